Background: an optimization exercise with open tools, aiming at small area, a short achievable clock period and few clock cycles. Do not read the settings as production practice.
At most, simulation tests tie the RTL to the original design; equivalence was not proved.
Order is by start time. A run may have started before the one above it ended, and the first run may already hold edits.
Not every run is shown, and edits may drop behaviour that the tests do not exercise.
No functional check of the RTL was part of runs 4, 5, 8, 11, 16 and 17.
No activity file was given, so power comes from the tool's default toggle rates.

$ cat flow/flow/run.sh
#!/bin/bash
# The standard layout, with two changes: synthesis maps the logic with ABC's
# area-oriented &nf mapper (flow/abc.script) instead of ORFS's script, and the
# port buffers are plain buf_1 cells. Everything else, the registers included,
# is the standard synthesis and flow.
set -euo pipefail
work=$PWD
cat > $work/flow_synth.tcl <<EOT
proc abc {args} {
  set i [lsearch -exact \$args -script]
  if {\$i >= 0} { set args [lreplace \$args \$i [expr {\$i + 1}] -script $work/flow/abc.script] }
  yosys abc {*}\$args
}
source $work/synth_recipe.tcl
EOT
bash standard.sh SYNTH_SCRIPT=$work/flow_synth.tcl \
  "BUFFER_PORTS_ARGS=-buffer_cell sky130_fd_sc_hd__buf_1" finish > $work/flow.log 2>&1
$ cat flow/flow/abc.script
&get -n
&dch
&nf -R 1000
&put
$ cat flow/standard.sh
#!/bin/bash
# synth_recipe.tcl (not shown) runs the flow's synth.tcl, then flattens the netlist and writes it again
# the make line also repeats each setting of config.mk as NAME=value (left out here)
make -C /OpenROAD-flow-scripts/flow DESIGN_CONFIG=/design/flow/config.mk WORK_HOME=/design/flow/orfs CLKGATE_MAP_FILE= SYNTH_SCRIPT=/design/flow/synth_recipe.tcl "${@:-finish}"
$ cat flow/config.mk
export PLATFORM = sky130hd
export DESIGN_NAME = lab2
export DESIGN_NICKNAME = lab2
export VERILOG_FILES = /design/flow/design.v
export SDC_FILE = /design/flow/constraint.sdc
export NUM_CORES = 4
export LEC_CHECK = 0
export CAP_MARGIN = 20
export CORE_AREA = 2 2 60 60
export DIE_AREA = 0 0 62 62
export SLEW_MARGIN = 20
$ cat flow/constraint.sdc
create_clock -name core_clock -period 5.0 [get_ports {clk_i}]
set_input_delay 1.0000 -clock core_clock [delete_from_list [all_inputs] [get_ports {clk_i}]]
set_output_delay 1.0000 -clock core_clock [all_outputs]
set_load 0.01 [all_outputs]
$ cat flow/design.v
`timescale 1ns / 1ps
module mul;
endmodule
`timescale 1ns / 1ps
module cuberoot(input [7:0] a_i, input [7:0] b_i, output [2:0] y);
wire n1;
wire n2;
wire n3;
wire n4;
wire n5;
wire n6;
wire n7;
wire n8;
wire n9;
wire n10;
wire n11;
wire n12;
wire n13;
wire n14;
wire n15;
wire n16;
wire n17;
wire n18;
wire n19;
wire n20;
wire n21;
wire n22;
wire n23;
wire n24;
wire n25;
wire n26;
wire n27;
wire n28;
wire n29;
wire n30;
wire n31;
wire n32;
wire n33;
wire n34;
wire n35;
wire n36;
wire n37;
wire n38;
wire n39;
wire n40;
wire n41;
wire n42;
wire n43;
wire n44;
wire n45;
wire n46;
wire n47;
wire n48;
wire n49;
wire n50;
wire n51;
wire n52;
wire n53;
wire n54;
wire n55;
wire n56;
wire n57;
wire n58;
wire n59;
wire n60;
wire n61;
wire n62;
wire n63;
wire n64;
wire n65;
wire n66;
wire n67;
wire n68;
wire n69;
wire n70;
wire n71;
wire n72;
wire n73;
wire n74;
wire n75;
wire n76;
wire n77;
wire n78;
wire n79;
wire n80;
wire n81;
wire n82;
wire n83;
wire n84;
wire n85;
assign n1 = ~b_i[6] & ~b_i[7];
assign n2 = ~a_i[3] & n1;
assign n3 = a_i[4] & ~n2;
assign n4 = a_i[3] & ~n1;
assign n5 = ~b_i[4] & ~b_i[5];
assign n6 = ~b_i[6] & n5;
assign n7 = b_i[6] & ~b_i[7];
assign n8 = ~n6 & ~n7;
assign n9 = a_i[2] & n8;
assign n10 = ~a_i[2] & ~n8;
assign n11 = ~n9 & ~n10;
assign n12 = ~b_i[2] & ~b_i[3];
assign n13 = ~b_i[4] & n12;
assign n14 = ~b_i[5] & b_i[6];
assign n15 = b_i[7] & ~n14;
assign n16 = n13 & ~n15;
assign n17 = ~b_i[5] & ~b_i[7];
assign n18 = ~b_i[6] & b_i[7];
assign n19 = ~n17 & ~n18;
assign n20 = ~n6 & ~n19;
assign n21 = ~n16 & ~n20;
assign n22 = ~a_i[1] & ~n21;
assign n23 = n11 & ~n22;
assign n24 = a_i[1] & n21;
assign n25 = n13 & ~n17;
assign n26 = ~b_i[4] & ~n6;
assign n27 = ~b_i[0] & ~b_i[1];
assign n28 = ~b_i[2] & n27;
assign n29 = ~b_i[3] & n28;
assign n30 = ~n26 & ~n29;
assign n31 = ~n25 & ~n30;
assign n32 = b_i[3] & ~n28;
assign n33 = b_i[5] & ~b_i[6];
assign n34 = ~n14 & ~n33;
assign n35 = ~n13 & n34;
assign n36 = ~n32 & n35;
assign n37 = ~n31 & ~n36;
assign n38 = ~n15 & ~n37;
assign n39 = b_i[6] & ~n29;
assign n40 = ~b_i[4] & ~n32;
assign n41 = ~n39 & n40;
assign n42 = b_i[5] & ~n41;
assign n43 = b_i[7] & ~n5;
assign n44 = ~n42 & n43;
assign n45 = ~n38 & ~n44;
assign n46 = a_i[0] & n45;
assign n47 = ~n24 & ~n46;
assign n48 = n23 & ~n47;
assign n49 = ~n9 & ~n48;
assign n50 = ~n4 & n49;
assign n51 = n3 & ~n50;
assign n52 = ~n11 & ~n24;
assign n53 = ~n48 & ~n52;
assign n54 = ~a_i[0] & ~n45;
assign n55 = ~n23 & n54;
assign n56 = n53 & ~n55;
assign n57 = ~n51 & ~n56;
assign n58 = ~a_i[4] & ~n4;
assign n59 = ~n3 & n49;
assign n60 = ~n58 & ~n59;
assign n61 = a_i[5] & a_i[6];
assign n62 = n60 & n61;
assign n63 = ~n57 & n62;
assign n64 = ~a_i[7] & ~n63;
assign n65 = ~a_i[5] & ~n60;
assign n66 = a_i[6] & a_i[7];
assign n67 = ~n65 & n66;
assign n68 = ~n64 & ~n67;
assign n69 = a_i[5] & n51;
assign n70 = ~a_i[6] & ~a_i[7];
assign y[2] = ~(~n69 & n70);
assign n71 = ~n11 & ~n22;
assign n72 = ~n54 & n71;
assign n73 = ~n53 & ~n72;
assign n74 = n60 & ~n73;
assign n75 = ~a_i[4] & ~a_i[5];
assign n76 = n2 & n75;
assign n77 = n49 & n76;
assign n78 = ~n74 & ~n77;
assign n79 = ~n11 & n22;
assign n80 = n54 & n79;
assign n81 = ~n78 & ~n80;
assign n82 = ~a_i[5] & ~n51;
assign n83 = ~n81 & n82;
assign n84 = ~y[2] & ~n83;
assign y[0] = ~(~n68 & ~n84);
assign n85 = ~y[2] & ~n77;
assign y[1] = ~(~n67 & ~n85);
endmodule
`timescale 1ns / 1ps
module root;
endmodule
`timescale 1ns / 1ps
module lab2(
    input clk_i,
    input rst_i,
    input [7:0] a_i,
    input [7:0] b_i,
    input start_i,
    output wire busy_o,
    output wire [3:0] y_bo
);
wire [2:0] y_next;
reg  [2:0] y;
cuberoot cuberoot_inst (.a_i(a_i), .b_i(b_i), .y(y_next));
assign busy_o = 1'b0;
assign y_bo = {1'b0, y};
always @(posedge clk_i)
    if (start_i && !rst_i)
        y <= y_next;
endmodule
==> impl_summary.txt, run 1 <==
----------------------------------------------------
[Die]
  Site row count ... 21
  Initial core utilization ... 0.123
  Core box area ... 3280 um^2
  Die area ... 3840 um^2
  Die boundary height ... 62 um
  Io pins ... 24
  Die boundary width ... 62 um

[Pwr]
  Worst VDD drop ... 0.0000348 V
  Clock network fraction of design power ... 0.383
  Sw frac ... 0.332
  Total net switching power ... 0.0375 mW
  Reported leakage power ... 0.178 nW
  Sequential share of power ... 0.272
  Design internal power ... 0.0757 mW
  PwrDens ... 204 nW/um^2
  Part of the power in combinational logic ... 0.345

[Critical path]
  Combined buffer and inverter count along the critical path ... 1
  Critical path endpoint category ... flop
  Maximum single-stage delay on the critical path ... 0.54 ns
  Highest net fanout along the worst path ... 3
  Data arrival time of the worst path ... 3.33 ns
  Number of gates on the worst path with buffers counted ... 14
  Max stage delay cell, worst path ... or4_1
  Worst setup path class ... input port to flop
  Setup crit start kind ... input port
  Most frequent cell on the critical path ... a21oi_1
  Cell type group with the largest total delay on the critical path ... simple AND/OR/NAND/NOR gates
  Cell-by-cell listing of the critical path ... buf_1, or4_1, o21ai_0, o21ai_0, a21oi_1, nor2_1, a21oi_1, nor2_1, nor2_1, nor4b_1, a21oi_1, a21oi_1, nor3_1, o21ai_0
  Worst EP required ... 5.08 ns

[Route]
  Detailed Routing Iterations Pass 1 ... 4
  Vias per std cell ... 4.02
  Antenna-violating nets left ... 0
  Routed wire length ... 1120 um
  First DRT Iteration DRCs ... 37
  Detailed-route via count ... 515
  DRC errors left ... 0
  Final routed wire length divided by cell count ... 8.72 um

[Run]
  Max-cap viol count ... 0

[STA]
  Final count of pins violating max slew ... 0
  RSZ-0062 raised after global routing ... false
  F_max ... 307 MHz
  Number of hold violations in the final report ... 0
  Finish-stage setup viols ... 0
  Min Tclk post-route ... 3.26 ns
  Setup TNS ... 0 ns
  Final worst path period share ... 0.652

[Global route]
  Global-route wire length before repair ... 1700 um
  Leftover overflow at the end of global routing ... 0
  Number of antenna violations at the first check in global routing ... 0
  Maximum number of pins on one net before global-route repair ... 8
  Via count of the first global-routing pass ... 442
  GRT busiest layer ... met1
  Total global routing track utilization ... 0.0593
  Met3 track utilization from global routing ... 0.00621
  Met2 routing resource usage after global routing ... 0.0833
  Met1 global-route usage ... 0.0855

[Placement]
  Final weighted congestion in routability-driven placement ... 0.801
  Instance area after placement ... 528 um^2
  Detail Placement HPWL ... 921 um
  Count of buffers inserted at the top-level ports ... 21

[Final layout]
  Largest register by flop count ... y
  Biggest registers after layout ... y x3
  Number of nets in the final layout ... 104
  Layout area overhead ... 37.6%
  Max reg flops ... 3
  Design area ... 554 um^2
  Number of diodes added for antenna fixing ... 0
  Layout cells sized above 1 ... 0.0366

[Synthesis]
  Proportion of synthesized chip area in sequential cells ... 0.224
  Post-Syn Area ... 403 um^2
  Number of distinct library cell variants in the gate-level netlist after synthesis ... 25
  Commonest cells in the netlist ... nor2_1 (9), o21ai_0 (9), a21oi_1 (8)
  Synthesized instance count ... 58
  Cell type with the highest aggregate area in the netlist ... edfxtp_1
  Number of synthesized register bits ... 3
  Synthesized area per cell ... 6.95 um^2
  Synth warn ... 1
  Cell types with the largest area share after synthesis ... edfxtp_1 (22%), o21ai_0 (11%), a21oi_1 (9.9%), nor2_1 (8.4%), ha_1 (6.2%)
  Number of flops mapped to enable cells by yosys ... 3
  Async S/R FF share, synth ... 0
  Top flip-flop cell by instance count after synthesis ... edfxtp_1
  Yosys top cell area share ... 0.224

[Hold path]
  Path class of the lowest-slack min-delay path ... input port to flop
  Worst hold stages ... 2

[Clock network]
  Clock root buffer master ... clkbuf_4
  Cts bufs inserted ... 3
  Setup repair bufs after CTS ... 0
  Count of hold-fix buffers inserted at cts ... 0
  Clock slew seen by the registers of the worst setup and hold paths ... 0.04 ns
  CTS-repair resized insts ... 0
  TritonCTS clock tree ... yes
  Sink Count ... 3
  CTS HTree Levels ... 1
  Number of buffers on the longest clock path ... 2

[Status]
  Result of the run ... complete, no violations

----------------------------------------------------
## layout by cell type, fill, tap and decap left out, types with 2 or more instances in the layout
cell / synthesis / layout
buf_1: 0 / 21
nor2_1: 9 / 9
o21ai_0: 9 / 9
a21oi_1: 8 / 8
clkinv_1: 3 / 3
nand2_1: 3 / 3
clkbuf_4: 0 / 3
edfxtp_1: 3 / 3
nor3_1: 2 / 2
or3_1: 2 / 2
ha_1: 2 / 2
conb_1: 1 / 2
## routing by layer
metal | wire [um] | share of wire
met1 | 545 | 0.49
met2 | 453 | 0.41
met3 | 91 | 0.082
met4 | 25 | 0.022
met5 | 0 | 0
## cells by family after synthesis
kind of cell	after synthesis	share of synthesized area
buffers and inverters	5	0.0652
DFF	3	0.224
other	1	0.00931
and+or+nand+nor	23	0.286
AOI/OAI and AO/OA	24	0.354
adders and majority gates	2	0.0621
## through the flow
step	cells	hold WS, ns	power, mW	worst slack, ns	util
2_1_floorplan	59	1.20	0.0572	1.95	-
5_1_grt	128	1.15	0.124	1.46	0.169
6_report	128	1.09	0.113	1.74	0.169
3_5_place_dp	124	1.34	0.0700	1.56	0.161
4_1_cts	128	1.10	0.115	1.75	0.169
3_3_place_gp	124	1.32	0.0697	1.62	0.161
## power groups by stage
stage               clock network, mW  logic, mW  registers (mW)
finish                         0.0433     0.0391          0.0308
global route                   0.0469     0.0457          0.0310
CTS                            0.0448     0.0392          0.0308
detailed placement                  0     0.0389          0.0312
global placement                    0     0.0387          0.0310
floorplan                           0     0.0250          0.0322
## final cells by class
cell class / count / area [um^2]
flip-flops and latches: 3 / 90.1
well taps: 46 / 57.6
fillers: 389 / 2730
multi-input cells: 51 / 290
inverters: 3 / 11.3
clock buffers: 4 / 26.3
repair buffers: 21 / 78.8
## worst paths after layout
kind | from | endpoint | slack [ns]
max | b_i[2] | y[0]$_DFFE_PP_ | 1.74
min | rst_i | y[1]$_DFFE_PP_ | 1.09
Testbench counts, summed over its fixed seeds: cycles 3,200.
==> run 2, diff against run 1 <==
--- a/flow/config.mk
+++ b/flow/config.mk
@@ -9,3 +9,4 @@
 export CORE_AREA = 2 2 60 60
 export DIE_AREA = 0 0 62 62
+export SETUP_SLACK_MARGIN = 1.5
 export SLEW_MARGIN = 20
==> run 2 against run 1 <==
Power is 0.40% higher. Largest power group unchanged. Count of clock-buffer cells in the layout unchanged. Largest cell class unchanged. Area after synthesis unchanged. Non-clock buffer count stayed put. Setup slack improved by 0.14 ns. Still clean.
==> impl_summary.txt, run 2 <==
----------------------------------------------------
[Final layout]
  Number of nets in the final layout ... 104 (unchanged)
  Highest-count cells in the layout ignoring fill and taps ... buf_1 (21), nor2_1 (9), o21ai_0 (9)
  Max reg flops ... 3 (unchanged)
  Layout area overhead ... 39.1%
  Layout cells sized above 1 ... 0.0488 (+0.0122)
  Leading cell type in the layout, fill and taps excluded ... buf_1
  Largest register by flop count ... y
  Biggest registers after layout ... y x3
  Number of diodes added for antenna fixing ... 0 (unchanged)

[Pwr]
  Reported leakage power ... 0.179 nW (+0.71%)
  PwrDens ... 203 nW/um^2 (-0.72%)
  Worst VDD drop ... 0.0000348 V (about the same)
  Total net switching power ... 0.0378 mW (+0.79%)
  Design internal power ... 0.0758 mW (+0.21%)
  Part of the power in combinational logic ... 0.348 (+0.003)
  Sw frac ... 0.333 (+0.00129)
  Sequential share of power ... 0.271 (about the same)
  Clock network fraction of design power ... 0.381 (-0.002)

[Critical path]
  Most frequent cell on the critical path ... o21ai_0
  Worst EP required ... 4.98 ns (-0.10 ns)
  Cell-by-cell listing of the critical path ... buf_1, or4_1, o21ai_0, o21ai_0, a21oi_1, nor2_1, a21oi_1, nor2_1, nor2_1, a21oi_1, o2111a_1, o21ai_0, o21ai_0
  Setup crit start kind ... input port
  Worst setup path class ... input port to flop
  Max stage delay cell, worst path ... or4_1
  End point of the critical path ... y[0]$_DFFE_PP_
  Critical path endpoint category ... flop
  Maximum single-stage delay on the critical path ... 0.54 ns (about the same)
  Highest net fanout along the worst path ... 3 (unchanged)
  Worst setup path startpoint ... b_i[2]
  Data arrival time of the worst path ... 3.10 ns (-0.23 ns)

[Route]
  Detailed Routing Iterations Pass 1 ... 4 (unchanged)
  Antenna-violating nets left ... 0 (unchanged)
  First DRT Iteration DRCs ... 35 (-5.4%)
  DRC errors left ... 0 (unchanged)
  Routed wire length ... 1120 um (about the same)
  Detailed-route via count ... 516 (+0.19%)
  Final routed wire length divided by cell count ... 8.73 um (about the same)
  Vias per std cell ... 4.03 (+0.19%)

[Die]
  Io pins ... 24 (unchanged)
  Site row count ... 21 (unchanged)
  Die boundary height ... 62 um (unchanged)
  Die boundary width ... 62 um (unchanged)
  Die area ... 3840 um^2 (unchanged)
  Core box area ... 3280 um^2 (unchanged)
  Initial core utilization ... 0.123 (unchanged)

[Clock network]
  Sink Count ... 3 (unchanged)
  Count of hold-fix buffers inserted at cts ... 0 (unchanged)
  Clock root buffer master ... clkbuf_4
  Number of buffers on the longest clock path ... 2 (unchanged)
  CTS HTree Levels ... 1 (unchanged)
  TritonCTS clock tree ... yes
  Clock slew seen by the registers of the worst setup and hold paths ... 0.04 ns (about the same)
  Cts bufs inserted ... 3 (unchanged)

[STA]
  Min Tclk post-route ... 3.12 ns (-0.138 ns)
  RSZ-0062 raised after global routing ... false
  F_max ... 320 MHz (+4.4%)
  Setup TNS ... 0 ns (unchanged)
  Finish-stage setup viols ... 0 (unchanged)
  Final count of pins violating max slew ... 0 (unchanged)
  Final worst path period share ... 0.624 (-0.0276)
  Number of hold violations in the final report ... 0 (unchanged)
  Hold slack final ... 1.09 ns (-0.000630 ns)

[Synthesis]
  Proportion of synthesized chip area in sequential cells ... 0.224 (unchanged)
  Synthesized area per cell ... 6.95 um^2 (unchanged)
  Synthesized instance count ... 58 (unchanged)
  Post-Syn Area ... 403 um^2 (unchanged)
  Number of synthesized register bits ... 3 (unchanged)
  Number of flops mapped to enable cells by yosys ... 3 (unchanged)
  Commonest cells in the netlist ... nor2_1 (9), o21ai_0 (9), a21oi_1 (8)
  Async S/R FF share, synth ... 0 (unchanged)
  Yosys top cell area share ... 0.224 (unchanged)
  Cell types with the largest area share after synthesis ... edfxtp_1 (22%), o21ai_0 (11%), a21oi_1 (9.9%), nor2_1 (8.4%), ha_1 (6.2%)
  Synth warn ... 1 (unchanged)
  Number of distinct library cell variants in the gate-level netlist after synthesis ... 25 (unchanged)
  Top flip-flop cell by instance count after synthesis ... edfxtp_1
  Cell type with the highest aggregate area in the netlist ... edfxtp_1

[Hold path]
  Path class of the lowest-slack min-delay path ... input port to flop

[Run]
  Max-cap viol count ... 0 (unchanged)

[Global route]
  Global-route wire length before repair ... 1700 um (unchanged)
  Number of antenna violations at the first check in global routing ... 0 (unchanged)
  Via count of the first global-routing pass ... 442 (unchanged)
  Total global routing track utilization ... 0.0593 (unchanged)
  Maximum number of pins on one net before global-route repair ... 8 (unchanged)
  Leftover overflow at the end of global routing ... 0 (unchanged)

[Placement]
  Final weighted congestion in routability-driven placement ... 0.801 (unchanged)
  Count of buffers inserted at the top-level ports ... 21 (unchanged)
  Detail Placement HPWL ... 921 um (unchanged)

[Status]
  Result of the run ... complete, no violations

----------------------------------------------------
==> run 2: cell types whose count changed in the layout (fill, tap and decap cells not counted) <==
cell / delta
nor4b_1: -1
nor4b_2: +1
==> run 2: critical path: cells and delay by family <==
kind,cells,cell delay [ns]
AND/OR/NAND/NOR,4,0.84
AO/OA/AOI/OAI,8,1.17
buffers and inverters,1,0.09
==> run 2: per-stage QoR <==
stage | area (um^2) | utilization | power, mW | setup slack [ns] | instances
floorplan | 407 | - | 0.0572 | 1.95 | 59
global placement | 528 | 0.161 | 0.0697 | 1.62 | 124
detailed placement | 528 | 0.161 | 0.0700 | 1.56 | 124
CTS | 554 | 0.169 | 0.115 | 1.75 | 128
global route | 561 | 0.171 | 0.124 | 1.61 | 128
finish | 561 | 0.171 | 0.114 | 1.88 | 128
==> run 2: cells by family (layout without fill, tap and decap cells) <==
family / count (synthesis) / in the layout / synth area share
buffers and inverters: 5 / 28 / 0.0652
and+or+nand+nor: 23 / 23 / 0.286
DFF: 3 / 3 / 0.224
AOI/OAI and AO/OA: 24 / 24 / 0.354
adders and majority gates: 2 / 2 / 0.0621
other: 1 / 2 / 0.00931
==> run 2: power groups by stage <==
stage	combinational (mW)	sequential, mW	clock (mW)
6_report	0.0395	0.0308	0.0433
5_1_grt	0.0460	0.0310	0.0469
4_1_cts	0.0392	0.0308	0.0448
3_5_place_dp	0.0389	0.0312	0
3_3_place_gp	0.0387	0.0310	0
2_1_floorplan	0.0250	0.0322	0
==> run 2: area by class of cell <==
class                   count  area, um^2
inverters                   3        11.3
well taps                  46        57.6
multi-input cells          51         297
clock buffers               4        26.3
fillers                   387        2720
repair buffers             21        78.8
flip-flops and latches      3        90.1
==> run 2: how the worst min path moves through the flow <==
stage / slack (ns) / depth (start not counted) / endpoint / startpoint
detailed placement: 1.34 / 2 / y[2]$_DFFE_PP_ / rst_i
CTS: 1.10 / 2 / y[1]$_DFFE_PP_ / rst_i
floorplan: 1.20 / 1 / y[2]$_DFFE_PP_ / a_i[7]
finish: 1.09 / 2 / y[1]$_DFFE_PP_ / rst_i
global route: 1.15 / 2 / y[1]$_DFFE_PP_ / rst_i
global placement: 1.32 / 2 / y[0]$_DFFE_PP_ / rst_i
==> run 2: what timing repair did <==
| item | in CTS | in global routing |
|---|---|---|
| resized for setup | 0 | 1 |
| endpoints found under the setup margin | 0 | 1 |
| setup buffers | 0 | 0 |
==> run 2: layer usage <==
metal / part of all wire / track usage / up-vias
met5: 0 / 0 / -
met3: 0.072 / 0.00621 / 3
li1: - / - / 265
met4: 0.022 / 0.0365 / 0
met1: 0.50 / 0.0855 / 224
met2: 0.41 / 0.0833 / 24
==> run 3, diff against run 2 <==
--- a/flow/config.mk
+++ b/flow/config.mk
@@ -9,4 +9,4 @@
 export CORE_AREA = 2 2 60 60
 export DIE_AREA = 0 0 62 62
-export SETUP_SLACK_MARGIN = 1.5
+export SETUP_SLACK_MARGIN = 3.0
 export SLEW_MARGIN = 20
==> run 3 against run 2 <==
Sequential power hardly changed. Critical path type unchanged. Power is 6.7% higher. Routed wire length is 0.90% higher. Largest cell class unchanged. Flip-flop and latch count stayed put. Maximum frequency is 6.6% higher. Sequential share of layout area is 1.3 points lower. Core utilization is 1.5 points higher. Largest power group is now combinational logic.
==> impl_summary.txt, run 3 <==
----------------------------------------------------
[Global route]
  Maximum number of pins on one net before global-route repair ... 8 (unchanged)
  Via count of the first global-routing pass ... 411 (-7.0%)
  Leftover overflow at the end of global routing ... 0 (unchanged)
  Total global routing track utilization ... 0.0618 (+0.00252)
  Global-route wire length before repair ... 1700 um (unchanged)
  Number of antenna violations at the first check in global routing ... 0 (unchanged)

[Die]
  Die boundary height ... 62 um (unchanged)
  Die area ... 3840 um^2 (unchanged)
  Die boundary width ... 62 um (unchanged)
  Core box area ... 3280 um^2 (unchanged)
  Initial core utilization ... 0.123 (unchanged)
  Io pins ... 24 (unchanged)
  Site row count ... 21 (unchanged)

[Final layout]
  Leading cell type in the layout, fill and taps excluded ... buf_1
  Layout area overhead ... 51.2%
  Largest register by flop count ... y
  Total area of multi-input combinational cells ... 322 um^2 (+8.4%)
  Max reg flops ... 3 (unchanged)
  Highest-count cells in the layout ignoring fill and taps ... buf_1 (19), nor2_1 (8), a21oi_1 (5), o21ai_1 (5), o21ai_0 (4)
  Filler Cells Inserted ... 376 (-2.8%)
  Design area ... 609 um^2 (+8.7%)
  Layout cells sized above 1 ... 0.179 (+0.130)
  FF+latch area ... 90.1 um^2 (unchanged)
  Biggest registers after layout ... y x3
  Number of diodes added for antenna fixing ... 0 (unchanged)
  Number of nets in the final layout ... 106 (+1.9%)

[Pwr]
  Reported leakage power ... 0.200 nW (+12%)
  Sequential share of power ... 0.253 (-0.018)
  Sw frac ... 0.335 (+0.00224)
  PnR Total Power ... 0.121 mW (+6.7%)
  Design internal power ... 0.0806 mW (+6.3%)
  Part of the power in combinational logic ... 0.391 (+0.043)
  Total net switching power ... 0.0406 mW (+7.4%)
  PwrDens ... 199 nW/um^2 (-1.9%)
  Worst VDD drop ... 0.0000369 V (+5.9%)
  Clock network fraction of design power ... 0.357 (-0.024)

[STA]
  Final worst path period share ... 0.586 (-0.0384)
  Setup TNS ... 0 ns (unchanged)
  Final count of pins violating max slew ... 0 (unchanged)
  RSZ-0062 raised after global routing ... true
  Hold slack final ... 1.10 ns (+0.00261 ns)
  Number of hold violations in the final report ... 0 (unchanged)
  Min Tclk post-route ... 2.93 ns (-0.192 ns)
  F_max ... 341 MHz (+6.6%)
  Finish-stage setup viols ... 0 (unchanged)

[Synthesis]
  Cell types with the largest area share after synthesis ... edfxtp_1 (22%), o21ai_0 (11%), a21oi_1 (9.9%), nor2_1 (8.4%), ha_1 (6.2%)
  Adder and majority cell fraction of the synthesized area ... 0.0621 (unchanged)
  Fraction of the mapped netlist area in compound gates ... 0.354 (unchanged)
  Number of synthesized register bits ... 3 (unchanged)
  Main combinational cell family by area after synthesis ... compound AO/OA/AOI/OAI gates
  Commonest cells in the netlist ... nor2_1 (9), o21ai_0 (9), a21oi_1 (8)
  Synth warn ... 1 (unchanged)
  Post-Syn Area ... 403 um^2 (unchanged)
  Synthesized area per cell ... 6.95 um^2 (unchanged)
  Number of flops mapped to enable cells by yosys ... 3 (unchanged)
  Number of distinct library cell variants in the gate-level netlist after synthesis ... 25 (unchanged)
  Top flip-flop cell by instance count after synthesis ... edfxtp_1
  Simple-gate share of the synthesized area ... 0.286 (unchanged)
  Cell type with the highest aggregate area in the netlist ... edfxtp_1
  Synthesized instance count ... 58 (unchanged)
  Async S/R FF share, synth ... 0 (unchanged)
  Mux share of post-synthesis cell area ... 0 (unchanged)
  Proportion of synthesized chip area in sequential cells ... 0.224 (unchanged)
  Yosys top cell area share ... 0.224 (unchanged)
  Fraction of synthesized cell area in xor and xnor cells ... 0 (unchanged)

[Route]
  Detailed-route via count ... 527 (+2.1%)
  DRC errors left ... 0 (unchanged)
  Final routed wire length divided by cell count ... 8.67 um (-0.66%)
  Routed wire length ... 1130 um (+0.90%)
  First DRT Iteration DRCs ... 16 (-54%)
  Antenna-violating nets left ... 0 (unchanged)
  Detailed Routing Iterations Pass 1 ... 4 (unchanged)
  Vias per std cell ... 4.05 (+0.56%)

[Critical path]
  Critical path endpoint category ... flop
  Setup crit start kind ... input port
  Worst EP required ... 4.98 ns (about the same)
  Data arrival time of the worst path ... 2.91 ns (-0.19 ns)
  Worst setup path class ... input port to flop
  Highest net fanout along the worst path ... 3 (unchanged)

[Hold path]
  Path class of the lowest-slack min-delay path ... input port to flop

[Clock network]
  Count of hold-fix buffers inserted at cts ... 0 (unchanged)
  Cts bufs inserted ... 3 (unchanged)
  Clock root buffer master ... clkbuf_4
  Clock slew seen by the registers of the worst setup and hold paths ... 0.04 ns (about the same)
  TritonCTS clock tree ... yes
  Sink Count ... 3 (unchanged)
  Number of buffers on the longest clock path ... 2 (unchanged)
  CTS HTree Levels ... 1 (unchanged)

[Placement]
  Instance area after placement ... 549 um^2 (+4.0%)
  Final weighted congestion in routability-driven placement ... 0.794 (-0.86%)
  Detail Placement HPWL ... 923 um (+0.12%)
  Count of buffers inserted at the top-level ports ... 21 (unchanged)

[Status]
  Result of the run ... complete, no violations

[Run]
  Max-cap viol count ... 0 (unchanged)

----------------------------------------------------
run 3: what timing repair did:
| item | CTS | global route |
|---|---|---|
| resized for setup | 3 | 4 |
| setup buffers | 2 | 0 |
| pin swaps | 4 | 4 |
| endpoints found under the setup margin | 3 | 3 |
run 3: critical path, stage by stage:
cell and delay (ns):
buf_6 0.09, or4_4 0.53, o21ai_1 0.09, o21ai_1 0.08
a21oi_1 0.12, nor2_1 0.07, buf_4 0.13, buf_4 0.12
nor2_1 0.14, a21oi_1 0.10, o2111a_1 0.25, o21ai_1 0.10
o21ai_1 0.07
run 3: kinds of logic after synthesis:
family	Yosys count
AOI/OAI and AO/OA	24
DFF	3
adders and majority gates	2
buffers and inverters	5
other	1
and+or+nand+nor	23
run 3: layer usage:
metal | vias up | global-route usage | wire length, um
li1 | 270 | - | -
met1 | 239 | 0.0767 | 479
met2 | 18 | 0.0908 | 540
met3 | 0 | 0.0166 | 107
met4 | 0 | 0.0456 | 0
met5 | - | 0 | 0
run 3: worst paths after layout:
check / from / endpoint / cells after the start
setup / recovery: b_i[2] / y[0]$_DFFE_PP_ / 13
hold / removal: rst_i / y[2]$_DFFE_PP_ / 2
run 3: area by class of cell:
class / count / share of cell area
Timing Repair Buffer: 23 / 0.168
Multi-Input combinational cell: 51 / 0.528
Tap cell: 46 / 0.0945
Clock buffer: 4 / 0.0431
Inverter: 3 / 0.0185
Sequential cell: 3 / 0.148
run 3: power by group through the flow:
stage,combinational (mW),sequential (mW),clock [mW]
after CTS,0.0457,0.0307,0.0454
after global placement,0.0420,0.0310,0
after global routing,0.0533,0.0310,0.0477
after floorplan,0.0277,0.0322,0
after detailed placement,0.0420,0.0310,0
final,0.0474,0.0306,0.0432
run 3: metrics by stage:
step,setup WS [ns],utilization,cells
finish,2.07,0.186,130
floorplan,2.06,-,59
global placement,1.78,0.167,124
CTS,2.07,0.182,130
global route,1.90,0.186,130
detailed placement,1.80,0.167,124
==> run 4, diff against run 3 <==
==> flow/design.v (replaced) <==
`timescale 1ns / 1ps
module mul;
endmodule
`timescale 1ns / 1ps
module cuberoot(input [7:0] a_i, input [7:0] b_i, output [2:0] y);
wire n1;
wire n2;
wire n3;
wire n4;
wire n5;
wire n6;
wire n7;
wire n8;
wire n9;
wire n10;
wire n11;
wire n12;
wire n13;
wire n14;
wire n15;
wire n16;
wire n17;
wire n18;
wire n19;
wire n20;
wire n21;
wire n22;
wire n23;
wire n24;
wire n25;
wire n26;
wire n27;
wire n28;
wire n29;
wire n30;
wire n31;
wire n32;
wire n33;
wire n34;
wire n35;
wire n36;
wire n37;
wire n38;
wire n39;
wire n40;
wire n41;
wire n42;
wire n43;
wire n44;
wire n45;
wire n46;
wire n47;
wire n48;
wire n49;
wire n50;
wire n51;
wire n52;
wire n53;
wire n54;
wire n55;
wire n56;
wire n57;
wire n58;
wire n59;
wire n60;
wire n61;
wire n62;
wire n63;
wire n64;
wire n65;
wire n66;
wire n67;
wire n68;
wire n69;
wire n70;
wire n71;
wire n72;
wire n73;
wire n74;
wire n75;
wire n76;
wire n77;
wire n78;
wire n79;
wire n80;
wire n81;
wire n82;
wire n83;
wire n84;
wire n85;
assign n1 = ~b_i[6] & ~b_i[7];
assign n2 = ~a_i[3] & n1;
assign n3 = a_i[4] & ~n2;
assign n4 = ~b_i[4] & ~b_i[5];
assign n5 = ~b_i[6] & n4;
assign n6 = ~b_i[6] & b_i[7];
assign n7 = ~b_i[5] & ~b_i[7];
assign n8 = ~n6 & ~n7;
assign n9 = ~n5 & ~n8;
assign n10 = ~b_i[4] & ~n6;
assign n11 = ~b_i[2] & ~b_i[3];
assign n12 = n10 & ~n11;
assign n13 = b_i[4] & b_i[5];
assign n14 = b_i[5] & b_i[7];
assign n15 = ~b_i[4] & ~n14;
assign n16 = ~n13 & ~n15;
assign n17 = ~n12 & ~n16;
assign n18 = n10 & n17;
assign n19 = ~n9 & ~n18;
assign n20 = ~a_i[1] & ~n19;
assign n21 = ~n7 & ~n14;
assign n22 = ~b_i[0] & ~b_i[1];
assign n23 = ~b_i[2] & n22;
assign n24 = b_i[3] & ~n23;
assign n25 = n11 & n22;
assign n26 = b_i[6] & ~n25;
assign n27 = ~n24 & ~n26;
assign n28 = ~n21 & ~n27;
assign n29 = ~n17 & ~n28;
assign n30 = n13 & ~n24;
assign n31 = ~n4 & ~n30;
assign n32 = ~b_i[6] & ~n25;
assign n33 = ~b_i[7] & ~n32;
assign n34 = ~n31 & n33;
assign n35 = ~n29 & ~n34;
assign n36 = a_i[0] & n35;
assign n37 = ~n20 & n36;
assign n38 = a_i[1] & n19;
assign n39 = b_i[6] & ~b_i[7];
assign n40 = ~n5 & ~n39;
assign n41 = a_i[2] & n40;
assign n42 = ~n38 & ~n41;
assign n43 = ~n37 & n42;
assign n44 = ~a_i[2] & ~n40;
assign n45 = ~n43 & ~n44;
assign n46 = a_i[3] & ~n1;
assign n47 = ~n45 & ~n46;
assign n48 = n3 & ~n47;
assign n49 = a_i[5] & n48;
assign n50 = ~a_i[6] & ~n49;
assign y[2] = ~(~a_i[7] & n50);
assign n51 = a_i[6] & a_i[7];
assign n52 = y[2] & ~n51;
assign n53 = ~a_i[4] & ~n46;
assign n54 = a_i[7] & n53;
assign n55 = n45 & ~n54;
assign n56 = ~a_i[4] & n2;
assign n57 = ~a_i[7] & ~n56;
assign n58 = ~a_i[5] & ~n3;
assign n59 = ~n57 & n58;
assign n60 = ~n55 & n59;
assign y[1] = ~n52 & ~n60;
assign n61 = ~a_i[0] & ~n35;
assign n62 = ~n20 & ~n61;
assign n63 = ~n41 & ~n44;
assign n64 = ~n38 & ~n63;
assign n65 = ~a_i[5] & n64;
assign n66 = ~n62 & n65;
assign n67 = ~n48 & n66;
assign n68 = ~n3 & ~n41;
assign n69 = ~n53 & ~n68;
assign n70 = ~a_i[5] & ~n69;
assign n71 = ~a_i[7] & ~n70;
assign n72 = ~n67 & n71;
assign n73 = y[1] & ~n72;
assign n74 = a_i[5] & a_i[6];
assign n75 = n69 & n74;
assign n76 = ~n50 & ~n75;
assign n77 = a_i[6] & n64;
assign n78 = ~a_i[6] & ~n65;
assign n79 = ~n20 & ~n38;
assign n80 = n61 & ~n79;
assign n81 = ~n78 & n80;
assign n82 = ~n77 & ~n81;
assign n83 = ~n48 & ~n82;
assign n84 = ~n76 & ~n83;
assign n85 = ~a_i[7] & ~n84;
assign y[0] = ~n73 & ~n85;
endmodule
`timescale 1ns / 1ps
module root;
endmodule
`timescale 1ns / 1ps
module lab2(
    input clk_i,
    input rst_i,
    input [7:0] a_i,
    input [7:0] b_i,
    input start_i,
    output wire busy_o,
    output wire [3:0] y_bo
);
wire [2:0] y_next;
reg  [2:0] y;
cuberoot cuberoot_inst (.a_i(a_i), .b_i(b_i), .y(y_next));
assign busy_o = 1'b0;
assign y_bo = {1'b0, y};
always @(posedge clk_i)
    if (start_i && !rst_i)
        y <= y_next;
endmodule
--- a/flow/config.mk
+++ b/flow/config.mk
@@ -9,4 +9,4 @@
 export CORE_AREA = 2 2 60 60
 export DIE_AREA = 0 0 62 62
-export SETUP_SLACK_MARGIN = 3.0
+export SETUP_SLACK_MARGIN = 1.5
 export SLEW_MARGIN = 20
==> run 4 against run 3 <==
Highest routed layer is now met4. Global-route usage barely moved. Routed wire length rose by 5.9%. Flip-flop and latch count did not move. Hold slack got worse by 0.014 ns. Still clean on timing, DRC and antenna. Critical path depth fell by 1. Setup slack got worse by 0.30 ns. Sequential power barely moved. Clock power fell by 4%.
==> impl_summary.txt, run 4 <==
----------------------------------------------------
[Final layout]
  Leading cell type in the layout, fill and taps excluded ... buf_1
  Filler Cells Inserted ... 379 (+0.80%)
  Layout cells sized above 1 ... 0.0778 (-0.101)
  Biggest registers after layout ... y x3
  Max reg flops ... 3 (unchanged)
  Number of nets in the final layout ... 115 (+8.5%)
  Number of diodes added for antenna fixing ... 0 (unchanged)
  Share of the core filled with cells in the final layout ... 0.195 (+0.00990)
  Highest-count cells in the layout ignoring fill and taps ... buf_1 (20), nor2_1 (11), a21oi_1 (8)
  Largest register by flop count ... y
  Layout area overhead ... 36.8%
  Final standard cell count with taps included and fillers excluded ... 136 (+4.6%)

[Placement]
  Final weighted congestion in routability-driven placement ... 0.718 (-9.7%)
  Number of placed instances with taps included ... 132 (+6.5%)
  Detail Placement HPWL ... 963 um (+4.4%)
  Worst setup slack after placement ... 1.36 ns (-0.433 ns)
  Count of buffers inserted at the top-level ports ... 21 (unchanged)

[Global route]
  Global-route wire length before repair ... 1770 um (+4.1%)
  Number of antenna violations at the first check in global routing ... 0 (unchanged)
  Via count of the first global-routing pass ... 483 (+18%)
  Maximum number of pins on one net before global-route repair ... 10 (+2)
  Leftover overflow at the end of global routing ... 0 (unchanged)
  Total global routing track utilization ... 0.0614 (-0.000423)

[Synthesis]
  Number of distinct library cell variants in the gate-level netlist after synthesis ... 25 (unchanged)
  Proportion of synthesized chip area in sequential cells ... 0.192 (-0.0316)
  Number of synthesized register bits ... 3 (unchanged)
  Yosys top cell area share ... 0.192 (-0.0316)
  Synthesized instance count ... 66 (+14%)
  Cell type with the highest aggregate area in the netlist ... edfxtp_1
  Post-Syn Area ... 469 um^2 (+16%)
  Commonest cells in the netlist ... nor2_1 (11), a21oi_1 (8), clkinv_1 (5), ha_1 (5), nand2_1 (4)
  Number of flops mapped to enable cells by yosys ... 3 (unchanged)
  Synth warn ... 1 (unchanged)
  Cell types with the largest area share after synthesis ... edfxtp_1 (19%), ha_1 (13%), nor2_1 (8.8%), a21oi_1 (8.5%), nor3b_1 (4.8%)
  Most frequently used cell type in the post-synthesis netlist ... nor2_1
  Async S/R FF share, synth ... 0 (unchanged)
  Synthesized area per cell ... 7.11 um^2 (+2.3%)
  Top flip-flop cell by instance count after synthesis ... edfxtp_1

[Clock network]
  Setup repair bufs after CTS ... 0 (-2)
  Cts bufs inserted ... 3 (unchanged)
  TritonCTS clock tree ... yes
  Count of hold-fix buffers inserted at cts ... 0 (unchanged)
  Number of buffers on the longest clock path ... 2 (unchanged)
  Clock slew seen by the registers of the worst setup and hold paths ... 0.04 ns (about the same)
  Clock root buffer master ... clkbuf_4
  Sink Count ... 3 (unchanged)
  CTS HTree Levels ... 1 (unchanged)

[Route]
  Detailed-route via count ... 557 (+5.7%)
  Routed wire length ... 1190 um (+5.9%)
  First DRT Iteration DRCs ... 12 (-4)
  Detailed Routing Iterations Pass 1 ... 4 (unchanged)
  Final routed wire length divided by cell count ... 8.77 um (+1.2%)
  Vias per std cell ... 4.10 (+1.0%)
  Antenna-violating nets left ... 0 (unchanged)
  DRC errors left ... 0 (unchanged)

[Critical path]
  Highest net fanout along the worst path ... 8 (+5)
  Data arrival time of the worst path ... 3.20 ns (+0.29 ns)
  Worst setup path class ... input port to flop
  Max stage delay cell, worst path ... o41ai_2
  Critical path endpoint category ... flop
  Cell type group with the largest total delay on the critical path ... compound AO/OA/AOI/OAI gates
  Maximum single-stage delay on the critical path ... 0.38 ns (-0.15 ns)
  Cell-by-cell listing of the critical path ... buf_1, ha_1, o41ai_2, clkinv_1, ha_1, nor3_1, nor2_1, o21ai_1, o21bai_1, or2_0, a21oi_1, a21oi_1
  Setup crit start kind ... input port
  Worst EP required ... 4.97 ns (about the same)
  Combined buffer and inverter count along the critical path ... 2 (-1)

[STA]
  Slew Limit Headroom ... 0.663
  RSZ-0062 raised after global routing ... false
  Final worst path period share ... 0.646 (+0.0600)
  Finish-stage setup viols ... 0 (unchanged)
  Final count of pins violating max slew ... 0 (unchanged)
  Setup TNS ... 0 ns (unchanged)
  F_max ... 310 MHz (-9.3%)
  Min Tclk post-route ... 3.23 ns (+0.300 ns)
  Worst slew pin tran ... 0.492 ns
  Number of hold violations in the final report ... 0 (unchanged)
  Final Worst Setup Slack ... 1.77 ns (-0.300 ns)

[Die]
  Die boundary height ... 62 um (unchanged)
  Io pins ... 24 (unchanged)
  Die boundary width ... 62 um (unchanged)
  Core box area ... 3280 um^2 (unchanged)
  Die area ... 3840 um^2 (unchanged)
  Site row count ... 21 (unchanged)
  Initial core utilization ... 0.143 (+0.0202)

[Status]
  Result of the run ... complete, no violations

[Run]
  Max-cap viol count ... 0 (unchanged)

[Pwr]
  Reported leakage power ... 0.215 nW (+7.9%)
  Worst VDD drop ... 0.0000345 V (-6.5%)
  PwrDens ... 180 nW/um^2 (-9.3%)
  PnR Total Power ... 0.116 mW (-4.5%)

[Hold path]
  Path class of the lowest-slack min-delay path ... input port to flop

----------------------------------------------------
## run 4: changes by cell type in the layout (fill, tap and decap cells not counted), sizes merged, moves of 2 or more
cell and change:
nor2 +2, buf -2, or3 -2, nor2b +2, o21ai -6, clkinv +2
ha +3, nor3b +3
## run 4: repair_timing
action,CTS,global route
hold endpoints to repair,0,0
gates resized for setup,0,5
setup endpoints to repair,0,2
## run 4: final timing paths
kind / from / slack [ns] / to / cells past startpoint
setup / recovery: b_i[7] / 1.77 / y[0]$_DFFE_PP_ / 12
hold / removal: rst_i / 1.08 / y[0]$_DFFE_PP_ / 2
## run 4: cell type report
class	instances	area [um^2]	share of cell area
Tap cell	46	57.6	0.0897
Inverter	5	18.8	0.0292
Clock buffer	4	26.3	0.0409
Timing Repair Buffer	21	80.1	0.125
Sequential cell	3	90.1	0.140
Multi-Input combinational cell	57	369	0.575
## run 4: per-layer routing
metal  share of wire  track usage  routed length (um)  vias to the layer above
met5               0            0                   0                        -
met1            0.42       0.0681                 499                      252
li1                -            -                   -                      286
met2            0.50        0.106                 592                       17
met4           0.018       0.0426                  21                        0
met3           0.066       0.0104                  79                        2
## run 4: logic make-up after synthesis
| group | share of synthesized area |
|---|---|
| AND/OR/NAND/NOR | 0.307 |
| AO/OA/AOI/OAI | 0.288 |
| buffers and inverters | 0.0720 |
| adder cells (fa/ha/maj) | 0.133 |
| flip-flops | 0.192 |
| other | 0.00799 |
## run 4: report_power, final
part	switching, mW	total [mW]	internal (mW)
combinational	0.0254	0.0433	0.0179
sequential	0.000436	0.0309	0.0304
clock	0.0117	0.0416	0.0299
## run 4: per-stage QoR
stage | hold WS, ns | area, um^2
after floorplan | 1.22 | 473
after global placement | 1.32 | 594
after detailed placement | 1.32 | 594
after CTS | 1.08 | 621
after global routing | 1.12 | 642
final | 1.08 | 642
==> run 5, diff against run 4 <==
==> flow/design.v (replaced) <==
`timescale 1ns / 1ps
module mul;
endmodule
`timescale 1ns / 1ps
module cuberoot(input [7:0] a_i, input [7:0] b_i, output [2:0] y);
wire n1;
wire n2;
wire n3;
wire n4;
wire n5;
wire n6;
wire n7;
wire n8;
wire n9;
wire n10;
wire n11;
wire n12;
wire n13;
wire n14;
wire n15;
wire n16;
wire n17;
wire n18;
wire n19;
wire n20;
wire n21;
wire n22;
wire n23;
wire n24;
wire n25;
wire n26;
wire n27;
wire n28;
wire n29;
wire n30;
wire n31;
wire n32;
wire n33;
wire n34;
wire n35;
wire n36;
wire n37;
wire n38;
wire n39;
wire n40;
wire n41;
wire n42;
wire n43;
wire n44;
wire n45;
wire n46;
wire n47;
wire n48;
wire n49;
wire n50;
wire n51;
wire n52;
wire n53;
wire n54;
wire n55;
wire n56;
wire n57;
wire n58;
wire n59;
wire n60;
wire n61;
wire n62;
wire n63;
wire n64;
wire n65;
wire n66;
wire n67;
wire n68;
wire n69;
wire n70;
wire n71;
wire n72;
wire n73;
wire n74;
wire n75;
wire n76;
wire n77;
wire n78;
wire n79;
wire n80;
wire n81;
wire n82;
wire n83;
wire n84;
wire n85;
wire n86;
wire n87;
wire n88;
wire n89;
wire n90;
wire n91;
wire n92;
wire n93;
wire n94;
wire n95;
wire n96;
wire n97;
wire n98;
wire n99;
wire n100;
wire n101;
wire n102;
assign n1 = ~b_i[4] & ~b_i[6];
assign n2 = ~b_i[5] & n1;
assign n3 = b_i[5] & b_i[7];
assign n4 = b_i[4] & ~b_i[7];
assign n5 = ~n3 & ~n4;
assign n6 = ~n2 & n5;
assign n7 = ~b_i[2] & ~b_i[3];
assign n8 = ~b_i[0] & ~b_i[1];
assign n9 = n7 & n8;
assign n10 = ~n6 & ~n9;
assign n11 = ~b_i[2] & n8;
assign n12 = b_i[3] & ~n11;
assign n13 = b_i[6] & ~b_i[7];
assign n14 = ~b_i[6] & b_i[7];
assign n15 = ~n13 & ~n14;
assign n16 = b_i[5] & n15;
assign n17 = ~n12 & ~n16;
assign n18 = ~b_i[6] & ~b_i[7];
assign n19 = ~b_i[5] & ~n18;
assign n20 = n17 & ~n19;
assign n21 = n10 & ~n20;
assign n22 = ~b_i[4] & ~n3;
assign n23 = n7 & n22;
assign n24 = ~b_i[5] & ~b_i[7];
assign n25 = ~n1 & n24;
assign n26 = a_i[1] & ~n14;
assign n27 = ~n25 & n26;
assign n28 = ~n23 & n27;
assign n29 = a_i[1] & n14;
assign n30 = n2 & n29;
assign n31 = ~n28 & ~n30;
assign n32 = n7 & ~n8;
assign n33 = n22 & n32;
assign n34 = ~n6 & n33;
assign n35 = b_i[4] & n3;
assign n36 = n7 & ~n24;
assign n37 = n22 & n36;
assign n38 = ~n35 & ~n37;
assign n39 = ~n34 & n38;
assign n40 = n31 & n39;
assign n41 = ~n21 & n40;
assign n42 = ~n14 & ~n25;
assign n43 = ~n23 & n42;
assign n44 = n2 & n14;
assign n45 = ~a_i[1] & ~n44;
assign n46 = ~n43 & n45;
assign n47 = ~n2 & ~n13;
assign n48 = a_i[2] & n47;
assign n49 = ~a_i[2] & ~n47;
assign n50 = ~n48 & ~n49;
assign n51 = ~n46 & n50;
assign n52 = ~a_i[0] & n31;
assign n53 = n51 & ~n52;
assign n54 = ~n41 & n53;
assign n55 = ~a_i[3] & n18;
assign n56 = a_i[4] & ~n55;
assign n57 = ~n48 & ~n56;
assign n58 = ~n54 & n57;
assign n59 = a_i[3] & ~n18;
assign n60 = ~a_i[4] & ~n59;
assign n61 = ~n58 & ~n60;
assign n62 = ~a_i[5] & ~n61;
assign n63 = a_i[6] & a_i[7];
assign n64 = ~n62 & n63;
assign n65 = ~n48 & ~n59;
assign n66 = ~n54 & n65;
assign n67 = n56 & ~n66;
assign n68 = a_i[5] & n67;
assign n69 = ~n57 & ~n60;
assign n70 = ~n54 & n69;
assign n71 = ~a_i[0] & n39;
assign n72 = ~n21 & n71;
assign n73 = ~n51 & n72;
assign n74 = n31 & ~n50;
assign n75 = a_i[5] & ~n74;
assign n76 = ~n73 & n75;
assign n77 = n70 & n76;
assign n78 = a_i[6] & ~a_i[7];
assign n79 = ~n77 & n78;
assign n80 = ~n68 & n79;
assign n81 = ~n64 & ~n80;
assign n82 = ~n46 & ~n72;
assign n83 = n74 & ~n82;
assign n84 = n70 & ~n83;
assign n85 = ~n67 & ~n84;
assign n86 = ~n48 & ~n54;
assign n87 = n46 & ~n50;
assign n88 = n72 & n87;
assign n89 = ~a_i[4] & n55;
assign n90 = ~n88 & n89;
assign n91 = n86 & n90;
assign n92 = ~a_i[6] & ~a_i[7];
assign n93 = ~a_i[5] & n92;
assign n94 = ~n91 & n93;
assign n95 = n85 & n94;
assign n96 = a_i[5] & n92;
assign n97 = n67 & n96;
assign n98 = ~n95 & ~n97;
assign y[0] = n81 & n98;
assign y[2] = ~(~n68 & n92);
assign n99 = ~a_i[4] & ~a_i[5];
assign n100 = n55 & n99;
assign n101 = n86 & n100;
assign n102 = ~y[2] & ~n101;
assign y[1] = ~(~n64 & ~n102);
endmodule
`timescale 1ns / 1ps
module root;
endmodule
`timescale 1ns / 1ps
module lab2(
    input clk_i,
    input rst_i,
    input [7:0] a_i,
    input [7:0] b_i,
    input start_i,
    output wire busy_o,
    output wire [3:0] y_bo
);
wire [2:0] y_next;
reg  [2:0] y;
cuberoot cuberoot_inst (.a_i(a_i), .b_i(b_i), .y(y_next));
assign busy_o = 1'b0;
assign y_bo = {1'b0, y};
always @(posedge clk_i)
    if (start_i && !rst_i)
        y <= y_next;
endmodule
==> flow/flow/abc.script (replaced) <==
&get -n
&nf -p
&put
==> run 5 against run 4 <==
Largest cell class unchanged. Flip-flop and latch count unchanged. Area after synthesis up 16%. Critical path type unchanged. Sequential share of layout area is 1.3 points lower. Routed wire length rose by 17%. Cell area increased by 10%. Global-route usage increased by 1.6 points. Highest routed layer unchanged.
==> impl_summary.txt, run 5 <==
----------------------------------------------------
[Status]
  Result of the run ... complete, no violations

[Die]
  Core box area ... 3280 um^2 (unchanged)
  Die boundary height ... 62 um (unchanged)
  Site row count ... 21 (unchanged)
  Die boundary width ... 62 um (unchanged)
  Io pins ... 24 (unchanged)
  Die area ... 3840 um^2 (unchanged)
  Initial core utilization ... 0.166 (+0.0229)

[Pwr]
  Reported leakage power ... 0.245 nW (+14%)
  PwrDens ... 171 nW/um^2 (-5.3%)
  Worst VDD drop ... 0.0000282 V (-18%)

[Hold path]
  Path class of the lowest-slack min-delay path ... input port to flop
  Hold Path End ... y[2]$_DFFE_PP_
  Hold path start ... rst_i
  Worst hold stages ... 2 (unchanged)

[Synthesis]
  Commonest cells in the netlist ... clkinv_1 (8), nor2_1 (8), a21oi_1 (5), ha_1 (5), nor3_1 (4)
  Synth warn ... 1 (unchanged)
  Number of flops mapped to enable cells by yosys ... 3 (unchanged)
  Async S/R FF share, synth ... 0 (unchanged)
  Synthesized area per cell ... 7.46 um^2 (+4.9%)
  Yosys top cell area share ... 0.166 (-0.0265)
  Top flip-flop cell by instance count after synthesis ... edfxtp_1
  Cell types with the largest area share after synthesis ... edfxtp_1 (17%), ha_1 (11%), clkinv_1 (5.5%), nor2_1 (5.5%), a21oi_1 (4.6%)
  Number of distinct library cell variants in the gate-level netlist after synthesis ... 33 (+32%)
  Synthesized instance count ... 73 (+11%)
  Number of synthesized register bits ... 3 (unchanged)
  Proportion of synthesized chip area in sequential cells ... 0.166 (-0.0265)
  Post-Syn Area ... 544 um^2 (+16%)
  Cell type with the highest aggregate area in the netlist ... edfxtp_1

[Route]
  First DRT Iteration DRCs ... 18 (+6)
  Detailed-route via count ... 638 (+15%)
  Antenna-violating nets left ... 0 (unchanged)
  Total length of routed met2 wires ... 615 um (+3.9%)
  Vias per std cell ... 4.46 (+8.9%)
  DRC errors left ... 0 (unchanged)
  Final routed wire length divided by cell count ... 9.73 um (+11%)
  DR top layer ... met4
  Routed wire length ... 1390 um (+17%)
  Routed met3 length ... 110 um (+39%)
  Met1 routed wirelength after detailed routing ... 641 um (+28%)
  Detailed Routing Iterations Pass 1 ... 5 (+1)

[STA]
  F_max ... 304 MHz (-1.8%)
  Hold slack final ... 1.10 ns (+0.0143 ns)
  Setup TNS ... 0 ns (unchanged)
  Final count of pins violating max slew ... 0 (unchanged)
  Number of hold violations in the final report ... 0 (unchanged)
  RSZ-0062 raised after global routing ... false
  Min Tclk post-route ... 3.29 ns (+0.0596 ns)
  Finish-stage setup viols ... 0 (unchanged)
  Final worst path period share ... 0.658 (+0.0119)
  Final Worst Setup Slack ... 1.71 ns (-0.0596 ns)

[Final layout]
  Final standard cell count with taps included and fillers excluded ... 143 (+5.1%)
  Leading cell type in the layout, fill and taps excluded ... buf_1
  Filler Cells Inserted ... 373 (-1.6%)
  Number of nets in the final layout ... 122 (+6.1%)
  Layout area overhead ... 30.1%
  Biggest registers after layout ... y x3
  Highest-count cells in the layout ignoring fill and taps ... buf_1 (20), clkinv_1 (8), nor2_1 (8)
  Number of diodes added for antenna fixing ... 0 (unchanged)
  Largest register by flop count ... y
  Max reg flops ... 3 (unchanged)
  Layout cells sized above 1 ... 0.0619 (-0.0159)

[Global route]
  Global-route wire length before repair ... 2230 um (+26%)
  Number of antenna violations at the first check in global routing ... 0 (unchanged)
  Total global routing track utilization ... 0.0771 (+0.0157)
  Leftover overflow at the end of global routing ... 0 (unchanged)
  Via count of the first global-routing pass ... 556 (+15%)
  Maximum number of pins on one net before global-route repair ... 9 (-1)

[Clock network]
  Sink Count ... 3 (unchanged)
  Clock root buffer master ... clkbuf_4
  Cts bufs inserted ... 3 (unchanged)
  Setup repair bufs after CTS ... 0 (unchanged)
  CTS HTree Levels ... 1 (unchanged)
  Number of buffers on the longest clock path ... 2 (unchanged)
  Clock slew seen by the registers of the worst setup and hold paths ... 0.04 ns (about the same)
  TritonCTS clock tree ... yes

[Placement]
  Final weighted congestion in routability-driven placement ... 0.789 (+10%)
  Worst setup slack after placement ... 1.42 ns (+0.0570 ns)
  Count of buffers inserted at the top-level ports ... 21 (unchanged)
  Detail Placement HPWL ... 1140 um (+19%)
  Number of placed instances with taps included ... 139 (+5.3%)

[Critical path]
  Worst EP required ... 4.97 ns (about the same)
  Number of gates on the worst path with buffers counted ... 10 (-2)
  Maximum single-stage delay on the critical path ... 0.40 ns (+0.02 ns)
  Cell-by-cell listing of the critical path ... buf_1, clkinv_1, ha_1, clkinv_1, a221oi_2, nor2_1, o311a_1, o311a_1, a221oi_1, nor4_1
  Combined buffer and inverter count along the critical path ... 3 (+1)
  Max stage delay cell, worst path ... o311a_1
  Setup crit start kind ... input port
  Cell type group with the largest total delay on the critical path ... compound AO/OA/AOI/OAI gates
  Worst setup path class ... input port to flop
  Critical path endpoint category ... flop
  Data arrival time of the worst path ... 3.25 ns (+0.05 ns)
  Highest net fanout along the worst path ... 5 (-3)

[Run]
  Max-cap viol count ... 0 (unchanged)

----------------------------------------------------
==> run 5: kinds of logic (layout without fill, tap and decap cells) <==
group | count (synthesis) | count (layout) | synth area share
buffers and inverters | 10 | 33 | 0.0828
AOI/OAI and AO/OA | 23 | 23 | 0.329
adders and majority gates | 5 | 5 | 0.115
DFF | 3 | 3 | 0.166
other | 1 | 2 | 0.00689
and+or+nand+nor | 30 | 30 | 0.280
muxes | 1 | 1 | 0.0207
==> run 5: how the worst max path moves through the flow <==
stage / startpoint / endpoint / slack (ns)
finish: b_i[6] / y[0]$_DFFE_PP_ / 1.71
global route: b_i[6] / y[0]$_DFFE_PP_ / 1.49
CTS: b_i[7] / y[0]$_DFFE_PP_ / 1.65
detailed placement: b_i[7] / y[0]$_DFFE_PP_ / 1.42
global placement: b_i[7] / y[1]$_DFFE_PP_ / 1.49
floorplan: b_i[6] / y[0]$_DFFE_PP_ / 1.90
==> run 5: timing repair <==
item,4_1_cts,5_1_grt
hold buffers,0,0
resized for setup,0,3
endpoints found under the setup margin,0,3
==> run 5: metal layers <==
layer | vias up | track usage
li1 | 325 | -
met1 | 285 | 0.105
met2 | 24 | 0.103
met3 | 4 | 0.0145
met4 | 0 | 0.0638
met5 | - | 0
==> run 5: area by class of cell <==
type,count,area (um^2),area share
well taps,46,57.6,0.0813
multi-input cells,61,424,0.599
clock buffers,4,26.3,0.0371
repair buffers,21,80.1,0.113
inverters,8,30.0,0.0424
flip-flops and latches,3,90.1,0.127
==> run 5: power breakdown <==
| part | switching (mW) | internal, mW |
|---|---|---|
| clock network | 0.0125 | 0.0299 |
| registers | 0.000401 | 0.0304 |
| logic | 0.0290 | 0.0188 |
| total | 0.0419 | 0.0791 |
==> run 5: per-stage QoR <==
stage          area [um^2]   util  total power, mW
5_1_grt                708  0.216            0.133
2_1_floorplan          548      -           0.0623
4_1_cts                696  0.212            0.122
3_5_place_dp           669  0.204           0.0770
6_report               708  0.216            0.121
3_3_place_gp           669  0.204           0.0775
==> run 6, diff against run 5 <==
==> flow/design.v: back to that of run 1 <==
==> flow/flow/abc.script (replaced) <==
&get -n
&dch
&nf -R 1000
&put
topo
upsize
dnsize
==> run 6 against run 5 <==
Global-route usage decreased by 1.9 points. Cell area decreased by 19%. Via count shrank 23%. Hold slack lost 0.0022 ns. Critical path type unchanged. Flip-flop and latch count did not move. Core utilization down 4.2 points. Count of clock-buffer cells in the layout is the same. Clock power is essentially flat.
==> impl_summary.txt, run 6 <==
----------------------------------------------------
[Route]
  Antenna-violating nets left ... 0 (unchanged)
  Routed wire length ... 1050 um (-25%)
  DRC errors left ... 0 (unchanged)
  Detailed-route via count ... 494 (-23%)
  First DRT Iteration DRCs ... 24 (+6)
  Detailed Routing Iterations Pass 1 ... 4 (-1)
  Vias per std cell ... 3.86 (-13%)
  Final routed wire length divided by cell count ... 8.19 um (-16%)

[STA]
  Final Worst Setup Slack ... 2.07 ns (+0.358 ns)
  Final worst path period share ... 0.586 (-0.0716)
  Setup TNS ... 0 ns (unchanged)
  Min Tclk post-route ... 2.93 ns (-0.358 ns)
  RSZ-0062 raised after global routing ... false
  Number of hold violations in the final report ... 0 (unchanged)
  Finish-stage setup viols ... 0 (unchanged)
  Final count of pins violating max slew ... 0 (unchanged)
  F_max ... 341 MHz (+12%)

[Pwr]
  Worst VDD drop ... 0.0000420 V (+49%)
  Clock network fraction of design power ... 0.368 (+0.017)
  Sw frac ... 0.327 (-0.0192)
  Sequential share of power ... 0.268 (+0.014)
  PwrDens ... 201 nW/um^2 (+17%)
  Reported leakage power ... 0.189 nW (-23%)
  Total net switching power ... 0.0375 mW (-10%)
  Part of the power in combinational logic ... 0.364 (-0.031)
  Design internal power ... 0.0772 mW (-2.4%)

[Final layout]
  Layout cells sized above 1 ... 0.0976 (+0.0357)
  Number of nets in the final layout ... 104 (-15%)
  Design area ... 572 um^2 (-19%)
  Filler Cells Inserted ... 383 (+2.7%)
  Share of the core filled with cells in the final layout ... 0.174 (-0.0415)
  Max reg flops ... 3 (unchanged)
  Layout area overhead ... 36.0%
  Highest-count cells in the layout ignoring fill and taps ... buf_1 (21), nor2_1 (8), a21oi_1 (7)
  Leading cell type in the layout, fill and taps excluded ... buf_1
  FF+latch area ... 90.1 um^2 (unchanged)
  Largest register by flop count ... y
  Biggest registers after layout ... y x3
  Total area of multi-input combinational cells ... 308 um^2 (-27%)
  Number of diodes added for antenna fixing ... 0 (unchanged)

[Clock network]
  Clock root buffer master ... clkbuf_4
  Clock slew seen by the registers of the worst setup and hold paths ... 0.04 ns (about the same)
  Sink Count ... 3 (unchanged)
  Setup repair bufs after CTS ... 0 (unchanged)
  Count of hold-fix buffers inserted at cts ... 0 (unchanged)
  CTS HTree Levels ... 1 (unchanged)
  CTS-repair resized insts ... 0 (unchanged)
  TritonCTS clock tree ... yes
  Number of buffers on the longest clock path ... 2 (unchanged)
  Cts bufs inserted ... 3 (unchanged)

[Run]
  Max-cap viol count ... 0 (unchanged)

[Synthesis]
  Cell types with the largest area share after synthesis ... edfxtp_1 (21%), a21oi_1 (8.3%), nor2_1 (7.1%), ha_1 (6.0%), o21ai_0 (6.0%)
  Commonest cells in the netlist ... nor2_1 (8), a21oi_1 (7), o21ai_0 (5)
  Cell type with the highest aggregate area in the netlist ... edfxtp_1
  Post-Syn Area ... 420 um^2 (-23%)
  Number of flops mapped to enable cells by yosys ... 3 (unchanged)
  Synthesized area per cell ... 7.25 um^2 (-2.8%)
  Top flip-flop cell by instance count after synthesis ... edfxtp_1
  Synthesized instance count ... 58 (-21%)
  Synth warn ... 1 (unchanged)
  Proportion of synthesized chip area in sequential cells ... 0.214 (+0.0488)
  Yosys top cell area share ... 0.214 (+0.0488)
  Async S/R FF share, synth ... 0 (unchanged)
  Number of distinct library cell variants in the gate-level netlist after synthesis ... 30 (-9.1%)
  Number of synthesized register bits ... 3 (unchanged)
  Most frequently used cell type in the post-synthesis netlist ... nor2_1

[Placement]
  Final weighted congestion in routability-driven placement ... 0.720 (-8.8%)
  Detail Placement HPWL ... 917 um (-20%)
  Instance area after placement ... 546 um^2 (-19%)
  Count of buffers inserted at the top-level ports ... 21 (unchanged)
  Worst setup slack after placement ... 1.81 ns (+0.390 ns)

[Critical path]
  Setup crit start kind ... input port
  Highest net fanout along the worst path ... 3 (-2)
  Data arrival time of the worst path ... 2.91 ns (-0.34 ns)
  Critical path endpoint category ... flop
  Worst EP required ... 4.98 ns (about the same)
  Worst setup path class ... input port to flop

[Hold path]
  Path class of the lowest-slack min-delay path ... input port to flop
  Worst hold stages ... 2 (unchanged)
  Hold path start ... rst_i
  Hold Path End ... y[1]$_DFFE_PP_

[Global route]
  Number of antenna violations at the first check in global routing ... 0 (unchanged)
  Maximum number of pins on one net before global-route repair ... 8 (-1)
  Global-route wire length before repair ... 1680 um (-25%)
  Met1 global-route usage ... 0.0705 (-0.0347)
  Leftover overflow at the end of global routing ... 0 (unchanged)
  Met3 track utilization from global routing ... 0.0166 (+0.00207)
  Total global routing track utilization ... 0.0580 (-0.0191)
  Met2 routing resource usage after global routing ... 0.0938 (-0.00893)
  GRT busiest layer ... met2
  Via count of the first global-routing pass ... 426 (-23%)

[Die]
  Core box area ... 3280 um^2 (unchanged)
  Site row count ... 21 (unchanged)
  Io pins ... 24 (unchanged)
  Die area ... 3840 um^2 (unchanged)
  Initial core utilization ... 0.128 (-0.0377)
  Die boundary width ... 62 um (unchanged)
  Die boundary height ... 62 um (unchanged)

[Status]
  Result of the run ... complete, no violations

----------------------------------------------------
## run 6: changes by cell type after synthesis, moves of 3 or more
cell / delta
clkinv_1: -7
ha_1: -3
o21ai_0: +4
o21ai_1: +4
## run 6: worst max-delay path by stage
stage                 from        endpoint  slack, ns  depth (start not counted)
finish              b_i[2]  y[0]$_DFFE_PP_       2.07                         13
global route        b_i[5]  y[0]$_DFFE_PP_       1.79                         14
CTS                 b_i[2]  y[0]$_DFFE_PP_       2.05                         13
detailed placement  b_i[2]  y[0]$_DFFE_PP_       1.81                         13
global placement    b_i[2]  y[0]$_DFFE_PP_       1.81                         13
floorplan           b_i[2]  y[0]$_DFFE_PP_       2.06                         12
## run 6: stage by stage
stage / cells / power (mW) / hold WS (ns)
5_1_grt: 128 / 0.126 / 1.12
3_5_place_dp: 124 / 0.0730 / 1.33
4_1_cts: 128 / 0.117 / 1.09
2_1_floorplan: 59 / 0.0602 / 1.21
3_3_place_gp: 124 / 0.0730 / 1.32
6_report: 128 / 0.115 / 1.09
## run 6: worst max-delay path: stages
cell,delay (ns)
buf_1,0.09
or4_1,0.54
o21ai_0,0.09
o21ai_1,0.09
a21oi_1,0.15
nor2_1,0.09
a21oi_2,0.15
nor2_1,0.08
nor2_4,0.09
a21oi_1,0.10
o2111a_1,0.27
o21ai_1,0.10
o21ai_1,0.07
## run 6: power groups by stage
stage	Combinational, mW	Clock [mW]	Sequential (mW)
after CTS	0.0422	0.0442	0.0307
after global placement	0.0419	0	0.0310
final	0.0418	0.0423	0.0307
after detailed placement	0.0419	0	0.0311
after global routing	0.0484	0.0470	0.0311
after floorplan	0.0280	0	0.0322
## run 6: routing by layer
layer / vias up / share of wire / routed length [um]
met5: - / 0 / 0
met4: 0 / 0.0048 / 5
met3: 2 / 0.084 / 88
met2: 22 / 0.46 / 480
met1: 207 / 0.45 / 474
li1: 263 / - / -
## run 6: kinds of logic after synthesis
| group | after synthesis | synth area share |
|---|---|---|
| and+or+nand+nor | 23 | 0.307 |
| AOI/OAI and AO/OA | 24 | 0.348 |
| adders and majority gates | 2 | 0.0595 |
| other | 1 | 0.00892 |
| buffers and inverters | 5 | 0.0625 |
| DFF | 3 | 0.214 |
## run 6: area by class of cell
class,count,area share
Multi-Input combinational cell,51,0.538
Sequential cell,3,0.158
Timing Repair Buffer,21,0.138
Tap cell,46,0.101
Clock buffer,4,0.0460
Inverter,3,0.0197
Testbench counts for the RTL of run 6, summed over its fixed seeds: cycles 3,200.
==> run 7, diff against run 6 <==
==> flow/flow/abc.script (replaced) <==
dch
map
topo
upsize
dnsize
==> run 7 against run 6 <==
The flow now stops in 1_2_yosys.
==> impl_summary.txt, run 7 <==
----------------------------------------------------
[Status]
  Err ... ERROR: ABC script did not complete successfully
  Stopping stage ... 1_2_yosys
  Result of the run ... did not finish

[Synthesis]
  Synth warn ... 1 (unchanged)

----------------------------------------------------
==> run 8, diff against run 7 <==
==> flow/design.v (replaced) <==
`timescale 1ns / 1ps
module mul;
endmodule
`timescale 1ns / 1ps
module cuberoot(input [7:0] a_i, input [7:0] b_i, output [2:0] y);
wire n1;
wire n2;
wire n3;
wire n4;
wire n5;
wire n6;
wire n7;
wire n8;
wire n9;
wire n10;
wire n11;
wire n12;
wire n13;
wire n14;
wire n15;
wire n16;
wire n17;
wire n18;
wire n19;
wire n20;
wire n21;
wire n22;
wire n23;
wire n24;
wire n25;
wire n26;
wire n27;
wire n28;
wire n29;
wire n30;
wire n31;
wire n32;
wire n33;
wire n34;
wire n35;
wire n36;
wire n37;
wire n38;
wire n39;
wire n40;
wire n41;
wire n42;
wire n43;
wire n44;
wire n45;
wire n46;
wire n47;
wire n48;
wire n49;
wire n50;
wire n51;
wire n52;
wire n53;
wire n54;
wire n55;
wire n56;
wire n57;
wire n58;
wire n59;
wire n60;
wire n61;
wire n62;
wire n63;
wire n64;
wire n65;
wire n66;
wire n67;
wire n68;
wire n69;
wire n70;
wire n71;
wire n72;
wire n73;
wire n74;
wire n75;
wire n76;
wire n77;
wire n78;
wire n79;
wire n80;
wire n81;
wire n82;
wire n83;
wire n84;
assign n1 = ~a_i[6] & ~a_i[7];
assign n2 = ~b_i[6] & ~b_i[7];
assign n3 = ~a_i[3] & n2;
assign n4 = a_i[4] & ~n3;
assign n5 = b_i[6] & ~b_i[7];
assign n6 = ~b_i[4] & ~b_i[5];
assign n7 = ~b_i[6] & n6;
assign n8 = ~n5 & ~n7;
assign n9 = a_i[2] & n8;
assign n10 = ~a_i[2] & ~n8;
assign n11 = ~n9 & ~n10;
assign n12 = ~b_i[6] & b_i[7];
assign n13 = ~b_i[5] & ~b_i[7];
assign n14 = ~n12 & ~n13;
assign n15 = ~n7 & ~n14;
assign n16 = ~b_i[4] & ~n12;
assign n17 = b_i[5] & b_i[7];
assign n18 = ~b_i[2] & ~b_i[3];
assign n19 = ~n17 & n18;
assign n20 = n16 & n19;
assign n21 = ~n15 & ~n20;
assign n22 = ~a_i[1] & ~n21;
assign n23 = n11 & ~n22;
assign n24 = a_i[1] & n21;
assign n25 = ~b_i[0] & ~b_i[1];
assign n26 = ~b_i[2] & n25;
assign n27 = ~b_i[5] & n2;
assign n28 = b_i[4] & ~n5;
assign n29 = b_i[5] & ~n16;
assign n30 = ~n28 & n29;
assign n31 = ~n27 & ~n30;
assign n32 = n26 & ~n31;
assign n33 = ~n26 & n31;
assign n34 = ~b_i[3] & ~n33;
assign n35 = b_i[4] & ~b_i[7];
assign n36 = ~n17 & ~n35;
assign n37 = ~n27 & n36;
assign n38 = ~n34 & ~n37;
assign n39 = b_i[4] & n17;
assign n40 = ~n12 & ~n20;
assign n41 = ~n15 & ~n40;
assign n42 = ~n39 & ~n41;
assign n43 = ~n38 & n42;
assign n44 = ~n32 & ~n43;
assign n45 = a_i[0] & n44;
assign n46 = ~n24 & ~n45;
assign n47 = n23 & ~n46;
assign n48 = ~n9 & ~n47;
assign n49 = a_i[3] & ~n2;
assign n50 = n48 & ~n49;
assign n51 = n4 & ~n50;
assign n52 = a_i[5] & n51;
assign n53 = ~a_i[4] & ~n49;
assign n54 = ~n4 & n48;
assign n55 = ~n53 & ~n54;
assign n56 = ~n47 & n55;
assign n57 = ~n11 & ~n24;
assign n58 = ~a_i[0] & ~n44;
assign n59 = ~n22 & ~n58;
assign n60 = n57 & ~n59;
assign n61 = n56 & ~n60;
assign n62 = ~a_i[4] & n3;
assign n63 = n48 & n62;
assign n64 = ~n11 & n22;
assign n65 = n58 & n64;
assign n66 = n63 & ~n65;
assign n67 = ~a_i[5] & ~n51;
assign n68 = ~n66 & n67;
assign n69 = ~n61 & n68;
assign n70 = ~n52 & ~n69;
assign n71 = n1 & ~n70;
assign n72 = ~n23 & n58;
assign n73 = a_i[5] & ~n57;
assign n74 = ~n72 & n73;
assign n75 = n56 & n74;
assign n76 = a_i[6] & ~a_i[7];
assign n77 = ~n52 & n76;
assign n78 = ~n75 & n77;
assign n79 = ~a_i[5] & ~n55;
assign n80 = a_i[6] & a_i[7];
assign n81 = ~n79 & n80;
assign n82 = ~n78 & ~n81;
assign y[0] = ~n71 & n82;
assign y[2] = ~(n1 & ~n52);
assign n83 = n63 & n79;
assign n84 = ~y[2] & ~n83;
assign y[1] = ~(~n81 & ~n84);
endmodule
`timescale 1ns / 1ps
module root;
endmodule
`timescale 1ns / 1ps
module lab2(
    input clk_i,
    input rst_i,
    input [7:0] a_i,
    input [7:0] b_i,
    input start_i,
    output wire busy_o,
    output wire [3:0] y_bo
);
wire [2:0] y_next;
reg  [2:0] y;
cuberoot cuberoot_inst (.a_i(a_i), .b_i(b_i), .y(y_next));
assign busy_o = 1'b0;
assign y_bo = {1'b0, y};
always @(posedge clk_i)
    if (start_i && !rst_i)
        y <= y_next;
endmodule
==> flow/flow/abc.script (replaced) <==
&get -n
&dch
&nf -R 1000
&put
==> run 8 against run 7 <==
The run now finishes clean.
==> impl_summary.txt, run 8 <==
----------------------------------------------------
[Status]
  Result of the run ... complete, no violations

[Critical path]
  Setup crit start kind ... input port
  Cell-by-cell listing of the critical path ... clkbuf_2, nor2b_1, or2_0, or4_4, clkinv_1, o21ai_0, a32oi_1, nand2_1, a21oi_2, nor2_1, a22oi_2, nand2b_1, o2111ai_1, nand2_1, a21oi_1
  Highest net fanout along the worst path ... 9
  Maximum single-stage delay on the critical path ... 0.50 ns
  Worst EP required ... 5.09 ns
  Max stage delay cell, worst path ... or4_4
  Data arrival time of the worst path ... 3.45 ns
  Number of gates on the worst path with buffers counted ... 15
  Critical path endpoint category ... flop
  Most frequent cell on the critical path ... nand2_1
  Cell type group with the largest total delay on the critical path ... simple AND/OR/NAND/NOR gates
  Worst setup path class ... input port to flop
  Combined buffer and inverter count along the critical path ... 2

[Route]
  Final routed wire length divided by cell count ... 8.10 um
  Total length of routed met2 wires ... 411 um
  Routed wire length ... 1100 um
  Vias per std cell ... 3.82
  Detailed-route via count ... 520
  Routed met3 length ... 106 um
  Met1 routed wirelength after detailed routing ... 564 um
  Antenna-violating nets left ... 0
  Detailed Routing Iterations Pass 1 ... 4
  DRC errors left ... 0
  First DRT Iteration DRCs ... 11
  DR top layer ... met4

[Synthesis]
  Number of distinct library cell variants in the gate-level netlist after synthesis ... 26
  Commonest cells in the netlist ... nand2_1 (12), nor2_1 (8), o21ai_0 (6)
  Synthesized area per cell ... 6.45 um^2
  Most frequently used cell type in the post-synthesis netlist ... nand2_1
  Proportion of synthesized chip area in sequential cells ... 0.212
  Async S/R FF share, synth ... 0
  Number of synthesized register bits ... 3
  Top flip-flop cell by instance count after synthesis ... edfxtp_1
  Post-Syn Area ... 425 um^2
  Synth warn ... 1 (unchanged)
  Yosys top cell area share ... 0.212
  Number of flops mapped to enable cells by yosys ... 3
  Synthesized instance count ... 66
  Cell types with the largest area share after synthesis ... edfxtp_1 (21%), nand2_1 (11%), o21ai_0 (7.1%), nor2_1 (7.1%), a21oi_1 (4.7%)
  Cell type with the highest aggregate area in the netlist ... edfxtp_1

[Global route]
  Number of antenna violations at the first check in global routing ... 0
  Total global routing track utilization ... 0.0567
  Via count of the first global-routing pass ... 403
  Global-route wire length before repair ... 1590 um
  Leftover overflow at the end of global routing ... 0
  Maximum number of pins on one net before global-route repair ... 10

[Hold path]
  Hold Path End ... y[1]$_DFFE_PP_
  Hold path start ... rst_i
  Path class of the lowest-slack min-delay path ... input port to flop
  Worst hold stages ... 2

[Clock network]
  Clock root buffer master ... clkbuf_4
  Setup repair bufs after CTS ... 0
  CTS HTree Levels ... 1
  Number of buffers on the longest clock path ... 2
  Cts bufs inserted ... 3
  Count of hold-fix buffers inserted at cts ... 0
  Sink Count ... 3
  TritonCTS clock tree ... yes
  Clock slew seen by the registers of the worst setup and hold paths ... 0.04 ns

[Final layout]
  Highest-count cells in the layout ignoring fill and taps ... buf_1 (19), nand2_1 (12), nor2_1 (8)
  Largest register by flop count ... y
  Final standard cell count with taps included and fillers excluded ... 136
  Number of diodes added for antenna fixing ... 0
  Biggest registers after layout ... y x3
  Number of nets in the final layout ... 111
  Filler Cells Inserted ... 375
  Layout cells sized above 1 ... 0.0889
  Leading cell type in the layout, fill and taps excluded ... buf_1
  Design area ... 592 um^2
  Max reg flops ... 3
  Layout area overhead ... 39.1%

[Die]
  Core box area ... 3280 um^2
  Initial core utilization ... 0.130
  Die boundary height ... 62 um
  Die area ... 3840 um^2
  Site row count ... 21
  Io pins ... 24
  Die boundary width ... 62 um

[Pwr]
  Part of the power in combinational logic ... 0.366
  PnR Total Power ... 0.116 mW
  PwrDens ... 197 nW/um^2
  Design internal power ... 0.0773 mW
  Sw frac ... 0.336
  Sequential share of power ... 0.264
  Total net switching power ... 0.0391 mW
  Reported leakage power ... 0.202 nW
  Worst VDD drop ... 0.0000384 V
  Clock network fraction of design power ... 0.370

[Placement]
  Instance area after placement ... 551 um^2
  Final weighted congestion in routability-driven placement ... 0.829
  Number of placed instances with taps included ... 132
  Count of buffers inserted at the top-level ports ... 21
  Detail Placement HPWL ... 922 um

[Run]
  Max-cap viol count ... 0

[STA]
  Setup TNS ... 0 ns
  Finish-stage setup viols ... 0
  Final count of pins violating max slew ... 0
  Final worst path period share ... 0.672
  Number of hold violations in the final report ... 0
  RSZ-0062 raised after global routing ... false
  F_max ... 298 MHz
  Min Tclk post-route ... 3.36 ns

----------------------------------------------------
run 8: per-stage QoR:
step,hold WS [ns],setup WS [ns],util
floorplan,1.20,1.75,-
global placement,1.32,1.26,0.168
detailed placement,1.32,1.22,0.168
CTS,1.07,1.51,0.178
global route,1.12,1.50,0.180
finish,1.08,1.64,0.180
run 8: routing by layer:
| layer | vias to the layer above | global-route usage |
|---|---|---|
| met5 | - | 0 |
| met4 | 0 | 0.0365 |
| met3 | 2 | 0.00828 |
| met2 | 22 | 0.0789 |
| met1 | 212 | 0.0804 |
| li1 | 284 | - |
run 8: worst max path at each step:
stage	startpoint	endpoint	slack [ns]
after global routing	b_i[7]	y[0]$_DFFE_PP_	1.50
after floorplan	b_i[7]	y[0]$_DFFE_PP_	1.75
after detailed placement	b_i[6]	y[0]$_DFFE_PP_	1.22
after CTS	b_i[7]	y[0]$_DFFE_PP_	1.51
after global placement	b_i[7]	y[0]$_DFFE_PP_	1.26
final	b_i[7]	y[0]$_DFFE_PP_	1.64
run 8: cell type report:
class,instances,area [um^2],area share
tap,46,57.6,0.0973
multi-input combinational,58,322,0.543
timing repair buffer,21,81.3,0.137
clock buffer,4,26.3,0.0444
inverter,4,15.0,0.0254
sequential,3,90.1,0.152
run 8: logic make-up (layout without fill, tap and decap cells):
logic type / after synthesis / count (layout) / share of synthesized area
DFF: 3 / 3 / 0.212
and+or+nand+nor: 37 / 37 / 0.415
buffers and inverters: 6 / 29 / 0.0706
adders and majority gates: 1 / 1 / 0.0294
other: 1 / 2 / 0.00882
AOI/OAI and AO/OA: 18 / 18 / 0.265
run 8: power by group through the flow:
stage	Clock (mW)	Combinational [mW]	Sequential (mW)
after floorplan	0	0.0263	0.0323
final	0.0431	0.0426	0.0307
after detailed placement	0	0.0402	0.0311
after global placement	0	0.0404	0.0311
after global routing	0.0460	0.0483	0.0310
after CTS	0.0455	0.0413	0.0307
run 8: what timing repair did:
item                       CTS  global route
pin swaps                    0             2
setup endpoints to repair    1             2
gates cloned                 0             0
resized for setup            2             3
==> run 9, diff against run 8 <==
==> flow/design.v: back to that of run 1 <==
==> flow/flow/abc.script (replaced) <==
&get -n
&dch
&nf -R 40
&put
==> run 9 against run 8 <==
Global-route usage is 0.59 points higher. Via count down 6.2%. Highest routed layer is now met3. Critical path type unchanged. Hold slack gained 0.0017 ns.
==> impl_summary.txt, run 9 <==
----------------------------------------------------
[Clock network]
  TritonCTS clock tree ... yes
  Number of buffers on the longest clock path ... 2 (unchanged)
  CTS-repair resized insts ... 0 (-2)
  Setup repair bufs after CTS ... 0 (unchanged)
  Count of hold-fix buffers inserted at cts ... 0 (unchanged)
  Clock root buffer master ... clkbuf_4
  CTS HTree Levels ... 1 (unchanged)
  Clock slew seen by the registers of the worst setup and hold paths ... 0.04 ns (about the same)
  Cts bufs inserted ... 3 (unchanged)
  Sink Count ... 3 (unchanged)

[Synthesis]
  Proportion of synthesized chip area in sequential cells ... 0.216 (+0.00445)
  Top flip-flop cell by instance count after synthesis ... edfxtp_1
  Synth warn ... 1 (unchanged)
  Number of distinct library cell variants in the gate-level netlist after synthesis ... 25 (-3.8%)
  Async S/R FF share, synth ... 0 (unchanged)
  Synthesized area per cell ... 7.58 um^2 (+18%)
  Synthesized instance count ... 55 (-17%)
  Yosys top cell area share ... 0.216 (+0.00445)
  Cell type with the highest aggregate area in the netlist ... edfxtp_1
  Cell types with the largest area share after synthesis ... edfxtp_1 (22%), a21oi_1 (7.2%), o21ai_0 (7.2%), ha_1 (6.0%), a22oi_1 (5.4%)
  Number of flops mapped to enable cells by yosys ... 3 (unchanged)
  Post-Syn Area ... 417 um^2 (-2.1%)
  Commonest cells in the netlist ... a21oi_1 (6), nor2_1 (6), o21ai_0 (6)
  Number of synthesized register bits ... 3 (unchanged)

[Route]
  DRC errors left ... 0 (unchanged)
  First DRT Iteration DRCs ... 32 (+21)
  Detailed Routing Iterations Pass 1 ... 4 (unchanged)
  Routed wire length ... 1110 um (+0.82%)
  Vias per std cell ... 3.90 (+2.1%)
  Final routed wire length divided by cell count ... 8.88 um (+9.7%)
  Antenna-violating nets left ... 0 (unchanged)
  Detailed-route via count ... 488 (-6.2%)

[Hold path]
  Path class of the lowest-slack min-delay path ... input port to flop

[Critical path]
  Setup crit start kind ... input port
  Highest net fanout along the worst path ... 6 (-3)
  Critical path endpoint category ... flop
  Data arrival time of the worst path ... 3.09 ns (-0.36 ns)
  Worst setup path class ... input port to flop
  Worst EP required ... 4.98 ns (-0.11 ns)

[Die]
  Die boundary width ... 62 um (unchanged)
  Core box area ... 3280 um^2 (unchanged)
  Io pins ... 24 (unchanged)
  Die area ... 3840 um^2 (unchanged)
  Site row count ... 21 (unchanged)
  Die boundary height ... 62 um (unchanged)
  Initial core utilization ... 0.127 (-0.00267)

[Pwr]
  PwrDens ... 203 nW/um^2 (+3.4%)
  PnR Total Power ... 0.115 mW (-0.77%)
  Reported leakage power ... 0.174 nW (-14%)
  Worst VDD drop ... 0.0000398 V (+3.6%)

[STA]
  Final Worst Setup Slack ... 1.89 ns (+0.249 ns)
  F_max ... 321 MHz (+8.0%)
  Finish-stage setup viols ... 0 (unchanged)
  RSZ-0062 raised after global routing ... false
  Final worst path period share ... 0.622 (-0.0497)
  Number of hold violations in the final report ... 0 (unchanged)
  Min Tclk post-route ... 3.11 ns (-0.249 ns)
  Final count of pins violating max slew ... 0 (unchanged)
  Setup TNS ... 0 ns (unchanged)

[Final layout]
  Highest-count cells in the layout ignoring fill and taps ... buf_1 (21), nor2_1 (6), a21oi_1 (6), o21ai_0 (6), nor3_1 (4)
  Leading cell type in the layout, fill and taps excluded ... buf_1
  Share of the core filled with cells in the final layout ... 0.173 (-0.00724)
  Final standard cell count with taps included and fillers excluded ... 125 (-8.1%)
  Biggest registers after layout ... y x3
  Number of nets in the final layout ... 101 (-9.0%)
  Max reg flops ... 3 (unchanged)
  Number of diodes added for antenna fixing ... 0 (unchanged)
  Layout area overhead ... 36.3%
  Largest register by flop count ... y
  Layout cells sized above 1 ... 0.0380 (-0.0509)

[Placement]
  Detail Placement HPWL ... 902 um (-2.2%)
  Final weighted congestion in routability-driven placement ... 0.784 (-5.4%)
  Count of buffers inserted at the top-level ports ... 21 (unchanged)
  Worst setup slack after placement ... 1.68 ns (+0.454 ns)
  Number of placed instances with taps included ... 121 (-8.3%)

[Run]
  Max-cap viol count ... 0 (unchanged)

[Global route]
  Via count of the first global-routing pass ... 467 (+16%)
  Total global routing track utilization ... 0.0627 (+0.00593)
  Leftover overflow at the end of global routing ... 0 (unchanged)
  Number of antenna violations at the first check in global routing ... 0 (unchanged)
  Maximum number of pins on one net before global-route repair ... 8 (-2)
  Global-route wire length before repair ... 1790 um (+13%)

[Status]
  Result of the run ... complete, no violations

----------------------------------------------------
-- run 9: changes by cell type after synthesis, sizes merged, moves of 2 or more --
cell	change
a22oi	+2
nand2b	-2
nor4	-2
nand2	-11
or2	-2
o31ai	+2
a21oi	+2
nand3	-2
nor2	-2
-- run 9: worst paths after layout --
path                   start        endpoint  slack (ns)  cells past startpoint
worst min-delay path   rst_i  y[2]$_DFFE_PP_        1.08                      2
worst max-delay path  b_i[5]  y[0]$_DFFE_PP_        1.89                     13
-- run 9: stage by stage --
stage | hold slack [ns] | instance area [um^2]
finish | 1.08 | 568
global placement | 1.32 | 542
global route | 1.09 | 568
CTS | 1.07 | 568
detailed placement | 1.32 | 542
floorplan | 1.20 | 420
-- run 9: routing by layer --
metal	track usage	up-vias	routed length, um
met3	0.0166	0	113
met1	0.0804	198	549
met2	0.0893	23	446
met5	0	-	0
li1	-	267	-
met4	0.0456	0	0
-- run 9: logic make-up after synthesis --
kind of cell,share of synthesized area
AO/OA/AOI/OAI,0.426
adder cells (fa/ha/maj),0.0601
buffers and inverters,0.0631
flip-flops,0.216
other,0.00900
AND/OR/NAND/NOR,0.225
-- run 9: report_power, final --
part	leakage [nW]	total [mW]	internal, mW	switching [mW]
clock network	0.0150	0.0431	0.0300	0.0132
logic	0.131	0.0417	0.0168	0.0248
registers	0.0287	0.0307	0.0303	0.000410
-- run 9: layout make-up --
class | count | area, um^2
fillers | 381 | 2720
multi-input cells | 48 | 304
flip-flops and latches | 3 | 90.1
repair buffers | 21 | 78.8
well taps | 46 | 57.6
clock buffers | 4 | 26.3
inverters | 3 | 11.3
-- run 9: worst max-delay path, cell delays in order --
cell and delay, ns:
buf_1 0.21, clkinv_1 0.11, ha_1 0.30, o31ai_1 0.07, o221ai_1 0.14, a22oi_1 0.28, a22oi_1 0.11, nor2_1 0.16
or2_0 0.17, a21oi_1 0.06, o2111a_1 0.23, o21ai_0 0.15, o21ai_0 0.10
Testbench counts for the RTL of run 9, summed over its fixed seeds: cycles 3,200.
==> run 10, diff against run 9 <==
==> flow/flow/abc.script (replaced) <==
&get -n
&dch
&nf -R 1000
&put
--- a/flow/config.mk
+++ b/flow/config.mk
@@ -9,4 +9,4 @@
 export CORE_AREA = 2 2 60 60
 export DIE_AREA = 0 0 62 62
-export SETUP_SLACK_MARGIN = 1.5
+export SETUP_SLACK_MARGIN = 1.0
 export SLEW_MARGIN = 20
==> run 10 against run 9 <==
Critical endpoint unchanged. Routed wire length increased by 0.54%. Cell count increased by 2.4%. Sequential power about the same.
==> impl_summary.txt, run 10 <==
----------------------------------------------------
[Global route]
  Number of antenna violations at the first check in global routing ... 0 (unchanged)
  Via count of the first global-routing pass ... 442 (-5.4%)
  Leftover overflow at the end of global routing ... 0 (unchanged)
  Global-route wire length before repair ... 1700 um (-5.4%)
  Total global routing track utilization ... 0.0593 (-0.00336)
  Maximum number of pins on one net before global-route repair ... 8 (unchanged)

[Final layout]
  Number of diodes added for antenna fixing ... 0 (unchanged)
  Largest register by flop count ... y
  Layout cells sized above 1 ... 0.0366 (-0.00139)
  Biggest registers after layout ... y x3
  Number of nets in the final layout ... 104 (+3.0%)
  Highest-count cells in the layout ignoring fill and taps ... buf_1 (21), nor2_1 (9), o21ai_0 (9)
  Design area ... 554 um^2 (-2.4%)
  Leading cell type in the layout, fill and taps excluded ... buf_1
  Layout area overhead ... 37.6%
  Max reg flops ... 3 (unchanged)

[Route]
  Vias per std cell ... 4.02 (+3.1%)
  Final routed wire length divided by cell count ... 8.72 um (-1.8%)
  DRC errors left ... 0 (unchanged)
  First DRT Iteration DRCs ... 37 (+16%)
  Detailed-route via count ... 515 (+5.5%)
  Detailed Routing Iterations Pass 1 ... 4 (unchanged)
  Routed wire length ... 1120 um (+0.54%)
  Antenna-violating nets left ... 0 (unchanged)

[Clock network]
  Clock slew seen by the registers of the worst setup and hold paths ... 0.04 ns (about the same)
  Sink Count ... 3 (unchanged)
  Cts bufs inserted ... 3 (unchanged)
  Setup repair bufs after CTS ... 0 (unchanged)
  Number of buffers on the longest clock path ... 2 (unchanged)
  Count of hold-fix buffers inserted at cts ... 0 (unchanged)
  Clock root buffer master ... clkbuf_4
  CTS-repair resized insts ... 0 (unchanged)
  TritonCTS clock tree ... yes
  CTS HTree Levels ... 1 (unchanged)

[Synthesis]
  Number of synthesized register bits ... 3 (unchanged)
  Synth warn ... 1 (unchanged)
  Number of distinct library cell variants in the gate-level netlist after synthesis ... 25 (unchanged)
  Top flip-flop cell by instance count after synthesis ... edfxtp_1
  Async S/R FF share, synth ... 0 (unchanged)
  Synthesized instance count ... 58 (+5.5%)
  Synthesized area per cell ... 6.95 um^2 (-8.3%)
  Post-Syn Area ... 403 um^2 (-3.3%)
  Yosys top cell area share ... 0.224 (+0.00739)
  Cell type with the highest aggregate area in the netlist ... edfxtp_1
  Commonest cells in the netlist ... nor2_1 (9), o21ai_0 (9), a21oi_1 (8)
  Proportion of synthesized chip area in sequential cells ... 0.224 (+0.00739)
  Cell types with the largest area share after synthesis ... edfxtp_1 (22%), o21ai_0 (11%), a21oi_1 (9.9%), nor2_1 (8.4%), ha_1 (6.2%)
  Number of flops mapped to enable cells by yosys ... 3 (unchanged)

[Critical path]
  Setup crit start kind ... input port
  Worst EP required ... 5.08 ns (+0.10 ns)
  Critical path endpoint category ... flop
  Data arrival time of the worst path ... 3.33 ns (+0.24 ns)
  Worst setup path class ... input port to flop
  Highest net fanout along the worst path ... 3 (-3)
  Worst setup path startpoint ... b_i[2]

[Die]
  Initial core utilization ... 0.123 (-0.00419)
  Die area ... 3840 um^2 (unchanged)
  Core box area ... 3280 um^2 (unchanged)
  Die boundary width ... 62 um (unchanged)
  Io pins ... 24 (unchanged)
  Die boundary height ... 62 um (unchanged)
  Site row count ... 21 (unchanged)

[Placement]
  Detail Placement HPWL ... 921 um (+2.1%)
  Instance area after placement ... 528 um^2 (-2.5%)
  Count of buffers inserted at the top-level ports ... 21 (unchanged)
  Final weighted congestion in routability-driven placement ... 0.801 (+2.1%)

[STA]
  Finish-stage setup viols ... 0 (unchanged)
  Final worst path period share ... 0.652 (+0.0292)
  Setup TNS ... 0 ns (unchanged)
  F_max ... 307 MHz (-4.5%)
  Min Tclk post-route ... 3.26 ns (+0.146 ns)
  Final count of pins violating max slew ... 0 (unchanged)
  RSZ-0062 raised after global routing ... false
  Number of hold violations in the final report ... 0 (unchanged)

[Status]
  Result of the run ... complete, no violations

[Hold path]
  Path class of the lowest-slack min-delay path ... input port to flop
  Hold path start ... rst_i

[Pwr]
  PnR Total Power ... 0.113 mW (-2.0%)
  Reported leakage power ... 0.178 nW (+1.9%)
  Worst VDD drop ... 0.0000348 V (-13%)
  PwrDens ... 204 nW/um^2 (+0.43%)

[Run]
  Max-cap viol count ... 0 (unchanged)

----------------------------------------------------
## run 10: cell count changes after synthesis, moves of 2 or more
| cell | delta |
|---|---|
| nor2_1 | +3 |
| a21oi_1 | +2 |
| o21ai_0 | +3 |
| nand2_1 | +2 |
| a22oi_1 | -2 |
| o31ai_1 | -2 |
| nor3_1 | -2 |
## run 10: area by class of cell
type                       instances  area, um^2
clock buffer                       4        26.3
timing repair buffer              21        78.8
sequential                         3        90.1
fill                             389        2730
multi-input combinational         51         290
tap                               46        57.6
inverter                           3        11.3
## run 10: cell families (layout without fill, tap and decap cells)
group / after synthesis / count (layout) / synth area share
compound gates: 24 / 24 / 0.354
fa+ha+maj: 2 / 2 / 0.0621
buf+inv: 5 / 28 / 0.0652
flops: 3 / 3 / 0.224
other cells: 1 / 2 / 0.00931
simple gates: 23 / 23 / 0.286
## run 10: power by group
part / total, mW / internal [mW] / switching, mW
registers: 0.0308 / 0.0303 / 0.000460
logic: 0.0391 / 0.0154 / 0.0237
clock network: 0.0433 / 0.0300 / 0.0134
total: 0.113 / 0.0757 / 0.0375
## run 10: per-stage QoR
step           hold slack [ns]   util  cells  setup slack (ns)
2_1_floorplan             1.20      -     59              1.95
3_3_place_gp              1.32  0.161    124              1.62
3_5_place_dp              1.34  0.161    124              1.56
4_1_cts                   1.10  0.169    128              1.75
5_1_grt                   1.15  0.169    128              1.46
6_report                  1.09  0.169    128              1.74
## run 10: layer usage
layer | GRT usage | vias to the layer above | part of all wire
met4 | 0.0365 | 0 | 0.022
li1 | - | 263 | -
met2 | 0.0833 | 27 | 0.41
met1 | 0.0855 | 222 | 0.49
met3 | 0.00621 | 3 | 0.082
met5 | 0 | - | 0
## run 10: worst max-delay path, cell delays in order
cell,delay (ns)
buf_1,0.09
or4_1,0.54
o21ai_0,0.09
o21ai_0,0.12
a21oi_1,0.16
nor2_1,0.08
a21oi_1,0.19
nor2_1,0.07
nor2_1,0.14
nor4b_1,0.42
a21oi_1,0.09
a21oi_1,0.14
nor3_1,0.06
o21ai_0,0.16
## run 10: final timing paths
kind | endpoint | slack [ns] | cells past startpoint
max | y[0]$_DFFE_PP_ | 1.74 | 14
min | y[1]$_DFFE_PP_ | 1.09 | 2
==> run 11, diff against run 10 <==
==> flow/design.v (replaced) <==
`timescale 1ns / 1ps
module mul;
endmodule
`timescale 1ns / 1ps
module cuberoot(input [7:0] a_i, input [7:0] b_i, output [2:0] y);
wire n1;
wire n2;
wire n3;
wire n4;
wire n5;
wire n6;
wire n7;
wire n8;
wire n9;
wire n10;
wire n11;
wire n12;
wire n13;
wire n14;
wire n15;
wire n16;
wire n17;
wire n18;
wire n19;
wire n20;
wire n21;
wire n22;
wire n23;
wire n24;
wire n25;
wire n26;
wire n27;
wire n28;
wire n29;
wire n30;
wire n31;
wire n32;
wire n33;
wire n34;
wire n35;
wire n36;
wire n37;
wire n38;
wire n39;
wire n40;
wire n41;
wire n42;
wire n43;
wire n44;
wire n45;
wire n46;
wire n47;
wire n48;
wire n49;
wire n50;
wire n51;
wire n52;
wire n53;
wire n54;
wire n55;
wire n56;
wire n57;
wire n58;
wire n59;
wire n60;
wire n61;
wire n62;
wire n63;
wire n64;
wire n65;
wire n66;
wire n67;
wire n68;
wire n69;
wire n70;
wire n71;
wire n72;
wire n73;
wire n74;
wire n75;
wire n76;
wire n77;
wire n78;
wire n79;
wire n80;
wire n81;
wire n82;
wire n83;
wire n84;
wire n85;
assign n1 = ~b_i[5] & ~b_i[6];
assign n2 = ~b_i[4] & n1;
assign n3 = ~b_i[5] & ~b_i[7];
assign n4 = ~b_i[6] & b_i[7];
assign n5 = ~n3 & ~n4;
assign n6 = ~n2 & ~n5;
assign n7 = ~b_i[2] & ~b_i[3];
assign n8 = b_i[5] & b_i[7];
assign n9 = ~b_i[4] & ~n8;
assign n10 = n7 & n9;
assign n11 = ~n4 & n10;
assign n12 = ~n6 & ~n11;
assign n13 = b_i[6] & ~b_i[7];
assign n14 = ~n2 & ~n13;
assign n15 = n12 & n14;
assign n16 = ~b_i[0] & ~b_i[1];
assign n17 = ~b_i[2] & n16;
assign n18 = b_i[3] & ~n17;
assign n19 = ~n12 & ~n14;
assign n20 = ~n18 & ~n19;
assign n21 = ~n15 & n20;
assign n22 = n7 & n16;
assign n23 = ~b_i[4] & ~n1;
assign n24 = ~b_i[7] & ~n23;
assign n25 = ~n8 & ~n24;
assign n26 = ~n22 & ~n25;
assign n27 = ~n21 & n26;
assign n28 = b_i[4] & n8;
assign n29 = ~n2 & ~n10;
assign n30 = ~n3 & ~n29;
assign n31 = ~n28 & ~n30;
assign n32 = ~n27 & n31;
assign n33 = ~a_i[0] & n32;
assign n34 = ~a_i[2] & ~n14;
assign n35 = a_i[2] & n14;
assign n36 = ~n34 & ~n35;
assign n37 = a_i[1] & n12;
assign n38 = ~n36 & ~n37;
assign n39 = ~a_i[1] & ~n12;
assign n40 = ~a_i[6] & ~n39;
assign n41 = n38 & ~n40;
assign n42 = n33 & n41;
assign n43 = ~a_i[6] & ~n42;
assign n44 = ~a_i[7] & ~n43;
assign n45 = ~b_i[6] & ~b_i[7];
assign n46 = a_i[3] & ~n45;
assign n47 = ~a_i[4] & ~n46;
assign n48 = a_i[7] & n47;
assign n49 = ~a_i[3] & n45;
assign n50 = a_i[4] & ~n49;
assign n51 = ~n35 & ~n50;
assign n52 = a_i[0] & ~n39;
assign n53 = ~n32 & n52;
assign n54 = ~n37 & ~n53;
assign n55 = n36 & ~n54;
assign n56 = n51 & ~n55;
assign n57 = ~n48 & ~n56;
assign n58 = ~a_i[4] & n49;
assign n59 = ~a_i[7] & ~n58;
assign n60 = ~a_i[5] & ~n59;
assign n61 = ~n57 & n60;
assign n62 = ~n44 & n61;
assign n63 = ~n35 & ~n46;
assign n64 = ~n55 & n63;
assign n65 = n50 & ~n64;
assign n66 = a_i[5] & n65;
assign n67 = ~a_i[6] & ~a_i[7];
assign n68 = n66 & n67;
assign n69 = ~n37 & ~n39;
assign n70 = a_i[6] & ~n69;
assign n71 = ~n38 & ~n70;
assign n72 = n33 & ~n71;
assign n73 = ~n47 & ~n51;
assign n74 = ~n41 & n73;
assign n75 = ~n72 & n74;
assign n76 = a_i[5] & ~a_i[6];
assign n77 = ~a_i[7] & ~n76;
assign n78 = ~n75 & n77;
assign n79 = ~n65 & n78;
assign n80 = a_i[5] & ~a_i[7];
assign n81 = a_i[6] & ~n80;
assign n82 = ~n79 & ~n81;
assign n83 = ~n68 & n82;
assign y[0] = ~(~n62 & ~n83);
assign y[2] = ~(~n66 & n67);
assign n84 = a_i[6] & a_i[7];
assign n85 = y[2] & ~n84;
assign y[1] = ~n61 & ~n85;
endmodule
`timescale 1ns / 1ps
module root;
endmodule
`timescale 1ns / 1ps
module lab2(
    input clk_i,
    input rst_i,
    input [7:0] a_i,
    input [7:0] b_i,
    input start_i,
    output wire busy_o,
    output wire [3:0] y_bo
);
wire [2:0] y_next;
reg  [2:0] y;
cuberoot cuberoot_inst (.a_i(a_i), .b_i(b_i), .y(y_next));
assign busy_o = 1'b0;
assign y_bo = {1'b0, y};
always @(posedge clk_i)
    if (start_i && !rst_i)
        y <= y_next;
endmodule
--- a/flow/config.mk
+++ b/flow/config.mk
@@ -9,4 +9,4 @@
 export CORE_AREA = 2 2 60 60
 export DIE_AREA = 0 0 62 62
-export SETUP_SLACK_MARGIN = 1.0
+export SETUP_SLACK_MARGIN = 1.5
 export SLEW_MARGIN = 20
==> run 11 against run 10 <==
Die area unchanged. Critical endpoint unchanged. First-iteration DRC count decreased by 89%. Still clean on timing, DRC and antenna. Clock power decreased by 0.9%. Largest cell class unchanged.
==> impl_summary.txt, run 11 <==
----------------------------------------------------
[Final layout]
  Max reg flops ... 3 (unchanged)
  Number of diodes added for antenna fixing ... 0 (unchanged)
  Leading cell type in the layout, fill and taps excluded ... buf_1
  Share of the core filled with cells in the final layout ... 0.187 (+0.0179)
  Filler Cells Inserted ... 389 (unchanged)
  Number of nets in the final layout ... 110 (+5.8%)
  Total area of multi-input combinational cells ... 340 um^2 (+17%)
  Layout cells sized above 1 ... 0.0920 (+0.0554)
  Biggest registers after layout ... y x3
  Design area ... 613 um^2 (+11%)
  Layout area overhead ... 44.1%
  FF+latch area ... 90.1 um^2 (unchanged)
  Highest-count cells in the layout ignoring fill and taps ... buf_1 (20), nor2_1 (11), a21oi_1 (8)
  Largest register by flop count ... y

[Critical path]
  Worst EP required ... 4.97 ns (-0.11 ns)
  Highest net fanout along the worst path ... 6 (+3)
  Worst setup path class ... input port to flop
  Critical path endpoint category ... flop
  Data arrival time of the worst path ... 3.17 ns (-0.16 ns)
  Setup crit start kind ... input port

[Route]
  Vias per std cell ... 4.05 (+0.73%)
  Detailed Routing Iterations Pass 1 ... 4 (unchanged)
  Detailed-route via count ... 539 (+4.7%)
  DRC errors left ... 0 (unchanged)
  Routed wire length ... 1140 um (+1.9%)
  Final routed wire length divided by cell count ... 8.55 um (-1.9%)
  Antenna-violating nets left ... 0 (unchanged)
  First DRT Iteration DRCs ... 4 (-89%)

[STA]
  Setup TNS ... 0 ns (unchanged)
  Final count of pins violating max slew ... 0 (unchanged)
  F_max ... 313 MHz (+2.1%)
  Finish-stage setup viols ... 0 (unchanged)
  Final worst path period share ... 0.638 (-0.0134)
  Number of hold violations in the final report ... 0 (unchanged)
  RSZ-0062 raised after global routing ... false
  Min Tclk post-route ... 3.19 ns (-0.0668 ns)

[Global route]
  Leftover overflow at the end of global routing ... 0 (unchanged)
  Met1 global-route usage ... 0.0680 (-0.0175)
  Global-route wire length before repair ... 1680 um (-0.82%)
  Total global routing track utilization ... 0.0601 (+0.000796)
  Maximum number of pins on one net before global-route repair ... 10 (+2)
  Met2 routing resource usage after global routing ... 0.101 (+0.0179)
  GRT busiest layer ... met2
  Via count of the first global-routing pass ... 451 (+2.0%)
  Met3 track utilization from global routing ... 0.00828 (+0.00207)
  Number of antenna violations at the first check in global routing ... 0 (unchanged)

[Die]
  Site row count ... 21 (unchanged)
  Io pins ... 24 (unchanged)
  Die boundary height ... 62 um (unchanged)
  Die boundary width ... 62 um (unchanged)
  Core box area ... 3280 um^2 (unchanged)
  Initial core utilization ... 0.130 (+0.00686)
  Die area ... 3840 um^2 (unchanged)

[Clock network]
  Count of hold-fix buffers inserted at cts ... 0 (unchanged)
  Setup repair bufs after CTS ... 0 (unchanged)
  Clock slew seen by the registers of the worst setup and hold paths ... 0.04 ns (about the same)
  Cts bufs inserted ... 3 (unchanged)
  Sink Count ... 3 (unchanged)
  TritonCTS clock tree ... yes
  Clock root buffer master ... clkbuf_4
  CTS HTree Levels ... 1 (unchanged)
  Number of buffers on the longest clock path ... 2 (unchanged)

[Synthesis]
  Proportion of synthesized chip area in sequential cells ... 0.212 (-0.0118)
  Number of distinct library cell variants in the gate-level netlist after synthesis ... 24 (-4.0%)
  Number of flops mapped to enable cells by yosys ... 3 (unchanged)
  Yosys top cell area share ... 0.212 (-0.0118)
  Async S/R FF share, synth ... 0 (unchanged)
  Number of synthesized register bits ... 3 (unchanged)
  Cell type with the highest aggregate area in the netlist ... edfxtp_1
  Most frequently used cell type in the post-synthesis netlist ... nor2_1
  Cell types with the largest area share after synthesis ... edfxtp_1 (21%), a21oi_1 (11%), nor2_1 (9.7%), ha_1 (8.8%), o21ai_0 (8.2%)
  Top flip-flop cell by instance count after synthesis ... edfxtp_1
  Synthesized area per cell ... 6.75 um^2 (-2.8%)
  Synth warn ... 1 (unchanged)
  Post-Syn Area ... 425 um^2 (+5.6%)
  Commonest cells in the netlist ... nor2_1 (11), a21oi_1 (9), o21ai_0 (7)
  Synthesized instance count ... 63 (+8.6%)

[Placement]
  Detail Placement HPWL ... 946 um (+2.6%)
  Instance area after placement ... 551 um^2 (+4.3%)
  Final weighted congestion in routability-driven placement ... 0.717 (-11%)
  Count of buffers inserted at the top-level ports ... 21 (unchanged)

[Status]
  Result of the run ... complete, no violations

[Pwr]
  PnR Total Power ... 0.115 mW (+1.6%)
  Worst VDD drop ... 0.0000367 V (+5.3%)
  PwrDens ... 187 nW/um^2 (-8.2%)
  Reported leakage power ... 0.195 nW (+9.7%)

[Run]
  Max-cap viol count ... 0 (unchanged)

[Hold path]
  Path class of the lowest-slack min-delay path ... input port to flop

----------------------------------------------------
==> run 11: cell families (layout without fill, tap and decap cells) <==
logic type,count (synthesis),after routing,share of synthesized area
other,1,2,0.00882
and+or+nand+nor,25,25,0.274
AOI/OAI and AO/OA,24,24,0.338
adders and majority gates,3,3,0.0882
buffers and inverters,7,30,0.0794
DFF,3,3,0.212
==> run 11: worst paths after layout <==
check	slack (ns)	from	depth (start not counted)	to
worst max-delay path	1.81	b_i[5]	12	y[0]$_DFFE_PP_
worst min-delay path	1.08	rst_i	2	y[0]$_DFFE_PP_
==> run 11: final cells by class <==
type                            count  area share
Tap cell                           46      0.0939
Clock buffer                        4      0.0429
Sequential cell                     3       0.147
Inverter                            5      0.0306
Timing Repair Buffer               21       0.131
Multi-Input combinational cell     54       0.555
==> run 11: per-stage QoR <==
| stage | hold slack, ns | setup WS [ns] | cells |
|---|---|---|---|
| 6_report | 1.08 | 1.81 | 133 |
| 2_1_floorplan | 1.18 | 1.81 | 64 |
| 3_3_place_gp | 1.32 | 1.21 | 129 |
| 4_1_cts | 1.08 | 1.52 | 133 |
| 5_1_grt | 1.11 | 1.54 | 133 |
| 3_5_place_dp | 1.32 | 1.22 | 129 |
==> run 11: power by group <==
part	internal, mW	switching (mW)	total (mW)
Combinational	0.0164	0.0248	0.0412
Clock	0.0299	0.0130	0.0429
Sequential	0.0304	0.000423	0.0308
Total	0.0767	0.0382	0.115
==> run 11: metal layers <==
metal,share of wire,routed length (um)
met1,0.46,521
met5,0,0
met4,0.0053,6
met2,0.46,527
met3,0.073,83
==> run 11: worst max-delay path: stages <==
cell and delay [ns]:
buf_1 0.27, or2_0 0.18, a21oi_1 0.08, a21oi_2 0.20
o21ai_0 0.10, a21oi_1 0.17, o311ai_2 0.14, and3b_1 0.20
o21ai_0 0.23, a21oi_1 0.13, o41ai_1 0.35, o21ai_0 0.11
==> run 11: timing repair <==
action / 4_1_cts / 5_1_grt
pin swaps: 0 / 0
endpoints found under the setup margin: 1 / 3
gates resized for setup: 1 / 7
==> run 12, diff against run 11 <==
==> flow/design.v: back to that of run 1 <==
==> flow/flow/abc.script (replaced) <==
strash
dch
map
topo
upsize
dnsize
==> run 12 against run 11 <==
Non-clock buffer count is the same. Flip-flop and latch count is the same. Via count grew 16%. Global-route usage grew 0.73 points. Largest power group is now combinational logic. Core utilization grew 3.0 points. First-iteration DRC count is the same. Setup slack gained 0.52 ns. Power grew 13%. Maximum frequency grew 20%.
==> impl_summary.txt, run 12 <==
----------------------------------------------------
[Critical path]
  Highest net fanout along the worst path ... 5 (-1)
  Data arrival time of the worst path ... 2.65 ns (-0.52 ns)
  Worst EP required ... 4.98 ns (about the same)
  Worst setup path class ... input port to flop
  Setup crit start kind ... input port
  Critical path endpoint category ... flop

[Synthesis]
  Synthesized instance count ... 84 (+33%)
  Number of flops mapped to enable cells by yosys ... 3 (unchanged)
  Fraction of synthesized cell area in xor and xnor cells ... 0 (unchanged)
  Adder and majority cell fraction of the synthesized area ... 0.0445 (-0.0437)
  Cell types with the largest area share after synthesis ... edfxtp_1 (16%), clkinv_1 (8.7%), nand2_1 (8.7%), a21oi_1 (6.2%), nand3_1 (5.3%)
  Simple-gate share of the synthesized area ... 0.307 (+0.0338)
  Post-Syn Area ... 562 um^2 (+32%)
  Synthesized area per cell ... 6.69 um^2 (-0.96%)
  Fraction of the mapped netlist area in compound gates ... 0.345 (+0.00698)
  Mux share of post-synthesis cell area ... 0 (unchanged)
  Yosys top cell area share ... 0.160 (-0.0514)
  Commonest cells in the netlist ... clkinv_1 (13), nand2_1 (13), nor2_1 (8)
  Async S/R FF share, synth ... 0 (unchanged)
  Cell type with the highest aggregate area in the netlist ... edfxtp_1
  Number of distinct library cell variants in the gate-level netlist after synthesis ... 32 (+33%)
  Synth warn ... 1 (unchanged)
  Number of synthesized register bits ... 3 (unchanged)
  Main combinational cell family by area after synthesis ... compound AO/OA/AOI/OAI gates
  Proportion of synthesized chip area in sequential cells ... 0.160 (-0.0514)
  Top flip-flop cell by instance count after synthesis ... edfxtp_1

[Global route]
  Met1 global-route usage ... 0.0870 (+0.0190)
  Total global routing track utilization ... 0.0674 (+0.00731)
  Met3 track utilization from global routing ... 0.0104 (+0.00207)
  Maximum number of pins on one net before global-route repair ... 7 (-3)
  GRT busiest layer ... met2
  Leftover overflow at the end of global routing ... 0 (unchanged)
  Met2 routing resource usage after global routing ... 0.116 (+0.0149)
  Number of antenna violations at the first check in global routing ... 0 (unchanged)
  Via count of the first global-routing pass ... 501 (+11%)
  Global-route wire length before repair ... 1950 um (+16%)

[Route]
  Final routed wire length divided by cell count ... 8.14 um (-4.8%)
  Detailed-route via count ... 627 (+16%)
  DRC errors left ... 0 (unchanged)
  Antenna-violating nets left ... 0 (unchanged)
  First DRT Iteration DRCs ... 4 (unchanged)
  Detailed Routing Iterations Pass 1 ... 4 (unchanged)
  Routed wire length ... 1250 um (+10%)
  Vias per std cell ... 4.07 (+0.46%)

[STA]
  Hold slack final ... 1.08 ns (-0.00302 ns)
  Min Tclk post-route ... 2.67 ns (-0.522 ns)
  Final Worst Setup Slack ... 2.33 ns (+0.522 ns)
  F_max ... 375 MHz (+20%)
  RSZ-0062 raised after global routing ... false
  Finish-stage setup viols ... 0 (unchanged)
  Final count of pins violating max slew ... 0 (unchanged)
  Number of hold violations in the final report ... 0 (unchanged)
  Setup TNS ... 0 ns (unchanged)
  Final worst path period share ... 0.534 (-0.104)

[Final layout]
  Number of diodes added for antenna fixing ... 0 (unchanged)
  Largest register by flop count ... y
  Leading cell type in the layout, fill and taps excluded ... buf_1
  Highest-count cells in the layout ignoring fill and taps ... buf_1 (21), clkinv_1 (13), nand2_1 (13)
  Number of nets in the final layout ... 130 (+18%)
  Layout area overhead ... 26.9%
  Biggest registers after layout ... y x3
  Max reg flops ... 3 (unchanged)
  Layout cells sized above 1 ... 0.148 (+0.0562)

[Clock network]
  Setup repair bufs after CTS ... 0 (unchanged)
  CTS HTree Levels ... 1 (unchanged)
  Sink Count ... 3 (unchanged)
  Number of buffers on the longest clock path ... 2 (unchanged)
  Count of hold-fix buffers inserted at cts ... 0 (unchanged)
  TritonCTS clock tree ... yes
  Clock slew seen by the registers of the worst setup and hold paths ... 0.03 ns (about the same)
  Clock root buffer master ... clkbuf_4
  CTS-repair resized insts ... 0 (-1)
  Cts bufs inserted ... 3 (unchanged)

[Hold path]
  Path class of the lowest-slack min-delay path ... input port to flop
  Hold Path End ... y[1]$_DFFE_PP_
  Worst hold stages ... 2 (unchanged)
  Hold path start ... rst_i

[Placement]
  Final weighted congestion in routability-driven placement ... 0.775 (+8.0%)
  Count of buffers inserted at the top-level ports ... 21 (unchanged)
  Detail Placement HPWL ... 1140 um (+21%)
  Worst setup slack after placement ... 2.11 ns (+0.888 ns)

[Die]
  Initial core utilization ... 0.171 (+0.0415)
  Die boundary height ... 62 um (unchanged)
  Die area ... 3840 um^2 (unchanged)
  Io pins ... 24 (unchanged)
  Die boundary width ... 62 um (unchanged)
  Site row count ... 21 (unchanged)
  Core box area ... 3280 um^2 (unchanged)

[Pwr]
  PwrDens ... 182 nW/um^2 (-3.0%)
  Reported leakage power ... 0.257 nW (+32%)
  Worst VDD drop ... 0.0000375 V (+2.4%)

[Run]
  Max-cap viol count ... 0 (unchanged)

[Status]
  Result of the run ... complete, no violations

----------------------------------------------------
==> run 12: cell count changes after synthesis, moves of 3 or more <==
| cell | before | now |
|---|---|---|
| o21ai_0 | 7 | 0 |
| clkinv_1 | 5 | 13 |
| nand2_1 | 4 | 13 |
| nor2_1 | 11 | 8 |
| nand3_1 | 1 | 6 |
==> run 12: power by group <==
group          total [mW]  internal [mW]  leakage (nW)  switching [mW]
clock              0.0412         0.0298        0.0150          0.0113
combinational      0.0579         0.0227         0.214          0.0352
sequential         0.0307         0.0303        0.0287        0.000346
==> run 12: layout make-up <==
type                       instances  area [um^2]
timing repair buffer              21         78.8
tap                               46         57.6
fill                             385         2570
multi-input combinational         64          399
inverter                          16         61.3
sequential                         3         90.1
clock buffer                       4         26.3
==> run 12: worst max path at each step <==
stage | end | depth (start not counted) | from
final | y[1]$_DFFE_PP_ | 10 | b_i[5]
after global routing | y[0]$_DFFE_PP_ | 13 | b_i[5]
after CTS | y[1]$_DFFE_PP_ | 10 | b_i[5]
after detailed placement | y[1]$_DFFE_PP_ | 10 | b_i[5]
after global placement | y[1]$_DFFE_PP_ | 10 | b_i[5]
after floorplan | y[1]$_DFFE_PP_ | 8 | b_i[6]
==> run 12: critical path, cell delays in order <==
cell and delay [ns]:
buf_1 0.11, clkinv_2 0.10, ha_1 0.21, o21ai_1 0.21
nand3_1 0.14, nand2_1 0.10, nand2_1 0.13, o211ai_2 0.24
a31oi_2 0.14, a31o_2 0.25
==> run 12: layer usage <==
| metal | vias up | share of wire |
|---|---|---|
| li1 | 342 | - |
| met1 | 276 | 0.44 |
| met2 | 9 | 0.53 |
| met3 | 0 | 0.027 |
| met4 | 0 | 0 |
| met5 | - | 0 |
==> run 12: cells by family after synthesis <==
logic type	Yosys count
flip-flops	3
AO/OA/AOI/OAI	24
other	1
AND/OR/NAND/NOR	36
buffers and inverters	18
adder cells (fa/ha/maj)	2
==> run 12: through the flow <==
step	utilization	instances	power, mW	cell area, um^2
CTS	0.217	154	0.132	713
global route	0.217	154	0.142	713
global placement	0.209	150	0.0891	687
detailed placement	0.209	150	0.0893	687
finish	0.217	154	0.130	713
floorplan	-	85	0.0744	566
Testbench counts for the RTL of run 12, summed over its fixed seeds: cycles 3,200.
==> run 13, diff against run 12 <==
==> flow/flow/abc.script (replaced) <==
&get -n
&dch
&nf -R 1000
&put
topo
upsize
dnsize
upsize
dnsize
==> run 13 against run 12 <==
Still clean. Cell area is 20% lower. Count of clock-buffer cells in the layout unchanged. Sequential share of layout area is 3.1 points higher. Non-clock buffer count stayed put. Critical path depth up 3. Flip-flop and latch count unchanged. First-iteration DRC count grew to 6.0 times the previous value. Area after synthesis decreased by 25%. Routed wire length fell by 16%.
==> impl_summary.txt, run 13 <==
----------------------------------------------------
[Synthesis]
  Yosys top cell area share ... 0.214 (+0.0539)
  Cell type with the highest aggregate area in the netlist ... edfxtp_1
  Most frequently used cell type in the post-synthesis netlist ... nor2_1
  Top flip-flop cell by instance count after synthesis ... edfxtp_1
  Synth warn ... 1 (unchanged)
  Number of distinct library cell variants in the gate-level netlist after synthesis ... 30 (-6.3%)
  Proportion of synthesized chip area in sequential cells ... 0.214 (+0.0539)
  Number of synthesized register bits ... 3 (unchanged)
  Post-Syn Area ... 420 um^2 (-25%)
  Cell types with the largest area share after synthesis ... edfxtp_1 (21%), a21oi_1 (8.3%), nor2_1 (7.1%), ha_1 (6.0%), o21ai_0 (6.0%)
  Synthesized instance count ... 58 (-31%)
  Commonest cells in the netlist ... nor2_1 (8), a21oi_1 (7), o21ai_0 (5)
  Synthesized area per cell ... 7.25 um^2 (+8.4%)
  Async S/R FF share, synth ... 0 (unchanged)
  Number of flops mapped to enable cells by yosys ... 3 (unchanged)

[Die]
  Die boundary height ... 62 um (unchanged)
  Die area ... 3840 um^2 (unchanged)
  Initial core utilization ... 0.128 (-0.0430)
  Die boundary width ... 62 um (unchanged)
  Core box area ... 3280 um^2 (unchanged)
  Io pins ... 24 (unchanged)
  Site row count ... 21 (unchanged)

[STA]
  Finish-stage setup viols ... 0 (unchanged)
  F_max ... 341 MHz (-8.9%)
  Min Tclk post-route ... 2.93 ns (+0.261 ns)
  Final worst path period share ... 0.586 (+0.0521)
  Number of hold violations in the final report ... 0 (unchanged)
  Hold slack final ... 1.09 ns (+0.0122 ns)
  Final count of pins violating max slew ... 0 (unchanged)
  RSZ-0062 raised after global routing ... false
  Setup TNS ... 0 ns (unchanged)

[Critical path]
  Highest net fanout along the worst path ... 3 (-2)
  Critical path endpoint category ... flop
  End point of the critical path ... y[0]$_DFFE_PP_
  Worst EP required ... 4.98 ns (about the same)
  Setup crit start kind ... input port
  Worst setup path class ... input port to flop
  Worst setup path startpoint ... b_i[2]
  Data arrival time of the worst path ... 2.91 ns (+0.26 ns)

[Route]
  First DRT Iteration DRCs ... 24 (+20)
  Detailed-route via count ... 494 (-21%)
  Antenna-violating nets left ... 0 (unchanged)
  Detailed Routing Iterations Pass 1 ... 4 (unchanged)
  Vias per std cell ... 3.86 (-5.2%)
  DRC errors left ... 0 (unchanged)
  Routed wire length ... 1050 um (-16%)
  Final routed wire length divided by cell count ... 8.19 um (+0.63%)

[Final layout]
  Share of the core filled with cells in the final layout ... 0.174 (-0.0430)
  Layout area overhead ... 36.0%
  Number of nets in the final layout ... 104 (-20%)
  Leading cell type in the layout, fill and taps excluded ... buf_1
  Biggest registers after layout ... y x3
  Layout cells sized above 1 ... 0.0976 (-0.0506)
  Filler Cells Inserted ... 383 (-0.52%)
  Number of diodes added for antenna fixing ... 0 (unchanged)
  Highest-count cells in the layout ignoring fill and taps ... buf_1 (21), nor2_1 (8), a21oi_1 (7)
  Max reg flops ... 3 (unchanged)
  FF+latch area ... 90.1 um^2 (unchanged)
  Total area of multi-input combinational cells ... 308 um^2 (-23%)
  Largest register by flop count ... y
  Final standard cell count with taps included and fillers excluded ... 128 (-17%)

[Clock network]
  Sink Count ... 3 (unchanged)
  Clock root buffer master ... clkbuf_4
  TritonCTS clock tree ... yes
  Number of buffers on the longest clock path ... 2 (unchanged)
  Count of hold-fix buffers inserted at cts ... 0 (unchanged)
  CTS HTree Levels ... 1 (unchanged)
  Cts bufs inserted ... 3 (unchanged)
  Clock slew seen by the registers of the worst setup and hold paths ... 0.04 ns (about the same)
  Setup repair bufs after CTS ... 0 (unchanged)
  CTS-repair resized insts ... 0 (unchanged)

[Global route]
  Via count of the first global-routing pass ... 426 (-15%)
  Number of antenna violations at the first check in global routing ... 0 (unchanged)
  Maximum number of pins on one net before global-route repair ... 8 (+1)
  Leftover overflow at the end of global routing ... 0 (unchanged)
  Global-route wire length before repair ... 1680 um (-14%)
  Total global routing track utilization ... 0.0580 (-0.00940)

[Placement]
  Final weighted congestion in routability-driven placement ... 0.720 (-7.1%)
  Number of placed instances with taps included ... 124 (-17%)
  Detail Placement HPWL ... 917 um (-20%)
  Count of buffers inserted at the top-level ports ... 21 (unchanged)

[Hold path]
  Path class of the lowest-slack min-delay path ... input port to flop

[Run]
  Max-cap viol count ... 0 (unchanged)

[Pwr]
  PwrDens ... 201 nW/um^2 (+10%)
  Worst VDD drop ... 0.0000420 V (+12%)
  Reported leakage power ... 0.189 nW (-26%)
  PnR Total Power ... 0.115 mW (-12%)

[Status]
  Result of the run ... complete, no violations

----------------------------------------------------
run 13: logic make-up after synthesis:
| family | after synthesis | synth area share |
|---|---|---|
| adder cells (fa/ha/maj) | 2 | 0.0595 |
| flip-flops | 3 | 0.214 |
| buffers and inverters | 5 | 0.0625 |
| AND/OR/NAND/NOR | 23 | 0.307 |
| AO/OA/AOI/OAI | 24 | 0.348 |
| other | 1 | 0.00892 |
run 13: worst min path at each step:
stage / from / end / slack, ns / cells after the start
floorplan: a_i[7] / y[0]$_DFFE_PP_ / 1.21 / 2
global route: rst_i / y[2]$_DFFE_PP_ / 1.12 / 2
CTS: rst_i / y[1]$_DFFE_PP_ / 1.09 / 2
global placement: rst_i / y[1]$_DFFE_PP_ / 1.32 / 2
finish: rst_i / y[1]$_DFFE_PP_ / 1.09 / 2
detailed placement: rst_i / y[1]$_DFFE_PP_ / 1.33 / 2
run 13: per-stage QoR:
stage | setup WS (ns) | area, um^2
6_report | 2.07 | 572
5_1_grt | 1.79 | 572
4_1_cts | 2.05 | 572
3_5_place_dp | 1.81 | 546
3_3_place_gp | 1.81 | 546
2_1_floorplan | 2.06 | 424
run 13: metal layers:
layer	GRT usage	up-vias	wire length, um
met4	0.0274	0	5
met2	0.0938	22	480
met3	0.0166	2	88
met1	0.0705	207	474
li1	-	263	-
met5	0	-	0
run 13: where the power goes:
group | total (mW) | internal, mW | switching (mW)
clock | 0.0423 | 0.0299 | 0.0124
sequential | 0.0307 | 0.0303 | 0.000405
combinational | 0.0418 | 0.0170 | 0.0248
total | 0.115 | 0.0772 | 0.0375
run 13: area by class of cell:
class,count,share of cell area
multi-input combinational,51,0.538
sequential,3,0.158
timing repair buffer,21,0.138
tap,46,0.101
clock buffer,4,0.0460
inverter,3,0.0197
run 13: critical path: stages:
cell and delay, ns:
buf_1 0.09, or4_1 0.54, o21ai_0 0.09, o21ai_1 0.09, a21oi_1 0.15, nor2_1 0.09, a21oi_2 0.15, nor2_1 0.08
nor2_4 0.09, a21oi_1 0.10, o2111a_1 0.27, o21ai_1 0.10, o21ai_1 0.07
==> run 14, diff against run 13 <==
==> flow/flow/abc.script (replaced) <==
&get -n
&dch
&nf -R 1000
&put
topo
buffer -c
upsize
dnsize
==> run 14 against run 13 <==
Still clean on timing, DRC and antenna. Sequential share of layout area is 0.14 points higher. Setup slack worse by 0.062 ns. Core utilization is 0.15 points lower. Global-route usage hardly changed. Combinational power is 3% lower. Critical path depth stayed put. Area after synthesis is 1.2% lower. Critical path type unchanged.
==> impl_summary.txt, run 14 <==
----------------------------------------------------
[Route]
  DRC errors left ... 0 (unchanged)
  Detailed Routing Iterations Pass 1 ... 4 (unchanged)
  Detailed-route via count ... 497 (+0.61%)
  Routed wire length ... 1060 um (+1.0%)
  Final routed wire length divided by cell count ... 8.27 um (+1.0%)
  Vias per std cell ... 3.88 (+0.61%)
  First DRT Iteration DRCs ... 9 (-63%)
  Antenna-violating nets left ... 0 (unchanged)

[Synthesis]
  Fraction of the mapped netlist area in compound gates ... 0.352 (+0.00420)
  Post-Syn Area ... 415 um^2 (-1.2%)
  Async S/R FF share, synth ... 0 (unchanged)
  Synth warn ... 1 (unchanged)
  Synthesized area per cell ... 7.16 um^2 (-1.2%)
  Number of synthesized register bits ... 3 (unchanged)
  Synthesized instance count ... 58 (unchanged)
  Proportion of synthesized chip area in sequential cells ... 0.217 (+0.00258)
  Fraction of synthesized cell area in xor and xnor cells ... 0 (unchanged)
  Yosys top cell area share ... 0.217 (+0.00258)
  Commonest cells in the netlist ... nor2_1 (8), a21oi_1 (7), o21ai_0 (6)
  Most frequently used cell type in the post-synthesis netlist ... nor2_1
  Main combinational cell family by area after synthesis ... compound AO/OA/AOI/OAI gates
  Cell types with the largest area share after synthesis ... edfxtp_1 (22%), a21oi_1 (8.4%), o21ai_0 (7.2%), nor2_1 (7.2%), ha_1 (6.0%)
  Adder and majority cell fraction of the synthesized area ... 0.0602 (+0.000717)
  Cell type with the highest aggregate area in the netlist ... edfxtp_1
  Number of flops mapped to enable cells by yosys ... 3 (unchanged)
  Number of distinct library cell variants in the gate-level netlist after synthesis ... 28 (-6.7%)
  Top flip-flop cell by instance count after synthesis ... edfxtp_1
  Simple-gate share of the synthesized area ... 0.298 (-0.00835)
  Mux share of post-synthesis cell area ... 0 (unchanged)

[Critical path]
  Setup crit start kind ... input port
  Worst EP required ... 4.98 ns (about the same)
  Critical path endpoint category ... flop
  Worst setup path class ... input port to flop
  Highest net fanout along the worst path ... 3 (unchanged)
  Data arrival time of the worst path ... 2.97 ns (+0.06 ns)

[Hold path]
  Hold Path End ... y[1]$_DFFE_PP_
  Hold path start ... rst_i
  Path class of the lowest-slack min-delay path ... input port to flop
  Worst hold stages ... 2 (unchanged)

[Die]
  Initial core utilization ... 0.126 (-0.00152)
  Die boundary width ... 62 um (unchanged)
  Io pins ... 24 (unchanged)
  Die area ... 3840 um^2 (unchanged)
  Core box area ... 3280 um^2 (unchanged)
  Die boundary height ... 62 um (unchanged)
  Site row count ... 21 (unchanged)

[Clock network]
  TritonCTS clock tree ... yes
  Sink Count ... 3 (unchanged)
  Number of buffers on the longest clock path ... 2 (unchanged)
  CTS HTree Levels ... 1 (unchanged)
  CTS-repair resized insts ... 0 (unchanged)
  Cts bufs inserted ... 3 (unchanged)
  Clock slew seen by the registers of the worst setup and hold paths ... 0.04 ns (about the same)
  Clock root buffer master ... clkbuf_4
  Setup repair bufs after CTS ... 0 (unchanged)
  Count of hold-fix buffers inserted at cts ... 0 (unchanged)

[STA]
  Min Tclk post-route ... 2.99 ns (+0.0616 ns)
  Setup TNS ... 0 ns (unchanged)
  Finish-stage setup viols ... 0 (unchanged)
  Number of hold violations in the final report ... 0 (unchanged)
  Final count of pins violating max slew ... 0 (unchanged)
  F_max ... 334 MHz (-2.1%)
  Final worst path period share ... 0.598 (+0.0123)
  RSZ-0062 raised after global routing ... false

[Final layout]
  Layout cells sized above 1 ... 0.0854 (-0.0122)
  Highest-count cells in the layout ignoring fill and taps ... buf_1 (21), nor2_1 (8), a21oi_1 (7)
  Largest register by flop count ... y
  Number of nets in the final layout ... 104 (unchanged)
  Biggest registers after layout ... y x3
  Max reg flops ... 3 (unchanged)
  Layout area overhead ... 36.4%
  Number of diodes added for antenna fixing ... 0 (unchanged)
  Leading cell type in the layout, fill and taps excluded ... buf_1
  Share of the core filled with cells in the final layout ... 0.173 (-0.00152)

[Pwr]
  PwrDens ... 202 nW/um^2 (+0.77%)
  Reported leakage power ... 0.193 nW (+1.8%)
  Worst VDD drop ... 0.0000446 V (+6.2%)

[Placement]
  Final weighted congestion in routability-driven placement ... 0.791 (+9.9%)
  Detail Placement HPWL ... 905 um (-1.3%)
  Count of buffers inserted at the top-level ports ... 21 (unchanged)

[Global route]
  Number of antenna violations at the first check in global routing ... 0 (unchanged)
  Total global routing track utilization ... 0.0584 (+0.000399)
  Maximum number of pins on one net before global-route repair ... 8 (unchanged)
  Leftover overflow at the end of global routing ... 0 (unchanged)
  Via count of the first global-routing pass ... 430 (+0.94%)
  Global-route wire length before repair ... 1690 um (+0.84%)

[Run]
  Max-cap viol count ... 0 (unchanged)

[Status]
  Result of the run ... complete, no violations

----------------------------------------------------
[run 14: cell types whose count changed after synthesis]
| cell | delta |
|---|---|
| clkinv_1 | -1 |
| o21ai_1 | -1 |
| nor2_2 | +1 |
| o21ai_0 | +1 |
| nor2_4 | -1 |
| inv_1 | +2 |
| inv_2 | -1 |
[run 14: how the worst max path moves through the flow]
| stage | end | depth (start not counted) | slack (ns) | startpoint |
|---|---|---|---|---|
| 6_report | y[0]$_DFFE_PP_ | 13 | 2.01 | b_i[2] |
| 5_1_grt | y[0]$_DFFE_PP_ | 14 | 1.84 | b_i[2] |
| 4_1_cts | y[0]$_DFFE_PP_ | 13 | 2.02 | b_i[2] |
| 3_5_place_dp | y[0]$_DFFE_PP_ | 13 | 1.78 | b_i[2] |
| 3_3_place_gp | y[0]$_DFFE_PP_ | 13 | 1.79 | b_i[2] |
| 2_1_floorplan | y[0]$_DFFE_PP_ | 12 | 2.03 | b_i[2] |
[run 14: layout make-up]
type / count / area, um^2
clock buffers: 4 / 26.3
fillers: 388 / 2720
inverters: 3 / 11.3
multi-input cells: 51 / 303
flip-flops and latches: 3 / 90.1
well taps: 46 / 57.6
repair buffers: 21 / 78.8
[run 14: routing by layer]
metal  routed length (um)  part of all wire  track usage  vias up
met2                  468              0.44       0.0908       19
met1                  470              0.44       0.0742      210
met5                    0                 0            0        -
met3                   94             0.089       0.0104        3
met4                   25             0.024       0.0365        0
li1                     -                 -            -      265
[run 14: worst max-delay path, cell delays in order]
cell and delay [ns]:
buf_1 0.09, or4_1 0.54, o21ai_0 0.09, o21ai_1 0.08, a21oi_1 0.16, nor2_1 0.10, a21oi_2 0.15, nor2_1 0.07
nor2_2 0.11, a21oi_1 0.11, o2111a_1 0.26, o21ai_0 0.14, o21ai_1 0.08
[run 14: cell families (layout without fill, tap and decap cells)]
logic type | Yosys count | in the layout
AOI/OAI and AO/OA | 24 | 24
adders and majority gates | 2 | 2
and+or+nand+nor | 23 | 23
buffers and inverters | 5 | 28
DFF | 3 | 3
other | 1 | 2
[run 14: through the flow]
step / std cells / hold WS (ns) / instance area, um^2 / setup slack [ns] / total power [mW]
after floorplan: 59 / 1.21 / 419 / 2.03 / 0.0590
after global placement: 124 / 1.32 / 541 / 1.79 / 0.0713
after detailed placement: 124 / 1.33 / 541 / 1.78 / 0.0715
after CTS: 128 / 1.08 / 567 / 2.02 / 0.117
after global routing: 128 / 1.11 / 567 / 1.84 / 0.125
final: 128 / 1.08 / 567 / 2.01 / 0.115
[run 14: power by group]
group | switching [mW] | internal (mW)
Combinational | 0.0241 | 0.0164
Clock | 0.0135 | 0.0300
Sequential | 0.000362 | 0.0303
==> run 15, diff against run 14 <==
==> flow/flow/abc.script (replaced) <==
strash
dch
map -D 1300
topo
upsize -D 1300
dnsize -D 1300
==> run 15 against run 14 <==
Global-route usage rose by 0.35 points. Count of clock-buffer cells in the layout did not move. Core utilization rose by 2.4 points. Still clean on timing, DRC and antenna. Via count rose by 10%. Sequential power barely moved. Cell area rose by 14%. Largest cell class unchanged. Critical path depth fell by 1.
==> impl_summary.txt, run 15 <==
----------------------------------------------------
[Final layout]
  Final standard cell count with taps included and fillers excluded ... 144 (+13%)
  Leading cell type in the layout, fill and taps excluded ... buf_1
  Highest-count cells in the layout ignoring fill and taps ... buf_1 (21), clkinv_1 (15), nor2_1 (10)
  Largest register by flop count ... y
  Filler Cells Inserted ... 380 (-2.1%)
  Biggest registers after layout ... y x3
  Layout cells sized above 1 ... 0.143 (+0.0575)
  Max reg flops ... 3 (unchanged)
  Layout area overhead ... 30.6%
  Number of diodes added for antenna fixing ... 0 (unchanged)
  Number of nets in the final layout ... 120 (+15%)

[Die]
  Initial core utilization ... 0.150 (+0.0240)
  Die area ... 3840 um^2 (unchanged)
  Die boundary width ... 62 um (unchanged)
  Site row count ... 21 (unchanged)
  Core box area ... 3280 um^2 (unchanged)
  Die boundary height ... 62 um (unchanged)
  Io pins ... 24 (unchanged)

[Clock network]
  CTS-repair resized insts ... 0 (unchanged)
  Setup repair bufs after CTS ... 0 (unchanged)
  Clock root buffer master ... clkbuf_4
  TritonCTS clock tree ... yes
  Number of buffers on the longest clock path ... 2 (unchanged)
  Sink Count ... 3 (unchanged)
  Count of hold-fix buffers inserted at cts ... 0 (unchanged)
  CTS HTree Levels ... 1 (unchanged)
  Clock slew seen by the registers of the worst setup and hold paths ... 0.04 ns (about the same)
  Cts bufs inserted ... 3 (unchanged)

[STA]
  RSZ-0062 raised after global routing ... false
  Final Worst Setup Slack ... 2.17 ns (+0.159 ns)
  Finish-stage setup viols ... 0 (unchanged)
  Final count of pins violating max slew ... 0 (unchanged)
  Number of hold violations in the final report ... 0 (unchanged)
  Min Tclk post-route ... 2.83 ns (-0.159 ns)
  Setup TNS ... 0 ns (unchanged)
  Final worst path period share ... 0.567 (-0.0317)
  F_max ... 353 MHz (+5.6%)

[Critical path]
  Number of gates on the worst path with buffers counted ... 12 (-1)
  End point of the critical path ... y[1]$_DFFE_PP_
  Cell type group with the largest total delay on the critical path ... compound AO/OA/AOI/OAI gates
  Worst setup path startpoint ... b_i[5]
  Setup crit start kind ... input port
  Combined buffer and inverter count along the critical path ... 4 (+3)
  Cell-by-cell listing of the critical path ... buf_1, clkinv_1, ha_1, clkinv_1, nor3_1, o21ai_2, a31oi_2, o21ai_2, a21oi_2, inv_1, o211ai_2, o21ai_1
  Max stage delay cell, worst path ... ha_1
  Worst setup path class ... input port to flop
  Worst EP required ... 4.97 ns (about the same)
  Critical path endpoint category ... flop
  Data arrival time of the worst path ... 2.81 ns (-0.16 ns)
  Maximum single-stage delay on the critical path ... 0.29 ns (-0.25 ns)
  Highest net fanout along the worst path ... 5 (+2)

[Run]
  Max-cap viol count ... 0 (unchanged)

[Placement]
  Worst setup slack after placement ... 1.93 ns (+0.148 ns)
  Count of buffers inserted at the top-level ports ... 21 (unchanged)
  Final weighted congestion in routability-driven placement ... 0.737 (-6.9%)
  Detail Placement HPWL ... 974 um (+7.6%)
  Number of placed instances with taps included ... 140 (+13%)

[Synthesis]
  Number of synthesized register bits ... 3 (unchanged)
  Commonest cells in the netlist ... clkinv_1 (15), nor2_1 (10), nand2_1 (7)
  Post-Syn Area ... 494 um^2 (+19%)
  Synthesized area per cell ... 6.68 um^2 (-6.7%)
  Proportion of synthesized chip area in sequential cells ... 0.182 (-0.0346)
  Cell types with the largest area share after synthesis ... edfxtp_1 (18%), clkinv_1 (11%), nor2_1 (7.6%), nor3_2 (6.1%), nand2_1 (5.3%)
  Synth warn ... 1 (unchanged)
  Most frequently used cell type in the post-synthesis netlist ... clkinv_1
  Async S/R FF share, synth ... 0 (unchanged)
  Number of flops mapped to enable cells by yosys ... 3 (unchanged)
  Number of distinct library cell variants in the gate-level netlist after synthesis ... 28 (unchanged)
  Top flip-flop cell by instance count after synthesis ... edfxtp_1
  Synthesized instance count ... 74 (+28%)
  Cell type with the highest aggregate area in the netlist ... edfxtp_1
  Yosys top cell area share ... 0.182 (-0.0346)

[Route]
  Antenna-violating nets left ... 0 (unchanged)
  Vias per std cell ... 3.81 (-2.0%)
  Detailed-route via count ... 548 (+10%)
  First DRT Iteration DRCs ... 8 (-1)
  Detailed Routing Iterations Pass 1 ... 6 (+2)
  DRC errors left ... 0 (unchanged)
  Final routed wire length divided by cell count ... 7.66 um (-7.4%)
  Routed wire length ... 1100 um (+4.2%)

[Pwr]
  PwrDens ... 188 nW/um^2 (-6.9%)
  Reported leakage power ... 0.210 nW (+8.9%)
  Worst VDD drop ... 0.0000369 V (-17%)

[Hold path]
  Hold path start ... rst_i
  Path class of the lowest-slack min-delay path ... input port to flop

[Global route]
  Via count of the first global-routing pass ... 469 (+9.1%)
  Total global routing track utilization ... 0.0619 (+0.00346)
  Number of antenna violations at the first check in global routing ... 0 (unchanged)
  Leftover overflow at the end of global routing ... 0 (unchanged)
  Maximum number of pins on one net before global-route repair ... 7 (-1)
  Global-route wire length before repair ... 1700 um (+0.41%)

[Status]
  Result of the run ... complete, no violations

----------------------------------------------------
==> run 15: cells by family after synthesis <==
kind of cell    synth area share
other cells              0.00759
compound gates             0.342
buf+inv                    0.159
flops                      0.182
fa+ha+maj                 0.0506
simple gates               0.258
==> run 15: metal layers <==
| metal | part of all wire | up-vias | routed length [um] | track usage |
|---|---|---|---|---|
| met1 | 0.42 | 238 | 459 | 0.0620 |
| met3 | 0.026 | 0 | 29 | 0.0124 |
| li1 | - | 299 | - | - |
| met2 | 0.56 | 11 | 614 | 0.116 |
| met4 | 0 | 0 | 0 | 0.0365 |
| met5 | 0 | - | 0 | 0 |
==> run 15: how the worst min path moves through the flow <==
stage / cells past startpoint / endpoint
4_1_cts: 2 / y[2]$_DFFE_PP_
3_3_place_gp: 2 / y[0]$_DFFE_PP_
3_5_place_dp: 2 / y[0]$_DFFE_PP_
6_report: 2 / y[2]$_DFFE_PP_
2_1_floorplan: 1 / y[0]$_DFFE_PP_
5_1_grt: 2 / y[2]$_DFFE_PP_
==> run 15: stage by stage <==
| stage | util | instance area (um^2) | hold WS (ns) | power [mW] |
|---|---|---|---|---|
| after CTS | 0.197 | 646 | 1.08 | 0.124 |
| after global placement | 0.189 | 619 | 1.32 | 0.0800 |
| after floorplan | - | 498 | 1.22 | 0.0666 |
| final | 0.197 | 646 | 1.08 | 0.121 |
| after global routing | 0.197 | 646 | 1.09 | 0.132 |
| after detailed placement | 0.189 | 619 | 1.32 | 0.0806 |
==> run 15: area by class of cell <==
| cell class | instances | area [um^2] | share of cell area |
|---|---|---|---|
| clock buffer | 4 | 26.3 | 0.0407 |
| multi-input combinational | 53 | 329 | 0.510 |
| timing repair buffer | 21 | 78.8 | 0.122 |
| sequential | 3 | 90.1 | 0.140 |
| inverter | 17 | 63.8 | 0.0988 |
| tap | 46 | 57.6 | 0.0891 |
==> run 15: where the power goes <==
| part | switching [mW] | leakage, nW | internal [mW] |
|---|---|---|---|
| clock network | 0.0116 | 0.0150 | 0.0298 |
| logic | 0.0303 | 0.166 | 0.0190 |
| registers | 0.000344 | 0.0288 | 0.0303 |
==> run 16, diff against run 15 <==
==> flow/design.v: back to that of run 11 <==
==> flow/flow/abc.script (replaced) <==
&get -n
&dch
&nf -R 1000
&put
topo
upsize
dnsize
==> run 16 against run 15 <==
Count of clock-buffer cells in the layout stayed put. Setup slack worse by 0.25 ns. Cell area is 5.0% lower. Still clean. Combinational power is 12% lower. Global-route usage is 0.21 points higher. Die area stayed put. Routed wire length is 1.9% lower. Area after synthesis is 6.6% lower. Highest routed layer unchanged.
==> impl_summary.txt, run 16 <==
----------------------------------------------------
[Synthesis]
  Synthesized area per cell ... 7.33 um^2 (+9.7%)
  Number of distinct library cell variants in the gate-level netlist after synthesis ... 28 (unchanged)
  Top flip-flop cell by instance count after synthesis ... edfxtp_1
  Main combinational cell family by area after synthesis ... compound AO/OA/AOI/OAI gates
  Fraction of the mapped netlist area in compound gates ... 0.390 (+0.0485)
  Proportion of synthesized chip area in sequential cells ... 0.195 (+0.0128)
  Yosys top cell area share ... 0.195 (+0.0128)
  Simple-gate share of the synthesized area ... 0.252 (-0.00620)
  Commonest cells in the netlist ... nor2_1 (11), a21oi_1 (7), clkinv_1 (5)
  Async S/R FF share, synth ... 0 (unchanged)
  Mux share of post-synthesis cell area ... 0 (unchanged)
  Most frequently used cell type in the post-synthesis netlist ... nor2_1
  Adder and majority cell fraction of the synthesized area ... 0.0813 (+0.0307)
  Cell types with the largest area share after synthesis ... edfxtp_1 (20%), nor2_1 (8.9%), ha_1 (8.1%), a21oi_1 (7.6%), a2111oi_4 (6.0%)
  Fraction of synthesized cell area in xor and xnor cells ... 0 (unchanged)
  Number of flops mapped to enable cells by yosys ... 3 (unchanged)
  Post-Syn Area ... 462 um^2 (-6.6%)
  Synthesized instance count ... 63 (-15%)
  Cell type with the highest aggregate area in the netlist ... edfxtp_1
  Number of synthesized register bits ... 3 (unchanged)
  Synth warn ... 1 (unchanged)

[Critical path]
  Worst EP required ... 4.97 ns (about the same)
  Setup crit start kind ... input port
  Max stage delay cell, worst path ... a2111oi_4
  Cell-by-cell listing of the critical path ... buf_1, a2111oi_4, a21oi_2, o21ai_1, a21oi_1, o311ai_1, and3b_1, o21ai_2, a21oi_2, nand2_1, nor3_1, o21ai_1
  Maximum single-stage delay on the critical path ... 0.42 ns (+0.13 ns)
  Critical path endpoint category ... flop
  Highest net fanout along the worst path ... 9 (+4)
  Data arrival time of the worst path ... 3.05 ns (+0.24 ns)
  Worst setup path class ... input port to flop

[Clock network]
  Number of buffers on the longest clock path ... 2 (unchanged)
  CTS HTree Levels ... 1 (unchanged)
  Setup repair bufs after CTS ... 0 (unchanged)
  Sink Count ... 3 (unchanged)
  Cts bufs inserted ... 3 (unchanged)
  Clock slew seen by the registers of the worst setup and hold paths ... 0.03 ns (about the same)
  CTS-repair resized insts ... 0 (unchanged)
  Clock root buffer master ... clkbuf_4
  TritonCTS clock tree ... yes
  Count of hold-fix buffers inserted at cts ... 0 (unchanged)

[Route]
  Detailed Routing Iterations Pass 1 ... 3 (-3)
  Detailed-route via count ... 519 (-5.3%)
  Final routed wire length divided by cell count ... 8.14 um (+6.2%)
  Antenna-violating nets left ... 0 (unchanged)
  First DRT Iteration DRCs ... 11 (+3)
  DRC errors left ... 0 (unchanged)
  Routed wire length ... 1080 um (-1.9%)
  Vias per std cell ... 3.90 (+2.5%)

[Die]
  Die area ... 3840 um^2 (unchanged)
  Initial core utilization ... 0.141 (-0.00990)
  Die boundary width ... 62 um (unchanged)
  Site row count ... 21 (unchanged)
  Io pins ... 24 (unchanged)
  Die boundary height ... 62 um (unchanged)
  Core box area ... 3280 um^2 (unchanged)

[STA]
  Final Worst Setup Slack ... 1.92 ns (-0.247 ns)
  Setup TNS ... 0 ns (unchanged)
  Final count of pins violating max slew ... 0 (unchanged)
  Final worst path period share ... 0.616 (+0.0493)
  F_max ... 325 MHz (-8.0%)
  RSZ-0062 raised after global routing ... false
  Finish-stage setup viols ... 0 (unchanged)
  Number of hold violations in the final report ... 0 (unchanged)
  Min Tclk post-route ... 3.08 ns (+0.247 ns)

[Final layout]
  Leading cell type in the layout, fill and taps excluded ... buf_1
  Number of nets in the final layout ... 110 (-8.3%)
  Largest register by flop count ... y
  Layout cells sized above 1 ... 0.0920 (-0.0509)
  Design area ... 613 um^2 (-5.0%)
  Final standard cell count with taps included and fillers excluded ... 133 (-7.6%)
  Highest-count cells in the layout ignoring fill and taps ... buf_1 (21), nor2_1 (11), a21oi_1 (7)
  Max reg flops ... 3 (unchanged)
  Biggest registers after layout ... y x3
  Number of diodes added for antenna fixing ... 0 (unchanged)
  Layout area overhead ... 32.8%

[Placement]
  Number of placed instances with taps included ... 129 (-7.9%)
  Final weighted congestion in routability-driven placement ... 0.818 (+11%)
  Instance area after placement ... 587 um^2 (-5.3%)
  Detail Placement HPWL ... 946 um (-2.8%)
  Count of buffers inserted at the top-level ports ... 21 (unchanged)
  Worst setup slack after placement ... 1.67 ns (-0.256 ns)

[Pwr]
  Reported leakage power ... 0.191 nW (-8.9%)
  Worst VDD drop ... 0.0000325 V (-12%)
  PwrDens ... 188 nW/um^2 (about the same)

[Global route]
  Number of antenna violations at the first check in global routing ... 0 (unchanged)
  Global-route wire length before repair ... 1840 um (+8.1%)
  Via count of the first global-routing pass ... 463 (-1.3%)
  Maximum number of pins on one net before global-route repair ... 10 (+3)
  Total global routing track utilization ... 0.0639 (+0.00206)
  Leftover overflow at the end of global routing ... 0 (unchanged)

[Hold path]
  Hold Path End ... y[1]$_DFFE_PP_
  Worst hold stages ... 2 (unchanged)
  Path class of the lowest-slack min-delay path ... input port to flop
  Hold path start ... rst_i

[Status]
  Result of the run ... complete, no violations

[Run]
  Max-cap viol count ... 0 (unchanged)

----------------------------------------------------
==> run 16: how the worst max path moves through the flow <==
stage	slack, ns	to	start
floorplan	2.14	y[0]$_DFFE_PP_	b_i[7]
global placement	1.77	y[0]$_DFFE_PP_	b_i[7]
detailed placement	1.67	y[0]$_DFFE_PP_	b_i[7]
CTS	1.91	y[0]$_DFFE_PP_	b_i[7]
global route	1.65	y[0]$_DFFE_PP_	b_i[7]
finish	1.92	y[0]$_DFFE_PP_	b_i[7]
==> run 16: through the flow <==
| step | power (mW) | util | hold slack, ns |
|---|---|---|---|
| detailed placement | 0.0748 | 0.179 | 1.33 |
| global placement | 0.0746 | 0.179 | 1.32 |
| finish | 0.115 | 0.187 | 1.09 |
| global route | 0.128 | 0.187 | 1.12 |
| floorplan | 0.0601 | - | 1.18 |
| CTS | 0.118 | 0.187 | 1.09 |
==> run 16: logic make-up after synthesis <==
kind of cell | Yosys count
simple gates | 25
compound gates | 24
buf+inv | 7
fa+ha+maj | 3
flops | 3
other cells | 1
==> run 16: power breakdown <==
part	internal, mW	total, mW	switching (mW)
Sequential	0.0304	0.0308	0.000433
Combinational	0.0173	0.0436	0.0263
Clock	0.0298	0.0409	0.0111
Total	0.0775	0.115	0.0379
==> run 16: cell type report <==
cell class                      count  area, um^2
Timing Repair Buffer               21        78.8
Multi-Input combinational cell     54         342
Inverter                            5        18.8
Fill cell                         381        2670
Tap cell                           46        57.6
Clock buffer                        4        26.3
Sequential cell                     3        90.1
==> run 16: per-layer routing <==
metal,share of wire,track usage
met1,0.50,0.0842
met3,0.082,0.0104
met4,0,0.0365
met2,0.41,0.0982
met5,0,0
==> run 16: worst max-delay path: cells and delay by family <==
family          cells  cell delay (ns)
compound gates      8             1.43
buf+inv             1             0.19
simple gates        3             0.43
==> run 17, diff against run 16 <==
==> flow/design.v (replaced) <==
`timescale 1ns / 1ps
module mul;
endmodule
`timescale 1ns / 1ps
module cuberoot(input [7:0] a_i, input [7:0] b_i, output [2:0] y);
wire n1;
wire n2;
wire n3;
wire n4;
wire n5;
wire n6;
wire n7;
wire n8;
wire n9;
wire n10;
wire n11;
wire n12;
wire n13;
wire n14;
wire n15;
wire n16;
wire n17;
wire n18;
wire n19;
wire n20;
wire n21;
wire n22;
wire n23;
wire n24;
wire n25;
wire n26;
wire n27;
wire n28;
wire n29;
wire n30;
wire n31;
wire n32;
wire n33;
wire n34;
wire n35;
wire n36;
wire n37;
wire n38;
wire n39;
wire n40;
wire n41;
wire n42;
wire n43;
wire n44;
wire n45;
wire n46;
wire n47;
wire n48;
wire n49;
wire n50;
wire n51;
wire n52;
wire n53;
wire n54;
wire n55;
wire n56;
wire n57;
wire n58;
wire n59;
wire n60;
wire n61;
wire n62;
wire n63;
wire n64;
wire n65;
wire n66;
wire n67;
wire n68;
wire n69;
wire n70;
wire n71;
wire n72;
wire n73;
wire n74;
wire n75;
wire n76;
wire n77;
wire n78;
wire n79;
wire n80;
wire n81;
wire n82;
wire n83;
assign n1 = ~a_i[6] & ~a_i[7];
assign n2 = b_i[5] & b_i[7];
assign n3 = ~b_i[2] & ~b_i[3];
assign n4 = ~b_i[4] & n3;
assign n5 = ~n2 & n4;
assign n6 = ~b_i[6] & b_i[7];
assign n7 = n5 & ~n6;
assign n8 = ~b_i[4] & ~b_i[6];
assign n9 = ~b_i[5] & n8;
assign n10 = ~b_i[5] & ~b_i[7];
assign n11 = ~n6 & ~n10;
assign n12 = ~n9 & ~n11;
assign n13 = ~n7 & ~n12;
assign n14 = a_i[1] & n13;
assign n15 = ~b_i[0] & ~b_i[1];
assign n16 = ~b_i[2] & n15;
assign n17 = ~b_i[3] & n16;
assign n18 = b_i[4] & ~b_i[7];
assign n19 = ~n2 & ~n18;
assign n20 = ~n9 & n19;
assign n21 = ~n17 & ~n20;
assign n22 = b_i[4] & n2;
assign n23 = ~n21 & ~n22;
assign n24 = b_i[3] & ~n16;
assign n25 = ~b_i[6] & ~b_i[7];
assign n26 = ~b_i[5] & ~n25;
assign n27 = b_i[6] & ~b_i[7];
assign n28 = b_i[5] & ~n8;
assign n29 = ~n27 & n28;
assign n30 = ~n26 & ~n29;
assign n31 = ~n24 & n30;
assign n32 = ~n23 & ~n31;
assign n33 = n10 & ~n21;
assign n34 = n5 & ~n33;
assign n35 = ~n32 & ~n34;
assign n36 = a_i[0] & ~n35;
assign n37 = ~n14 & ~n36;
assign n38 = ~a_i[1] & ~n13;
assign n39 = ~n9 & ~n27;
assign n40 = a_i[2] & n39;
assign n41 = ~a_i[2] & ~n39;
assign n42 = ~n40 & ~n41;
assign n43 = ~n38 & n42;
assign n44 = ~n37 & n43;
assign n45 = ~a_i[3] & n25;
assign n46 = a_i[4] & ~n45;
assign n47 = a_i[3] & ~n25;
assign n48 = ~a_i[4] & ~n47;
assign n49 = ~n40 & ~n44;
assign n50 = ~n48 & ~n49;
assign n51 = ~n46 & ~n50;
assign n52 = ~n44 & ~n51;
assign n53 = ~n14 & ~n42;
assign n54 = ~a_i[0] & n35;
assign n55 = ~n38 & ~n54;
assign n56 = n53 & ~n55;
assign n57 = n52 & ~n56;
assign n58 = ~a_i[4] & n45;
assign n59 = n49 & n58;
assign n60 = n38 & ~n42;
assign n61 = n54 & n60;
assign n62 = n59 & ~n61;
assign n63 = ~n47 & n49;
assign n64 = n46 & ~n63;
assign n65 = ~a_i[5] & ~n64;
assign n66 = ~n62 & n65;
assign n67 = ~n57 & n66;
assign n68 = a_i[5] & n64;
assign n69 = ~n67 & ~n68;
assign n70 = n1 & ~n69;
assign n71 = ~a_i[5] & n51;
assign n72 = a_i[6] & a_i[7];
assign n73 = ~n71 & n72;
assign n74 = ~n53 & ~n54;
assign n75 = ~n43 & ~n74;
assign n76 = a_i[5] & ~n75;
assign n77 = n52 & n76;
assign n78 = a_i[6] & ~a_i[7];
assign n79 = ~n68 & n78;
assign n80 = ~n77 & n79;
assign n81 = ~n73 & ~n80;
assign y[0] = ~n70 & n81;
assign n82 = n59 & n71;
assign y[2] = ~(n1 & ~n68);
assign n83 = ~n73 & y[2];
assign y[1] = ~n82 & ~n83;
endmodule
`timescale 1ns / 1ps
module root;
endmodule
`timescale 1ns / 1ps
module lab2(
    input clk_i,
    input rst_i,
    input [7:0] a_i,
    input [7:0] b_i,
    input start_i,
    output wire busy_o,
    output wire [3:0] y_bo
);
wire [2:0] y_next;
reg  [2:0] y;
cuberoot cuberoot_inst (.a_i(a_i), .b_i(b_i), .y(y_next));
assign busy_o = 1'b0;
assign y_bo = {1'b0, y};
always @(posedge clk_i)
    if (start_i && !rst_i)
        y <= y_next;
endmodule
==> flow/flow/abc.script (replaced) <==
strash
dch
map -D 1700
topo
upsize -D 1700
dnsize -D 1700
==> run 17 against run 16 <==
Still clean on timing, DRC and antenna. Clock power grew 5.4%. Via count grew 3.7%. Routed wire length is essentially flat. Synthesized cell count grew 16%. Power shrank 1.2%. Global-route usage shrank 0.29 points. Flip-flop and latch count is the same. Critical path type unchanged. Highest routed layer is now met4.
==> impl_summary.txt, run 17 <==
----------------------------------------------------
[Status]
  Result of the run ... complete, no violations

[Placement]
  Instance area after placement ... 551 um^2 (-6.2%)
  Count of buffers inserted at the top-level ports ... 21 (unchanged)
  Detail Placement HPWL ... 970 um (+2.6%)
  Final weighted congestion in routability-driven placement ... 0.745 (-8.9%)

[Critical path]
  Maximum single-stage delay on the critical path ... 0.29 ns (-0.13 ns)
  Critical path endpoint category ... flop
  Highest net fanout along the worst path ... 4 (-5)
  Worst EP required ... 4.98 ns (about the same)
  Cell-by-cell listing of the critical path ... buf_1, nor3_1, nor2_1, o32ai_1, o21ai_1, a21oi_1, nor2_1, or2_1, o22ai_1, nor2_1, nand3_1, nand4_1, nand2_1, a31oi_1
  Combined buffer and inverter count along the critical path ... 1 (unchanged)
  Cell type group with the largest total delay on the critical path ... simple AND/OR/NAND/NOR gates
  Max stage delay cell, worst path ... nor3_1
  Setup crit start kind ... input port
  Most frequent cell on the critical path ... nor2_1
  Data arrival time of the worst path ... 2.87 ns (-0.18 ns)
  Worst setup path class ... input port to flop

[Route]
  Antenna-violating nets left ... 0 (unchanged)
  Total length of routed met2 wires ... 602 um (+34%)
  Routed wire length ... 1080 um (about the same)
  First DRT Iteration DRCs ... 11 (unchanged)
  Routed met3 length ... 45 um (-49%)
  Met1 routed wirelength after detailed routing ... 406 um (-26%)
  Vias per std cell ... 3.76 (-3.6%)
  Final routed wire length divided by cell count ... 7.57 um (-6.9%)
  DR top layer ... met4
  DRC errors left ... 0 (unchanged)
  Detailed Routing Iterations Pass 1 ... 2 (-1)
  Detailed-route via count ... 538 (+3.7%)

[Synthesis]
  Synth warn ... 1 (unchanged)
  Top flip-flop cell by instance count after synthesis ... edfxtp_1
  Most frequently used cell type in the post-synthesis netlist ... nor2_1
  Number of flops mapped to enable cells by yosys ... 3 (unchanged)
  Commonest cells in the netlist ... nor2_1 (16), clkinv_1 (12), nand2_1 (10)
  Proportion of synthesized chip area in sequential cells ... 0.212 (+0.0166)
  Cell type with the highest aggregate area in the netlist ... edfxtp_1
  Synthesized instance count ... 73 (+16%)
  Synthesized area per cell ... 5.83 um^2 (-20%)
  Post-Syn Area ... 425 um^2 (-7.9%)
  Cell types with the largest area share after synthesis ... edfxtp_1 (21%), nor2_1 (14%), clkinv_1 (11%), nand2_1 (8.8%), nand3_1 (5.9%)
  Number of synthesized register bits ... 3 (unchanged)
  Async S/R FF share, synth ... 0 (unchanged)
  Yosys top cell area share ... 0.212 (+0.0166)
  Number of distinct library cell variants in the gate-level netlist after synthesis ... 21 (-25%)

[Final layout]
  Highest-count cells in the layout ignoring fill and taps ... buf_1 (21), nor2_1 (16), clkinv_1 (12)
  Number of diodes added for antenna fixing ... 0 (unchanged)
  Filler Cells Inserted ... 388 (+1.8%)
  Leading cell type in the layout, fill and taps excluded ... buf_1
  Largest register by flop count ... y
  Number of nets in the final layout ... 118 (+7.3%)
  Layout area overhead ... 35.6%
  Biggest registers after layout ... y x3
  Layout cells sized above 1 ... 0.0309 (-0.0610)
  Max reg flops ... 3 (unchanged)
  Design area ... 577 um^2 (-5.9%)

[STA]
  Min Tclk post-route ... 2.90 ns (-0.184 ns)
  RSZ-0062 raised after global routing ... false
  Final count of pins violating max slew ... 0 (unchanged)
  F_max ... 345 MHz (+6.4%)
  Number of hold violations in the final report ... 0 (unchanged)
  Final worst path period share ... 0.579 (-0.0368)
  Finish-stage setup viols ... 0 (unchanged)
  Setup TNS ... 0 ns (unchanged)

[Clock network]
  CTS HTree Levels ... 1 (unchanged)
  Clock slew seen by the registers of the worst setup and hold paths ... 0.04 ns (about the same)
  CTS-repair resized insts ... 0 (unchanged)
  Count of hold-fix buffers inserted at cts ... 0 (unchanged)
  Cts bufs inserted ... 3 (unchanged)
  Sink Count ... 3 (unchanged)
  Number of buffers on the longest clock path ... 2 (unchanged)
  TritonCTS clock tree ... yes
  Setup repair bufs after CTS ... 0 (unchanged)
  Clock root buffer master ... clkbuf_4

[Global route]
  Maximum number of pins on one net before global-route repair ... 7 (-3)
  Global-route wire length before repair ... 1720 um (-6.4%)
  Number of antenna violations at the first check in global routing ... 0 (unchanged)
  Total global routing track utilization ... 0.0610 (-0.00294)
  Leftover overflow at the end of global routing ... 0 (unchanged)
  Via count of the first global-routing pass ... 509 (+9.9%)

[Die]
  Core box area ... 3280 um^2 (unchanged)
  Die boundary width ... 62 um (unchanged)
  Initial core utilization ... 0.130 (-0.0110)
  Io pins ... 24 (unchanged)
  Die boundary height ... 62 um (unchanged)
  Site row count ... 21 (unchanged)
  Die area ... 3840 um^2 (unchanged)

[Run]
  Max-cap viol count ... 0 (unchanged)

[Pwr]
  PwrDens ... 198 nW/um^2 (+5.0%)
  Worst VDD drop ... 0.0000441 V (+35%)
  Sw frac ... 0.337 (+0.00895)
  Total net switching power ... 0.0384 mW (+1.5%)
  Sequential share of power ... 0.269 (+0.002)
  Part of the power in combinational logic ... 0.352 (-0.026)
  Clock network fraction of design power ... 0.378 (+0.023)
  Reported leakage power ... 0.202 nW (+5.5%)
  Design internal power ... 0.0755 mW (-2.5%)

[Hold path]
  Path class of the lowest-slack min-delay path ... input port to flop

----------------------------------------------------
==> run 17: cell count changes after synthesis, sizes merged, moves of 2 or more <==
cell | previous run | this run
nand3 | 1 | 5
nor2 | 11 | 16
clkinv | 5 | 12
a2111oi | 2 | 0
nand2 | 4 | 10
a32oi | 0 | 2
ha | 3 | 1
a21oi | 9 | 2
==> run 17: layout make-up <==
| type | count | area, um^2 | area share |
|---|---|---|---|
| flip-flops and latches | 3 | 90.1 | 0.156 |
| clock buffers | 4 | 26.3 | 0.0456 |
| multi-input cells | 56 | 275 | 0.477 |
| repair buffers | 21 | 78.8 | 0.137 |
| inverters | 13 | 48.8 | 0.0846 |
| well taps | 46 | 57.6 | 0.0998 |
==> run 17: power groups by stage <==
| stage | sequential, mW | combinational (mW) | clock (mW) |
|---|---|---|---|
| floorplan | 0.0323 | 0.0272 | 0 |
| global placement | 0.0311 | 0.0397 | 0 |
| detailed placement | 0.0311 | 0.0404 | 0 |
| CTS | 0.0307 | 0.0406 | 0.0448 |
| global route | 0.0310 | 0.0464 | 0.0457 |
| finish | 0.0307 | 0.0401 | 0.0431 |
==> run 17: layer usage <==
layer  vias up  global-route usage
met5         -                   0
met3         4             0.00621
met1       233              0.0520
li1        291                   -
met2        10               0.125
met4         0              0.0456
==> run 17: logic make-up (layout without fill, tap and decap cells) <==
logic type | Yosys count | count (layout) | share of synthesized area
simple gates | 38 | 38 | 0.379
fa+ha+maj | 1 | 1 | 0.0294
other cells | 1 | 2 | 0.00882
flops | 3 | 3 | 0.212
compound gates | 15 | 15 | 0.221
buf+inv | 15 | 38 | 0.150
==> run 17: final timing paths <==
path / from / endpoint / slack, ns / depth (start not counted)
setup / recovery: b_i[1] / y[0]$_DFFE_PP_ / 2.10 / 14
hold / removal: rst_i / y[0]$_DFFE_PP_ / 1.07 / 2
==> run 17: stage by stage <==
stage	utilization	power [mW]	std cells	worst slack [ns]	hold WS (ns)
floorplan	-	0.0595	74	2.22	1.22
global placement	0.168	0.0708	139	1.90	1.33
detailed placement	0.168	0.0715	139	1.87	1.32
CTS	0.176	0.116	143	2.12	1.08
global route	0.176	0.123	143	1.95	1.11
finish	0.176	0.114	143	2.10	1.07
==> run 18, diff against run 17 <==
==> flow/design.v: back to that of run 1 <==
==> flow/flow/abc.script (replaced) <==
&get -n
&dch
&nf -R 1000
&put
topo
upsize
dnsize
--- a/flow/config.mk
+++ b/flow/config.mk
@@ -9,4 +9,4 @@
 export CORE_AREA = 2 2 60 60
 export DIE_AREA = 0 0 62 62
-export SETUP_SLACK_MARGIN = 1.5
+export SETUP_SLACK_MARGIN = 0.5
 export SLEW_MARGIN = 20
==> run 18 against run 17 <==
Still clean on timing, DRC and antenna. Routed wire length down 3.2%. Count of clock-buffer cells in the layout is the same. Sequential power about the same. Setup slack lost 0.035 ns. Critical path depth is 1 lower. Sequential share of layout area up 0.14 points. Cell count decreased by 10%. Die area did not move. Critical path type unchanged. Largest power group unchanged.
==> impl_summary.txt, run 18 <==
----------------------------------------------------
[Status]
  Result of the run ... complete, no violations

[Critical path]
  Max stage delay cell, worst path ... or4_1
  Highest net fanout along the worst path ... 3 (-1)
  Maximum single-stage delay on the critical path ... 0.54 ns (+0.25 ns)
  Most frequent cell on the critical path ... o21ai_1
  Data arrival time of the worst path ... 2.91 ns (+0.04 ns)
  Critical path endpoint category ... flop
  Worst EP required ... 4.98 ns (about the same)
  Cell-by-cell listing of the critical path ... buf_1, or4_1, o21ai_0, o21ai_1, a21oi_1, nor2_1, a21oi_2, nor2_1, nor2_4, a21oi_1, o2111a_1, o21ai_1, o21ai_1
  Worst setup path class ... input port to flop
  Setup crit start kind ... input port

[Synthesis]
  Cell types with the largest area share after synthesis ... edfxtp_1 (21%), a21oi_1 (8.3%), nor2_1 (7.1%), ha_1 (6.0%), o21ai_0 (6.0%)
  Proportion of synthesized chip area in sequential cells ... 0.214 (+0.00252)
  Synthesized instance count ... 58 (-21%)
  Number of flops mapped to enable cells by yosys ... 3 (unchanged)
  Commonest cells in the netlist ... nor2_1 (8), a21oi_1 (7), o21ai_0 (5)
  Number of distinct library cell variants in the gate-level netlist after synthesis ... 30 (+43%)
  Most frequently used cell type in the post-synthesis netlist ... nor2_1
  Yosys top cell area share ... 0.214 (+0.00252)
  Synth warn ... 1 (unchanged)
  Async S/R FF share, synth ... 0 (unchanged)
  Synthesized area per cell ... 7.25 um^2 (+24%)
  Post-Syn Area ... 420 um^2 (-1.2%)
  Top flip-flop cell by instance count after synthesis ... edfxtp_1
  Cell type with the highest aggregate area in the netlist ... edfxtp_1
  Number of synthesized register bits ... 3 (unchanged)

[Pwr]
  Worst VDD drop ... 0.0000420 V (-4.7%)
  PwrDens ... 201 nW/um^2 (+1.5%)
  PnR Total Power ... 0.115 mW (+0.64%)
  Reported leakage power ... 0.189 nW (-6.1%)

[Clock network]
  Number of buffers on the longest clock path ... 2 (unchanged)
  Cts bufs inserted ... 3 (unchanged)
  CTS HTree Levels ... 1 (unchanged)
  Clock root buffer master ... clkbuf_4
  Clock slew seen by the registers of the worst setup and hold paths ... 0.04 ns (about the same)
  Sink Count ... 3 (unchanged)
  TritonCTS clock tree ... yes
  Count of hold-fix buffers inserted at cts ... 0 (unchanged)
  Setup repair bufs after CTS ... 0 (unchanged)
  CTS-repair resized insts ... 0 (unchanged)

[Die]
  Die boundary height ... 62 um (unchanged)
  Die boundary width ... 62 um (unchanged)
  Site row count ... 21 (unchanged)
  Io pins ... 24 (unchanged)
  Initial core utilization ... 0.128 (-0.00152)
  Core box area ... 3280 um^2 (unchanged)
  Die area ... 3840 um^2 (unchanged)

[Final layout]
  Highest-count cells in the layout ignoring fill and taps ... buf_1 (21), nor2_1 (8), a21oi_1 (7)
  Total area of multi-input combinational cells ... 308 um^2 (+12%)
  FF+latch area ... 90.1 um^2 (unchanged)
  Layout cells sized above 1 ... 0.0976 (+0.0666)
  Number of nets in the final layout ... 104 (-12%)
  Max reg flops ... 3 (unchanged)
  Largest register by flop count ... y
  Number of diodes added for antenna fixing ... 0 (unchanged)
  Final standard cell count with taps included and fillers excluded ... 128 (-10%)
  Leading cell type in the layout, fill and taps excluded ... buf_1
  Layout area overhead ... 36.0%
  Biggest registers after layout ... y x3
  Filler Cells Inserted ... 383 (-1.3%)
  Share of the core filled with cells in the final layout ... 0.174 (-0.00152)

[Global route]
  Total global routing track utilization ... 0.0580 (-0.00299)
  Via count of the first global-routing pass ... 426 (-16%)
  Leftover overflow at the end of global routing ... 0 (unchanged)
  Maximum number of pins on one net before global-route repair ... 8 (+1)
  Global-route wire length before repair ... 1680 um (-2.4%)
  Number of antenna violations at the first check in global routing ... 0 (unchanged)

[Route]
  First DRT Iteration DRCs ... 24 (+13)
  Final routed wire length divided by cell count ... 8.19 um (+8.1%)
  Detailed Routing Iterations Pass 1 ... 4 (+2)
  Routed wire length ... 1050 um (-3.2%)
  Detailed-route via count ... 494 (-8.2%)
  DRC errors left ... 0 (unchanged)
  Vias per std cell ... 3.86 (+2.6%)
  Antenna-violating nets left ... 0 (unchanged)

[Placement]
  Number of placed instances with taps included ... 124 (-11%)
  Count of buffers inserted at the top-level ports ... 21 (unchanged)
  Final weighted congestion in routability-driven placement ... 0.720 (-3.4%)
  Detail Placement HPWL ... 917 um (-5.5%)

[Hold path]
  Path class of the lowest-slack min-delay path ... input port to flop

[STA]
  F_max ... 341 MHz (-1.2%)
  Number of hold violations in the final report ... 0 (unchanged)
  Final worst path period share ... 0.586 (+0.00692)
  Hold slack final ... 1.09 ns (+0.0200 ns)
  Finish-stage setup viols ... 0 (unchanged)
  RSZ-0062 raised after global routing ... false
  Setup TNS ... 0 ns (unchanged)
  Final count of pins violating max slew ... 0 (unchanged)
  Min Tclk post-route ... 2.93 ns (+0.0346 ns)

[Run]
  Max-cap viol count ... 0 (unchanged)

----------------------------------------------------
-- run 18: area by class of cell --
type,count,share of cell area
Multi-Input combinational cell,51,0.538
Sequential cell,3,0.158
Timing Repair Buffer,21,0.138
Tap cell,46,0.101
Clock buffer,4,0.0460
Inverter,3,0.0197
-- run 18: kinds of logic after synthesis --
logic type,after synthesis,synth area share
AO/OA/AOI/OAI,24,0.348
adder cells (fa/ha/maj),2,0.0595
buffers and inverters,5,0.0625
flip-flops,3,0.214
other,1,0.00892
AND/OR/NAND/NOR,23,0.307
-- run 18: stage by stage --
step	instance area, um^2	setup WS [ns]
after floorplan	424	2.06
after global placement	546	1.81
after detailed placement	546	1.81
after CTS	572	2.05
after global routing	572	1.79
final	572	2.07
-- run 18: critical path: cells and delay by family --
family,cells,cell delay (ns)
compound gates,8,1.02
buf+inv,1,0.09
simple gates,4,0.80
-- run 18: power breakdown --
part | switching (mW) | internal [mW]
clock network | 0.0124 | 0.0299
registers | 0.000405 | 0.0303
logic | 0.0248 | 0.0170
total | 0.0375 | 0.0772
-- run 18: routing by layer --
metal,part of all wire,up-vias,track usage
met4,0.0048,0,0.0274
met5,0,-,0
met2,0.46,22,0.0938
met3,0.084,2,0.0166
li1,-,263,-
met1,0.45,207,0.0705
-- run 18: worst paths after layout --
| kind | from | end | cells past startpoint |
|---|---|---|---|
| setup / recovery | b_i[2] | y[0]$_DFFE_PP_ | 13 |
| hold / removal | rst_i | y[1]$_DFFE_PP_ | 2 |
Testbench counts for the RTL of run 18, summed over its fixed seeds: cycles 3,200.
==> run 19, diff against run 18 <==
--- a/flow/config.mk
+++ b/flow/config.mk
@@ -8,5 +8,7 @@
 export CAP_MARGIN = 20
 export CORE_AREA = 2 2 60 60
+export CTS_CLUSTER_DIAMETER = 200
+export CTS_CLUSTER_SIZE = 30
 export DIE_AREA = 0 0 62 62
-export SETUP_SLACK_MARGIN = 0.5
+export SETUP_SLACK_MARGIN = 1.5
 export SLEW_MARGIN = 20
==> run 19 against run 18 <==
Core utilization is the same. Cell area is the same. Die area is the same. Critical path depth is the same. Routed wire length is the same. Sequential share of layout area is the same. Setup slack is the same. Synthesized cell count is the same. Critical path type unchanged. Largest power group unchanged.
==> impl_summary.txt, run 19 <==
----------------------------------------------------
[Status]
  Result of the run ... complete, no violations

[Route]
  Final routed wire length divided by cell count ... 8.19 um (unchanged)
  Antenna-violating nets left ... 0 (unchanged)
  DRC errors left ... 0 (unchanged)
  First DRT Iteration DRCs ... 24 (unchanged)
  Detailed Routing Iterations Pass 1 ... 4 (unchanged)
  Vias per std cell ... 3.86 (unchanged)
  Detailed-route via count ... 494 (unchanged)
  Routed wire length ... 1050 um (unchanged)

[Clock network]
  Setup repair bufs after CTS ... 0 (unchanged)
  CTS HTree Levels ... 1 (unchanged)
  Clock slew seen by the registers of the worst setup and hold paths ... 0.04 ns (about the same)
  Sink Count ... 3 (unchanged)
  CTS-repair resized insts ... 0 (unchanged)
  Cts bufs inserted ... 3 (unchanged)
  Number of buffers on the longest clock path ... 2 (unchanged)
  Count of hold-fix buffers inserted at cts ... 0 (unchanged)
  Clock root buffer master ... clkbuf_4
  TritonCTS clock tree ... yes

[Critical path]
  Cell-by-cell listing of the critical path ... buf_1, or4_1, o21ai_0, o21ai_1, a21oi_1, nor2_1, a21oi_2, nor2_1, nor2_4, a21oi_1, o2111a_1, o21ai_1, o21ai_1
  Most frequent cell on the critical path ... o21ai_1
  Highest net fanout along the worst path ... 3 (unchanged)
  Combined buffer and inverter count along the critical path ... 1 (unchanged)
  Data arrival time of the worst path ... 2.91 ns (about the same)
  Max stage delay cell, worst path ... or4_1
  Cell type group with the largest total delay on the critical path ... compound AO/OA/AOI/OAI gates
  Worst EP required ... 4.98 ns (about the same)
  Worst setup path class ... input port to flop
  Setup crit start kind ... input port
  Critical path endpoint category ... flop
  Maximum single-stage delay on the critical path ... 0.54 ns (about the same)

[Die]
  Site row count ... 21 (unchanged)
  Io pins ... 24 (unchanged)
  Initial core utilization ... 0.128 (unchanged)
  Die area ... 3840 um^2 (unchanged)
  Die boundary height ... 62 um (unchanged)
  Die boundary width ... 62 um (unchanged)
  Core box area ... 3280 um^2 (unchanged)

[Final layout]
  Number of diodes added for antenna fixing ... 0 (unchanged)
  Total area of multi-input combinational cells ... 308 um^2 (unchanged)
  Leading cell type in the layout, fill and taps excluded ... buf_1
  Biggest registers after layout ... y x3
  Highest-count cells in the layout ignoring fill and taps ... buf_1 (21), nor2_1 (8), a21oi_1 (7)
  Layout area overhead ... 36.0% (unchanged)
  Filler Cells Inserted ... 383 (unchanged)
  Design area ... 572 um^2 (unchanged)
  FF+latch area ... 90.1 um^2 (unchanged)
  Max reg flops ... 3 (unchanged)
  Largest register by flop count ... y
  Number of nets in the final layout ... 104 (unchanged)
  Layout cells sized above 1 ... 0.0976 (unchanged)

[Global route]
  Total global routing track utilization ... 0.0580 (unchanged)
  Leftover overflow at the end of global routing ... 0 (unchanged)
  Number of antenna violations at the first check in global routing ... 0 (unchanged)
  Via count of the first global-routing pass ... 426 (unchanged)
  Maximum number of pins on one net before global-route repair ... 8 (unchanged)
  Global-route wire length before repair ... 1680 um (unchanged)

[STA]
  Final worst path period share ... 0.586 (unchanged)
  Final count of pins violating max slew ... 0 (unchanged)
  RSZ-0062 raised after global routing ... false
  Number of hold violations in the final report ... 0 (unchanged)
  Setup TNS ... 0 ns (unchanged)
  F_max ... 341 MHz (unchanged)
  Finish-stage setup viols ... 0 (unchanged)
  Min Tclk post-route ... 2.93 ns (unchanged)

[Synthesis]
  Fraction of synthesized cell area in xor and xnor cells ... 0 (unchanged)
  Number of distinct library cell variants in the gate-level netlist after synthesis ... 30 (unchanged)
  Cell type with the highest aggregate area in the netlist ... edfxtp_1
  Mux share of post-synthesis cell area ... 0 (unchanged)
  Fraction of the mapped netlist area in compound gates ... 0.348 (unchanged)
  Proportion of synthesized chip area in sequential cells ... 0.214 (unchanged)
  Simple-gate share of the synthesized area ... 0.307 (unchanged)
  Post-Syn Area ... 420 um^2 (unchanged)
  Adder and majority cell fraction of the synthesized area ... 0.0595 (unchanged)
  Commonest cells in the netlist ... nor2_1 (8), a21oi_1 (7), o21ai_0 (5)
  Main combinational cell family by area after synthesis ... compound AO/OA/AOI/OAI gates
  Cell types with the largest area share after synthesis ... edfxtp_1 (21%), a21oi_1 (8.3%), nor2_1 (7.1%), ha_1 (6.0%), o21ai_0 (6.0%)
  Async S/R FF share, synth ... 0 (unchanged)
  Yosys top cell area share ... 0.214 (unchanged)
  Synthesized area per cell ... 7.25 um^2 (unchanged)
  Synthesized instance count ... 58 (unchanged)
  Synth warn ... 1 (unchanged)
  Top flip-flop cell by instance count after synthesis ... edfxtp_1
  Number of synthesized register bits ... 3 (unchanged)
  Number of flops mapped to enable cells by yosys ... 3 (unchanged)
  Most frequently used cell type in the post-synthesis netlist ... nor2_1

[Pwr]
  Reported leakage power ... 0.189 nW (unchanged)
  Worst VDD drop ... 0.0000420 V (unchanged)
  PwrDens ... 201 nW/um^2 (unchanged)

[Placement]
  Detail Placement HPWL ... 917 um (unchanged)
  Final weighted congestion in routability-driven placement ... 0.720 (unchanged)
  Instance area after placement ... 546 um^2 (unchanged)
  Count of buffers inserted at the top-level ports ... 21 (unchanged)

[Hold path]
  Path class of the lowest-slack min-delay path ... input port to flop

[Run]
  Max-cap viol count ... 0 (unchanged)

----------------------------------------------------
==> run 19: cell counts in the layout (fill, tap and decap cells not counted) <==
No cell type changed its count.
==> run 19: cells by family after synthesis <==
| group | count (synthesis) |
|---|---|
| flops | 3 |
| fa+ha+maj | 2 |
| other cells | 1 |
| simple gates | 23 |
| buf+inv | 5 |
| compound gates | 24 |
==> run 19: power breakdown <==
group          internal, mW  switching, mW
registers            0.0303       0.000405
clock network        0.0299         0.0124
logic                0.0170         0.0248
total                0.0772         0.0375
==> run 19: layout make-up <==
cell class / instances / area share
flip-flops and latches: 3 / 0.158
clock buffers: 4 / 0.0460
inverters: 3 / 0.0197
well taps: 46 / 0.101
repair buffers: 21 / 0.138
multi-input cells: 51 / 0.538
==> run 19: final timing paths <==
| kind | startpoint | endpoint | depth (start not counted) |
|---|---|---|---|
| setup / recovery | b_i[2] | y[0]$_DFFE_PP_ | 13 |
| hold / removal | rst_i | y[1]$_DFFE_PP_ | 2 |
==> run 19: through the flow <==
step	power [mW]	utilization	setup WS [ns]	hold slack (ns)	std cells
finish	0.115	0.174	2.07	1.09	128
global route	0.126	0.174	1.79	1.12	128
CTS	0.117	0.174	2.05	1.09	128
detailed placement	0.0730	0.166	1.81	1.33	124
global placement	0.0730	0.166	1.81	1.32	124
floorplan	0.0602	-	2.06	1.21	59
==> run 19: per-layer routing <==
| metal | GRT usage | part of all wire | vias up |
|---|---|---|---|
| li1 | - | - | 263 |
| met1 | 0.0705 | 0.45 | 207 |
| met2 | 0.0938 | 0.46 | 22 |
| met3 | 0.0166 | 0.084 | 2 |
| met4 | 0.0274 | 0.0048 | 0 |
| met5 | 0 | 0 | - |
==> run 20, diff against run 19 <==
--- a/flow/config.mk
+++ b/flow/config.mk
@@ -8,6 +8,5 @@
 export CAP_MARGIN = 20
 export CORE_AREA = 2 2 60 60
-export CTS_CLUSTER_DIAMETER = 200
-export CTS_CLUSTER_SIZE = 30
+export CTS_BUF_LIST = sky130_fd_sc_hd__clkbuf_2
 export DIE_AREA = 0 0 62 62
 export SETUP_SLACK_MARGIN = 1.5
==> run 20 against run 19 <==
Still clean. Routed wire length grew 0.86%. Maximum frequency shrank 0.83%. Clock power down about 20%. Synthesized cell count unchanged. Critical endpoint unchanged. Largest cell class unchanged.
==> impl_summary.txt, run 20 <==
----------------------------------------------------
[Die]
  Die boundary height ... 62 um (unchanged)
  Initial core utilization ... 0.128 (unchanged)
  Site row count ... 21 (unchanged)
  Die area ... 3840 um^2 (unchanged)
  Core box area ... 3280 um^2 (unchanged)
  Io pins ... 24 (unchanged)
  Die boundary width ... 62 um (unchanged)

[Critical path]
  Cell type group with the largest total delay on the critical path ... compound AO/OA/AOI/OAI gates
  Maximum single-stage delay on the critical path ... 0.54 ns (about the same)
  Setup crit start kind ... input port
  Cell-by-cell listing of the critical path ... buf_1, or4_1, o21ai_0, o21ai_1, a21oi_1, nor2_1, a21oi_2, nor2_1, nor2_4, a21oi_1, o2111a_1, o21ai_1, o21ai_1
  Most frequent cell on the critical path ... o21ai_1
  Combined buffer and inverter count along the critical path ... 1 (unchanged)
  Critical path endpoint category ... flop
  Worst EP required ... 4.96 ns (-0.02 ns)
  Max stage delay cell, worst path ... or4_1
  Data arrival time of the worst path ... 2.91 ns (about the same)
  Worst setup path class ... input port to flop
  Highest net fanout along the worst path ... 3 (unchanged)

[Global route]
  Leftover overflow at the end of global routing ... 0 (unchanged)
  Total global routing track utilization ... 0.0593 (+0.00127)
  Global-route wire length before repair ... 1680 um (+0.42%)
  Via count of the first global-routing pass ... 426 (unchanged)
  Maximum number of pins on one net before global-route repair ... 8 (unchanged)
  Number of antenna violations at the first check in global routing ... 0 (unchanged)

[Synthesis]
  Post-Syn Area ... 420 um^2 (unchanged)
  Cell types with the largest area share after synthesis ... edfxtp_1 (21%), a21oi_1 (8.3%), nor2_1 (7.1%), ha_1 (6.0%), o21ai_0 (6.0%)
  Proportion of synthesized chip area in sequential cells ... 0.214 (unchanged)
  Commonest cells in the netlist ... nor2_1 (8), a21oi_1 (7), o21ai_0 (5)
  Number of synthesized register bits ... 3 (unchanged)
  Yosys top cell area share ... 0.214 (unchanged)
  Number of flops mapped to enable cells by yosys ... 3 (unchanged)
  Top flip-flop cell by instance count after synthesis ... edfxtp_1
  Synthesized instance count ... 58 (unchanged)
  Async S/R FF share, synth ... 0 (unchanged)
  Synth warn ... 1 (unchanged)
  Synthesized area per cell ... 7.25 um^2 (unchanged)
  Most frequently used cell type in the post-synthesis netlist ... nor2_1
  Cell type with the highest aggregate area in the netlist ... edfxtp_1
  Number of distinct library cell variants in the gate-level netlist after synthesis ... 30 (unchanged)

[Placement]
  Detail Placement HPWL ... 917 um (unchanged)
  Count of buffers inserted at the top-level ports ... 21 (unchanged)
  Final weighted congestion in routability-driven placement ... 0.720 (unchanged)
  Instance area after placement ... 546 um^2 (unchanged)

[Clock network]
  Number of buffers on the longest clock path ... 2 (unchanged)
  Sink Count ... 3 (unchanged)
  CTS-repair resized insts ... 0 (unchanged)
  Clock root buffer master ... clkbuf_2
  Setup repair bufs after CTS ... 0 (unchanged)
  CTS HTree Levels ... 1 (unchanged)
  Clock slew seen by the registers of the worst setup and hold paths ... 0.04 ns (about the same)
  Cts bufs inserted ... 3 (unchanged)
  TritonCTS clock tree ... yes
  Count of hold-fix buffers inserted at cts ... 0 (unchanged)

[Route]
  Final routed wire length divided by cell count ... 8.26 um (+0.86%)
  DRC errors left ... 0 (unchanged)
  Antenna-violating nets left ... 0 (unchanged)
  Detailed-route via count ... 499 (+1.0%)
  Detailed Routing Iterations Pass 1 ... 4 (unchanged)
  First DRT Iteration DRCs ... 25 (+4.2%)
  Routed wire length ... 1060 um (+0.86%)
  Vias per std cell ... 3.90 (+1.0%)

[STA]
  Final count of pins violating max slew ... 0 (unchanged)
  Finish-stage setup viols ... 0 (unchanged)
  Min Tclk post-route ... 2.95 ns (+0.0246 ns)
  Hold slack final ... 1.12 ns (+0.0268 ns)
  RSZ-0062 raised after global routing ... false
  Final worst path period share ... 0.591 (+0.00492)
  Number of hold violations in the final report ... 0 (unchanged)
  F_max ... 338 MHz (-0.83%)
  Setup TNS ... 0 ns (unchanged)

[Run]
  Max-cap viol count ... 0 (unchanged)

[Final layout]
  Largest register by flop count ... y
  Highest-count cells in the layout ignoring fill and taps ... buf_1 (21), nor2_1 (8), a21oi_1 (7)
  Biggest registers after layout ... y x3
  Leading cell type in the layout, fill and taps excluded ... buf_1
  Design area ... 566 um^2 (-1.1%)
  Layout cells sized above 1 ... 0.110 (+0.0122)
  Number of nets in the final layout ... 104 (unchanged)
  Max reg flops ... 3 (unchanged)
  Number of diodes added for antenna fixing ... 0 (unchanged)
  Layout area overhead ... 34.5%

[Status]
  Result of the run ... complete, no violations

[Hold path]
  Path class of the lowest-slack min-delay path ... input port to flop

[Pwr]
  PwrDens ... 188 nW/um^2 (-6.4%)
  Worst VDD drop ... 0.0000333 V (-21%)
  Reported leakage power ... 0.191 nW (+0.86%)

----------------------------------------------------
[run 20: cell counts after synthesis]
No cell type changed its count.
[run 20: through the flow]
step           setup slack [ns]  utilization  std cells  power, mW
2_1_floorplan              2.06            -         59     0.0602
3_3_place_gp               1.81        0.166        124     0.0730
3_5_place_dp               1.81        0.166        124     0.0730
4_1_cts                    2.03        0.172        128      0.109
5_1_grt                    1.78        0.172        128      0.118
6_report                   2.05        0.172        128      0.106
[run 20: logic make-up (layout without fill, tap and decap cells)]
logic type,after synthesis,in the layout,share of synthesized area
adder cells (fa/ha/maj),2,2,0.0595
buffers and inverters,5,28,0.0625
AND/OR/NAND/NOR,23,23,0.307
other,1,2,0.00892
AO/OA/AOI/OAI,24,24,0.348
flip-flops,3,3,0.214
[run 20: layout make-up]
cell class / count / area [um^2]
clock buffer: 4 / 20.0
fill: 384 / 2720
inverter: 3 / 11.3
multi-input combinational: 51 / 308
sequential: 3 / 90.1
tap: 46 / 57.6
timing repair buffer: 21 / 78.8
[run 20: routing by layer]
| layer | share of wire | up-vias | track usage |
|---|---|---|---|
| li1 | - | 264 | - |
| met1 | 0.44 | 211 | 0.0705 |
| met2 | 0.46 | 22 | 0.0938 |
| met3 | 0.090 | 2 | 0.0166 |
| met4 | 0.0047 | 0 | 0.0365 |
| met5 | 0 | - | 0 |
[run 20: report_power, final]
part	internal [mW]	switching, mW	total, mW	leakage, nW
sequential	0.0303	0.000405	0.0307	0.0287
clock	0.0211	0.0126	0.0337	0.0166
combinational	0.0170	0.0248	0.0418	0.146
total	0.0683	0.0378	0.106	0.191
[run 20: worst paths after layout]
| path | start | to | slack (ns) | depth (start not counted) |
|---|---|---|---|---|
| worst max-delay path | b_i[2] | y[0]$_DFFE_PP_ | 2.05 | 13 |
| worst min-delay path | rst_i | y[1]$_DFFE_PP_ | 1.12 | 2 |
==> run 21, diff against run 20 <==
--- a/flow/flow/run.sh
+++ b/flow/flow/run.sh
@@ -15,3 +15,4 @@
 EOT
 bash standard.sh SYNTH_SCRIPT=$work/flow_synth.tcl \
-  "BUFFER_PORTS_ARGS=-buffer_cell sky130_fd_sc_hd__buf_1" finish > $work/flow.log 2>&1
+  "BUFFER_PORTS_ARGS=-buffer_cell sky130_fd_sc_hd__buf_1" \
+  "CTS_ARGS=-repair_clock_nets -dont_use_dummy_load -sink_clustering_enable -sink_clustering_size 4 -sink_clustering_max_diameter 100 -buf_list sky130_fd_sc_hd__clkbuf_2" finish > $work/flow.log 2>&1
--- a/flow/config.mk
+++ b/flow/config.mk
@@ -8,5 +8,4 @@
 export CAP_MARGIN = 20
 export CORE_AREA = 2 2 60 60
-export CTS_BUF_LIST = sky130_fd_sc_hd__clkbuf_2
 export DIE_AREA = 0 0 62 62
 export SETUP_SLACK_MARGIN = 1.5
==> run 21 against run 20 <==
Combinational power about the same. Still clean. Global-route usage decreased by 0.17 points. Count of clock-buffer cells in the layout decreased by 1. Clock power decreased by 21%. Via count decreased by 0.40%. Synthesized cell count unchanged. Die area unchanged. Flip-flop and latch count unchanged. Maximum frequency about the same. Area after synthesis unchanged. First-iteration DRC count increased by 24%. Largest power group unchanged. Highest routed layer unchanged.
==> impl_summary.txt, run 21 <==
----------------------------------------------------
[Final layout]
  Biggest registers after layout ... y x3
  Layout area overhead ... 33.3%
  Max reg flops ... 3 (unchanged)
  Number of nets in the final layout ... 104 (unchanged)
  Final standard cell count with taps included and fillers excluded ... 127 (-0.78%)
  Leading cell type in the layout, fill and taps excluded ... buf_1
  Highest-count cells in the layout ignoring fill and taps ... buf_1 (21), nor2_1 (8), a21oi_1 (7)
  Layout cells sized above 1 ... 0.0988 (-0.0110)
  Design area ... 561 um^2 (-0.88%)
  Largest register by flop count ... y
  Share of the core filled with cells in the final layout ... 0.171 (-0.00152)
  Number of diodes added for antenna fixing ... 0 (unchanged)

[Hold path]
  Path class of the lowest-slack min-delay path ... input port to flop
  Worst hold stages ... 2 (unchanged)

[Synthesis]
  Cell type with the highest aggregate area in the netlist ... edfxtp_1
  Synthesized area per cell ... 7.25 um^2 (unchanged)
  Adder and majority cell fraction of the synthesized area ... 0.0595 (unchanged)
  Simple-gate share of the synthesized area ... 0.307 (unchanged)
  Number of synthesized register bits ... 3 (unchanged)
  Fraction of the mapped netlist area in compound gates ... 0.348 (unchanged)
  Mux share of post-synthesis cell area ... 0 (unchanged)
  Synth warn ... 1 (unchanged)
  Commonest cells in the netlist ... nor2_1 (8), a21oi_1 (7), o21ai_0 (5)
  Most frequently used cell type in the post-synthesis netlist ... nor2_1
  Top flip-flop cell by instance count after synthesis ... edfxtp_1
  Yosys top cell area share ... 0.214 (unchanged)
  Main combinational cell family by area after synthesis ... compound AO/OA/AOI/OAI gates
  Proportion of synthesized chip area in sequential cells ... 0.214 (unchanged)
  Async S/R FF share, synth ... 0 (unchanged)
  Number of flops mapped to enable cells by yosys ... 3 (unchanged)
  Post-Syn Area ... 420 um^2 (unchanged)
  Number of distinct library cell variants in the gate-level netlist after synthesis ... 30 (unchanged)
  Fraction of synthesized cell area in xor and xnor cells ... 0 (unchanged)
  Cell types with the largest area share after synthesis ... edfxtp_1 (21%), a21oi_1 (8.3%), nor2_1 (7.1%), ha_1 (6.0%), o21ai_0 (6.0%)
  Synthesized instance count ... 58 (unchanged)

[Global route]
  Met3 track utilization from global routing ... 0.0166 (unchanged)
  Number of antenna violations at the first check in global routing ... 0 (unchanged)
  Leftover overflow at the end of global routing ... 0 (unchanged)
  Via count of the first global-routing pass ... 422 (-0.94%)
  GRT busiest layer ... met2
  Met2 routing resource usage after global routing ... 0.0923 (-0.00149)
  Maximum number of pins on one net before global-route repair ... 8 (unchanged)
  Global-route wire length before repair ... 1660 um (-1.2%)
  Met1 global-route usage ... 0.0705 (unchanged)
  Total global routing track utilization ... 0.0576 (-0.00169)

[Status]
  Result of the run ... complete, no violations

[Critical path]
  Cell-by-cell listing of the critical path ... buf_1, or4_1, o21ai_0, o21ai_1, a21oi_1, nor2_1, a21oi_2, nor2_1, nor2_4, a21oi_1, o2111a_1, o21ai_1, o21ai_1
  Critical path endpoint category ... flop
  Maximum single-stage delay on the critical path ... 0.54 ns (about the same)
  Setup crit start kind ... input port
  Most frequent cell on the critical path ... o21ai_1
  Max stage delay cell, worst path ... or4_1
  Worst EP required ... 4.95 ns (about the same)
  Number of gates on the worst path with buffers counted ... 13 (unchanged)
  Combined buffer and inverter count along the critical path ... 1 (unchanged)
  Highest net fanout along the worst path ... 3 (unchanged)
  Data arrival time of the worst path ... 2.91 ns (about the same)
  Cell type group with the largest total delay on the critical path ... compound AO/OA/AOI/OAI gates
  Worst setup path class ... input port to flop

[Die]
  Die boundary height ... 62 um (unchanged)
  Die boundary width ... 62 um (unchanged)
  Io pins ... 24 (unchanged)
  Initial core utilization ... 0.128 (unchanged)
  Site row count ... 21 (unchanged)
  Core box area ... 3280 um^2 (unchanged)
  Die area ... 3840 um^2 (unchanged)

[STA]
  F_max ... 338 MHz (about the same)
  Final count of pins violating max slew ... 0 (unchanged)
  Number of hold violations in the final report ... 0 (unchanged)
  RSZ-0062 raised after global routing ... false
  Finish-stage setup viols ... 0 (unchanged)
  Final worst path period share ... 0.591 (about the same)
  Final Worst Setup Slack ... 2.04 ns (-0.00217 ns)
  Min Tclk post-route ... 2.96 ns (+0.00217 ns)
  Hold slack final ... 1.12 ns (+0.00221 ns)
  Setup TNS ... 0 ns (unchanged)

[Placement]
  Count of buffers inserted at the top-level ports ... 21 (unchanged)
  Instance area after placement ... 546 um^2 (unchanged)
  Final weighted congestion in routability-driven placement ... 0.720 (unchanged)
  Detail Placement HPWL ... 917 um (unchanged)
  Worst setup slack after placement ... 1.81 ns (unchanged)
  Number of placed instances with taps included ... 124 (unchanged)

[Route]
  Antenna-violating nets left ... 0 (unchanged)
  Routed wire length ... 1050 um (-0.38%)
  Detailed Routing Iterations Pass 1 ... 4 (unchanged)
  First DRT Iteration DRCs ... 31 (+24%)
  DRC errors left ... 0 (unchanged)
  Detailed-route via count ... 497 (-0.40%)
  Vias per std cell ... 3.91 (+0.38%)
  Final routed wire length divided by cell count ... 8.29 um (+0.41%)

[Clock network]
  Count of hold-fix buffers inserted at cts ... 0 (unchanged)
  CTS-repair resized insts ... 0 (unchanged)
  CTS HTree Levels ... 1 (unchanged)
  Clock slew seen by the registers of the worst setup and hold paths ... 0.04 ns (about the same)
  Cts bufs inserted ... 3 (unchanged)
  TritonCTS clock tree ... yes
  Number of buffers on the longest clock path ... 2 (unchanged)
  Clock root buffer master ... clkbuf_2
  Sink Count ... 3 (unchanged)
  Setup repair bufs after CTS ... 0 (unchanged)

[Pwr]
  PnR Total Power ... 0.0991 mW (-6.6%)
  Reported leakage power ... 0.187 nW (-2.2%)
  PwrDens ... 177 nW/um^2 (-5.8%)
  Worst VDD drop ... 0.0000329 V (-1.0%)

[Run]
  Max-cap viol count ... 0 (unchanged)

----------------------------------------------------
-- run 21: cell count changes in the layout (fill, tap and decap cells not counted) --
cell | previous run | this run
clkbuf_2 | 4 | 3
-- run 21: layout make-up --
| cell class | count | area, um^2 |
|---|---|---|
| flip-flops and latches | 3 | 90.1 |
| inverters | 3 | 11.3 |
| well taps | 46 | 57.6 |
| repair buffers | 21 | 78.8 |
| clock buffers | 3 | 15.0 |
| fillers | 384 | 2720 |
| multi-input cells | 51 | 308 |
-- run 21: path summary, 6_finish.rpt --
check             slack [ns]   start              to
setup / recovery        2.04  b_i[2]  y[0]$_DFFE_PP_
hold / removal          1.12   rst_i  y[1]$_DFFE_PP_
-- run 21: layer usage --
layer	wire length (um)	vias up
li1	-	263
met1	468	210
met2	483	22
met3	95	2
met4	5	0
met5	0	-
-- run 21: where the power goes --
group	internal, mW	switching [mW]	leakage (nW)
registers	0.0303	0.000405	0.0287
clock network	0.0160	0.0107	0.0125
logic	0.0170	0.0248	0.146
total	0.0633	0.0359	0.187
-- run 21: logic make-up (layout without fill, tap and decap cells) --
| family | after synthesis | count (layout) |
|---|---|---|
| buffers and inverters | 5 | 27 |
| flip-flops | 3 | 3 |
| adder cells (fa/ha/maj) | 2 | 2 |
| other | 1 | 2 |
| AO/OA/AOI/OAI | 24 | 24 |
| AND/OR/NAND/NOR | 23 | 23 |
==> run 22, diff against run 21 <==
--- a/flow/flow/run.sh
+++ b/flow/flow/run.sh
@@ -16,3 +16,3 @@
 bash standard.sh SYNTH_SCRIPT=$work/flow_synth.tcl \
   "BUFFER_PORTS_ARGS=-buffer_cell sky130_fd_sc_hd__buf_1" \
-  "CTS_ARGS=-repair_clock_nets -dont_use_dummy_load -sink_clustering_enable -sink_clustering_size 4 -sink_clustering_max_diameter 100 -buf_list sky130_fd_sc_hd__clkbuf_2" finish > $work/flow.log 2>&1
+  "CTS_ARGS=-repair_clock_nets -dont_use_dummy_load -buf_list sky130_fd_sc_hd__clkbuf_2" finish > $work/flow.log 2>&1
==> run 22 against run 21 <==
Cell count unchanged. Synthesized cell count unchanged. Cell area is the same. Global-route usage unchanged. Sequential power barely moved. Maximum frequency unchanged. Still clean. Critical path depth did not move. Clock power about the same. Combinational power about the same. Setup slack unchanged.
==> impl_summary.txt, run 22 <==
----------------------------------------------------
[Clock network]
  CTS HTree Levels ... 1 (unchanged)
  Number of buffers on the longest clock path ... 2 (unchanged)
  CTS-repair resized insts ... 0 (unchanged)
  Sink Count ... 3 (unchanged)
  TritonCTS clock tree ... yes
  Clock root buffer master ... clkbuf_2
  Count of hold-fix buffers inserted at cts ... 0 (unchanged)
  Cts bufs inserted ... 3 (unchanged)
  Setup repair bufs after CTS ... 0 (unchanged)
  Clock slew seen by the registers of the worst setup and hold paths ... 0.04 ns (about the same)

[Die]
  Die area ... 3840 um^2 (unchanged)
  Io pins ... 24 (unchanged)
  Initial core utilization ... 0.128 (unchanged)
  Die boundary height ... 62 um (unchanged)
  Site row count ... 21 (unchanged)
  Die boundary width ... 62 um (unchanged)
  Core box area ... 3280 um^2 (unchanged)

[Synthesis]
  Post-Syn Area ... 420 um^2 (unchanged)
  Proportion of synthesized chip area in sequential cells ... 0.214 (unchanged)
  Top flip-flop cell by instance count after synthesis ... edfxtp_1
  Synthesized area per cell ... 7.25 um^2 (unchanged)
  Number of flops mapped to enable cells by yosys ... 3 (unchanged)
  Number of distinct library cell variants in the gate-level netlist after synthesis ... 30 (unchanged)
  Yosys top cell area share ... 0.214 (unchanged)
  Synthesized instance count ... 58 (unchanged)
  Async S/R FF share, synth ... 0 (unchanged)
  Number of synthesized register bits ... 3 (unchanged)
  Commonest cells in the netlist ... nor2_1 (8), a21oi_1 (7), o21ai_0 (5)
  Most frequently used cell type in the post-synthesis netlist ... nor2_1
  Synth warn ... 1 (unchanged)
  Cell type with the highest aggregate area in the netlist ... edfxtp_1
  Cell types with the largest area share after synthesis ... edfxtp_1 (21%), a21oi_1 (8.3%), nor2_1 (7.1%), ha_1 (6.0%), o21ai_0 (6.0%)

[Route]
  Final routed wire length divided by cell count ... 8.29 um (unchanged)
  Antenna-violating nets left ... 0 (unchanged)
  Met1 routed wirelength after detailed routing ... 468 um (unchanged)
  DRC errors left ... 0 (unchanged)
  Vias per std cell ... 3.91 (unchanged)
  Routed wire length ... 1050 um (unchanged)
  Detailed Routing Iterations Pass 1 ... 4 (unchanged)
  First DRT Iteration DRCs ... 31 (unchanged)
  Detailed-route via count ... 497 (unchanged)
  Routed met3 length ... 95 um (unchanged)
  Total length of routed met2 wires ... 483 um (unchanged)
  DR top layer ... met4

[Run]
  Max-cap viol count ... 0 (unchanged)

[Global route]
  Global-route wire length before repair ... 1660 um (unchanged)
  Maximum number of pins on one net before global-route repair ... 8 (unchanged)
  Total global routing track utilization ... 0.0576 (unchanged)
  Via count of the first global-routing pass ... 422 (unchanged)
  Number of antenna violations at the first check in global routing ... 0 (unchanged)
  Leftover overflow at the end of global routing ... 0 (unchanged)

[Final layout]
  Largest register by flop count ... y
  Number of diodes added for antenna fixing ... 0 (unchanged)
  Biggest registers after layout ... y x3
  Filler Cells Inserted ... 384 (unchanged)
  Highest-count cells in the layout ignoring fill and taps ... buf_1 (21), nor2_1 (8), a21oi_1 (7)
  Leading cell type in the layout, fill and taps excluded ... buf_1
  Number of nets in the final layout ... 104 (unchanged)
  Layout area overhead ... 33.3% (unchanged)
  Max reg flops ... 3 (unchanged)
  Layout cells sized above 1 ... 0.0988 (unchanged)

[Critical path]
  Combined buffer and inverter count along the critical path ... 1 (unchanged)
  Setup crit start kind ... input port
  Max stage delay cell, worst path ... or4_1
  Critical path endpoint category ... flop
  Most frequent cell on the critical path ... o21ai_1
  Cell type group with the largest total delay on the critical path ... compound AO/OA/AOI/OAI gates
  Worst EP required ... 4.95 ns (about the same)
  Cell-by-cell listing of the critical path ... buf_1, or4_1, o21ai_0, o21ai_1, a21oi_1, nor2_1, a21oi_2, nor2_1, nor2_4, a21oi_1, o2111a_1, o21ai_1, o21ai_1
  Maximum single-stage delay on the critical path ... 0.54 ns (about the same)
  Worst setup path class ... input port to flop
  Highest net fanout along the worst path ... 3 (unchanged)
  Data arrival time of the worst path ... 2.91 ns (about the same)

[Pwr]
  Reported leakage power ... 0.187 nW (unchanged)
  PnR Total Power ... 0.0991 mW (unchanged)
  PwrDens ... 177 nW/um^2 (unchanged)
  Worst VDD drop ... 0.0000329 V (unchanged)

[STA]
  Finish-stage setup viols ... 0 (unchanged)
  Hold slack final ... 1.12 ns (unchanged)
  Setup TNS ... 0 ns (unchanged)
  F_max ... 338 MHz (unchanged)
  Number of hold violations in the final report ... 0 (unchanged)
  Min Tclk post-route ... 2.96 ns (unchanged)
  RSZ-0062 raised after global routing ... false
  Final count of pins violating max slew ... 0 (unchanged)
  Final worst path period share ... 0.591 (unchanged)

[Placement]
  Detail Placement HPWL ... 917 um (unchanged)
  Count of buffers inserted at the top-level ports ... 21 (unchanged)
  Final weighted congestion in routability-driven placement ... 0.720 (unchanged)

[Status]
  Result of the run ... complete, no violations

[Hold path]
  Path class of the lowest-slack min-delay path ... input port to flop

----------------------------------------------------
[run 22: power by group]
part | total, mW | leakage (nW) | internal, mW | switching, mW
Combinational | 0.0418 | 0.146 | 0.0170 | 0.0248
Clock | 0.0267 | 0.0125 | 0.0160 | 0.0107
Sequential | 0.0307 | 0.0287 | 0.0303 | 0.000405
Total | 0.0991 | 0.187 | 0.0633 | 0.0359
[run 22: layout make-up]
cell class	count	area (um^2)	area share
Multi-Input combinational cell	51	308	0.549
Sequential cell	3	90.1	0.161
Timing Repair Buffer	21	78.8	0.141
Tap cell	46	57.6	0.103
Clock buffer	3	15.0	0.0268
Inverter	3	11.3	0.0201
[run 22: worst paths after layout]
check | from | endpoint | slack (ns) | depth (start not counted)
setup / recovery | b_i[2] | y[0]$_DFFE_PP_ | 2.04 | 13
hold / removal | rst_i | y[1]$_DFFE_PP_ | 1.12 | 2
[run 22: cells by family (layout without fill, tap and decap cells)]
| kind of cell | Yosys count | in the layout | share of synthesized area |
|---|---|---|---|
| AOI/OAI and AO/OA | 24 | 24 | 0.348 |
| and+or+nand+nor | 23 | 23 | 0.307 |
| buffers and inverters | 5 | 27 | 0.0625 |
| DFF | 3 | 3 | 0.214 |
| adders and majority gates | 2 | 2 | 0.0595 |
| other | 1 | 2 | 0.00892 |
[run 22: metrics by stage]
step           cell area, um^2  utilization  setup slack, ns  cells
4_1_cts                    561        0.171             2.03    127
3_5_place_dp               546        0.166             1.81    124
3_3_place_gp               546        0.166             1.81    124
5_1_grt                    561        0.171             1.77    127
6_report                   561        0.171             2.04    127
2_1_floorplan              424            -             2.06     59
[run 22: metal layers]
layer / global-route usage / vias up
met3: 0.0166 / 2
met4: 0.0274 / 0
li1: - / 263
met2: 0.0923 / 22
met5: 0 / -
met1: 0.0705 / 210
==> run 23, diff against run 22 <==
--- a/flow/flow/run.sh
+++ b/flow/flow/run.sh
@@ -1,7 +1,8 @@
 #!/bin/bash
-# The standard layout, with two changes: synthesis maps the logic with ABC's
-# area-oriented &nf mapper (flow/abc.script) instead of ORFS's script, and the
-# port buffers are plain buf_1 cells. Everything else, the registers included,
-# is the standard synthesis and flow.
+# The standard layout, with three changes: synthesis maps the logic with
+# flow/abc.script instead of ORFS's ABC script, the port buffers are plain
+# buf_1 cells, and clock tree synthesis uses clkbuf_2 cells without a dummy
+# load. Everything else, the registers included, is the standard synthesis
+# and flow.
 set -euo pipefail
 work=$PWD
==> run 23 against run 22 <==
Critical path type unchanged. Routed wire length did not move. Flip-flop and latch count did not move. Largest power group unchanged. Maximum frequency stayed put. Via count did not move. Non-clock buffer count stayed put. Cell count unchanged. Hold slack unchanged. Synthesized cell count stayed put. Global-route usage is the same. Cell area unchanged.
==> impl_summary.txt, run 23 <==
----------------------------------------------------
[Synthesis]
  Synthesized instance count ... 58 (unchanged)
  Number of synthesized register bits ... 3 (unchanged)
  Synthesized area per cell ... 7.25 um^2 (unchanged)
  Proportion of synthesized chip area in sequential cells ... 0.214 (unchanged)
  Commonest cells in the netlist ... nor2_1 (8), a21oi_1 (7), o21ai_0 (5)
  Number of flops mapped to enable cells by yosys ... 3 (unchanged)
  Cell types with the largest area share after synthesis ... edfxtp_1 (21%), a21oi_1 (8.3%), nor2_1 (7.1%), ha_1 (6.0%), o21ai_0 (6.0%)
  Yosys top cell area share ... 0.214 (unchanged)
  Post-Syn Area ... 420 um^2 (unchanged)
  Cell type with the highest aggregate area in the netlist ... edfxtp_1
  Number of distinct library cell variants in the gate-level netlist after synthesis ... 30 (unchanged)
  Most frequently used cell type in the post-synthesis netlist ... nor2_1
  Top flip-flop cell by instance count after synthesis ... edfxtp_1
  Async S/R FF share, synth ... 0 (unchanged)
  Synth warn ... 1 (unchanged)

[Critical path]
  Highest net fanout along the worst path ... 3 (unchanged)
  Worst setup path class ... input port to flop
  Data arrival time of the worst path ... 2.91 ns (about the same)
  Most frequent cell on the critical path ... o21ai_1
  Worst EP required ... 4.95 ns (about the same)
  Max stage delay cell, worst path ... or4_1
  Setup crit start kind ... input port
  Maximum single-stage delay on the critical path ... 0.54 ns (about the same)
  Cell-by-cell listing of the critical path ... buf_1, or4_1, o21ai_0, o21ai_1, a21oi_1, nor2_1, a21oi_2, nor2_1, nor2_4, a21oi_1, o2111a_1, o21ai_1, o21ai_1
  Critical path endpoint category ... flop

[Final layout]
  Max reg flops ... 3 (unchanged)
  Highest-count cells in the layout ignoring fill and taps ... buf_1 (21), nor2_1 (8), a21oi_1 (7)
  Layout cells sized above 1 ... 0.0988 (unchanged)
  Largest register by flop count ... y
  Number of diodes added for antenna fixing ... 0 (unchanged)
  Number of nets in the final layout ... 104 (unchanged)
  Final standard cell count with taps included and fillers excluded ... 127 (unchanged)
  Leading cell type in the layout, fill and taps excluded ... buf_1
  Layout area overhead ... 33.3% (unchanged)
  Biggest registers after layout ... y x3

[Die]
  Initial core utilization ... 0.128 (unchanged)
  Die boundary width ... 62 um (unchanged)
  Site row count ... 21 (unchanged)
  Die boundary height ... 62 um (unchanged)
  Core box area ... 3280 um^2 (unchanged)
  Io pins ... 24 (unchanged)
  Die area ... 3840 um^2 (unchanged)

[Route]
  Antenna-violating nets left ... 0 (unchanged)
  Routed wire length ... 1050 um (unchanged)
  Vias per std cell ... 3.91 (unchanged)
  Detailed Routing Iterations Pass 1 ... 4 (unchanged)
  First DRT Iteration DRCs ... 31 (unchanged)
  Final routed wire length divided by cell count ... 8.29 um (unchanged)
  DRC errors left ... 0 (unchanged)
  Detailed-route via count ... 497 (unchanged)

[Hold path]
  Path class of the lowest-slack min-delay path ... input port to flop
  Worst hold stages ... 2 (unchanged)

[Placement]
  Detail Placement HPWL ... 917 um (unchanged)
  Count of buffers inserted at the top-level ports ... 21 (unchanged)
  Final weighted congestion in routability-driven placement ... 0.720 (unchanged)
  Number of placed instances with taps included ... 124 (unchanged)

[Clock network]
  Count of hold-fix buffers inserted at cts ... 0 (unchanged)
  Sink Count ... 3 (unchanged)
  CTS HTree Levels ... 1 (unchanged)
  Setup repair bufs after CTS ... 0 (unchanged)
  CTS-repair resized insts ... 0 (unchanged)
  Clock root buffer master ... clkbuf_2
  Number of buffers on the longest clock path ... 2 (unchanged)
  Cts bufs inserted ... 3 (unchanged)
  TritonCTS clock tree ... yes
  Clock slew seen by the registers of the worst setup and hold paths ... 0.04 ns (about the same)

[Global route]
  Maximum number of pins on one net before global-route repair ... 8 (unchanged)
  Leftover overflow at the end of global routing ... 0 (unchanged)
  Via count of the first global-routing pass ... 422 (unchanged)
  Global-route wire length before repair ... 1660 um (unchanged)
  Number of antenna violations at the first check in global routing ... 0 (unchanged)
  Total global routing track utilization ... 0.0576 (unchanged)

[STA]
  Min Tclk post-route ... 2.96 ns (unchanged)
  Finish-stage setup viols ... 0 (unchanged)
  Final worst path period share ... 0.591 (unchanged)
  Number of hold violations in the final report ... 0 (unchanged)
  Setup TNS ... 0 ns (unchanged)
  RSZ-0062 raised after global routing ... false
  Final count of pins violating max slew ... 0 (unchanged)
  F_max ... 338 MHz (unchanged)

[Run]
  Max-cap viol count ... 0 (unchanged)

[Pwr]
  PwrDens ... 177 nW/um^2 (unchanged)
  Reported leakage power ... 0.187 nW (unchanged)
  Worst VDD drop ... 0.0000329 V (unchanged)

[Status]
  Result of the run ... complete, no violations

----------------------------------------------------
==> run 23: critical path, delay by kind of cell <==
kind | cells | cell delay [ns]
compound gates | 8 | 1.00
buf+inv | 1 | 0.09
simple gates | 4 | 0.80
==> run 23: area by class of cell <==
cell class	count	area [um^2]
inverters	3	11.3
fillers	384	2720
multi-input cells	51	308
clock buffers	3	15.0
flip-flops and latches	3	90.1
repair buffers	21	78.8
well taps	46	57.6
==> run 23: cells by family after synthesis <==
| kind of cell | Yosys count | synth area share |
|---|---|---|
| AO/OA/AOI/OAI | 24 | 0.348 |
| AND/OR/NAND/NOR | 23 | 0.307 |
| buffers and inverters | 5 | 0.0625 |
| flip-flops | 3 | 0.214 |
| adder cells (fa/ha/maj) | 2 | 0.0595 |
| other | 1 | 0.00892 |
==> run 23: final timing paths <==
path / startpoint / end / slack [ns]
hold / removal: rst_i / y[1]$_DFFE_PP_ / 1.12
setup / recovery: b_i[2] / y[0]$_DFFE_PP_ / 2.04
==> run 23: metal layers <==
layer | track usage | part of all wire | vias up
met5 | 0 | 0 | -
met2 | 0.0923 | 0.46 | 22
met4 | 0.0274 | 0.0047 | 0
li1 | - | - | 263
met1 | 0.0705 | 0.44 | 210
met3 | 0.0166 | 0.090 | 2
==> run 23: report_power, final <==
group / internal (mW) / switching (mW)
registers: 0.0303 / 0.000405
clock network: 0.0160 / 0.0107
logic: 0.0170 / 0.0248
==> run 23: through the flow <==
step                hold slack (ns)  utilization  instance area [um^2]  power (mW)  setup WS [ns]
finish                         1.12        0.171                   561      0.0991           2.04
global route                   1.15        0.171                   561       0.110           1.77
CTS                            1.11        0.171                   561       0.101           2.03
detailed placement             1.33        0.166                   546      0.0730           1.81
global placement               1.32        0.166                   546      0.0730           1.81
floorplan                      1.21            -                   424      0.0602           2.06

[port drivers added, routing unchanged]
How much do the figures lean on ideal ports? The routed layouts below were timed once more, with nothing changed but the port constraints.
Step 1 assumes that a clkbuf_16 drives the clock port and a buf_2 every other input.
Step 2 adds t to the input delays and takes it off the output delays; t is the mean of the earliest and latest rising clock arrival at the registers after step 1. Input paths then give back, and output paths get back, about the clock's delay inside the block.
a / b / c = no drivers / after step 1 / after step 2; a / b = the first two.
run | t, ns | setup slack, ns | hold WS [ns] | cell pins on the clock port's net
run 1 | 0.253 | 1.742 / 1.738 / 1.485 | 1.094 / 1.099 / 1.352 | 1
run 2 | 0.253 | 1.880 / 1.876 / 1.623 | 1.094 / 1.099 / 1.351 | 1
run 3 | 0.249 | 2.071 / 2.055 / 1.806 | 1.096 / 1.103 / 1.352 | 1
run 4 | 0.244 | 1.771 / 1.768 / 1.524 | 1.082 / 1.088 / 1.332 | 1
run 5 | 0.248 | 1.712 / 1.708 / 1.460 | 1.096 / 1.104 / 1.352 | 1
run 6 | 0.246 | 2.070 / 2.066 / 1.819 | 1.094 / 1.101 / 1.348 | 1
run 8 | 0.249 | 1.639 / 1.632 / 1.383 | 1.078 / 1.085 / 1.334 | 1
run 9 | 0.248 | 1.888 / 1.877 / 1.628 | 1.080 / 1.088 / 1.336 | 1
run 10 | 0.253 | 1.742 / 1.738 / 1.485 | 1.094 / 1.099 / 1.352 | 1
run 11 | 0.250 | 1.809 / 1.802 / 1.552 | 1.085 / 1.093 / 1.343 | 1
run 12 | 0.241 | 2.331 / 2.321 / 2.080 | 1.082 / 1.088 / 1.329 | 1
run 13 | 0.246 | 2.070 / 2.066 / 1.819 | 1.094 / 1.101 / 1.348 | 1
run 14 | 0.252 | 2.008 / 2.002 / 1.751 | 1.081 / 1.088 / 1.340 | 1
run 15 | 0.243 | 2.167 / 2.161 / 1.918 | 1.084 / 1.092 / 1.335 | 1
run 16 | 0.242 | 1.920 / 1.917 / 1.675 | 1.093 / 1.100 / 1.343 | 1
run 17 | 0.252 | 2.105 / 2.103 / 1.851 | 1.074 / 1.083 / 1.335 | 1
run 18 | 0.246 | 2.070 / 2.066 / 1.819 | 1.094 / 1.101 / 1.348 | 1
run 19 | 0.246 | 2.070 / 2.066 / 1.819 | 1.094 / 1.101 / 1.348 | 1
run 20 | 0.217 | 2.045 / 2.041 / 1.824 | 1.121 / 1.128 / 1.345 | 1
run 21 | 0.210 | 2.043 / 2.039 / 1.829 | 1.123 / 1.131 / 1.340 | 1
run 22 | 0.210 | 2.043 / 2.039 / 1.829 | 1.123 / 1.131 / 1.340 | 1
run 23 | 0.210 | 2.043 / 2.039 / 1.829 | 1.123 / 1.131 / 1.340 | 1
After both steps setup and hold are still met in every run listed. The setup slack of run 3, which loses most, moves by -0.016 ns with the drivers and by -0.265 ns with both steps.
